What follows belongs to an exercise in optimizing a design on an open flow for small area; a production flow would make more cautious choices. Where RTL was checked, it was by simulation tests only, not by an equivalence proof against the original. The runs stand in the order in which they began. Some may have run side by side, so a run need not build on the results above it, and the first need not be the original design. Some runs may be left out. An edit can pass the tests and still lose a function that they never use. Only the layout flow was run in run 1; the RTL was not checked for function there. In runs 7 to 20 the design's own scripts or RTL, not TritonCTS, make the clock network. The clock port is modelled as an ideal driver, which makes a skipped or thinned clock tree look cheaper than it is; a real chip needs a root buffer or a tree. No activity file was given, so power comes from the tool's default toggle rates.

## design/flow/run.sh

```bash
#!/bin/bash
# synth_recipe.tcl (not shown) runs the flow's synth.tcl, then flattens the netlist and writes it again
# the make line also repeats each setting of config.mk as NAME=value (left out here)
make -C /OpenROAD-flow-scripts/flow DESIGN_CONFIG=/design/flow/config.mk WORK_HOME=/design/flow/orfs CLKGATE_MAP_FILE= SYNTH_SCRIPT=/design/flow/synth_recipe.tcl finish
```

## design/flow/config.mk

```make
export PLATFORM = sky130hd
export DESIGN_NAME = adc_verilog
export DESIGN_NICKNAME = adc_verilog
export VERILOG_FILES = /design/flow/design.v
export SDC_FILE = /design/flow/constraint.sdc
export NUM_CORES = 4
export LEC_CHECK = 0
export CAP_MARGIN = 20
export CORE_MARGIN = 2
export CORE_UTILIZATION = 40
export SLEW_MARGIN = 20
```

## design/flow/constraint.sdc

```tcl
create_clock -name core_clock -period 10.0 [get_ports {CLK_IN}]
set_input_delay 2.0000 -clock core_clock [delete_from_list [all_inputs] [get_ports {CLK_IN}]]
set_output_delay 2.0000 -clock core_clock [all_outputs]
set_load 0.01 [all_outputs]
```

## design/flow/design.v

```verilog
`timescale 1ns / 1ps
module adc_verilog(CLK_IN, RST, SPI_MISO, AD_CONV, SPI_SCK, SPI_SS_B, AMP_CS,
	SF_CE0, FPGA_INIT_B, DAC_CS, SPI_MOSI, AMP_SHDN, DATA);
	input CLK_IN;		 
	input RST;			 
	input SPI_MISO;		 
	output reg AMP_CS;											 
	output SPI_MOSI, AD_CONV, SPI_SCK;							 
	output SPI_SS_B, SF_CE0, FPGA_INIT_B, AMP_SHDN, DAC_CS;		 
	output [13:0] DATA;											 
	integer counter_adc;			 
	integer counter_preamp;			 
	integer clk_divider_adc;		 
	integer clk_divider_preamp;		 
	reg init;			 
	reg data_conv;		 
	reg [13:0] data_in;		 
	reg [13:0] in_buffer;	 
	reg SPI_SCK_REG;		 
	reg SPI_MOSI_REG;		 
	reg AD_CONV_REG;		 
	reg CLK_AMP;			 
	reg CLK_ADC;			 
	wire adc_fall = (clk_divider_adc == 1) && CLK_ADC;
	wire amp_fall = (clk_divider_preamp == 20) && CLK_AMP;
	parameter preamp_gain = 8'b00010001;	 
	assign DATA = in_buffer;						 
	assign SPI_MOSI = SPI_MOSI_REG;					 
	assign SPI_SCK = init ? SPI_SCK_REG : CLK_AMP;	 
	assign AD_CONV = AD_CONV_REG;					 
	assign SPI_SS_B = 1; 							 
	assign SF_CE0 = 1;								 
	assign DAC_CS = 1;								 
	assign FPGA_INIT_B = 0;							 
	assign AMP_SHDN = 0;							 
	always@(posedge CLK_IN)
	begin
		if(RST)
		begin
			CLK_ADC <= 0;
			clk_divider_adc <= 0;
		end
		else if(clk_divider_adc == 1)
		begin
			CLK_ADC <= ~CLK_ADC;
			clk_divider_adc <= 0;
		end
		else
			clk_divider_adc <= clk_divider_adc + 1;
	end
	always@(posedge CLK_IN)
	begin
		if(RST)
		begin
			clk_divider_preamp <= 0;
			CLK_AMP <= 0;
		end
		else if(clk_divider_preamp == 20)
		begin
			clk_divider_preamp <= 0;
			CLK_AMP <= ~CLK_AMP;
		end
		else
			clk_divider_preamp <= clk_divider_preamp + 1;
	end
	always@(CLK_ADC, data_conv)
	begin
		SPI_SCK_REG = data_conv ? CLK_ADC : 0;
	end
	always@(posedge CLK_IN)
	begin
		if(RST)
		begin
			AD_CONV_REG <= 0;
			data_conv <= 0;
			counter_adc <= 0;
			data_in <= 14'b0;
			in_buffer <= 14'b0;
		end
		else if(adc_fall && init == 1)
		begin
			if(data_conv == 0)
			begin
				AD_CONV_REG <= 1;
				data_conv <= 1;
				counter_adc <= 0;
				data_in <= 14'b0;
			end
			else if(data_conv == 1)
			begin
				AD_CONV_REG <= 0;
				data_in[13:1] <= data_in[12:0];
				data_in[0] <= SPI_MISO;
				counter_adc <= counter_adc + 1;
				if(counter_adc == 16)
					in_buffer <= data_in;
				else if(counter_adc == 33)
				begin
					counter_adc <= 0;
					data_conv <= 0;
				end
			end
		end
	end
	always@(posedge CLK_IN)
	begin
		if(RST)
		begin
			AMP_CS <= 1;
			SPI_MOSI_REG <= 0;
			counter_preamp <= 0;
			init <= 0;
		end
		else if(amp_fall && init == 0)
		begin
			AMP_CS <= 0;
			SPI_MOSI_REG <= preamp_gain[7 - counter_preamp];
			counter_preamp <= counter_preamp + 1;
			if(counter_preamp == 8)
			begin
				SPI_MOSI_REG <= 0;
				counter_preamp <= 0;
				init <= 1;
				AMP_CS <= 1;
			end
		end
	end
endmodule
```

==> results of run 1 <==
[flip-flops by register name, summed over array words and instances (netlist names)]
name and count:
data_in 14, AMP_CS 1, AD_CONV_REG 1, counter_adc 32
in_buffer 14, counter_preamp 32, SPI_MOSI_REG 1, CLK_AMP 1
clk_divider_adc 32, init 1, data_conv 1, CLK_ADC 1
clk_divider_preamp 32
[critical path, delay by kind of cell (launching register included)]
family                 cells  cell delay, ns
buffers and inverters      1            0.54
and+or+nand+nor            2            0.32
DFF                        1            0.41
[area by class of cell]
type,count,area share
multi-input combinational,679,0.479
sequential,163,0.382
clock buffer,21,0.0551
tap,234,0.0343
timing repair buffer,23,0.0255
clock inverter,10,0.0126
inverter,25,0.0110
[kinds of logic (layout without fill, tap and decap cells)]
group,count (synthesis),in the layout,synth area share
AO/OA/AOI/OAI,109,109,0.0854
XOR/XNOR,86,86,0.0986
adder cells (fa/ha/maj),10,10,0.0164
buffers and inverters,74,79,0.0405
flip-flops,163,163,0.427
multiplexers,14,14,0.0183
other,2,5,0.000983
AND/OR/NAND/NOR,455,455,0.313
[report_power, final]
group / total [mW] / switching [mW] / internal [mW] / leakage (nW)
clock network: 0.636 / 0.253 / 0.384 / 0.281
logic: 0.0306 / 0.0220 / 0.00865 / 1.28
registers: 0.657 / 0.00442 / 0.653 / 1.31
total: 1.32 / 0.279 / 1.05 / 2.88
[stage by stage]
| step | std cells | setup slack (ns) |
|---|---|---|
| 2_1_floorplan | 916 | 6.97 |
| 3_3_place_gp | 1124 | 6.26 |
| 3_5_place_dp | 1124 | 6.25 |
| 4_1_cts | 1155 | 6.27 |
| 5_1_grt | 1155 | 6.24 |
| 6_report | 1155 | 6.31 |
[per-layer routing]
metal	vias up	global-route usage	wire (um)
li1	3213	-	-
met1	2903	0.235	8190
met2	86	0.259	7260
met3	9	0.0404	507
met4	0	0.0379	121
met5	-	0	0
[worst paths after layout]
kind                                start                            to  slack, ns  cells past startpoint
max                data_conv$_SDFFE_PP0P_                       SPI_SCK       6.31                      3
min                   AMP_CS$_SDFFE_PP1P_           AMP_CS$_SDFFE_PP1P_       0.45                      1
max reg2reg  counter_adc[14]$_SDFFE_PP0P_  counter_adc[12]$_SDFFE_PP0P_       7.18                      6
min reg2reg           AMP_CS$_SDFFE_PP1P_           AMP_CS$_SDFFE_PP1P_       0.45                      1
[cells in the final DEF, fill, tap and decap left out, types with 27 or more instances in the layout]
cell type                   n
sky130_fd_sc_hd__a21oi_1   32
sky130_fd_sc_hd__and3_1    29
sky130_fd_sc_hd__dfxtp_1  163
sky130_fd_sc_hd__nand2_1   46
sky130_fd_sc_hd__nand3_1   46
sky130_fd_sc_hd__nand4_1   36
sky130_fd_sc_hd__nor2_1   141
sky130_fd_sc_hd__nor3_1    33
sky130_fd_sc_hd__nor4_1    36
sky130_fd_sc_hd__or3_1     27
sky130_fd_sc_hd__xnor2_1   45
sky130_fd_sc_hd__xor2_1    41
==> impl_metrics.toml, run 1 <==
[run_status]
run_status = "finished clean"

[clock_tree]
clk_pin_slew_ns = 0.06
cts_inserted_buffers = 17
skew_pair_late_insertion_delay_ns = 0.42
cts-htree-levels = 4
postCtsResizedCells = 0
tritoncts = "yes"
cts-root-to-sink-buffers = 2
clock-sinks = 163
hold_buffers = 0
post-cts-setup-buffers = 0
cts_root_buffer = "sky130_fd_sc_hd__clkbuf_16"

[pwr]
leakage_nw = 2.88
power_density_nw_per_um2 = 155
p_total_mw = 1.32
worst_ir_drop_vdd_uv = 92.9

[grt]
grt_pass1_vias = 5641
grt_pass1_wl_um = 27800
grt_start_max_net_pins = 58
antenna_found_initial = 0
global_route.overflow_total = 0
grt_util_all_layers = 0.167

[sta]
number_of_pins_with_negative_max_slew_slack_in_the_final_report = 0
grt_setup_unrepaired = "no"
setup-tns-final_ns = 0
timing.slew.headroom = 0.404
timing_worst_slew_pin_value_ns = 0.891
finalClockSkew_ns = 0.00709
final_min_period_over_clock_period = 0.369
finalHoldViolations = 0
timing.fmax_mhz = 271
final_report_setup_violation_count = 0
finalCriticalPeriod_ns = 3.69
holdWs_ns = 0.455

[synthesis]
proportion_of_synthesized_chip_area_in_sequential_cells = 0.427
synth.most_common_cell = "sky130_fd_sc_hd__dfxtp_1"
count_of_yosys_warnings_during_synthesis = 1
synthArstFlopShare = 0
yosysTopAreaCellShare = 0.427
netlist_area_um2 = 7640
synth_top_flop_cell = "sky130_fd_sc_hd__dfxtp_1"
postSynthAreaPerCell_um2 = 8.37
synth.area.top_cells = "sky130_fd_sc_hd__dfxtp_1 (43%), sky130_fd_sc_hd__nor2_1 (6.9%), sky130_fd_sc_hd__xnor2_1 (5.2%)"
synth_edf_count = 0
ys_seq_elements = 163
netlist.top_cell.by_area = "sky130_fd_sc_hd__dfxtp_1"
post_synth_inst_count = 913
number_of_library_cell_types_mapped_by_synthesis = 50
top_cells_by_count_synth = "sky130_fd_sc_hd__dfxtp_1 (163), sky130_fd_sc_hd__nor2_1 (141), sky130_fd_sc_hd__nand2_1 (46), sky130_fd_sc_hd__nand3_1 (46), sky130_fd_sc_hd__xnor2_1 (45)"

[critical_path]
cp.arrival_ns = 1.69
critical_path.startpoint_type = "flop"
cpMaxStageDelayCell = "sky130_fd_sc_hd__clkdlybuf4s50_1"
kind_of_capture_point_of_the_worst_setup_path = "output port"
crit_path_max_cell_delay_ns = 0.54
critical_path.cell_chain = "nand3_1 -> nand2_1 -> clkdlybuf4s50_1"
kind_of_critical_path = "reg2out"
crit_path_max_fanout = 3
crit_required_ns = 8.00

[cells_and_area]
syn_to_final_growth_pct = 11.8
antenna-diode-count = 0
stdcell_area_um2 = 8540
filler_cell_count = 1811
final_layout_size_suffix_gt1_frac = 0.0521
finalCoreUtilization = 0.456
ff_latch_area_um2 = 3260
multi_input_area_um2 = 4090
finalNetCount = 922

[detailed_routing]
avgRoutedWirePerCell_um = 13.9
postRouteWirelength_um = 16100
vias_per_cell = 5.38
antenna_violating_nets_post_route = 0
routed-via-count = 6211
drtPass1Iterations = 5
initialDrtViolationCount = 464
drc = 0

[floorplan]
top_level_port_count = 26
floorplan.initialDensity = 0.408
core-area_um2 = 18700
fp.dieH_um = 142
floorplan.die_area_um2 = 20200
placementRows = 50
die_w_um = 142

[flow_run]
max_cap_violations = 0

[place]
hpwl_um = 10500
gp_congestion = 0.846
port-buffer-count = 20
placement.cell_area_um2 = 7950

[worst_hold_path]
holdCritPathClass = "reg2reg"
==> run 2: changes to the inputs <==
==> design/flow/design.v (replaced) <==
`timescale 1ns / 1ps
module adc_verilog(CLK_IN, RST, SPI_MISO, AD_CONV, SPI_SCK, SPI_SS_B, AMP_CS,
	SF_CE0, FPGA_INIT_B, DAC_CS, SPI_MOSI, AMP_SHDN, DATA);
	input CLK_IN;
	input RST;
	input SPI_MISO;
	output AMP_CS;
	output SPI_MOSI, AD_CONV, SPI_SCK;
	output SPI_SS_B, SF_CE0, FPGA_INIT_B, AMP_SHDN, DAC_CS;
	output [13:0] DATA;
	reg [4:0] L;
	reg [5:0] H;
	reg [13:0] data_in;
	reg [13:0] in_buffer;
	wire setup = H[5] & (H[4] | H[2]);
	wire wrap_l = setup ? (L == 5'd20) : (L[1:0] == 2'd3);
	wire last = setup & (H == 6'd63);
	wire sample = (L[1:0] == 2'd3);
	wire load = ~setup & (H == 6'd17) & sample;
	assign DATA = in_buffer;
	assign AMP_CS = ~(H[5] & H[4]);
	assign SPI_MOSI = H[5] & H[4] & H[2] & H[1];
	assign AD_CONV = (H == 6'd1);
	assign SPI_SCK = setup ? H[0] : ((H != 6'd0) & L[1]);
	assign SPI_SS_B = 1;
	assign SF_CE0 = 1;
	assign DAC_CS = 1;
	assign FPGA_INIT_B = 0;
	assign AMP_SHDN = 0;
	always @(posedge CLK_IN)
	begin
		if (RST)
		begin
			L <= 5'd0;
			H <= 6'd46;
		end
		else if (wrap_l)
		begin
			L <= last ? 5'd2 : 5'd0;
			H <= (~setup & (H == 6'd34)) ? 6'd0 : H + 6'd1;
		end
		else
			L <= L + 5'd1;
	end
	always @(posedge CLK_IN)
	begin
		if (sample)
			data_in <= {data_in[12:0], SPI_MISO};
	end
	always @(posedge CLK_IN)
	begin
		if (RST)
			in_buffer <= 14'b0;
		else if (load)
			in_buffer <= data_in;
	end
endmodule
==> impl_metrics.toml, run 2 <==
[detailed_routing]
drtPass1Iterations = 4
avgRoutedWirePerCell_um = 12.5
antenna_violating_nets_post_route = 0
initialDrtViolationCount = 30
drc = 0
vias_per_cell = 4.95
routed-via-count = 1024
postRouteWirelength_um = 2590

[clock_tree]
post-cts-setup-buffers = 0
clock-sinks = 39
cts_root_buffer = "sky130_fd_sc_hd__clkbuf_8"
skew_pair_late_insertion_delay_ns = 0.29
cts-htree-levels = 2
cts_inserted_buffers = 5
postCtsResizedCells = 0
hold_buffers = 0
cts-root-to-sink-buffers = 2
clk_pin_slew_ns = 0.07
tritoncts = "yes"

[critical_path]
crit_path_max_fanout = 6
cp.arrival_ns = 1.79
kind_of_critical_path = "reg2out"
kind_of_capture_point_of_the_worst_setup_path = "output port"
crit_required_ns = 8.00
ff2ff_setup_slack_ns = 7.53
critical_path.startpoint_type = "flop"

[cells_and_area]
final_layout_size_suffix_gt1_frac = 0.0503
finished_layout_cells = 207
syn_to_final_growth_pct = 16.4
final_cell_mix = "sky130_fd_sc_hd__dfxtp_1 (25), sky130_fd_sc_hd__nor2_1 (23), sky130_fd_sc_hd__clkdlybuf4s50_1 (20)"
antenna-diode-count = 0
finalCoreUtilization = 0.497
finalNetCount = 167
layout.cells.most_common = "sky130_fd_sc_hd__dfxtp_1"
layout_top_registers = "data_in (14), in_buffer (14), H (6)"
filler_cell_count = 349
stdcell_area_um2 = 1860

[sta]
timing_worst_slew_pin_value_ns = 0.858
number_of_pins_with_negative_max_slew_slack_in_the_final_report = 0
final_min_period_over_clock_period = 0.379
finalCriticalPeriod_ns = 3.79
timing.slew.headroom = 0.428
final_report_setup_violation_count = 0
setup-tns-final_ns = 0
timing.fmax_mhz = 264
grt_setup_unrepaired = "no"
finalClockSkew_ns = 0.00278
finalHoldViolations = 0

[pwr]
worst_ir_drop_vdd_uv = 79.6
combPwrFrac = 0.026
pwr-share-seq = 0.613
clkPwrFrac = 0.361
power_density_nw_per_um2 = 148
leakage_nw = 0.663
power.net_switching_mw = 0.0574
intPower_mw = 0.218
power.share.switching = 0.208

[synthesis]
top_cells_by_count_synth = "sky130_fd_sc_hd__dfxtp_1 (25), sky130_fd_sc_hd__nor2_1 (23), sky130_fd_sc_hd__mux2i_1 (15), sky130_fd_sc_hd__edfxtp_1 (14)"
count_of_yosys_warnings_during_synthesis = 1
number_of_library_cell_types_mapped_by_synthesis = 31
netlist.top_cell.by_area = "sky130_fd_sc_hd__dfxtp_1"
netlist_area_um2 = 1600
synth_edf_count = 14
synth_top_flop_cell = "sky130_fd_sc_hd__dfxtp_1"
ys_seq_elements = 39
synth.most_common_cell = "sky130_fd_sc_hd__dfxtp_1"
synthArstFlopShare = 0
proportion_of_synthesized_chip_area_in_sequential_cells = 0.576
post_synth_inst_count = 139
yosysTopAreaCellShare = 0.313
synth.area.top_cells = "sky130_fd_sc_hd__dfxtp_1 (31%), sky130_fd_sc_hd__edfxtp_1 (26%), sky130_fd_sc_hd__mux2i_1 (9.4%)"
postSynthAreaPerCell_um2 = 11.5

[grt]
grt_util_all_layers = 0.132
grt_pass1_vias = 992
grt_pass1_wl_um = 4360
global_route.overflow_total = 0
antenna_found_initial = 0
grt_start_max_net_pins = 23

[floorplan]
placementRows = 22
top_level_port_count = 26
core-area_um2 = 3740
fp.dieH_um = 67.2
die_w_um = 67.2
floorplan.die_area_um2 = 4520
floorplan.initialDensity = 0.427

[place]
hpwl_um = 1730
placed_cells = 199
gp_congestion = 0.772
port-buffer-count = 20
placement.cell_area_um2 = 1780

[flow_run]
max_cap_violations = 0

[run_status]
run_status = "finished clean"

[worst_hold_path]
holdCritPathClass = "reg2reg"
==> run 2: changes by cell type in the layout (fill, tap and decap cells not counted), moves of 36 or more <==
cell	delta
sky130_fd_sc_hd__nand3_1	-41
sky130_fd_sc_hd__nand4_1	-36
sky130_fd_sc_hd__xor2_1	-39
sky130_fd_sc_hd__nand2_1	-40
sky130_fd_sc_hd__xnor2_1	-44
sky130_fd_sc_hd__dfxtp_1	-138
sky130_fd_sc_hd__nor2_1	-118
==> run 2: final timing paths <==
| path | start | end | cells past startpoint |
|---|---|---|---|
| setup / recovery | H[0]$_SDFFE_PP0P_ | SPI_SCK | 6 |
| hold / removal | data_in[7]$_DFFE_PP_ | data_in[8]$_DFFE_PP_ | 0 |
| setup reg to reg | L[1]$_SDFF_PP0_ | in_buffer[12]$_SDFFE_PP0P_ | 4 |
| hold reg to reg | data_in[7]$_DFFE_PP_ | data_in[8]$_DFFE_PP_ | 0 |
==> run 2: final cells by class <==
cell class / instances / area, um2 / area share
clock buffer: 7 / 76.3 / 0.0410
clock inverter: 1 / 5.00 / 0.00269
timing repair buffer: 20 / 200 / 0.108
sequential: 39 / 921 / 0.495
inverter: 4 / 15.0 / 0.00806
multi-input combinational: 88 / 584 / 0.314
tap: 48 / 60.1 / 0.0323
==> run 2: metal layers <==
layer | up-vias | share of wire | GRT usage
met3 | 5 | 0.052 | 0.0400
li1 | 508 | - | -
met1 | 486 | 0.47 | 0.164
met5 | - | 0 | 0
met4 | 0 | 0.020 | 0.0689
met2 | 25 | 0.45 | 0.208
==> run 2: cells by family after synthesis <==
| group | count (synthesis) | synth area share |
|---|---|---|
| flip-flops | 39 | 0.576 |
| AND/OR/NAND/NOR | 48 | 0.146 |
| buffers and inverters | 15 | 0.0657 |
| other | 2 | 0.00470 |
| multiplexers | 16 | 0.102 |
| AO/OA/AOI/OAI | 10 | 0.0423 |
| XOR/XNOR | 3 | 0.0164 |
| adder cells (fa/ha/maj) | 6 | 0.0469 |
==> run 2: power groups by stage <==
stage,registers [mW],clock network (mW),logic [mW]
global route,0.169,0.110,0.00839
floorplan,0.172,0,0.00661
detailed placement,0.173,0,0.00734
finish,0.169,0.0995,0.00717
CTS,0.169,0.104,0.00731
global placement,0.172,0,0.00705
==> run 2: critical path: stages, from the launching register on <==
cell	delay, ns
sky130_fd_sc_hd__dfxtp_1	0.41
sky130_fd_sc_hd__inv_1	0.10
sky130_fd_sc_hd__ha_1	0.20
sky130_fd_sc_hd__nand3b_1	0.08
sky130_fd_sc_hd__nand3_1	0.08
sky130_fd_sc_hd__o21ai_0	0.08
sky130_fd_sc_hd__clkdlybuf4s50_1	0.55
==> run 2: per-stage QoR <==
| step | setup WS [ns] | power (mW) | hold slack (ns) |
|---|---|---|---|
| floorplan | 7.05 | 0.178 | 0.426 |
| global placement | 6.49 | 0.180 | 0.428 |
| detailed placement | 6.48 | 0.180 | 0.439 |
| CTS | 6.19 | 0.280 | 0.456 |
| global route | 6.11 | 0.287 | 0.473 |
| finish | 6.21 | 0.276 | 0.454 |
==> run 3: changes to the inputs <==
==> design/flow/flow/run.sh (new file) <==
#!/bin/bash
# Standard ORFS layout with smaller port buffers, a lean clock tree and no
# tie-cell fan-out splitting. Each tool's output goes to the ORFS logs and
# to flow.log here.
set -euo pipefail
export BUFFER_PORTS_ARGS="-buffer_cell sky130_fd_sc_hd__buf_1"
export CTS_ARGS="-sink_clustering_enable -repair_clock_nets -dont_use_dummy_load -buf_list sky130_fd_sc_hd__clkbuf_4 -root_buf sky130_fd_sc_hd__clkbuf_4 -sink_clustering_size 40 -sink_clustering_max_diameter 200"
export SKIP_REPAIR_TIE_FANOUT=1
bash standard.sh > flow.log 2>&1
==> design/flow/standard.sh (new file) <==
#!/bin/bash
# synth_recipe.tcl (not shown) runs the flow's synth.tcl, then flattens the netlist and writes it again
# the make line also repeats each setting of config.mk as NAME=value (left out here)
make -C /OpenROAD-flow-scripts/flow DESIGN_CONFIG=/design/flow/config.mk WORK_HOME=/design/flow/orfs CLKGATE_MAP_FILE= SYNTH_SCRIPT=/design/flow/synth_recipe.tcl "${@:-finish}"
removed: design/flow/run.sh
==> impl_metrics.toml, run 3 <==
[synthesis]
count_of_yosys_warnings_during_synthesis = 1
post_synth_inst_count = 139
netlist_area_um2 = 1600
netlist.top_cell.by_area = "sky130_fd_sc_hd__dfxtp_1"
synth_top_flop_cell = "sky130_fd_sc_hd__dfxtp_1"
yosysTopAreaCellShare = 0.313
synth.area.top_cells = "sky130_fd_sc_hd__dfxtp_1 (31%), sky130_fd_sc_hd__edfxtp_1 (26%), sky130_fd_sc_hd__mux2i_1 (9.4%)"
synthArstFlopShare = 0
top_cells_by_count_synth = "sky130_fd_sc_hd__dfxtp_1 (25), sky130_fd_sc_hd__nor2_1 (23), sky130_fd_sc_hd__mux2i_1 (15), sky130_fd_sc_hd__edfxtp_1 (14)"
postSynthAreaPerCell_um2 = 11.5
synth.most_common_cell = "sky130_fd_sc_hd__dfxtp_1"
synth_edf_count = 14
proportion_of_synthesized_chip_area_in_sequential_cells = 0.576
number_of_library_cell_types_mapped_by_synthesis = 31
ys_seq_elements = 39

[place]
port-buffer-count = 20
hpwl_um = 1770
gp_congestion = 0.762
placement.cell_area_um2 = 1640

[sta]
grt_setup_unrepaired = "no"
timing.slew.headroom = 0.345
final_report_setup_violation_count = 0
timing.fmax_mhz = 291
finalHoldViolations = 0
finalCriticalPeriod_ns = 3.44
timing_worst_slew_pin_value_ns = 0.982
number_of_pins_with_negative_max_slew_slack_in_the_final_report = 0
finalClockSkew_ns = 0.0165
final_min_period_over_clock_period = 0.344
setup-tns-final_ns = 0

[cells_and_area]
final_cell_mix = "sky130_fd_sc_hd__dfxtp_1 (25), sky130_fd_sc_hd__nor2_1 (23), sky130_fd_sc_hd__buf_1 (20)"
final_layout_size_suffix_gt1_frac = 0.0458
stdcell_area_um2 = 1680
filler_cell_count = 379
layout.cells.most_common = "sky130_fd_sc_hd__dfxtp_1"
syn_to_final_growth_pct = 5.16
finalNetCount = 164
layout_top_registers = "data_in (14), in_buffer (14), H (6)"
antenna-diode-count = 0

[floorplan]
floorplan.initialDensity = 0.427
die_w_um = 67.2
fp.dieH_um = 67.2
floorplan.die_area_um2 = 4520
placementRows = 22
core-area_um2 = 3740
top_level_port_count = 26

[grt]
grt_pass1_vias = 967
global_route.usage.met2 = 0.223
global_route.overflow_total = 0
grt_start_max_net_pins = 23
grt_pass1_wl_um = 4310
antenna_found_initial = 0
busiest_layer = "met2"
grt_use_met3 = 0.0433
grt_util_all_layers = 0.131
grt.met1_usage = 0.147

[detailed_routing]
avgRoutedWirePerCell_um = 12.8
vias_per_cell = 4.97
routed-via-count = 999
drtPass1Iterations = 5
postRouteWirelength_um = 2570
initialDrtViolationCount = 44
antenna_violating_nets_post_route = 0
drc = 0

[critical_path]
r2r_start = "L[0]$_SDFF_PP0_"
crit_required_ns = 8.00
critical_path.startpoint_type = "flop"
worst_r2r_path_depth = 4
setup.worst_path.start = "H[2]$_SDFFE_PP1P_"
crit_path_max_fanout = 8
cp.arrival_ns = 1.44
critical_path.endpoint = "SPI_SCK"
ff2ff_setup_slack_ns = 7.52
kind_of_capture_point_of_the_worst_setup_path = "output port"
rr_endpoint = "in_buffer[11]$_SDFFE_PP0P_"
kind_of_critical_path = "reg2out"

[pwr]
power_density_nw_per_um2 = 144
worst_ir_drop_vdd_uv = 67.5
leakage_nw = 0.588

[clock_tree]
clock-sinks = 39
skew_pair_late_insertion_delay_ns = 0.34
cts-htree-levels = 2
cts_root_buffer = "sky130_fd_sc_hd__clkbuf_4"
cts-root-to-sink-buffers = 2
clk_pin_slew_ns = 0.10
postCtsResizedCells = 0
tritoncts = "yes"
post-cts-setup-buffers = 0
hold_buffers = 0
cts_inserted_buffers = 5

[flow_run]
max_cap_violations = 0

[run_status]
run_status = "finished clean"

[worst_hold_path]
holdCritPathClass = "reg2reg"
[run 3: worst min path at each step]
stage,slack [ns],cells after the start,start,to
finish,0.45,0,data_in[5]$_DFFE_PP_,data_in[6]$_DFFE_PP_
global route,0.46,0,data_in[5]$_DFFE_PP_,data_in[6]$_DFFE_PP_
CTS,0.45,0,data_in[5]$_DFFE_PP_,data_in[6]$_DFFE_PP_
detailed placement,0.44,0,data_in[7]$_DFFE_PP_,data_in[8]$_DFFE_PP_
global placement,0.43,0,data_in[5]$_DFFE_PP_,data_in[6]$_DFFE_PP_
floorplan,0.43,0,data_in[9]$_DFFE_PP_,data_in[10]$_DFFE_PP_
[run 3: metal layers]
layer,routed length [um],vias to the layer above
li1,-,502
met1,1120,465
met2,1250,26
met3,148,6
met4,52,0
met5,0,-
[run 3: critical path: stages (launching register included)]
cell,delay (ns)
sky130_fd_sc_hd__dfxtp_1,0.40
sky130_fd_sc_hd__nor3_1,0.32
sky130_fd_sc_hd__nand3b_1,0.12
sky130_fd_sc_hd__nand3_1,0.08
sky130_fd_sc_hd__o21ai_0,0.07
sky130_fd_sc_hd__buf_1,0.13
[run 3: metrics by stage]
| step | power, mW | worst slack (ns) | hold WS, ns | utilization | instances |
|---|---|---|---|---|---|
| after floorplan | 0.178 | 7.05 | 0.426 | - | 139 |
| after global placement | 0.179 | 6.83 | 0.431 | 0.439 | 196 |
| after detailed placement | 0.179 | 6.77 | 0.435 | 0.439 | 196 |
| after CTS | 0.246 | 6.54 | 0.454 | 0.449 | 201 |
| after global routing | 0.253 | 6.40 | 0.456 | 0.449 | 201 |
| final | 0.243 | 6.56 | 0.453 | 0.449 | 201 |
[run 3: layout make-up]
cell class	count	area (um2)	area share
multi-input cells	85	573	0.341
well taps	48	60.1	0.0357
flip-flops and latches	39	921	0.548
inverters	4	15.0	0.00893
clock buffers	5	37.5	0.0223
repair buffers	20	75.1	0.0446
[run 3: cell families after synthesis]
| family | synth area share |
|---|---|
| simple gates | 0.146 |
| xor+xnor | 0.0164 |
| compound gates | 0.0423 |
| mux | 0.102 |
| flops | 0.576 |
| other cells | 0.00470 |
| buf+inv | 0.0657 |
| fa+ha+maj | 0.0469 |
[run 3: report_power, final]
group	internal (mW)	switching [mW]	leakage, nW
combinational	0.00175	0.00484	0.236
sequential	0.167	0.00194	0.329
clock	0.0235	0.0439	0.0230
total	0.192	0.0507	0.588
==> run 4: changes to the inputs <==
==> design/flow/design.v (replaced) <==
`timescale 1ns / 1ps
module adc_verilog(CLK_IN, RST, SPI_MISO, AD_CONV, SPI_SCK, SPI_SS_B, AMP_CS,
	SF_CE0, FPGA_INIT_B, DAC_CS, SPI_MOSI, AMP_SHDN, DATA);
	input CLK_IN;
	input RST;
	input SPI_MISO;
	output AD_CONV;
	output SPI_SCK;
	output SPI_SS_B;
	output AMP_CS;
	output SF_CE0;
	output FPGA_INIT_B;
	output DAC_CS;
	output SPI_MOSI;
	output AMP_SHDN;
	output [13:0] DATA;
	wire n5;
	wire n6;
	wire n8;
	wire n10;
	wire n11;
	wire n12;
	wire n13;
	wire n14;
	wire n15;
	wire n16;
	wire n17;
	wire n18;
	wire n19;
	wire n20;
	wire n21;
	wire n22;
	wire n23;
	wire n24;
	wire n25;
	wire n26;
	wire n27;
	wire n28;
	wire n29;
	wire n30;
	wire n31;
	wire n32;
	wire n33;
	wire n34;
	wire n35;
	wire n36;
	wire n37;
	wire n38;
	wire n39;
	wire n40;
	wire n41;
	wire n42;
	wire n43;
	wire n44;
	wire n45;
	wire n46;
	wire n47;
	wire n48;
	wire n49;
	wire n50;
	wire n51;
	wire n52;
	wire n53;
	wire n54;
	wire n55;
	wire n56;
	wire n57;
	wire n58;
	wire n59;
	wire n60;
	wire n61;
	wire n62;
	wire n63;
	wire n64;
	wire n65;
	wire n66;
	wire n67;
	wire n68;
	wire n69;
	wire n70;
	wire n71;
	wire n72;
	wire n73;
	wire n74;
	wire n75;
	wire n76;
	wire n77;
	wire n78;
	wire n79;
	wire n80;
	wire n81;
	wire n82;
	wire n83;
	wire n84;
	wire n85;
	wire n86;
	wire n87;
	wire n88;
	wire n89;
	wire n90;
	wire n91;
	wire n92;
	wire n93;
	wire n94;
	wire n95;
	wire n96;
	wire n97;
	wire n98;
	wire n99;
	wire n100;
	wire n101;
	wire n102;
	wire n103;
	wire n104;
	wire n105;
	wire n106;
	wire n107;
	wire n108;
	wire n109;
	wire n110;
	wire n111;
	wire n112;
	wire n113;
	wire n114;
	wire n115;
	wire n116;
	wire n117;
	wire n118;
	wire n119;
	wire n120;
	wire n121;
	wire n122;
	wire n123;
	wire n124;
	wire n125;
	wire n126;
	wire n127;
	wire n128;
	wire n7 = 1'b1;
	wire n9 = 1'b0;
	reg r_r_0;
	always @(posedge CLK_IN) r_r_0 <= n86;
	assign n55 = r_r_0;
	reg r_r_1;
	always @(posedge CLK_IN) r_r_1 <= n84;
	assign n51 = r_r_1;
	reg r_r_2;
	always @(posedge CLK_IN) r_r_2 <= n53;
	assign n57 = r_r_2;
	reg r_q_0;
	always @(posedge CLK_IN) r_q_0 <= n83;
	assign n25 = r_q_0;
	reg r_q_1;
	always @(posedge CLK_IN) r_q_1 <= n54;
	assign n27 = r_q_1;
	reg r_H_0;
	always @(posedge CLK_IN) r_H_0 <= n82;
	assign n35 = r_H_0;
	reg r_H_1;
	always @(posedge CLK_IN) r_H_1 <= n78;
	assign n37 = r_H_1;
	reg r_H_2;
	always @(posedge CLK_IN) r_H_2 <= n73;
	assign n32 = r_H_2;
	reg r_H_3;
	always @(posedge CLK_IN) r_H_3 <= n70;
	assign n33 = r_H_3;
	reg r_H_4;
	always @(posedge CLK_IN) r_H_4 <= n66;
	assign n29 = r_H_4;
	reg r_H_5;
	always @(posedge CLK_IN) r_H_5 <= n81;
	assign n39 = r_H_5;
	reg r_DATA_0;
	always @(posedge CLK_IN) r_DATA_0 <= n87;
	assign n11 = r_DATA_0;
	reg r_DATA_1;
	always @(posedge CLK_IN) r_DATA_1 <= n88;
	assign n12 = r_DATA_1;
	reg r_DATA_2;
	always @(posedge CLK_IN) r_DATA_2 <= n89;
	assign n13 = r_DATA_2;
	reg r_DATA_3;
	always @(posedge CLK_IN) r_DATA_3 <= n90;
	assign n14 = r_DATA_3;
	reg r_DATA_4;
	always @(posedge CLK_IN) r_DATA_4 <= n91;
	assign n15 = r_DATA_4;
	reg r_DATA_5;
	always @(posedge CLK_IN) r_DATA_5 <= n92;
	assign n16 = r_DATA_5;
	reg r_DATA_6;
	always @(posedge CLK_IN) r_DATA_6 <= n93;
	assign n17 = r_DATA_6;
	reg r_DATA_7;
	always @(posedge CLK_IN) r_DATA_7 <= n94;
	assign n18 = r_DATA_7;
	reg r_DATA_8;
	always @(posedge CLK_IN) r_DATA_8 <= n95;
	assign n19 = r_DATA_8;
	reg r_DATA_9;
	always @(posedge CLK_IN) r_DATA_9 <= n96;
	assign n20 = r_DATA_9;
	reg r_DATA_10;
	always @(posedge CLK_IN) r_DATA_10 <= n97;
	assign n21 = r_DATA_10;
	reg r_DATA_11;
	always @(posedge CLK_IN) r_DATA_11 <= n98;
	assign n22 = r_DATA_11;
	reg r_DATA_12;
	always @(posedge CLK_IN) r_DATA_12 <= n99;
	assign n23 = r_DATA_12;
	reg r_DATA_13;
	always @(posedge CLK_IN) r_DATA_13 <= n100;
	assign n24 = r_DATA_13;
	reg r_data_in_0;
	always @(posedge CLK_IN) r_data_in_0 <= n101;
	assign n102 = r_data_in_0;
	reg r_data_in_1;
	always @(posedge CLK_IN) r_data_in_1 <= n103;
	assign n104 = r_data_in_1;
	reg r_data_in_2;
	always @(posedge CLK_IN) r_data_in_2 <= n105;
	assign n106 = r_data_in_2;
	reg r_data_in_3;
	always @(posedge CLK_IN) r_data_in_3 <= n107;
	assign n108 = r_data_in_3;
	reg r_data_in_4;
	always @(posedge CLK_IN) r_data_in_4 <= n109;
	assign n110 = r_data_in_4;
	reg r_data_in_5;
	always @(posedge CLK_IN) r_data_in_5 <= n111;
	assign n112 = r_data_in_5;
	reg r_data_in_6;
	always @(posedge CLK_IN) r_data_in_6 <= n113;
	assign n114 = r_data_in_6;
	reg r_data_in_7;
	always @(posedge CLK_IN) r_data_in_7 <= n115;
	assign n116 = r_data_in_7;
	reg r_data_in_8;
	always @(posedge CLK_IN) r_data_in_8 <= n117;
	assign n118 = r_data_in_8;
	reg r_data_in_9;
	always @(posedge CLK_IN) r_data_in_9 <= n119;
	assign n120 = r_data_in_9;
	reg r_data_in_10;
	always @(posedge CLK_IN) r_data_in_10 <= n121;
	assign n122 = r_data_in_10;
	reg r_data_in_11;
	always @(posedge CLK_IN) r_data_in_11 <= n123;
	assign n124 = r_data_in_11;
	reg r_data_in_12;
	always @(posedge CLK_IN) r_data_in_12 <= n125;
	assign n126 = r_data_in_12;
	reg r_data_in_13;
	always @(posedge CLK_IN) r_data_in_13 <= n127;
	assign n128 = r_data_in_13;
	g_clkinv_1 u0 (.A(n25), .Y(n26));
	g_nor2_1 u1 (.A(n26), .B(n27), .Y(n28));
	g_clkinv_1 u2 (.A(n29), .Y(n30));
	g_clkinv_1 u3 (.A(n28), .Y(n31));
	g_nor2_1 u4 (.A(n32), .B(n33), .Y(n34));
	g_clkinv_1 u5 (.A(n35), .Y(n36));
	g_nor2_1 u6 (.A(n36), .B(n37), .Y(n38));
	g_clkinv_1 u7 (.A(n39), .Y(n40));
	g_nand3_1 u8 (.A(n34), .B(n38), .C(n40), .Y(n41));
	g_nor3_1 u9 (.A(n30), .B(n31), .C(n41), .Y(n42));
	g_nor2_1 u10 (.A(RST), .B(n42), .Y(n43));
	g_nor2b_1 u11 (.A(RST), .B_N(n42), .Y(n44));
	g_o21ai_0 u12 (.A1(n32), .A2(n29), .B1(n39), .Y(n45));
	g_nor3_1 u13 (.A(n32), .B(n33), .C(n29), .Y(n46));
	g_clkinv_1 u14 (.A(n37), .Y(n47));
	g_nand3_1 u15 (.A(n40), .B(n46), .C(n47), .Y(n48));
	g_a21oi_1 u16 (.A1(n48), .A2(n45), .B1(n35), .Y(n49));
	g_a21oi_1 u17 (.A1(n27), .A2(n45), .B1(n49), .Y(n6));
	g_nor2_1 u18 (.A(n29), .B(n41), .Y(n5));
	g_nand2_1 u19 (.A(n39), .B(n29), .Y(n8));
	g_clkinv_1 u20 (.A(n32), .Y(n50));
	g_nor3_1 u21 (.A(n47), .B(n50), .C(n8), .Y(n10));
	g_clkinv_1 u22 (.A(n51), .Y(n52));
	g_nor2_1 u23 (.A(RST), .B(n52), .Y(n53));
	g_nor2_1 u24 (.A(n26), .B(RST), .Y(n54));
	g_clkinv_1 u25 (.A(n55), .Y(n56));
	g_nor2b_1 u26 (.A(n51), .B_N(n57), .Y(n58));
	g_nand3_1 u27 (.A(n27), .B(n56), .C(n58), .Y(n59));
	g_clkinv_1 u28 (.A(n45), .Y(n60));
	g_o22ai_1 u29 (.A1(n45), .A2(n59), .B1(n31), .B2(n60), .Y(n61));
	g_clkinv_1 u30 (.A(n61), .Y(n62));
	g_nor4_1 u31 (.A(n47), .B(n50), .C(n36), .D(n62), .Y(n63));
	g_nand2_1 u32 (.A(n33), .B(n63), .Y(n64));
	g_nor2_1 u33 (.A(n30), .B(n64), .Y(n65));
	g_a211oi_1 u34 (.A1(n30), .A2(n64), .B1(n65), .C1(RST), .Y(n66));
	g_clkinv_1 u35 (.A(n64), .Y(n67));
	g_nor2_1 u36 (.A(n33), .B(n63), .Y(n68));
	g_clkinv_1 u37 (.A(RST), .Y(n69));
	g_o21ai_0 u38 (.A1(n67), .A2(n68), .B1(n69), .Y(n70));
	g_nor2_1 u39 (.A(n36), .B(n62), .Y(n71));
	g_a21oi_1 u40 (.A1(n37), .A2(n71), .B1(n32), .Y(n72));
	g_o21ai_0 u41 (.A1(n63), .A2(n72), .B1(n69), .Y(n73));
	g_nor2_1 u42 (.A(n35), .B(n47), .Y(n74));
	g_nor2_1 u43 (.A(n38), .B(n74), .Y(n75));
	g_nand3_1 u44 (.A(n39), .B(n46), .C(n74), .Y(n76));
	g_nand2_1 u45 (.A(n61), .B(n76), .Y(n77));
	g_o221ai_1 u46 (.A1(n75), .A2(n77), .B1(n47), .B2(n61), .C1(n69), .Y(n78));
	g_o22ai_1 u47 (.A1(n62), .A2(n76), .B1(n8), .B2(n64), .Y(n79));
	g_nor2_1 u48 (.A(n39), .B(n65), .Y(n80));
	g_o21ai_0 u49 (.A1(n79), .A2(n80), .B1(n69), .Y(n81));
	g_a211oi_1 u50 (.A1(n36), .A2(n77), .B1(RST), .C1(n71), .Y(n82));
	g_a211oi_1 u51 (.A1(n25), .A2(n60), .B1(n27), .C1(RST), .Y(n83));
	g_nor2_1 u52 (.A(RST), .B(n56), .Y(n84));
	g_nor2_1 u53 (.A(n52), .B(n57), .Y(n85));
	g_nor3_1 u54 (.A(RST), .B(n85), .C(n58), .Y(n86));
	adc_sel2 u55 (.a(n44), .b(n43), .x(n102), .y(n11), .z(n87));
	adc_sel2 u56 (.a(n44), .b(n43), .x(n122), .y(n21), .z(n97));
	adc_sel2 u57 (.a(n44), .b(n43), .x(n124), .y(n22), .z(n98));
	adc_sel2 u58 (.a(n44), .b(n43), .x(n126), .y(n23), .z(n99));
	adc_sel2 u59 (.a(n44), .b(n43), .x(n128), .y(n24), .z(n100));
	adc_sel2 u60 (.a(n44), .b(n43), .x(n104), .y(n12), .z(n88));
	adc_sel2 u61 (.a(n44), .b(n43), .x(n106), .y(n13), .z(n89));
	adc_sel2 u62 (.a(n44), .b(n43), .x(n108), .y(n14), .z(n90));
	adc_sel2 u63 (.a(n44), .b(n43), .x(n110), .y(n15), .z(n91));
	adc_sel2 u64 (.a(n44), .b(n43), .x(n112), .y(n16), .z(n92));
	adc_sel2 u65 (.a(n44), .b(n43), .x(n114), .y(n17), .z(n93));
	adc_sel2 u66 (.a(n44), .b(n43), .x(n116), .y(n18), .z(n94));
	adc_sel2 u67 (.a(n44), .b(n43), .x(n118), .y(n19), .z(n95));
	adc_sel2 u68 (.a(n44), .b(n43), .x(n120), .y(n20), .z(n96));
	adc_sel2 u69 (.a(n28), .b(n31), .x(SPI_MISO), .y(n102), .z(n101));
	adc_sel2 u70 (.a(n28), .b(n31), .x(n120), .y(n122), .z(n121));
	adc_sel2 u71 (.a(n28), .b(n31), .x(n122), .y(n124), .z(n123));
	adc_sel2 u72 (.a(n28), .b(n31), .x(n124), .y(n126), .z(n125));
	adc_sel2 u73 (.a(n28), .b(n31), .x(n126), .y(n128), .z(n127));
	adc_sel2 u74 (.a(n28), .b(n31), .x(n102), .y(n104), .z(n103));
	adc_sel2 u75 (.a(n28), .b(n31), .x(n104), .y(n106), .z(n105));
	adc_sel2 u76 (.a(n28), .b(n31), .x(n106), .y(n108), .z(n107));
	adc_sel2 u77 (.a(n28), .b(n31), .x(n108), .y(n110), .z(n109));
	adc_sel2 u78 (.a(n28), .b(n31), .x(n110), .y(n112), .z(n111));
	adc_sel2 u79 (.a(n28), .b(n31), .x(n112), .y(n114), .z(n113));
	adc_sel2 u80 (.a(n28), .b(n31), .x(n114), .y(n116), .z(n115));
	adc_sel2 u81 (.a(n28), .b(n31), .x(n116), .y(n118), .z(n117));
	adc_sel2 u82 (.a(n28), .b(n31), .x(n118), .y(n120), .z(n119));
	assign AD_CONV = n5;
	assign SPI_SCK = n6;
	assign SPI_SS_B = 1'b1;
	assign AMP_CS = n8;
	assign SF_CE0 = 1'b1;
	assign FPGA_INIT_B = 1'b0;
	assign DAC_CS = 1'b1;
	assign SPI_MOSI = n10;
	assign AMP_SHDN = 1'b0;
	assign DATA[0] = n11;
	assign DATA[1] = n12;
	assign DATA[2] = n13;
	assign DATA[3] = n14;
	assign DATA[4] = n15;
	assign DATA[5] = n16;
	assign DATA[6] = n17;
	assign DATA[7] = n18;
	assign DATA[8] = n19;
	assign DATA[9] = n20;
	assign DATA[10] = n21;
	assign DATA[11] = n22;
	assign DATA[12] = n23;
	assign DATA[13] = n24;
endmodule
module g_a211oi_1(A1, A2, B1, C1, Y);
	input A1, A2, B1, C1;
	output Y;
	assign Y = (~A1&~B1&~C1) | (~A2&~B1&~C1);
endmodule
module g_a21oi_1(A1, A2, B1, Y);
	input A1, A2, B1;
	output Y;
	assign Y = (~A1&~B1) | (~A2&~B1);
endmodule
module g_clkinv_1(A, Y);
	input A;
	output Y;
	assign Y = (~A);
endmodule
module g_nand2_1(A, B, Y);
	input A, B;
	output Y;
	assign Y = (~A) | (~B);
endmodule
module g_nand3_1(A, B, C, Y);
	input A, B, C;
	output Y;
	assign Y = (~A) | (~B) | (~C);
endmodule
module g_nor2_1(A, B, Y);
	input A, B;
	output Y;
	assign Y = (~A&~B);
endmodule
module g_nor2b_1(A, B_N, Y);
	input A, B_N;
	output Y;
	assign Y = (~A&B_N);
endmodule
module g_nor3_1(A, B, C, Y);
	input A, B, C;
	output Y;
	assign Y = (~A&~B&~C);
endmodule
module g_nor4_1(A, B, C, D, Y);
	input A, B, C, D;
	output Y;
	assign Y = (~A&~B&~C&~D);
endmodule
module g_o21ai_0(A1, A2, B1, Y);
	input A1, A2, B1;
	output Y;
	assign Y = (~A1&~A2) | (~B1);
endmodule
module g_o221ai_1(A1, A2, B1, B2, C1, Y);
	input A1, A2, B1, B2, C1;
	output Y;
	assign Y = (~B1&~B2) | (~A1&~A2) | (~C1);
endmodule
module g_o22ai_1(A1, A2, B1, B2, Y);
	input A1, A2, B1, B2;
	output Y;
	assign Y = (~B1&~B2) | (~A1&~A2);
endmodule
module adc_sel2(a, x, b, y, z);
	input a, x, b, y;
	output z;
	assign z = (a & x) | (b & y);
endmodule
==> design/flow/flow/run.sh (replaced) <==
#!/bin/bash
# Standard ORFS layout (standard.sh) with:
#  - the smallest buffer on every port,
#  - combinational cells downsized after floorplan (the design has slack to spare),
#  - a small clock tree without dummy loads,
#  - tie cells left as synthesis made them.
# ORFS writes each step's full log under orfs/logs; make's output goes to flow.log.
set -euo pipefail
HERE=$(pwd)
export BUFFER_PORTS_ARGS="-buffer_cell sky130_fd_sc_hd__buf_1"
export POST_FLOORPLAN_TCL="$HERE/flow/downsize.tcl"
export CTS_ARGS="-sink_clustering_enable -repair_clock_nets -dont_use_dummy_load -buf_list sky130_fd_sc_hd__clkbuf_4 -root_buf sky130_fd_sc_hd__clkbuf_4 -sink_clustering_size 40 -sink_clustering_max_diameter 200"
export SKIP_REPAIR_TIE_FANOUT=1
bash standard.sh > "$HERE/flow.log" 2>&1
==> design/flow/flow/downsize.tcl (new file) <==
# Give every combinational cell the smallest drive strength of its function.
# Flip-flops, tie cells, tap cells and buffers are left as they are.
set db [ord::get_db]
set n 0
foreach inst [[ord::get_db_block] getInsts] {
  set master [$inst getMaster]
  set name [$master getName]
  if {![regexp {^(sky130_fd_sc_hd__[a-z0-9]+)_([0-9]+)$} $name -> base sz]} { continue }
  if {[regexp {__(df|edf|sdf|dl|conb|tap|fill|decap|buf|clkbuf|clkdly|dlygate|dlymetal)} $name]} { continue }
  set best $name
  set bestw [$master getWidth]
  foreach s {0 1 2 4 6 8 12 16} {
    set cm [$db findMaster ${base}_$s]
    if {$cm eq "NULL"} { continue }
    if {[$cm getWidth] < $bestw} {
      set best ${base}_$s
      set bestw [$cm getWidth]
    }
  }
  if {$best ne $name} {
    replace_cell [$inst getName] $best
    incr n
  }
}
puts "downsize.tcl: resized $n cells"
--- a/design/flow/config.mk
+++ b/design/flow/config.mk
@@ -9,3 +9,4 @@
 export CORE_MARGIN = 2
 export CORE_UTILIZATION = 40
 export SLEW_MARGIN = 20
+export SYNTH_HIERARCHICAL = 1
==> impl_metrics.toml, run 4 <==
[run_status]
run_status = "finished clean"

[clock_tree]
post-cts-setup-buffers = 0
skew_pair_late_insertion_delay_ns = 0.34
tritoncts = "yes"
cts_inserted_buffers = 5
postCtsResizedCells = 0
cts-htree-levels = 2
cts_root_buffer = "sky130_fd_sc_hd__clkbuf_4"
clk_pin_slew_ns = 0.09
hold_buffers = 0
cts-root-to-sink-buffers = 2
clock-sinks = 39

[floorplan]
die_w_um = 65.3
top_level_port_count = 26
core-area_um2 = 3630
floorplan.initialDensity = 0.414
floorplan.die_area_um2 = 4270
fp.dieH_um = 65.3
placementRows = 22

[pwr]
worst_ir_drop_vdd_uv = 75.1
leakage_nw = 0.585
power_density_nw_per_um2 = 195

[critical_path]
crit_path_max_fanout = 5
kind_of_capture_point_of_the_worst_setup_path = "output port"
cp.arrival_ns = 1.36
kind_of_critical_path = "reg2out"
cpMaxStageDelayCell = "sky130_fd_sc_hd__dfxtp_1"
worst_r2r_path_depth = 10
worst_path_most_repeated_cell = "sky130_fd_sc_hd__a21oi_1"
crit_path_max_cell_delay_ns = 0.36
critical_path.startpoint_type = "flop"
crit_required_ns = 8.00
critical_path.cell_chain = "o21ai_1 -> a21oi_1 -> a21oi_1 -> buf_1"

[sta]
final_min_period_over_clock_period = 0.336
grt_setup_unrepaired = "no"
setup-tns-final_ns = 0
finalClockSkew_ns = 0.0311
final_report_setup_violation_count = 0
timing.slew.headroom = 0.282
finalHoldViolations = 0
timing_worst_slew_pin_value_ns = 1.08
number_of_pins_with_negative_max_slew_slack_in_the_final_report = 0
finalCriticalPeriod_ns = 3.36
timing.fmax_mhz = 297

[grt]
global_route.overflow_total = 0
grt_start_max_net_pins = 17
grt_pass1_vias = 925
grt_util_all_layers = 0.128
grt_pass1_wl_um = 4060
antenna_found_initial = 0

[flow_run]
max_cap_violations = 0

[synthesis]
synth_edf_count = 0
count_of_yosys_warnings_during_synthesis = 7
yosysTopAreaCellShare = 0.519
number_of_library_cell_types_mapped_by_synthesis = 16
ys_seq_elements = 39
yosys.area_share.simple = 0.111
share_of_the_synthesized_area_in_compound_gates_ao_oa_aoi_oai = 0.237
top_cells_by_count_synth = "sky130_fd_sc_hd__dfxtp_1 (39), sky130_fd_sc_hd__a22o_1 (28), sky130_fd_sc_hd__buf_4 (19), sky130_fd_sc_hd__nor2_1 (15), sky130_fd_sc_hd__inv_1 (13)"
synth_top_family_by_area = "compound AO/OA/AOI/OAI gates"
postSynthAreaPerCell_um2 = 10.5
synth_top_flop_cell = "sky130_fd_sc_hd__dfxtp_1"
synth_fa_ha_area_frac = 0
netlist_area_um2 = 1500
synth_xor_area_frac = 0
synth.area.top_cells = "sky130_fd_sc_hd__dfxtp_1 (52%), sky130_fd_sc_hd__a22o_1 (16%), sky130_fd_sc_hd__buf_4 (9.5%)"
netlist.top_cell.by_area = "sky130_fd_sc_hd__dfxtp_1"
synth.most_common_cell = "sky130_fd_sc_hd__dfxtp_1"
proportion_of_synthesized_chip_area_in_sequential_cells = 0.519
synthArstFlopShare = 0
yosys-mux-area-fraction = 0
post_synth_inst_count = 143

[place]
placed_cells = 192
port-buffer-count = 20
placement.cell_area_um2 = 1420
gp_congestion = 0.802
hpwl_um = 1710

[worst_hold_path]
holdCritPathClass = "reg2reg"
whs_path_depth = 2

[detailed_routing]
drtPass1Iterations = 6
avgRoutedWirePerCell_um = 13.1
routed-via-count = 1019
vias_per_cell = 5.17
initialDrtViolationCount = 63
drc = 0
antenna_violating_nets_post_route = 0
postRouteWirelength_um = 2580

[cells_and_area]
filler_cell_count = 379
finished_layout_cells = 197
antenna-diode-count = 0
finalNetCount = 154
final_cell_mix = "sky130_fd_sc_hd__dfxtp_1 (39), sky130_fd_sc_hd__a22o_1 (28), sky130_fd_sc_hd__buf_1 (20)"
final_layout_size_suffix_gt1_frac = 0.0336
multi_input_area_um2 = 458
stdcell_area_um2 = 1460
finalCoreUtilization = 0.402
layout.cells.most_common = "sky130_fd_sc_hd__dfxtp_1"
syn_to_final_growth_pct = -2.91
ff_latch_area_um2 = 781
run 4: cell count changes after synthesis, moves of 4 or more:
cell / before / now
sky130_fd_sc_hd__dfxtp_1: 25 / 39
sky130_fd_sc_hd__buf_4: 6 / 19
sky130_fd_sc_hd__inv_1: 4 / 13
sky130_fd_sc_hd__edfxtp_1: 14 / 0
sky130_fd_sc_hd__mux2i_1: 15 / 0
sky130_fd_sc_hd__nor2_1: 23 / 15
sky130_fd_sc_hd__nor3_2: 0 / 4
sky130_fd_sc_hd__ha_1: 6 / 0
sky130_fd_sc_hd__o21ai_1: 0 / 4
sky130_fd_sc_hd__a22o_1: 0 / 28
run 4: report_power, final:
part	total [mW]	leakage, nW	switching (mW)	internal, mW
sequential	0.194	0.318	0.0166	0.177
combinational	0.0259	0.244	0.0112	0.0147
clock	0.0657	0.0230	0.0422	0.0235
total	0.285	0.585	0.0700	0.215
run 4: layer usage:
metal	global-route usage	wire [um]	vias up	part of all wire
met1	0.148	1210	492	0.47
met5	0	0	-	0
met4	0.0703	37	0	0.014
met2	0.207	1190	26	0.46
met3	0.0428	142	4	0.055
li1	-	-	497	-
run 4: cell families (layout without fill, tap and decap cells):
kind of cell    Yosys count  count (layout)
compound gates           41              41
buf+inv                  32              38
flops                    39              39
other cells               2               2
simple gates             29              29
run 4: area by class of cell:
type / instances / share of cell area
Timing Repair Buffer: 20 / 0.0514
Inverter: 13 / 0.0334
Sequential cell: 39 / 0.535
Tap cell: 48 / 0.0411
Clock buffer: 5 / 0.0257
Multi-Input combinational cell: 72 / 0.314
run 4: critical path: cells and delay by family (launching register included):
family / cells / cell delay (ns)
compound gates: 3 / 0.51
buf+inv: 1 / 0.17
flops: 1 / 0.36
run 4: worst paths after layout:
check,start,to,slack (ns)
worst max-delay path,r_H_4$_DFF_P_,SPI_SCK,6.64
worst min-delay path,r_q_0$_DFF_P_,r_q_1$_DFF_P_,0.46
worst max register to register,r_q_0$_DFF_P_,r_H_5$_DFF_P_,6.74
worst min register to register,r_q_0$_DFF_P_,r_q_1$_DFF_P_,0.46
run 4: per-module statistics from Yosys, one instance, submodules excluded, a selection:
module       copies in the design  cells inside
g_nand2_1                       3             1
g_a21oi_1                       3             1
g_o221ai_1                      1             1
g_nor3_1                        4             1
g_clkinv_1                     13             1
adc_verilog                     1            60
g_o22ai_1                       2             1
g_nor2_1                       15             1
run 4: metrics by stage:
stage                     total power [mW]  hold slack (ns)  setup WS [ns]
after global routing                 0.300            0.480           6.41
after global placement               0.220            0.429           6.68
after CTS                            0.289            0.459           6.62
final                                0.285            0.459           6.64
after detailed placement             0.223            0.442           6.59
after floorplan                      0.216            0.412           7.14
==> run 5: changes to the inputs <==
--- a/design/flow/config.mk
+++ b/design/flow/config.mk
@@ -7,6 +7,6 @@
 export LEC_CHECK = 0
 export CAP_MARGIN = 20
 export CORE_MARGIN = 2
-export CORE_UTILIZATION = 40
+export CORE_UTILIZATION = 60
 export SLEW_MARGIN = 20
 export SYNTH_HIERARCHICAL = 1
==> impl_metrics.toml, run 5 <==
[run_status]
run_status = "finished clean"

[synthesis]
count_of_yosys_warnings_during_synthesis = 7
top_cells_by_count_synth = "sky130_fd_sc_hd__dfxtp_1 (39), sky130_fd_sc_hd__a22o_1 (28), sky130_fd_sc_hd__buf_4 (19), sky130_fd_sc_hd__nor2_1 (15), sky130_fd_sc_hd__inv_1 (13)"
netlist.top_cell.by_area = "sky130_fd_sc_hd__dfxtp_1"
proportion_of_synthesized_chip_area_in_sequential_cells = 0.519
yosysTopAreaCellShare = 0.519
postSynthAreaPerCell_um2 = 10.5
synth.area.top_cells = "sky130_fd_sc_hd__dfxtp_1 (52%), sky130_fd_sc_hd__a22o_1 (16%), sky130_fd_sc_hd__buf_4 (9.5%)"
synth_top_flop_cell = "sky130_fd_sc_hd__dfxtp_1"
synthArstFlopShare = 0
synth.most_common_cell = "sky130_fd_sc_hd__dfxtp_1"
number_of_library_cell_types_mapped_by_synthesis = 16
synth_edf_count = 0
post_synth_inst_count = 143
ys_seq_elements = 39
netlist_area_um2 = 1500

[clock_tree]
hold_buffers = 0
post-cts-setup-buffers = 0
cts-htree-levels = 2
clock-sinks = 39
clk_pin_slew_ns = 0.11
postCtsResizedCells = 0
skew_pair_late_insertion_delay_ns = 0.33
cts_root_buffer = "sky130_fd_sc_hd__clkbuf_4"
cts_inserted_buffers = 5
tritoncts = "yes"
cts-root-to-sink-buffers = 2

[grt]
antenna_found_initial = 0
global_route.usage.met2 = 0.309
grt_pass1_vias = 879
grt_util_all_layers = 0.191
grt_use_met3 = 0.0833
busiest_layer = "met2"
grt.met1_usage = 0.221
global_route.overflow_total = 0
grt_pass1_wl_um = 3840
grt_start_max_net_pins = 17

[detailed_routing]
routed-via-count = 987
antenna_violating_nets_post_route = 0
postRouteWirelength_um = 2310
avgRoutedWirePerCell_um = 12.9
drc = 0
vias_per_cell = 5.51
initialDrtViolationCount = 9
drtPass1Iterations = 2

[place]
hpwl_um = 1600
placed_cells = 174
gp_congestion = 0.872
placement.cell_area_um2 = 1400
port-buffer-count = 20

[sta]
finalCriticalPeriod_ns = 3.39
number_of_pins_with_negative_max_slew_slack_in_the_final_report = 0
final_report_setup_violation_count = 0
timing.fmax_mhz = 295
grt_setup_unrepaired = "no"
finalHoldViolations = 0
setup-tns-final_ns = 0
timing.slew.headroom = 0.325
final_min_period_over_clock_period = 0.339
timing_worst_slew_pin_value_ns = 1.01
finalClockSkew_ns = 0.0243

[worst_hold_path]
hold_path.startpoint = "r_q_0$_DFF_P_"
hold-path-endpoint = "r_q_1$_DFF_P_"
whs_path_depth = 2
holdCritPathClass = "reg2reg"

[critical_path]
r2r_start = "r_q_1$_DFF_P_"
crit_required_ns = 8.00
worst_r2r_path_depth = 9
kind_of_capture_point_of_the_worst_setup_path = "output port"
ff2ff_setup_slack_ns = 6.80
critical_path.startpoint_type = "flop"
cp.arrival_ns = 1.39
crit_path_max_fanout = 5
rr_endpoint = "r_H_5$_DFF_P_"
kind_of_critical_path = "reg2out"

[flow_run]
max_cap_violations = 0

[cells_and_area]
stdcell_area_um2 = 1440
antenna-diode-count = 0
syn_to_final_growth_pct = -4.41
finalNetCount = 154
final_layout_size_suffix_gt1_frac = 0.0336
finished_layout_cells = 179
final_cell_mix = "sky130_fd_sc_hd__dfxtp_1 (39), sky130_fd_sc_hd__a22o_1 (28), sky130_fd_sc_hd__buf_1 (20)"
layout.cells.most_common = "sky130_fd_sc_hd__dfxtp_1"

[floorplan]
placementRows = 18
floorplan.die_area_um2 = 2920
top_level_port_count = 26
floorplan.initialDensity = 0.618
core-area_um2 = 2430
die_w_um = 54.1
fp.dieH_um = 54.1

[pwr]
power_density_nw_per_um2 = 197
worst_ir_drop_vdd_uv = 120
leakage_nw = 0.585
[run 5: cells by family (layout without fill, tap and decap cells)]
family          Yosys count  count (layout)  synth area share
flops                    39              39             0.519
buf+inv                  32              38             0.127
compound gates           41              41             0.237
simple gates             29              29             0.111
other cells               2               2           0.00499
[run 5: modules after synthesis (local to each module, per instance), a selection]
module | flops+latches | cell area [um2] | cells inside | copies in the design
adc_sel2 | 0 | 8.76 | 1 | 28
g_a211oi_1 | 0 | 12.5 | 1 | 3
g_a21oi_1 | 0 | 8.76 | 1 | 3
g_nand2_1 | 0 | 3.75 | 1 | 3
g_nand3_1 | 0 | 5.00 | 1 | 4
g_nor2_1 | 0 | 3.75 | 1 | 15
g_nor4_1 | 0 | 12.5 | 1 | 1
g_o221ai_1 | 0 | 15.0 | 1 | 1
g_o22ai_1 | 0 | 6.26 | 1 | 2
[run 5: report_power, final]
| part | internal, mW | leakage (nW) | total, mW | switching (mW) |
|---|---|---|---|---|
| Clock | 0.0235 | 0.0230 | 0.0644 | 0.0409 |
| Combinational | 0.0147 | 0.244 | 0.0253 | 0.0106 |
| Sequential | 0.177 | 0.318 | 0.193 | 0.0159 |
| Total | 0.215 | 0.585 | 0.283 | 0.0675 |
[run 5: worst max-delay path by stage]
stage,startpoint,to,depth (start not counted)
global placement,RST,r_DATA_1$_DFF_P_,3
global route,r_q_1$_DFF_P_,r_H_5$_DFF_P_,9
floorplan,r_H_4$_DFF_P_,SPI_SCK,3
finish,r_H_2$_DFF_P_,SPI_SCK,5
detailed placement,RST,r_DATA_10$_DFF_P_,3
CTS,r_H_2$_DFF_P_,SPI_SCK,5
[run 5: per-stage QoR]
step | utilization | setup slack, ns | power [mW] | hold slack (ns)
2_1_floorplan | - | 7.14 | 0.216 | 0.412
3_3_place_gp | 0.576 | 6.67 | 0.221 | 0.430
3_5_place_dp | 0.576 | 6.64 | 0.222 | 0.433
4_1_cts | 0.591 | 6.61 | 0.287 | 0.430
5_1_grt | 0.591 | 6.30 | 0.301 | 0.450
6_report | 0.591 | 6.61 | 0.283 | 0.425
[run 5: routing by layer]
| metal | share of wire | wire length [um] | vias up |
|---|---|---|---|
| met2 | 0.47 | 1080 | 21 |
| met4 | 0.013 | 29 | 0 |
| met5 | 0 | 0 | - |
| met1 | 0.47 | 1080 | 463 |
| li1 | - | - | 499 |
| met3 | 0.049 | 114 | 4 |
[run 5: area by class of cell]
class | count | area [um2]
Fill cell | 226 | 995
Clock buffer | 5 | 37.5
Sequential cell | 39 | 781
Multi-Input combinational cell | 72 | 458
Tap cell | 30 | 37.5
Timing Repair Buffer | 20 | 75.1
Inverter | 13 | 48.8
[run 5: worst max-delay path, stage by stage (launching register included)]
cell and delay, ns:
sky130_fd_sc_hd__dfxtp_1 0.35, sky130_fd_sc_hd__nor3_1 0.28, sky130_fd_sc_hd__nand3_1 0.12, sky130_fd_sc_hd__a21oi_1 0.15, sky130_fd_sc_hd__a21oi_1 0.05, sky130_fd_sc_hd__buf_1 0.13
==> run 6: changes to the inputs <==
--- a/design/flow/config.mk
+++ b/design/flow/config.mk
@@ -7,6 +7,6 @@
 export LEC_CHECK = 0
 export CAP_MARGIN = 20
 export CORE_MARGIN = 2
-export CORE_UTILIZATION = 60
+export CORE_UTILIZATION = 80
 export SLEW_MARGIN = 20
 export SYNTH_HIERARCHICAL = 1
==> impl_metrics.toml, run 6 <==
[synthesis]
top_cells_by_count_synth = "sky130_fd_sc_hd__dfxtp_1 (39), sky130_fd_sc_hd__a22o_1 (28), sky130_fd_sc_hd__buf_4 (19), sky130_fd_sc_hd__nor2_1 (15), sky130_fd_sc_hd__inv_1 (13)"
netlist.top_cell.by_area = "sky130_fd_sc_hd__dfxtp_1"
count_of_yosys_warnings_during_synthesis = 7
synth.most_common_cell = "sky130_fd_sc_hd__dfxtp_1"
ys_seq_elements = 39
synth.area.top_cells = "sky130_fd_sc_hd__dfxtp_1 (52%), sky130_fd_sc_hd__a22o_1 (16%), sky130_fd_sc_hd__buf_4 (9.5%)"
netlist_area_um2 = 1500
number_of_library_cell_types_mapped_by_synthesis = 16
proportion_of_synthesized_chip_area_in_sequential_cells = 0.519
post_synth_inst_count = 143
yosysTopAreaCellShare = 0.519
synthArstFlopShare = 0
postSynthAreaPerCell_um2 = 10.5
synth_top_flop_cell = "sky130_fd_sc_hd__dfxtp_1"
synth_edf_count = 0

[detailed_routing]
avgRoutedWirePerCell_um = 15.2
drc = 0
postRouteWirelength_um = 2650
antenna_violating_nets_post_route = 0
initialDrtViolationCount = 25
routed-via-count = 1037
drtPass1Iterations = 4
vias_per_cell = 5.96

[floorplan]
fp.dieH_um = 47.4
floorplan.initialDensity = 0.862
placementRows = 15
core-area_um2 = 1750
die_w_um = 47.4
top_level_port_count = 26
floorplan.die_area_um2 = 2240

[sta]
final_report_setup_violation_count = 0
number_of_pins_with_negative_max_slew_slack_in_the_final_report = 0
finalClockSkew_ns = 0.0178
final_min_period_over_clock_period = 0.337
grt_setup_unrepaired = "no"
timing.fmax_mhz = 297
timing.slew.headroom = 0.355
setup-tns-final_ns = 0
finalHoldViolations = 0
finalCriticalPeriod_ns = 3.37
timing_worst_slew_pin_value_ns = 0.965

[clock_tree]
hold_buffers = 0
clk_pin_slew_ns = 0.11
skew_pair_late_insertion_delay_ns = 0.34
tritoncts = "yes"
post-cts-setup-buffers = 0
postCtsResizedCells = 0
cts_inserted_buffers = 5
cts-htree-levels = 2
cts_root_buffer = "sky130_fd_sc_hd__clkbuf_4"
cts-root-to-sink-buffers = 2
clock-sinks = 39

[grt]
grt_start_max_net_pins = 17
grt_util_all_layers = 0.262
grt_pass1_wl_um = 3930
global_route.overflow_total = 0
antenna_found_initial = 0
grt_pass1_vias = 904

[cells_and_area]
final_layout_size_suffix_gt1_frac = 0.0336
antenna-diode-count = 0
finished_layout_cells = 174
filler_cell_count = 116
layout.cells.most_common = "sky130_fd_sc_hd__dfxtp_1"
syn_to_final_growth_pct = -4.83
finalNetCount = 154
final_cell_mix = "sky130_fd_sc_hd__dfxtp_1 (39), sky130_fd_sc_hd__a22o_1 (28), sky130_fd_sc_hd__buf_1 (20)"

[place]
placed_cells = 169
port-buffer-count = 20
hpwl_um = 1810
gp_congestion = 0.874

[critical_path]
kind_of_critical_path = "reg2out"
crit_path_max_fanout = 5
kind_of_capture_point_of_the_worst_setup_path = "output port"
crit_required_ns = 8.00
critical_path.startpoint_type = "flop"
cp.arrival_ns = 1.37

[pwr]
p_total_mw = 0.288
worst_ir_drop_vdd_uv = 158
power_density_nw_per_um2 = 201
leakage_nw = 0.585

[worst_hold_path]
holdCritPathClass = "reg2reg"

[run_status]
run_status = "finished clean"

[flow_run]
max_cap_violations = 0
## run 6: cell counts after synthesis
No cell type changed its count.
## run 6: cell families after synthesis
| logic type | share of synthesized area |
|---|---|
| other | 0.00499 |
| buffers and inverters | 0.127 |
| AND/OR/NAND/NOR | 0.111 |
| flip-flops | 0.519 |
| AO/OA/AOI/OAI | 0.237 |
## run 6: worst paths after layout
kind                      start       endpoint  slack, ns  cells past startpoint
setup / recovery  r_H_4$_DFF_P_        SPI_SCK       6.63                      4
hold reg to reg   r_q_0$_DFF_P_  r_q_1$_DFF_P_       0.46                      2
hold / removal    r_q_0$_DFF_P_  r_q_1$_DFF_P_       0.46                      2
setup reg to reg  r_q_0$_DFF_P_  r_H_5$_DFF_P_       6.73                     10
## run 6: modules after synthesis, one instance, submodules excluded, excerpt
module / flip-flops and latches / cells / area [um2] / times used
g_a211oi_1: 0 / 1 / 12.5 / 3
g_nor2_1: 0 / 1 / 3.75 / 15
g_o22ai_1: 0 / 1 / 6.26 / 2
g_nor3_1: 0 / 1 / 10.0 / 4
g_nand2_1: 0 / 1 / 3.75 / 3
g_nand3_1: 0 / 1 / 5.00 / 4
g_o221ai_1: 0 / 1 / 15.0 / 1
adc_verilog: 39 / 60 / 931 / 1
g_o21ai_0: 0 / 1 / 5.00 / 4
g_clkinv_1: 0 / 1 / 3.75 / 13
g_nor2b_1: 0 / 1 / 13.8 / 2
## run 6: critical path: stages, from the launching register on
cell and delay (ns):
sky130_fd_sc_hd__dfxtp_1 0.36, sky130_fd_sc_hd__o21ai_1 0.27, sky130_fd_sc_hd__a21oi_1 0.11, sky130_fd_sc_hd__a21oi_1 0.12
sky130_fd_sc_hd__buf_1 0.17
## run 6: layout make-up
type,count,area (um2),area share
tap,25,31.3,0.0219
sequential,39,781,0.545
clock buffer,5,37.5,0.0262
inverter,13,48.8,0.0341
multi-input combinational,72,458,0.320
timing repair buffer,20,75.1,0.0524
## run 6: power breakdown
group	internal [mW]	switching [mW]
Sequential	0.177	0.0173
Clock	0.0235	0.0435
Combinational	0.0148	0.0120
Total	0.215	0.0728
## run 6: layer usage
layer  vias up  routed length [um]  track usage
li1        495                   -            -
met4         0                  65        0.144
met1       484                1110        0.302
met5         -                   0            0
met3        12                 153       0.0846
met2        46                1320        0.427
## run 6: through the flow
| stage | util | setup WS, ns | area [um2] | hold slack (ns) |
|---|---|---|---|---|
| floorplan | - | 7.14 | 1500 | 0.412 |
| global placement | 0.799 | 6.72 | 1390 | 0.430 |
| detailed placement | 0.799 | 6.65 | 1390 | 0.435 |
| CTS | 0.820 | 6.62 | 1430 | 0.457 |
| global route | 0.820 | 6.37 | 1430 | 0.487 |
| finish | 0.820 | 6.63 | 1430 | 0.457 |
==> run 7: changes to the inputs <==
==> design/flow/flow/run.sh (replaced) <==
#!/bin/bash
# Standard ORFS layout (standard.sh) with:
#  - the smallest buffer on every port,
#  - combinational cells downsized and tie cells merged after floorplan
#    (flow/downsize.tcl; the design has slack to spare),
#  - CTS's tree replaced by one level of clock buffers (flow/clock.tcl),
#  - tie cells left as synthesis made them.
# ORFS writes each step's full log under orfs/logs; make's output goes to flow.log.
set -euo pipefail
HERE=$(pwd)
export BUFFER_PORTS_ARGS="-buffer_cell sky130_fd_sc_hd__buf_1"
export POST_FLOORPLAN_TCL="$HERE/flow/downsize.tcl"
export POST_CTS_TCL="$HERE/flow/clock.tcl"
export CTS_ARGS="-sink_clustering_enable -repair_clock_nets -dont_use_dummy_load -buf_list sky130_fd_sc_hd__clkbuf_4 -root_buf sky130_fd_sc_hd__clkbuf_4 -sink_clustering_size 40 -sink_clustering_max_diameter 200"
export SKIP_REPAIR_TIE_FANOUT=1
bash standard.sh > "$HERE/flow.log" 2>&1
==> design/flow/flow/clock.tcl (new file) <==
# Replace the clock tree built by CTS with one level of clock buffers driven
# straight from the clock port: sinks are split into equal groups by location
# (recursive median bisection) and each group gets one buffer at its centre.
set cbuf [expr {[info exists ::env(CLK_LEAF_BUF)] ? $::env(CLK_LEAF_BUF) : "sky130_fd_sc_hd__clkbuf_8"}]
set ngroups [expr {[info exists ::env(CLK_GROUPS)] ? $::env(CLK_GROUPS) : 2}]
set block [ord::get_db_block]
set db [ord::get_db]
set clk [$block findNet CLK_IN]

# remove the existing clock buffers (everything CTS put between port and flops)
set changed 1
while {$changed} {
  set changed 0
  foreach it [$clk getITerms] {
    set inst [$it getInst]
    set m [[$inst getMaster] getName]
    if {![regexp {clkbuf|clkinv|buf_} $m]} { continue }
    set out [[$inst findITerm X] getNet]
    foreach s [$out getITerms] {
      if {[$s getInst] eq $inst} { continue }
      $s disconnect
      $s connect $clk
    }
    [$inst findITerm A] disconnect
    [$inst findITerm X] disconnect
    odb::dbInst_destroy $inst
    odb::dbNet_destroy $out
    set changed 1
    break
  }
}
set sinks {}
foreach it [$clk getITerms] { lappend sinks $it }
set n [llength $sinks]

# balanced split: recursive bisection at the median along the wider side
set pts {}
set i 0
foreach s $sinks {
  set b [[$s getInst] getBBox]
  lappend pts [list [expr {([$b xMin]+[$b xMax])/2.0}] [expr {([$b yMin]+[$b yMax])/2.0}] $i]
  incr i
}
proc split_groups {pts k} {
  if {$k <= 1} { return [list $pts] }
  set xs {}; set ys {}
  foreach p $pts { lappend xs [lindex $p 0]; lappend ys [lindex $p 1] }
  set xs [lsort -real $xs]; set ys [lsort -real $ys]
  set dim [expr {([lindex $xs end]-[lindex $xs 0]) >= ([lindex $ys end]-[lindex $ys 0]) ? 0 : 1}]
  set sorted [lsort -real -index $dim $pts]
  set k1 [expr {$k / 2}]
  set n1 [expr {int(round([llength $pts] * double($k1) / $k))}]
  return [concat [split_groups [lrange $sorted 0 [expr {$n1-1}]] $k1] [split_groups [lrange $sorted $n1 end] [expr {$k-$k1}]]]
}
set groups [split_groups $pts $ngroups]
set asg [lrepeat [llength $sinks] 0]
set cent {}
set g 0
foreach grp $groups {
  set sx 0; set sy 0
  foreach p $grp { set sx [expr {$sx+[lindex $p 0]}]; set sy [expr {$sy+[lindex $p 1]}]; lset asg [lindex $p 2] $g }
  lappend cent [list [expr {$sx/[llength $grp]}] [expr {$sy/[llength $grp]}]]
  incr g
}
set master [$db findMaster $cbuf]
for {set g 0} {$g < $ngroups} {incr g} {
  set inst [odb::dbInst_create $block $master "clkbuf_leaf_$g"]
  set net [odb::dbNet_create $block "clknet_leaf_$g"]
  $net setSigType CLOCK
  set c [lindex $cent $g]
  $inst setLocation [expr {int([lindex $c 0])}] [expr {int([lindex $c 1])}]
  $inst setPlacementStatus PLACED
  [$inst findITerm A] connect $clk
  [$inst findITerm X] connect $net
  set k 0
  foreach s $sinks a $asg {
    if {$a == $g} { $s disconnect; $s connect $net; incr k }
  }
  puts "clock.tcl: group $g has $k sinks"
}
detailed_placement
estimate_parasitics -placement
--- a/design/flow/flow/downsize.tcl
+++ b/design/flow/flow/downsize.tcl
@@ -23,3 +23,33 @@
   }
 }
 puts "downsize.tcl: resized $n cells"
+
+# One tie cell has both a high and a low output: let a single conb_1 drive
+# every constant net.
+set ties {}
+foreach inst [[ord::get_db_block] getInsts] {
+  if {[[$inst getMaster] getName] eq "sky130_fd_sc_hd__conb_1"} { lappend ties $inst }
+}
+if {[llength $ties] > 1} {
+  set keep [lindex $ties 0]
+  foreach inst [lrange $ties 1 end] {
+    foreach pin {HI LO} {
+      set net [[$inst findITerm $pin] getNet]
+      if {$net eq "NULL"} { continue }
+      set kt [$keep findITerm $pin]
+      if {[$kt getNet] ne "NULL"} {
+        # keep's pin is already used: move this net's loads onto keep's net
+        set knet [$kt getNet]
+        foreach it [$net getITerms] { if {[$it getInst] ne $inst} { $it disconnect; $it connect $knet } }
+        foreach bt [$net getBTerms] { $bt disconnect; $bt connect $knet }
+        [$inst findITerm $pin] disconnect
+        odb::dbNet_destroy $net
+      } else {
+        [$inst findITerm $pin] disconnect
+        $kt connect $net
+      }
+    }
+    odb::dbInst_destroy $inst
+  }
+  puts "downsize.tcl: merged [llength $ties] tie cells into one"
+}
--- a/design/flow/config.mk
+++ b/design/flow/config.mk
@@ -7,6 +7,6 @@
 export LEC_CHECK = 0
 export CAP_MARGIN = 20
 export CORE_MARGIN = 2
-export CORE_UTILIZATION = 80
+export CORE_UTILIZATION = 60
 export SLEW_MARGIN = 20
 export SYNTH_HIERARCHICAL = 1
==> impl_metrics.toml, run 7 <==
[clock_tree]
clock-sinks = 39
clk_pin_slew_ns = 0.11
skew_pair_late_insertion_delay_ns = 0.16

[sta]
final_report_setup_violation_count = 0
setup-tns-final_ns = 0
timing.slew.headroom = 0.332
final_min_period_over_clock_period = 0.323
grt_setup_unrepaired = "no"
finalCriticalPeriod_ns = 3.23
timing_worst_slew_pin_value_ns = 0.998
holdWs_ns = 0.447
finalHoldViolations = 0
fin_ws_ns = 6.77
timing.fmax_mhz = 310
finalClockSkew_ns = 0.00341
number_of_pins_with_negative_max_slew_slack_in_the_final_report = 0

[detailed_routing]
postRouteWirelength_um = 2340
initialDrtViolationCount = 25
drc = 0
drtPass1Iterations = 4
antenna_violating_nets_post_route = 0
avgRoutedWirePerCell_um = 13.4
routed-via-count = 970
vias_per_cell = 5.54

[place]
preCtsSetupSlack_ns = 6.64
hpwl_um = 1610
port-buffer-count = 20
placement.cell_area_um2 = 1400
placed_cells = 173
gp_congestion = 0.809

[synthesis]
top_cells_by_count_synth = "sky130_fd_sc_hd__dfxtp_1 (39), sky130_fd_sc_hd__a22o_1 (28), sky130_fd_sc_hd__buf_4 (19), sky130_fd_sc_hd__nor2_1 (15), sky130_fd_sc_hd__inv_1 (13)"
synth_edf_count = 0
number_of_library_cell_types_mapped_by_synthesis = 16
synthArstFlopShare = 0
synth.area.top_cells = "sky130_fd_sc_hd__dfxtp_1 (52%), sky130_fd_sc_hd__a22o_1 (16%), sky130_fd_sc_hd__buf_4 (9.5%)"
proportion_of_synthesized_chip_area_in_sequential_cells = 0.519
postSynthAreaPerCell_um2 = 10.5
ys_seq_elements = 39
synth_xor_area_frac = 0
netlist.top_cell.by_area = "sky130_fd_sc_hd__dfxtp_1"
count_of_yosys_warnings_during_synthesis = 7
synth.most_common_cell = "sky130_fd_sc_hd__dfxtp_1"
netlist_area_um2 = 1500
share_of_the_synthesized_area_in_compound_gates_ao_oa_aoi_oai = 0.237
yosysTopAreaCellShare = 0.519
post_synth_inst_count = 143
synth_top_flop_cell = "sky130_fd_sc_hd__dfxtp_1"
yosys-mux-area-fraction = 0
synth_fa_ha_area_frac = 0
yosys.area_share.simple = 0.111
synth_top_family_by_area = "compound AO/OA/AOI/OAI gates"

[cells_and_area]
ff_latch_area_um2 = 781
stdcell_area_um2 = 1420
finalCoreUtilization = 0.585
finished_layout_cells = 175
multi_input_area_um2 = 454
filler_cell_count = 213
syn_to_final_growth_pct = -5.32
finalNetCount = 151
layout.cells.most_common = "sky130_fd_sc_hd__dfxtp_1"
antenna-diode-count = 0
final_layout_size_suffix_gt1_frac = 0.0138
final_cell_mix = "sky130_fd_sc_hd__dfxtp_1 (39), sky130_fd_sc_hd__a22o_1 (28), sky130_fd_sc_hd__buf_1 (20)"

[floorplan]
die_w_um = 54.1
top_level_port_count = 26
core-area_um2 = 2430
floorplan.die_area_um2 = 2920
fp.dieH_um = 54.1
floorplan.initialDensity = 0.618
placementRows = 18

[critical_path]
kind_of_critical_path = "reg2reg"
critical_path.startpoint_type = "flop"
crit_path_max_fanout = 16
cp.arrival_ns = 3.33
crit_required_ns = 10.11
kind_of_capture_point_of_the_worst_setup_path = "flop"

[grt]
grt_start_max_net_pins = 21
global_route.overflow_total = 0
grt_pass1_wl_um = 3620
grt_util_all_layers = 0.172
antenna_found_initial = 0
grt_pass1_vias = 781

[flow_run]
max_cap_violations = 0

[run_status]
run_status = "finished clean"

[pwr]
leakage_nw = 0.573
worst_ir_drop_vdd_uv = 145
power_density_nw_per_um2 = 193
p_total_mw = 0.275

[worst_hold_path]
holdCritPathClass = "reg2reg"
run 7: cell type report:
| class | instances | area share |
|---|---|---|
| plain buffers | 2 | 0.0193 |
| inverters | 13 | 0.0343 |
| multi-input cells | 71 | 0.319 |
| flip-flops and latches | 39 | 0.548 |
| well taps | 30 | 0.0264 |
| repair buffers | 20 | 0.0527 |
run 7: critical path, cell delays in order (launching register included):
cell and delay, ns:
sky130_fd_sc_hd__dfxtp_1 0.34, sky130_fd_sc_hd__inv_1 0.05, sky130_fd_sc_hd__nor2_1 0.75, sky130_fd_sc_hd__inv_1 0.52, sky130_fd_sc_hd__o22ai_1 0.40, sky130_fd_sc_hd__inv_1 0.13, sky130_fd_sc_hd__nor4_1 0.43, sky130_fd_sc_hd__nand2_1 0.20
sky130_fd_sc_hd__nor2_1 0.18, sky130_fd_sc_hd__nor2_1 0.06, sky130_fd_sc_hd__o21ai_1 0.12
run 7: modules after synthesis, one instance, submodules excluded, excerpt:
module,times used,flip-flops and latches,cell area (um2),cells
g_a21oi_1,3,0,8.76,1
g_nor2_1,15,0,3.75,1
g_o221ai_1,1,0,15.0,1
g_o21ai_0,4,0,5.00,1
g_o22ai_1,2,0,6.26,1
g_nand2_1,3,0,3.75,1
g_clkinv_1,13,0,3.75,1
g_nand3_1,4,0,5.00,1
g_nor3_1,4,0,10.0,1
adc_verilog,1,39,931,60
g_a211oi_1,3,0,12.5,1
g_nor4_1,1,0,12.5,1
run 7: report_power, final:
group	total (mW)	internal [mW]	switching (mW)
clock network	0.0556	0.0187	0.0369
registers	0.194	0.177	0.0166
logic	0.0260	0.0147	0.0113
run 7: cell families after synthesis:
family	Yosys count
and+or+nand+nor	29
buffers and inverters	32
AOI/OAI and AO/OA	41
other	2
DFF	39
run 7: final timing paths:
kind	start	end	slack (ns)	cells after the start
worst max-delay path	r_q_0$_DFF_P_	r_H_5$_DFF_P_	6.77	10
worst min-delay path	r_r_0$_DFF_P_	r_r_1$_DFF_P_	0.45	2
worst max register to register	r_q_0$_DFF_P_	r_H_5$_DFF_P_	6.77	10
worst min register to register	r_r_0$_DFF_P_	r_r_1$_DFF_P_	0.45	2
run 7: routing by layer:
| metal | up-vias | part of all wire | wire length, um | track usage |
|---|---|---|---|---|
| met1 | 460 | 0.53 | 1230 | 0.266 |
| met4 | 0 | 0.0081 | 19 | 0.0500 |
| met3 | 2 | 0.038 | 88 | 0.0333 |
| met5 | - | 0 | 0 | 0 |
| li1 | 488 | - | - | - |
| met2 | 20 | 0.43 | 1000 | 0.240 |
==> run 8: changes to the inputs <==
--- a/design/flow/config.mk
+++ b/design/flow/config.mk
@@ -6,7 +6,7 @@
 export NUM_CORES = 4
 export LEC_CHECK = 0
 export CAP_MARGIN = 20
-export CORE_MARGIN = 2
-export CORE_UTILIZATION = 60
+export CORE_AREA = 2 2 46 46
+export DIE_AREA = 0 0 48 48
 export SLEW_MARGIN = 20
 export SYNTH_HIERARCHICAL = 1
==> impl_metrics.toml, run 8 <==
[sta]
final_min_period_over_clock_period = 0.324
holdWs_ns = 0.466
finalClockSkew_ns = 0.00676
finalHoldViolations = 0
grt_setup_unrepaired = "no"
setup-tns-final_ns = 0
final_report_setup_violation_count = 0
finalCriticalPeriod_ns = 3.24
number_of_pins_with_negative_max_slew_slack_in_the_final_report = 0
timing.slew.headroom = 0.347
timing.fmax_mhz = 309
timing_worst_slew_pin_value_ns = 0.977

[synthesis]
top_cells_by_count_synth = "sky130_fd_sc_hd__dfxtp_1 (39), sky130_fd_sc_hd__a22o_1 (28), sky130_fd_sc_hd__buf_4 (19), sky130_fd_sc_hd__nor2_1 (15), sky130_fd_sc_hd__inv_1 (13)"
synth.area.top_cells = "sky130_fd_sc_hd__dfxtp_1 (52%), sky130_fd_sc_hd__a22o_1 (16%), sky130_fd_sc_hd__buf_4 (9.5%)"
yosysTopAreaCellShare = 0.519
netlist.top_cell.by_area = "sky130_fd_sc_hd__dfxtp_1"
yosys.area_share.simple = 0.111
synthArstFlopShare = 0
netlist_area_um2 = 1500
synth_top_family_by_area = "compound AO/OA/AOI/OAI gates"
synth_xor_area_frac = 0
post_synth_inst_count = 143
synth_edf_count = 0
synth_fa_ha_area_frac = 0
ys_seq_elements = 39
share_of_the_synthesized_area_in_compound_gates_ao_oa_aoi_oai = 0.237
synth_top_flop_cell = "sky130_fd_sc_hd__dfxtp_1"
proportion_of_synthesized_chip_area_in_sequential_cells = 0.519
number_of_library_cell_types_mapped_by_synthesis = 16
count_of_yosys_warnings_during_synthesis = 7
postSynthAreaPerCell_um2 = 10.5
yosys-mux-area-fraction = 0
synth.most_common_cell = "sky130_fd_sc_hd__dfxtp_1"

[critical_path]
ff2ff_setup_slack_ns = 6.79
critical_path.cell_chain = "o21ai_1 -> a21oi_1 -> a21oi_1 -> buf_1"
cpMaxStageDelayCell = "sky130_fd_sc_hd__dfxtp_1"
r2r_start = "r_q_0$_DFF_P_"
critical_path.startpoint_type = "flop"
crit_required_ns = 8.00
worst_r2r_path_depth = 10
cp.arrival_ns = 1.24
kind_of_critical_path = "reg2out"
kind_of_capture_point_of_the_worst_setup_path = "output port"
rr_endpoint = "r_H_5$_DFF_P_"
crit_path_max_fanout = 5
crit_path_max_cell_delay_ns = 0.37
worst_path_most_repeated_cell = "sky130_fd_sc_hd__a21oi_1"

[pwr]
leakage_nw = 0.573
worst_ir_drop_vdd_uv = 147
power_density_nw_per_um2 = 192
p_total_mw = 0.273

[grt]
antenna_found_initial = 0
grt_util_all_layers = 0.232
grt_pass1_vias = 869
grt_pass1_wl_um = 3730
grt_start_max_net_pins = 21
global_route.overflow_total = 0

[detailed_routing]
avgRoutedWirePerCell_um = 13.7
routed_wire_length_on_met2_um = 1160
vias_per_cell = 5.77
postRouteWirelength_um = 2340
routed_metal_1_wire_length_um = 1050
drc = 0
top_layer = "met4"
routed-via-count = 981
drtPass1Iterations = 4
antenna_violating_nets_post_route = 0
initialDrtViolationCount = 19
wl_met3_um = 79

[place]
placed_cells = 168
port-buffer-count = 20
gp_congestion = 0.841
hpwl_um = 1670

[flow_run]
max_cap_violations = 0

[worst_hold_path]
whs_path_depth = 1
hold-path-endpoint = "r_q_0$_DFF_P_"
hold_path.startpoint = "r_q_0$_DFF_P_"
holdCritPathClass = "reg2reg"

[cells_and_area]
final_layout_size_suffix_gt1_frac = 0.0138
final_cell_mix = "sky130_fd_sc_hd__dfxtp_1 (39), sky130_fd_sc_hd__a22o_1 (28), sky130_fd_sc_hd__buf_1 (20)"
antenna-diode-count = 0
finished_layout_cells = 170
layout.cells.most_common = "sky130_fd_sc_hd__dfxtp_1"
syn_to_final_growth_pct = -5.74
finalNetCount = 151

[clock_tree]
clk_pin_slew_ns = 0.11
skew_pair_late_insertion_delay_ns = 0.16
clock-sinks = 39

[floorplan]
floorplan.die_area_um2 = 2300
core-area_um2 = 1780
top_level_port_count = 26
floorplan.initialDensity = 0.844
fp.dieH_um = 48
placementRows = 15
die_w_um = 48

[run_status]
run_status = "finished clean"
-- run 8: layout make-up --
cell class                      count  area, um2
Fill cell                         121        365
Buffer                              2       27.5
Tap cell                           25       31.3
Timing Repair Buffer               20       75.1
Sequential cell                    39        781
Inverter                           13       48.8
Multi-Input combinational cell     71        454
-- run 8: routing by layer --
metal / vias to the layer above / global-route usage
li1: 490 / -
met1: 464 / 0.298
met2: 22 / 0.379
met3: 5 / 0.0377
met4: 0 / 0.108
met5: - / 0
-- run 8: how the worst max path moves through the flow --
stage | depth (start not counted) | slack, ns | start | end
after floorplan | 3 | 7.14 | r_H_4$_DFF_P_ | SPI_SCK
after global placement | 3 | 6.71 | RST | r_DATA_5$_DFF_P_
after detailed placement | 3 | 6.64 | RST | r_DATA_13$_DFF_P_
after global routing | 10 | 6.42 | r_q_0$_DFF_P_ | r_H_5$_DFF_P_
final | 4 | 6.76 | r_H_4$_DFF_P_ | SPI_SCK
-- run 8: kinds of logic after synthesis --
family	count (synthesis)
simple gates	29
compound gates	41
flops	39
buf+inv	32
other cells	2
-- run 8: through the flow --
stage	util	instance area, um2	worst slack (ns)
floorplan	-	1500	7.14
finish	0.795	1420	6.76
global route	0.795	1420	6.42
detailed placement	0.780	1390	6.64
global placement	0.780	1390	6.71
-- run 8: report_power, final --
group / internal (mW) / switching (mW)
clock network: 0.0187 / 0.0355
registers: 0.177 / 0.0163
logic: 0.0147 / 0.0106
total: 0.210 / 0.0624
-- run 8: modules after synthesis (local to each module, per instance) --
module / times used / area [um2] / flops+latches / cells inside
adc_sel2: 28 / 8.76 / 0 / 1
g_a21oi_1: 3 / 8.76 / 0 / 1
g_clkinv_1: 13 / 3.75 / 0 / 1
g_nor4_1: 1 / 12.5 / 0 / 1
g_nand2_1: 3 / 3.75 / 0 / 1
g_o22ai_1: 2 / 6.26 / 0 / 1
g_nor2b_1: 2 / 13.8 / 0 / 1
g_nor3_1: 4 / 10.0 / 0 / 1
adc_verilog: 1 / 931 / 39 / 60
g_o21ai_0: 4 / 5.00 / 0 / 1
g_o221ai_1: 1 / 15.0 / 0 / 1
g_nor2_1: 15 / 3.75 / 0 / 1
g_nand3_1: 4 / 5.00 / 0 / 1
g_a211oi_1: 3 / 12.5 / 0 / 1
-- run 8: critical path, delay by kind of cell, from the launching register on --
family / cells / cell delay (ns)
AO/OA/AOI/OAI: 3 / 0.52
buffers and inverters: 1 / 0.17
flip-flops: 1 / 0.37
==> run 9: changes to the inputs <==
--- a/design/flow/config.mk
+++ b/design/flow/config.mk
@@ -6,7 +6,8 @@
 export NUM_CORES = 4
 export LEC_CHECK = 0
 export CAP_MARGIN = 20
-export CORE_AREA = 2 2 46 46
-export DIE_AREA = 0 0 48 48
+export CORE_AREA = 2 2 59 59
+export DIE_AREA = 0 0 61 61
+export PLACE_DENSITY = 0.85
 export SLEW_MARGIN = 20
 export SYNTH_HIERARCHICAL = 1
==> impl_metrics.toml, run 9 <==
[sta]
grt_setup_unrepaired = "no"
finalClockSkew_ns = 0.00998
finalCriticalPeriod_ns = 3.27
timing.fmax_mhz = 306
fin_ws_ns = 6.73
final_report_setup_violation_count = 0
timing.slew.headroom = 0.347
finalHoldViolations = 0
final_min_period_over_clock_period = 0.327
setup-tns-final_ns = 0
number_of_pins_with_negative_max_slew_slack_in_the_final_report = 0
timing_worst_slew_pin_value_ns = 0.977

[detailed_routing]
antenna_violating_nets_post_route = 0
postRouteWirelength_um = 2360
top_layer = "met4"
initialDrtViolationCount = 35
routed_metal_1_wire_length_um = 1110
drc = 0
wl_met3_um = 157
drtPass1Iterations = 4
routed_wire_length_on_met2_um = 1080
routed-via-count = 1013
vias_per_cell = 5.36
avgRoutedWirePerCell_um = 12.5

[clock_tree]
skew_pair_late_insertion_delay_ns = 0.17
clock-sinks = 39
clk_pin_slew_ns = 0.11

[synthesis]
netlist_area_um2 = 1500
number_of_library_cell_types_mapped_by_synthesis = 16
synthArstFlopShare = 0
proportion_of_synthesized_chip_area_in_sequential_cells = 0.519
synth_edf_count = 0
yosysTopAreaCellShare = 0.519
synth.area.top_cells = "sky130_fd_sc_hd__dfxtp_1 (52%), sky130_fd_sc_hd__a22o_1 (16%), sky130_fd_sc_hd__buf_4 (9.5%)"
top_cells_by_count_synth = "sky130_fd_sc_hd__dfxtp_1 (39), sky130_fd_sc_hd__a22o_1 (28), sky130_fd_sc_hd__buf_4 (19), sky130_fd_sc_hd__nor2_1 (15), sky130_fd_sc_hd__inv_1 (13)"
netlist.top_cell.by_area = "sky130_fd_sc_hd__dfxtp_1"
synth.most_common_cell = "sky130_fd_sc_hd__dfxtp_1"
post_synth_inst_count = 143
postSynthAreaPerCell_um2 = 10.5
ys_seq_elements = 39
synth_top_flop_cell = "sky130_fd_sc_hd__dfxtp_1"
count_of_yosys_warnings_during_synthesis = 7

[place]
preCtsSetupSlack_ns = 6.65
gp_congestion = 0.883
hpwl_um = 1690
port-buffer-count = 20

[grt]
antenna_found_initial = 0
grt_start_max_net_pins = 21
grt_pass1_vias = 894
grt_util_all_layers = 0.133
grt_pass1_wl_um = 3790
global_route.overflow_total = 0

[pwr]
worst_ir_drop_vdd_uv = 85.0
power_density_nw_per_um2 = 190
leakage_nw = 0.573

[worst_hold_path]
hold_path.startpoint = "r_r_0$_DFF_P_"
holdCritPathClass = "reg2reg"
hold-path-endpoint = "r_r_1$_DFF_P_"
whs_path_depth = 2

[cells_and_area]
filler_cell_count = 299
antenna-diode-count = 0
final_cell_mix = "sky130_fd_sc_hd__dfxtp_1 (39), sky130_fd_sc_hd__a22o_1 (28), sky130_fd_sc_hd__buf_1 (20)"
finalNetCount = 151
layout.cells.most_common = "sky130_fd_sc_hd__dfxtp_1"
syn_to_final_growth_pct = -4.16
finalCoreUtilization = 0.468
final_layout_size_suffix_gt1_frac = 0.0138

[floorplan]
floorplan.die_area_um2 = 3720
fp.dieH_um = 61
floorplan.initialDensity = 0.489
placementRows = 20
core-area_um2 = 3080
top_level_port_count = 26
die_w_um = 61

[critical_path]
ff2ff_setup_slack_ns = 6.73
kind_of_capture_point_of_the_worst_setup_path = "flop"
crit_required_ns = 10.11
cpMaxStageDelayCell = "sky130_fd_sc_hd__nor2_1"
crit_path_max_fanout = 16
crit_buf_inv = 3
cp.arrival_ns = 3.38
r2r_start = "r_q_0$_DFF_P_"
worst_r2r_path_depth = 10
setup.worst_path.start = "r_q_0$_DFF_P_"
crit_family = "simple AND/OR/NAND/NOR gates"
rr_endpoint = "r_H_5$_DFF_P_"
critical_path.startpoint_type = "flop"
critical_path.cell_chain = "inv_1 -> nor2_1 -> inv_1 -> o22ai_1 -> inv_1 -> nor4_1 -> nand2_1 -> nor2_1 -> nor2_1 -> o21ai_1"
crit_path_max_cell_delay_ns = 0.69
kind_of_critical_path = "reg2reg"

[run_status]
run_status = "finished clean"

[flow_run]
max_cap_violations = 0
run 9: kinds of logic after synthesis:
kind of cell / share of synthesized area
AND/OR/NAND/NOR: 0.111
other: 0.00499
AO/OA/AOI/OAI: 0.237
flip-flops: 0.519
buffers and inverters: 0.127
run 9: how the worst max path moves through the flow:
| stage | to | slack, ns | cells past startpoint |
|---|---|---|---|
| 3_5_place_dp | r_DATA_9$_DFF_P_ | 6.65 | 3 |
| 5_1_grt | r_H_5$_DFF_P_ | 6.43 | 10 |
| 2_1_floorplan | SPI_SCK | 7.14 | 3 |
| 6_report | r_H_5$_DFF_P_ | 6.73 | 10 |
| 3_3_place_gp | r_DATA_9$_DFF_P_ | 6.75 | 3 |
run 9: Yosys stat by module, one instance, submodules excluded, a selection:
| module | cells | flops+latches |
|---|---|---|
| adc_sel2 | 1 | 0 |
| adc_verilog | 60 | 39 |
| g_a21oi_1 | 1 | 0 |
| g_clkinv_1 | 1 | 0 |
| g_nand2_1 | 1 | 0 |
| g_nor2_1 | 1 | 0 |
| g_nor2b_1 | 1 | 0 |
| g_nor3_1 | 1 | 0 |
| g_o21ai_0 | 1 | 0 |
| g_o22ai_1 | 1 | 0 |
run 9: through the flow:
stage,cells,hold slack [ns],power [mW],cell area [um2]
6_report,189,0.447,0.274,1440
3_5_place_dp,187,0.436,0.222,1410
2_1_floorplan,143,0.412,0.216,1500
3_3_place_gp,187,0.426,0.220,1410
5_1_grt,189,0.481,0.287,1440
run 9: tightest hold or removal path, stage by stage (launching register included):
cell and delay (ns):
sky130_fd_sc_hd__dfxtp_1 0.32, sky130_fd_sc_hd__inv_1 0.06, sky130_fd_sc_hd__nor2_1 0.04
run 9: final cells by class:
cell class	instances	area (um2)	share of cell area
inverters	13	48.8	0.0339
multi-input cells	71	454	0.315
plain buffers	2	27.5	0.0191
well taps	44	55.1	0.0382
flip-flops and latches	39	781	0.542
repair buffers	20	75.1	0.0521
run 9: power by group:
group	total, mW	leakage (nW)	switching (mW)	internal (mW)
Sequential	0.193	0.318	0.0161	0.177
Clock	0.0544	0.0144	0.0357	0.0187
Combinational	0.0261	0.241	0.0114	0.0148
run 9: routing by layer:
metal	global-route usage	up-vias
li1	-	490
met1	0.184	477
met2	0.210	40
met3	0.0426	6
met4	0.0155	0
met5	0	-
==> run 10: changes to the inputs <==
--- a/design/flow/config.mk
+++ b/design/flow/config.mk
@@ -8,6 +8,5 @@
 export CAP_MARGIN = 20
 export CORE_AREA = 2 2 59 59
 export DIE_AREA = 0 0 61 61
-export PLACE_DENSITY = 0.85
 export SLEW_MARGIN = 20
 export SYNTH_HIERARCHICAL = 1
==> impl_metrics.toml, run 10 <==
[synthesis]
proportion_of_synthesized_chip_area_in_sequential_cells = 0.519
synth_edf_count = 0
number_of_library_cell_types_mapped_by_synthesis = 16
count_of_yosys_warnings_during_synthesis = 7
ys_seq_elements = 39
synth.most_common_cell = "sky130_fd_sc_hd__dfxtp_1"
yosysTopAreaCellShare = 0.519
postSynthAreaPerCell_um2 = 10.5
netlist_area_um2 = 1500
top_cells_by_count_synth = "sky130_fd_sc_hd__dfxtp_1 (39), sky130_fd_sc_hd__a22o_1 (28), sky130_fd_sc_hd__buf_4 (19), sky130_fd_sc_hd__nor2_1 (15), sky130_fd_sc_hd__inv_1 (13)"
synth.area.top_cells = "sky130_fd_sc_hd__dfxtp_1 (52%), sky130_fd_sc_hd__a22o_1 (16%), sky130_fd_sc_hd__buf_4 (9.5%)"
synth_top_flop_cell = "sky130_fd_sc_hd__dfxtp_1"
synthArstFlopShare = 0
post_synth_inst_count = 143
netlist.top_cell.by_area = "sky130_fd_sc_hd__dfxtp_1"

[floorplan]
floorplan.initialDensity = 0.489
floorplan.die_area_um2 = 3720
core-area_um2 = 3080
placementRows = 20
top_level_port_count = 26
die_w_um = 61
fp.dieH_um = 61

[place]
placed_cells = 187
placement.cell_area_um2 = 1410
hpwl_um = 1640
gp_congestion = 0.934
port-buffer-count = 20

[sta]
finalClockSkew_ns = 0.00371
timing_worst_slew_pin_value_ns = 1.03
final_report_setup_violation_count = 0
grt_setup_unrepaired = "no"
finalHoldViolations = 0
number_of_pins_with_negative_max_slew_slack_in_the_final_report = 0
timing.fmax_mhz = 304
timing.slew.headroom = 0.310
setup-tns-final_ns = 0
final_min_period_over_clock_period = 0.329
finalCriticalPeriod_ns = 3.29

[pwr]
power.share.switching = 0.230
pwr-share-seq = 0.705
combPwrFrac = 0.094
p_total_mw = 0.273
worst_ir_drop_vdd_uv = 108
power.net_switching_mw = 0.0629
leakage_nw = 0.573
clkPwrFrac = 0.201
intPower_mw = 0.210
power_density_nw_per_um2 = 190

[detailed_routing]
wl_met3_um = 95
postRouteWirelength_um = 2350
routed_wire_length_on_met2_um = 1010
avgRoutedWirePerCell_um = 12.4
initialDrtViolationCount = 90
antenna_violating_nets_post_route = 0
top_layer = "met4"
drc = 0
vias_per_cell = 5.05
routed_metal_1_wire_length_um = 1220
drtPass1Iterations = 4
routed-via-count = 955

[clock_tree]
clk_pin_slew_ns = 0.11
clock-sinks = 39
skew_pair_late_insertion_delay_ns = 0.16

[cells_and_area]
layout.cells.most_common = "sky130_fd_sc_hd__dfxtp_1"
multi_input_area_um2 = 454
finished_layout_cells = 189
ff_latch_area_um2 = 781
antenna-diode-count = 0
final_layout_size_suffix_gt1_frac = 0.0138
stdcell_area_um2 = 1440
syn_to_final_growth_pct = -4.16
final_cell_mix = "sky130_fd_sc_hd__dfxtp_1 (39), sky130_fd_sc_hd__a22o_1 (28), sky130_fd_sc_hd__buf_1 (20)"
filler_cell_count = 290
finalNetCount = 151

[critical_path]
ff2ff_setup_slack_ns = 6.79
worst_r2r_path_depth = 10
kind_of_capture_point_of_the_worst_setup_path = "output port"
r2r_start = "r_q_0$_DFF_P_"
rr_endpoint = "r_H_5$_DFF_P_"
cp.arrival_ns = 1.29
critical_path.startpoint_type = "flop"
kind_of_critical_path = "reg2out"
crit_required_ns = 8.00
crit_path_max_fanout = 5

[worst_hold_path]
hold-path-endpoint = "r_r_1$_DFF_P_"
holdCritPathClass = "reg2reg"
hold_path.startpoint = "r_r_0$_DFF_P_"
whs_path_depth = 2

[grt]
grt_util_all_layers = 0.147
antenna_found_initial = 0
global_route.overflow_total = 0
grt_start_max_net_pins = 21
grt_pass1_vias = 943
grt_pass1_wl_um = 4160

[run_status]
run_status = "finished clean"

[flow_run]
max_cap_violations = 0
run 10: through the flow:
| step | setup slack, ns | hold slack, ns | util |
|---|---|---|---|
| 2_1_floorplan | 7.14 | 0.412 | - |
| 3_3_place_gp | 6.65 | 0.430 | 0.459 |
| 3_5_place_dp | 6.65 | 0.433 | 0.459 |
| 5_1_grt | 6.39 | 0.479 | 0.468 |
| 6_report | 6.71 | 0.443 | 0.468 |
run 10: Yosys stat by module, one instance, submodules excluded, excerpt:
module      copies in the design  cell area, um2  cells
adc_sel2                      28            8.76      1
g_a211oi_1                     3            12.5      1
g_nand2_1                      3            3.75      1
g_nand3_1                      4            5.00      1
g_o21ai_0                      4            5.00      1
g_o221ai_1                     1            15.0      1
g_o22ai_1                      2            6.26      1
run 10: layout make-up:
cell class | count | share of cell area
multi-input cells | 71 | 0.315
inverters | 13 | 0.0339
plain buffers | 2 | 0.0191
well taps | 44 | 0.0382
repair buffers | 20 | 0.0521
flip-flops and latches | 39 | 0.542
run 10: routing by layer:
layer / track usage / vias to the layer above
met4: 0.0435 / 0
met5: 0 / -
met3: 0.0426 / 4
met1: 0.194 / 429
met2: 0.235 / 32
li1: - / 490
run 10: critical path: stages (launching register included):
cell	delay, ns
sky130_fd_sc_hd__dfxtp_1	0.37
sky130_fd_sc_hd__nor3_1	0.29
sky130_fd_sc_hd__nand3_1	0.13
sky130_fd_sc_hd__a21oi_1	0.15
sky130_fd_sc_hd__a21oi_1	0.06
sky130_fd_sc_hd__buf_1	0.13
run 10: worst max-delay path by stage:
stage / from / to / slack [ns] / cells past startpoint
final: r_H_2$_DFF_P_ / SPI_SCK / 6.71 / 5
after global routing: r_q_0$_DFF_P_ / r_H_5$_DFF_P_ / 6.39 / 10
after detailed placement: RST / r_DATA_0$_DFF_P_ / 6.65 / 3
after global placement: RST / r_DATA_0$_DFF_P_ / 6.65 / 3
after floorplan: r_H_4$_DFF_P_ / SPI_SCK / 7.14 / 3
run 10: cells by family after synthesis:
logic type	synth area share
other	0.00499
AOI/OAI and AO/OA	0.237
DFF	0.519
buffers and inverters	0.127
and+or+nand+nor	0.111
run 10: power groups by stage:
stage,Clock (mW),Sequential (mW),Combinational (mW)
floorplan,0,0.192,0.0237
global placement,0,0.196,0.0248
detailed placement,0,0.197,0.0258
global route,0.0634,0.197,0.0286
finish,0.0548,0.193,0.0257
==> run 11: changes to the inputs <==
==> design/flow/design.v (replaced) <==
`timescale 1ns / 1ps
module adc_verilog(CLK_IN, RST, SPI_MISO, AD_CONV, SPI_SCK, SPI_SS_B, AMP_CS,
	SF_CE0, FPGA_INIT_B, DAC_CS, SPI_MOSI, AMP_SHDN, DATA);
	input CLK_IN;
	input RST;
	input SPI_MISO;
	output AD_CONV;
	output SPI_SCK;
	output SPI_SS_B;
	output AMP_CS;
	output SF_CE0;
	output FPGA_INIT_B;
	output DAC_CS;
	output SPI_MOSI;
	output AMP_SHDN;
	output [13:0] DATA;
	wire n5;
	wire n6;
	wire n8;
	wire n10;
	wire n11;
	wire n12;
	wire n13;
	wire n14;
	wire n15;
	wire n16;
	wire n17;
	wire n18;
	wire n19;
	wire n20;
	wire n21;
	wire n22;
	wire n23;
	wire n24;
	wire n25;
	wire n26;
	wire n27;
	wire n28;
	wire n29;
	wire n30;
	wire n31;
	wire n32;
	wire n33;
	wire n34;
	wire n35;
	wire n36;
	wire n37;
	wire n38;
	wire n39;
	wire n40;
	wire n41;
	wire n42;
	wire n43;
	wire n44;
	wire n45;
	wire n46;
	wire n47;
	wire n48;
	wire n49;
	wire n50;
	wire n51;
	wire n52;
	wire n53;
	wire n54;
	wire n55;
	wire n56;
	wire n57;
	wire n58;
	wire n59;
	wire n60;
	wire n61;
	wire n62;
	wire n63;
	wire n64;
	wire n65;
	wire n66;
	wire n67;
	wire n68;
	wire n69;
	wire n70;
	wire n71;
	wire n72;
	wire n73;
	wire n74;
	wire n75;
	wire n76;
	wire n77;
	wire n78;
	wire n79;
	wire n80;
	wire n81;
	wire n82;
	wire n83;
	wire n84;
	wire n85;
	wire n86;
	wire n87;
	wire n88;
	wire n89;
	wire n90;
	wire n91;
	wire n92;
	wire n93;
	wire n94;
	wire n95;
	wire n96;
	wire n97;
	wire n98;
	wire n99;
	wire n100;
	wire n101;
	wire n102;
	wire n103;
	wire n104;
	wire n105;
	wire n106;
	wire n107;
	wire n108;
	wire n109;
	wire n110;
	wire n111;
	wire n112;
	wire n113;
	wire n114;
	wire n115;
	wire n116;
	wire n117;
	wire n118;
	wire n119;
	wire n120;
	wire n121;
	wire n7 = 1'b1;
	wire n9 = 1'b0;
	reg r_q_0;
	always @(posedge CLK_IN) r_q_0 <= n76;
	assign n25 = r_q_0;
	reg r_q_1;
	always @(posedge CLK_IN) r_q_1 <= n56;
	assign n27 = r_q_1;
	reg r_H_0;
	always @(posedge CLK_IN) r_H_0 <= n75;
	assign n40 = r_H_0;
	reg r_H_1;
	always @(posedge CLK_IN) r_H_1 <= n72;
	assign n29 = r_H_1;
	reg r_H_2;
	always @(posedge CLK_IN) r_H_2 <= n70;
	assign n35 = r_H_2;
	reg r_H_3;
	always @(posedge CLK_IN) r_H_3 <= n68;
	assign n37 = r_H_3;
	reg r_H_4;
	always @(posedge CLK_IN) r_H_4 <= n64;
	assign n38 = r_H_4;
	reg r_DATA_0;
	always @(posedge CLK_IN) r_DATA_0 <= n77;
	assign n11 = r_DATA_0;
	reg r_DATA_1;
	always @(posedge CLK_IN) r_DATA_1 <= n78;
	assign n12 = r_DATA_1;
	reg r_DATA_2;
	always @(posedge CLK_IN) r_DATA_2 <= n79;
	assign n13 = r_DATA_2;
	reg r_DATA_3;
	always @(posedge CLK_IN) r_DATA_3 <= n80;
	assign n14 = r_DATA_3;
	reg r_DATA_4;
	always @(posedge CLK_IN) r_DATA_4 <= n81;
	assign n15 = r_DATA_4;
	reg r_DATA_5;
	always @(posedge CLK_IN) r_DATA_5 <= n82;
	assign n16 = r_DATA_5;
	reg r_DATA_6;
	always @(posedge CLK_IN) r_DATA_6 <= n83;
	assign n17 = r_DATA_6;
	reg r_DATA_7;
	always @(posedge CLK_IN) r_DATA_7 <= n84;
	assign n18 = r_DATA_7;
	reg r_DATA_8;
	always @(posedge CLK_IN) r_DATA_8 <= n85;
	assign n19 = r_DATA_8;
	reg r_DATA_9;
	always @(posedge CLK_IN) r_DATA_9 <= n86;
	assign n20 = r_DATA_9;
	reg r_DATA_10;
	always @(posedge CLK_IN) r_DATA_10 <= n87;
	assign n21 = r_DATA_10;
	reg r_DATA_11;
	always @(posedge CLK_IN) r_DATA_11 <= n88;
	assign n22 = r_DATA_11;
	reg r_DATA_12;
	always @(posedge CLK_IN) r_DATA_12 <= n89;
	assign n23 = r_DATA_12;
	reg r_DATA_13;
	always @(posedge CLK_IN) r_DATA_13 <= n90;
	assign n24 = r_DATA_13;
	reg r_data_in_0;
	always @(posedge CLK_IN) r_data_in_0 <= n91;
	assign n92 = r_data_in_0;
	reg r_data_in_1;
	always @(posedge CLK_IN) r_data_in_1 <= n93;
	assign n94 = r_data_in_1;
	reg r_data_in_2;
	always @(posedge CLK_IN) r_data_in_2 <= n95;
	assign n96 = r_data_in_2;
	reg r_data_in_3;
	always @(posedge CLK_IN) r_data_in_3 <= n97;
	assign n98 = r_data_in_3;
	reg r_data_in_4;
	always @(posedge CLK_IN) r_data_in_4 <= n99;
	assign n100 = r_data_in_4;
	reg r_data_in_5;
	always @(posedge CLK_IN) r_data_in_5 <= n101;
	assign n102 = r_data_in_5;
	reg r_data_in_6;
	always @(posedge CLK_IN) r_data_in_6 <= n103;
	assign n104 = r_data_in_6;
	reg r_data_in_7;
	always @(posedge CLK_IN) r_data_in_7 <= n105;
	assign n106 = r_data_in_7;
	reg r_data_in_8;
	always @(posedge CLK_IN) r_data_in_8 <= n107;
	assign n108 = r_data_in_8;
	reg r_data_in_9;
	always @(posedge CLK_IN) r_data_in_9 <= n109;
	assign n110 = r_data_in_9;
	reg r_data_in_10;
	always @(posedge CLK_IN) r_data_in_10 <= n111;
	assign n112 = r_data_in_10;
	reg r_data_in_11;
	always @(posedge CLK_IN) r_data_in_11 <= n113;
	assign n114 = r_data_in_11;
	reg r_data_in_12;
	always @(posedge CLK_IN) r_data_in_12 <= n115;
	assign n116 = r_data_in_12;
	reg r_data_in_13;
	always @(posedge CLK_IN) r_data_in_13 <= n117;
	assign n118 = r_data_in_13;
	reg r_r_0;
	always @(posedge CLK_IN) r_r_0 <= n119;
	assign n54 = r_r_0;
	reg r_r_1;
	always @(posedge CLK_IN) r_r_1 <= n120;
	assign n33 = r_r_1;
	reg r_r_2;
	always @(posedge CLK_IN) r_r_2 <= n121;
	assign n32 = r_r_2;
	g_clkinv_1 u0 (.A(n25), .Y(n26));
	g_nor2_1 u1 (.A(n26), .B(n27), .Y(n28));
	g_clkinv_1 u2 (.A(n29), .Y(n30));
	g_clkinv_1 u3 (.A(n28), .Y(n31));
	g_nand2_1 u4 (.A(n32), .B(n33), .Y(n34));
	g_clkinv_1 u5 (.A(n35), .Y(n36));
	g_nor2_1 u6 (.A(n37), .B(n38), .Y(n39));
	g_clkinv_1 u7 (.A(n40), .Y(n41));
	g_nand3_1 u8 (.A(n36), .B(n39), .C(n41), .Y(n42));
	g_nor4_1 u9 (.A(n30), .B(n31), .C(n34), .D(n42), .Y(n43));
	g_nor2_1 u10 (.A(RST), .B(n43), .Y(n44));
	g_nor2b_1 u11 (.A(RST), .B_N(n43), .Y(n45));
	g_clkinv_1 u12 (.A(n32), .Y(n46));
	g_nand2b_1 u13 (.A_N(n33), .B(n46), .Y(n47));
	g_nand2_1 u14 (.A(n34), .B(n47), .Y(n48));
	g_clkinv_1 u15 (.A(n39), .Y(n49));
	g_nor3_1 u16 (.A(n28), .B(n49), .C(RST), .Y(n50));
	g_nor2_1 u17 (.A(n28), .B(n49), .Y(n51));
	g_nor2_1 u18 (.A(RST), .B(n51), .Y(n52));
	g_clkinv_1 u19 (.A(n38), .Y(n8));
	g_or3_1 u20 (.A(n29), .B(n42), .C(n47), .X(n53));
	g_nor2_1 u21 (.A(n54), .B(n53), .Y(n55));
	g_o32ai_1 u22 (.A1(n27), .A2(n49), .A3(n55), .B1(n41), .B2(n39), .Y(n6));
	g_nor2b_1 u23 (.A(n53), .B_N(n54), .Y(n5));
	g_nor3_1 u24 (.A(n30), .B(n8), .C(n36), .Y(n10));
	g_nor2_1 u25 (.A(n26), .B(RST), .Y(n56));
	g_nor4_1 u26 (.A(n46), .B(n33), .C(n54), .D(n51), .Y(n57));
	g_o21ai_0 u27 (.A1(n27), .A2(n39), .B1(n57), .Y(n58));
	g_nor2_1 u28 (.A(n41), .B(n58), .Y(n59));
	g_nand2_1 u29 (.A(n29), .B(n59), .Y(n60));
	g_nor2_1 u30 (.A(n36), .B(n60), .Y(n61));
	g_nand2_1 u31 (.A(n37), .B(n61), .Y(n62));
	g_nor2_1 u32 (.A(n8), .B(n62), .Y(n63));
	g_a211oi_1 u33 (.A1(n8), .A2(n62), .B1(RST), .C1(n63), .Y(n64));
	g_nor3_1 u34 (.A(n49), .B(n58), .C(n36), .Y(n65));
	g_o21ai_0 u35 (.A1(n37), .A2(n61), .B1(n62), .Y(n66));
	g_clkinv_1 u36 (.A(RST), .Y(n67));
	g_o21ai_0 u37 (.A1(n65), .A2(n66), .B1(n67), .Y(n68));
	g_a211o_1 u38 (.A1(n36), .A2(n60), .B1(n61), .C1(n65), .X(n69));
	g_nand2_1 u39 (.A(n67), .B(n69), .Y(n70));
	g_o21ai_0 u40 (.A1(n29), .A2(n59), .B1(n60), .Y(n71));
	g_o21ai_0 u41 (.A1(n65), .A2(n71), .B1(n67), .Y(n72));
	g_a21oi_1 u42 (.A1(n35), .A2(n39), .B1(n58), .Y(n73));
	g_nor2_1 u43 (.A(n40), .B(n73), .Y(n74));
	g_nor3_1 u44 (.A(n59), .B(n74), .C(RST), .Y(n75));
	g_a211oi_1 u45 (.A1(n25), .A2(n49), .B1(n27), .C1(RST), .Y(n76));
	adc_sel2 u46 (.a(n45), .b(n44), .x(n92), .y(n11), .z(n77));
	adc_sel2 u47 (.a(n45), .b(n44), .x(n112), .y(n21), .z(n87));
	adc_sel2 u48 (.a(n45), .b(n44), .x(n114), .y(n22), .z(n88));
	adc_sel2 u49 (.a(n45), .b(n44), .x(n116), .y(n23), .z(n89));
	adc_sel2 u50 (.a(n45), .b(n44), .x(n118), .y(n24), .z(n90));
	adc_sel2 u51 (.a(n45), .b(n44), .x(n94), .y(n12), .z(n78));
	adc_sel2 u52 (.a(n45), .b(n44), .x(n96), .y(n13), .z(n79));
	adc_sel2 u53 (.a(n45), .b(n44), .x(n98), .y(n14), .z(n80));
	adc_sel2 u54 (.a(n45), .b(n44), .x(n100), .y(n15), .z(n81));
	adc_sel2 u55 (.a(n45), .b(n44), .x(n102), .y(n16), .z(n82));
	adc_sel2 u56 (.a(n45), .b(n44), .x(n104), .y(n17), .z(n83));
	adc_sel2 u57 (.a(n45), .b(n44), .x(n106), .y(n18), .z(n84));
	adc_sel2 u58 (.a(n45), .b(n44), .x(n108), .y(n19), .z(n85));
	adc_sel2 u59 (.a(n45), .b(n44), .x(n110), .y(n20), .z(n86));
	adc_sel2 u60 (.a(n52), .b(n50), .x(n48), .y(n54), .z(n119));
	adc_sel2 u61 (.a(n52), .b(n50), .x(n54), .y(n33), .z(n120));
	adc_sel2 u62 (.a(n52), .b(n50), .x(n33), .y(n32), .z(n121));
	adc_sel2 u63 (.a(n28), .b(n31), .x(SPI_MISO), .y(n92), .z(n91));
	adc_sel2 u64 (.a(n28), .b(n31), .x(n110), .y(n112), .z(n111));
	adc_sel2 u65 (.a(n28), .b(n31), .x(n112), .y(n114), .z(n113));
	adc_sel2 u66 (.a(n28), .b(n31), .x(n114), .y(n116), .z(n115));
	adc_sel2 u67 (.a(n28), .b(n31), .x(n116), .y(n118), .z(n117));
	adc_sel2 u68 (.a(n28), .b(n31), .x(n92), .y(n94), .z(n93));
	adc_sel2 u69 (.a(n28), .b(n31), .x(n94), .y(n96), .z(n95));
	adc_sel2 u70 (.a(n28), .b(n31), .x(n96), .y(n98), .z(n97));
	adc_sel2 u71 (.a(n28), .b(n31), .x(n98), .y(n100), .z(n99));
	adc_sel2 u72 (.a(n28), .b(n31), .x(n100), .y(n102), .z(n101));
	adc_sel2 u73 (.a(n28), .b(n31), .x(n102), .y(n104), .z(n103));
	adc_sel2 u74 (.a(n28), .b(n31), .x(n104), .y(n106), .z(n105));
	adc_sel2 u75 (.a(n28), .b(n31), .x(n106), .y(n108), .z(n107));
	adc_sel2 u76 (.a(n28), .b(n31), .x(n108), .y(n110), .z(n109));
	assign AD_CONV = n5;
	assign SPI_SCK = n6;
	assign SPI_SS_B = 1'b1;
	assign AMP_CS = n8;
	assign SF_CE0 = 1'b1;
	assign FPGA_INIT_B = 1'b0;
	assign DAC_CS = 1'b1;
	assign SPI_MOSI = n10;
	assign AMP_SHDN = 1'b0;
	assign DATA[0] = n11;
	assign DATA[1] = n12;
	assign DATA[2] = n13;
	assign DATA[3] = n14;
	assign DATA[4] = n15;
	assign DATA[5] = n16;
	assign DATA[6] = n17;
	assign DATA[7] = n18;
	assign DATA[8] = n19;
	assign DATA[9] = n20;
	assign DATA[10] = n21;
	assign DATA[11] = n22;
	assign DATA[12] = n23;
	assign DATA[13] = n24;
endmodule
module g_a211o_1(A1, A2, B1, C1, X);
	input A1, A2, B1, C1;
	output X;
	assign X = (A1&A2) | (B1) | (C1);
endmodule
module g_a211oi_1(A1, A2, B1, C1, Y);
	input A1, A2, B1, C1;
	output Y;
	assign Y = (~A1&~B1&~C1) | (~A2&~B1&~C1);
endmodule
module g_a21oi_1(A1, A2, B1, Y);
	input A1, A2, B1;
	output Y;
	assign Y = (~A1&~B1) | (~A2&~B1);
endmodule
module g_clkinv_1(A, Y);
	input A;
	output Y;
	assign Y = (~A);
endmodule
module g_nand2_1(A, B, Y);
	input A, B;
	output Y;
	assign Y = (~A) | (~B);
endmodule
module g_nand2b_1(A_N, B, Y);
	input A_N, B;
	output Y;
	assign Y = (A_N) | (~B);
endmodule
module g_nand3_1(A, B, C, Y);
	input A, B, C;
	output Y;
	assign Y = (~A) | (~B) | (~C);
endmodule
module g_nor2_1(A, B, Y);
	input A, B;
	output Y;
	assign Y = (~A&~B);
endmodule
module g_nor2b_1(A, B_N, Y);
	input A, B_N;
	output Y;
	assign Y = (~A&B_N);
endmodule
module g_nor3_1(A, B, C, Y);
	input A, B, C;
	output Y;
	assign Y = (~A&~B&~C);
endmodule
module g_nor4_1(A, B, C, D, Y);
	input A, B, C, D;
	output Y;
	assign Y = (~A&~B&~C&~D);
endmodule
module g_o21ai_0(A1, A2, B1, Y);
	input A1, A2, B1;
	output Y;
	assign Y = (~A1&~A2) | (~B1);
endmodule
module g_o32ai_1(A1, A2, A3, B1, B2, Y);
	input A1, A2, A3, B1, B2;
	output Y;
	assign Y = (~A1&~A2&~A3) | (~B1&~B2);
endmodule
module g_or3_1(A, B, C, X);
	input A, B, C;
	output X;
	assign X = (A) | (B) | (C);
endmodule
module adc_sel2(a, x, b, y, z);
	input a, x, b, y;
	output z;
	assign z = (a & x) | (b & y);
endmodule
==> impl_metrics.toml, run 11 <==
[place]
hpwl_um = 1540
port-buffer-count = 20
gp_congestion = 0.743
placed_cells = 181

[clock_tree]
skew_pair_late_insertion_delay_ns = 0.16
clock-sinks = 38
clk_pin_slew_ns = 0.11

[detailed_routing]
postRouteWirelength_um = 2190
vias_per_cell = 5.06
drc = 0
antenna_violating_nets_post_route = 0
routed-via-count = 926
avgRoutedWirePerCell_um = 12.0
initialDrtViolationCount = 17
drtPass1Iterations = 4

[pwr]
clkPwrFrac = 0.201
intPower_mw = 0.207
power.share.switching = 0.232
leakage_nw = 0.560
combPwrFrac = 0.097
power.net_switching_mw = 0.0625
worst_ir_drop_vdd_uv = 74.4
p_total_mw = 0.270
power_density_nw_per_um2 = 190
pwr-share-seq = 0.702

[synthesis]
netlist_area_um2 = 1470
count_of_yosys_warnings_during_synthesis = 7
postSynthAreaPerCell_um2 = 10.8
yosysTopAreaCellShare = 0.517
synth_top_flop_cell = "sky130_fd_sc_hd__dfxtp_1"
ys_seq_elements = 38
synth.area.top_cells = "sky130_fd_sc_hd__dfxtp_1 (52%), sky130_fd_sc_hd__a22o_1 (18%), sky130_fd_sc_hd__buf_4 (9.7%)"
top_cells_by_count_synth = "sky130_fd_sc_hd__dfxtp_1 (38), sky130_fd_sc_hd__a22o_1 (31), sky130_fd_sc_hd__buf_4 (19), sky130_fd_sc_hd__nor2_1 (11), sky130_fd_sc_hd__inv_1 (9)"
netlist.top_cell.by_area = "sky130_fd_sc_hd__dfxtp_1"
proportion_of_synthesized_chip_area_in_sequential_cells = 0.517
number_of_library_cell_types_mapped_by_synthesis = 18
synth_edf_count = 0
synthArstFlopShare = 0
post_synth_inst_count = 136
synth.most_common_cell = "sky130_fd_sc_hd__dfxtp_1"

[sta]
final_min_period_over_clock_period = 0.361
number_of_pins_with_negative_max_slew_slack_in_the_final_report = 0
grt_setup_unrepaired = "no"
timing.fmax_mhz = 277
timing_worst_slew_pin_value_ns = 1.04
finalHoldViolations = 0
finalCriticalPeriod_ns = 3.61
timing.slew.headroom = 0.302
final_report_setup_violation_count = 0
setup-tns-final_ns = 0
finalClockSkew_ns = 0.00334

[floorplan]
core-area_um2 = 3080
die_w_um = 61
top_level_port_count = 26
floorplan.initialDensity = 0.478
floorplan.die_area_um2 = 3720
placementRows = 20
fp.dieH_um = 61

[critical_path]
crit_required_ns = 8.00
cpMaxStageDelayCell = "sky130_fd_sc_hd__or3_1"
critical_path.cell_chain = "nor2_1 -> nand3_1 -> or3_1 -> nor2_1 -> o32ai_1 -> buf_1"
crit_path_max_fanout = 5
crit_family = "simple AND/OR/NAND/NOR gates"
critical_path.startpoint_type = "flop"
worst_path_most_repeated_cell = "sky130_fd_sc_hd__nor2_1"
cp.arrival_ns = 1.61
crit_path_max_cell_delay_ns = 0.40
crit_buf_inv = 1
kind_of_critical_path = "reg2out"
kind_of_capture_point_of_the_worst_setup_path = "output port"

[cells_and_area]
finished_layout_cells = 183
layout.cells.most_common = "sky130_fd_sc_hd__dfxtp_1"
syn_to_final_growth_pct = -3.40
antenna-diode-count = 0
final_layout_size_suffix_gt1_frac = 0.0216
finalNetCount = 145
final_cell_mix = "sky130_fd_sc_hd__dfxtp_1 (38), sky130_fd_sc_hd__a22o_1 (31), sky130_fd_sc_hd__buf_1 (20)"

[grt]
grt_pass1_wl_um = 3680
grt_pass1_vias = 831
antenna_found_initial = 0
global_route.overflow_total = 0
grt_start_max_net_pins = 20
grt_util_all_layers = 0.133

[worst_hold_path]
holdCritPathClass = "reg2reg"

[run_status]
run_status = "finished clean"

[flow_run]
max_cap_violations = 0
==> run 11: cell count changes after synthesis, sizes merged, moves of 2 or more <==
cell | before | now
nor2 | 15 | 11
a22o | 28 | 31
nand3 | 4 | 1
nand2 | 3 | 5
a21oi | 3 | 1
o22ai | 2 | 0
inv | 13 | 9
==> run 11: per-module statistics from Yosys (local to each module, per instance), excerpt <==
module	flip-flops and latches	cells inside	area (um2)	times used
g_nor2b_1	0	1	13.8	2
g_nand3_1	0	1	5.00	1
g_o21ai_0	0	1	5.00	5
adc_verilog	38	59	911	1
g_a211oi_1	0	1	12.5	2
g_o32ai_1	0	1	16.3	1
g_a211o_1	0	1	8.76	1
g_nor2_1	0	1	3.75	11
g_nand2_1	0	1	3.75	5
==> run 11: layer usage <==
layer / track usage / vias to the layer above / wire length [um]
li1: - / 477 / -
met1: 0.187 / 425 / 1140
met2: 0.201 / 22 / 908
met3: 0.0299 / 2 / 107
met4: 0.0466 / 0 / 27
met5: 0 / - / 0
==> run 11: final timing paths <==
path	from	to	slack, ns	depth (start not counted)
hold reg to reg	r_q_0$_DFF_P_	r_q_0$_DFF_P_	0.45	1
setup reg to reg	r_q_0$_DFF_P_	r_DATA_2$_DFF_P_	7.49	7
hold / removal	r_q_0$_DFF_P_	r_q_0$_DFF_P_	0.45	1
setup / recovery	r_H_3$_DFF_P_	SPI_SCK	6.39	6
==> run 11: worst reg2reg max path, cell delays in order (launching register included) <==
cell	delay, ns
sky130_fd_sc_hd__dfxtp_1	0.34
sky130_fd_sc_hd__inv_1	0.05
sky130_fd_sc_hd__nor2_1	0.08
sky130_fd_sc_hd__buf_4	0.22
sky130_fd_sc_hd__inv_1	0.24
sky130_fd_sc_hd__nor4_1	0.39
sky130_fd_sc_hd__nor2b_1	0.87
sky130_fd_sc_hd__a22o_1	0.27
==> run 11: layout make-up <==
cell class                      instances  area, um2
Multi-Input combinational cell         69        460
Fill cell                             307       1660
Buffer                                  2       27.5
Sequential cell                        38        761
Tap cell                               44       55.1
Timing Repair Buffer                   21       82.6
Inverter                                9       33.8
==> run 11: kinds of logic after synthesis <==
group / after synthesis / synth area share
other: 2 / 0.00511
AND/OR/NAND/NOR: 27 / 0.116
AO/OA/AOI/OAI: 41 / 0.242
buffers and inverters: 28 / 0.120
flip-flops: 38 / 0.517
==> run 11: power groups by stage <==
| stage | combinational [mW] | sequential (mW) | clock (mW) |
|---|---|---|---|
| global route | 0.0295 | 0.192 | 0.0636 |
| detailed placement | 0.0263 | 0.193 | 0 |
| finish | 0.0263 | 0.189 | 0.0542 |
| global placement | 0.0255 | 0.193 | 0 |
| floorplan | 0.0240 | 0.188 | 0 |
==> run 11: per-stage QoR <==
step,hold slack [ns],instance area [um2],utilization,setup slack (ns)
final,0.449,1420,0.461,6.39
after detailed placement,0.431,1390,0.452,6.59
after global routing,0.461,1420,0.461,6.21
after global placement,0.433,1390,0.452,6.63
after floorplan,0.423,1470,-,6.62
==> run 12: changes to the inputs <==
--- a/design/flow/flow/downsize.tcl
+++ b/design/flow/flow/downsize.tcl
@@ -1,5 +1,7 @@
-# Give every combinational cell the smallest drive strength of its function.
+# Remove the buffers synthesis inserted (global placement does this only when
+# it is timing driven), then give every combinational cell the smallest drive strength of its function.
 # Flip-flops, tie cells, tap cells and buffers are left as they are.
+remove_buffers
 set db [ord::get_db]
 set n 0
 foreach inst [[ord::get_db_block] getInsts] {
--- a/design/flow/config.mk
+++ b/design/flow/config.mk
@@ -8,5 +8,6 @@
 export CAP_MARGIN = 20
 export CORE_AREA = 2 2 59 59
 export DIE_AREA = 0 0 61 61
+export GPL_TIMING_DRIVEN = 0
 export SLEW_MARGIN = 20
 export SYNTH_HIERARCHICAL = 1
==> impl_metrics.toml, run 12 <==
[grt]
grt_start_max_net_pins = 20
global_route.overflow_total = 0
grt_util_all_layers = 0.136
grt_pass1_vias = 860
grt_pass1_wl_um = 3790
antenna_found_initial = 0

[detailed_routing]
routed-via-count = 935
drc = 0
avgRoutedWirePerCell_um = 12.4
initialDrtViolationCount = 50
drtPass1Iterations = 4
postRouteWirelength_um = 2250
antenna_violating_nets_post_route = 0
vias_per_cell = 5.14

[critical_path]
worst_r2r_path_depth = 6
cp.arrival_ns = 1.67
rr_endpoint = "r_DATA_2$_DFF_P_"
ff2ff_setup_slack_ns = 7.13
r2r_start = "r_q_0$_DFF_P_"
crit_required_ns = 8.00
critical_path.startpoint_type = "flop"
kind_of_capture_point_of_the_worst_setup_path = "output port"
crit_path_max_fanout = 5
kind_of_critical_path = "reg2out"
critical_path.endpoint = "SPI_SCK"
setup.worst_path.start = "r_H_3$_DFF_P_"

[pwr]
pwr-share-seq = 0.698
leakage_nw = 0.554
worst_ir_drop_vdd_uv = 53.7
power.net_switching_mw = 0.0638
combPwrFrac = 0.094
intPower_mw = 0.207
clkPwrFrac = 0.208
power_density_nw_per_um2 = 191
power.share.switching = 0.236

[place]
placement.cell_area_um2 = 1390
placed_cells = 180
port-buffer-count = 20
gp_congestion = 0.794
hpwl_um = 1570

[floorplan]
placementRows = 20
floorplan.die_area_um2 = 3720
floorplan.initialDensity = 0.478
fp.dieH_um = 61
core-area_um2 = 3080
die_w_um = 61
top_level_port_count = 26

[synthesis]
yosys-mux-area-fraction = 0
postSynthAreaPerCell_um2 = 10.8
yosys.area_share.simple = 0.116
number_of_library_cell_types_mapped_by_synthesis = 18
synth.most_common_cell = "sky130_fd_sc_hd__dfxtp_1"
ys_seq_elements = 38
count_of_yosys_warnings_during_synthesis = 7
synth_edf_count = 0
synth.area.top_cells = "sky130_fd_sc_hd__dfxtp_1 (52%), sky130_fd_sc_hd__a22o_1 (18%), sky130_fd_sc_hd__buf_4 (9.7%)"
synth_fa_ha_area_frac = 0
synth_top_flop_cell = "sky130_fd_sc_hd__dfxtp_1"
synth_xor_area_frac = 0
yosysTopAreaCellShare = 0.517
top_cells_by_count_synth = "sky130_fd_sc_hd__dfxtp_1 (38), sky130_fd_sc_hd__a22o_1 (31), sky130_fd_sc_hd__buf_4 (19), sky130_fd_sc_hd__nor2_1 (11), sky130_fd_sc_hd__inv_1 (9)"
synthArstFlopShare = 0
post_synth_inst_count = 136
synth_top_family_by_area = "compound AO/OA/AOI/OAI gates"
netlist.top_cell.by_area = "sky130_fd_sc_hd__dfxtp_1"
netlist_area_um2 = 1470
share_of_the_synthesized_area_in_compound_gates_ao_oa_aoi_oai = 0.242
proportion_of_synthesized_chip_area_in_sequential_cells = 0.517

[cells_and_area]
syn_to_final_growth_pct = -3.74
antenna-diode-count = 0
finished_layout_cells = 182
final_cell_mix = "sky130_fd_sc_hd__dfxtp_1 (38), sky130_fd_sc_hd__a22o_1 (31), sky130_fd_sc_hd__buf_1 (20)"
final_layout_size_suffix_gt1_frac = 0.0217
stdcell_area_um2 = 1420
finalNetCount = 144
layout.cells.most_common = "sky130_fd_sc_hd__dfxtp_1"

[clock_tree]
clk_pin_slew_ns = 0.11
clock-sinks = 38
skew_pair_late_insertion_delay_ns = 0.17

[sta]
number_of_pins_with_negative_max_slew_slack_in_the_final_report = 0
final_min_period_over_clock_period = 0.367
finalHoldViolations = 0
final_report_setup_violation_count = 0
setup-tns-final_ns = 0
grt_setup_unrepaired = "no"
finalClockSkew_ns = 0.00637
timing.fmax_mhz = 272
timing.slew.headroom = 0.336
timing_worst_slew_pin_value_ns = 0.994
finalCriticalPeriod_ns = 3.67

[run_status]
run_status = "finished clean"

[flow_run]
max_cap_violations = 0

[worst_hold_path]
holdCritPathClass = "reg2reg"
## run 12: cell counts after synthesis
No cell type changed its count.
## run 12: worst max-delay path, cell delays in order, from the launching register on
cell and delay (ns):
sky130_fd_sc_hd__dfxtp_1 0.34, sky130_fd_sc_hd__nor2_1 0.25, sky130_fd_sc_hd__nand3_1 0.14, sky130_fd_sc_hd__or3_1 0.41
sky130_fd_sc_hd__nor2_1 0.13, sky130_fd_sc_hd__o32ai_1 0.09, sky130_fd_sc_hd__buf_1 0.14
## run 12: stage by stage
stage               total power, mW  hold WS, ns  worst slack (ns)  utilization
floorplan                     0.213        0.423              6.62            -
global placement              0.217        0.432              6.55        0.450
detailed placement            0.218        0.434              6.52        0.450
global route                  0.286        0.469              6.18        0.460
finish                        0.271        0.447              6.33        0.460
## run 12: final cells by class
cell class,count,area [um2]
timing repair buffer,20,75.1
buffer,2,27.5
inverter,9,33.8
multi-input combinational,69,463
tap,44,55.1
fill,313,1660
sequential,38,761
## run 12: layer usage
metal	global-route usage	share of wire	wire length, um	up-vias
met5	0	0	0	-
met3	0.0256	0.039	88	2
met4	0.0373	0.0080	18	0
met1	0.177	0.47	1060	440
met2	0.229	0.48	1090	17
li1	-	-	-	476
## run 12: worst min-delay path by stage
stage | start | endpoint | slack, ns | cells after the start
floorplan | r_q_0$_DFF_P_ | r_q_0$_DFF_P_ | 0.42 | 1
global placement | r_q_0$_DFF_P_ | r_q_0$_DFF_P_ | 0.43 | 1
detailed placement | r_q_0$_DFF_P_ | r_q_0$_DFF_P_ | 0.43 | 1
global route | r_q_0$_DFF_P_ | r_q_0$_DFF_P_ | 0.47 | 1
finish | r_q_0$_DFF_P_ | r_q_0$_DFF_P_ | 0.45 | 1
## run 12: power by group through the flow
stage / combinational [mW] / clock [mW] / sequential [mW]
detailed placement: 0.0256 / 0 / 0.193
finish: 0.0256 / 0.0562 / 0.189
floorplan: 0.0240 / 0 / 0.188
global route: 0.0292 / 0.0655 / 0.192
global placement: 0.0252 / 0 / 0.192
## run 12: cells by family (layout without fill, tap and decap cells)
| kind of cell | after synthesis | after routing |
|---|---|---|
| buffers and inverters | 28 | 31 |
| flip-flops | 38 | 38 |
| AO/OA/AOI/OAI | 41 | 41 |
| other | 2 | 1 |
| AND/OR/NAND/NOR | 27 | 27 |
## run 12: modules after synthesis (local to each module, per instance), a selection
| module | times used | area [um2] | cells inside |
|---|---|---|---|
| g_o21ai_0 | 5 | 5.00 | 1 |
| g_a21oi_1 | 1 | 8.76 | 1 |
| g_a211o_1 | 1 | 8.76 | 1 |
| adc_sel2 | 31 | 8.76 | 1 |
| g_nor2_1 | 11 | 3.75 | 1 |
| g_a211oi_1 | 2 | 12.5 | 1 |
| g_nand2b_1 | 1 | 6.26 | 1 |
| g_or3_1 | 1 | 6.26 | 1 |
| g_nand2_1 | 5 | 3.75 | 1 |
| g_nand3_1 | 1 | 5.00 | 1 |
| g_o32ai_1 | 1 | 16.3 | 1 |
| g_nor2b_1 | 2 | 13.8 | 1 |
==> run 13: changes to the inputs <==
--- a/design/flow/flow/run.sh
+++ b/design/flow/flow/run.sh
@@ -11,6 +11,7 @@
 export BUFFER_PORTS_ARGS="-buffer_cell sky130_fd_sc_hd__buf_1"
 export POST_FLOORPLAN_TCL="$HERE/flow/downsize.tcl"
 export POST_CTS_TCL="$HERE/flow/clock.tcl"
+export CLK_GROUPS=3 CLK_LEAF_BUF=sky130_fd_sc_hd__clkbuf_4
 export CTS_ARGS="-sink_clustering_enable -repair_clock_nets -dont_use_dummy_load -buf_list sky130_fd_sc_hd__clkbuf_4 -root_buf sky130_fd_sc_hd__clkbuf_4 -sink_clustering_size 40 -sink_clustering_max_diameter 200"
 export SKIP_REPAIR_TIE_FANOUT=1
 bash standard.sh > "$HERE/flow.log" 2>&1
==> impl_metrics.toml, run 13 <==
[synthesis]
share_of_the_synthesized_area_in_compound_gates_ao_oa_aoi_oai = 0.242
synth.most_common_cell = "sky130_fd_sc_hd__dfxtp_1"
count_of_yosys_warnings_during_synthesis = 7
synth.area.top_cells = "sky130_fd_sc_hd__dfxtp_1 (52%), sky130_fd_sc_hd__a22o_1 (18%), sky130_fd_sc_hd__buf_4 (9.7%)"
synth_top_flop_cell = "sky130_fd_sc_hd__dfxtp_1"
synth_xor_area_frac = 0
synth_edf_count = 0
netlist_area_um2 = 1470
yosys-mux-area-fraction = 0
yosys.area_share.simple = 0.116
proportion_of_synthesized_chip_area_in_sequential_cells = 0.517
synth_fa_ha_area_frac = 0
post_synth_inst_count = 136
netlist.top_cell.by_area = "sky130_fd_sc_hd__dfxtp_1"
top_cells_by_count_synth = "sky130_fd_sc_hd__dfxtp_1 (38), sky130_fd_sc_hd__a22o_1 (31), sky130_fd_sc_hd__buf_4 (19), sky130_fd_sc_hd__nor2_1 (11), sky130_fd_sc_hd__inv_1 (9)"
synthArstFlopShare = 0
yosysTopAreaCellShare = 0.517
ys_seq_elements = 38
number_of_library_cell_types_mapped_by_synthesis = 18
postSynthAreaPerCell_um2 = 10.8
synth_top_family_by_area = "compound AO/OA/AOI/OAI gates"

[grt]
global_route.overflow_total = 0
grt_pass1_wl_um = 3900
grt_pass1_vias = 882
grt_start_max_net_pins = 18
grt_util_all_layers = 0.143
antenna_found_initial = 0

[floorplan]
core-area_um2 = 3080
top_level_port_count = 26
placementRows = 20
fp.dieH_um = 61
floorplan.die_area_um2 = 3720
die_w_um = 61
floorplan.initialDensity = 0.478

[pwr]
power_density_nw_per_um2 = 189
power.share.switching = 0.239
leakage_nw = 0.554
clkPwrFrac = 0.192
worst_ir_drop_vdd_uv = 79.1
pwr-share-seq = 0.711
power.net_switching_mw = 0.0638
intPower_mw = 0.203
combPwrFrac = 0.097

[cells_and_area]
antenna-diode-count = 0
layout.cells.most_common = "sky130_fd_sc_hd__dfxtp_1"
syn_to_final_growth_pct = -4.09
final_cell_mix = "sky130_fd_sc_hd__dfxtp_1 (38), sky130_fd_sc_hd__a22o_1 (31), sky130_fd_sc_hd__buf_1 (20)"
stdcell_area_um2 = 1410
finalNetCount = 145
final_layout_size_suffix_gt1_frac = 0.0288
finished_layout_cells = 183

[sta]
timing.slew.headroom = 0.356
final_min_period_over_clock_period = 0.371
holdWs_ns = 0.448
timing.fmax_mhz = 269
finalClockSkew_ns = 0.00521
final_report_setup_violation_count = 0
finalCriticalPeriod_ns = 3.71
setup-tns-final_ns = 0
finalHoldViolations = 0
grt_setup_unrepaired = "no"
fin_ws_ns = 6.29
timing_worst_slew_pin_value_ns = 0.963
number_of_pins_with_negative_max_slew_slack_in_the_final_report = 0

[clock_tree]
clock-sinks = 38
skew_pair_late_insertion_delay_ns = 0.18
clk_pin_slew_ns = 0.12

[critical_path]
crit_path_max_cell_delay_ns = 0.41
crit_family = "simple AND/OR/NAND/NOR gates"
cp.arrival_ns = 1.71
kind_of_critical_path = "reg2out"
kind_of_capture_point_of_the_worst_setup_path = "output port"
critical_path.startpoint_type = "flop"
worst_path_most_repeated_cell = "sky130_fd_sc_hd__nor2_1"
crit_required_ns = 8.00
crit_path_max_fanout = 5
cpMaxStageDelayCell = "sky130_fd_sc_hd__or3_1"
crit_buf_inv = 1
critical_path.cell_chain = "nor2_1 -> nand3_1 -> or3_1 -> nor2_1 -> o32ai_1 -> buf_1"

[place]
preCtsSetupSlack_ns = 6.52
gp_congestion = 0.794
hpwl_um = 1570
placed_cells = 180
placement.cell_area_um2 = 1390
port-buffer-count = 20

[worst_hold_path]
holdCritPathClass = "reg2reg"

[detailed_routing]
postRouteWirelength_um = 2320
antenna_violating_nets_post_route = 0
vias_per_cell = 5.16
drc = 0
routed-via-count = 944
initialDrtViolationCount = 32
avgRoutedWirePerCell_um = 12.7
drtPass1Iterations = 4

[flow_run]
max_cap_violations = 0

[run_status]
run_status = "finished clean"
==> run 13: cell count changes in the layout (fill, tap and decap cells not counted) <==
cell                       change
sky130_fd_sc_hd__clkbuf_4      +3
sky130_fd_sc_hd__clkbuf_8      -2
==> run 13: kinds of logic after synthesis <==
family                 after synthesis
AOI/OAI and AO/OA                   41
buffers and inverters               28
DFF                                 38
other                                2
and+or+nand+nor                     27
==> run 13: final timing paths <==
check | startpoint | end | slack (ns) | cells after the start
worst max-delay path | r_H_3$_DFF_P_ | SPI_SCK | 6.29 | 6
worst min-delay path | r_q_0$_DFF_P_ | r_q_0$_DFF_P_ | 0.45 | 1
worst max register to register | r_q_0$_DFF_P_ | r_DATA_2$_DFF_P_ | 7.12 | 6
worst min register to register | r_q_0$_DFF_P_ | r_q_0$_DFF_P_ | 0.45 | 1
==> run 13: power by group through the flow <==
stage | clock [mW] | sequential [mW] | combinational (mW)
after floorplan | 0 | 0.188 | 0.0240
after detailed placement | 0 | 0.193 | 0.0256
after global routing | 0.0611 | 0.192 | 0.0293
after global placement | 0 | 0.192 | 0.0252
final | 0.0513 | 0.189 | 0.0257
==> run 13: per-stage QoR <==
stage,power [mW],utilization
6_report,0.266,0.458
3_3_place_gp,0.217,0.450
5_1_grt,0.282,0.458
2_1_floorplan,0.213,-
3_5_place_dp,0.218,0.450
==> run 13: per-module statistics from Yosys, one instance, submodules excluded, a selection <==
module,copies in the design,cell area [um2],flops+latches
adc_verilog,1,911,38
g_a211oi_1,2,12.5,0
g_nor4_1,2,12.5,0
adc_sel2,31,8.76,0
g_a211o_1,1,8.76,0
g_or3_1,1,6.26,0
g_nand3_1,1,5.00,0
g_o21ai_0,5,5.00,0
g_nor2_1,11,3.75,0
g_clkinv_1,9,3.75,0
==> run 13: layout make-up <==
type	instances	area (um2)
Timing Repair Buffer	20	75.1
Inverter	9	33.8
Fill cell	320	1670
Buffer	3	22.5
Multi-Input combinational cell	69	463
Tap cell	44	55.1
Sequential cell	38	761
==> run 13: routing by layer <==
metal	up-vias	track usage	part of all wire
li1	479	-	-
met5	-	0	0
met1	443	0.179	0.47
met4	0	0.0466	0.0099
met2	20	0.233	0.48
met3	2	0.0448	0.038
==> run 14: changes to the inputs <==
==> design/flow/flow/run.sh (replaced) <==
#!/bin/bash
# Standard ORFS layout (standard.sh) with:
#  - the smallest buffer on every port,
#  - synthesis buffers removed, combinational cells downsized and tie cells
#    merged after floorplan
#    (flow/downsize.tcl; the design has slack to spare),
#  - CTS's tree replaced by one level of clock buffers (flow/clock.tcl),
#  - tie cells left as synthesis made them.
# ORFS writes each step's full log under orfs/logs; make's output goes to flow.log.
set -euo pipefail
HERE=$(pwd)
export BUFFER_PORTS_ARGS="-buffer_cell sky130_fd_sc_hd__buf_1"
export POST_FLOORPLAN_TCL="$HERE/flow/downsize.tcl"
export POST_CTS_TCL="$HERE/flow/clock.tcl"
export CTS_ARGS="-sink_clustering_enable -repair_clock_nets -dont_use_dummy_load -buf_list sky130_fd_sc_hd__clkbuf_4 -root_buf sky130_fd_sc_hd__clkbuf_4 -sink_clustering_size 40 -sink_clustering_max_diameter 200"
export SKIP_REPAIR_TIE_FANOUT=1
bash standard.sh > "$HERE/flow.log" 2>&1
==> impl_metrics.toml, run 14 <==
[run_status]
run_status = "finished clean"

[synthesis]
count_of_yosys_warnings_during_synthesis = 7
postSynthAreaPerCell_um2 = 10.8
top_cells_by_count_synth = "sky130_fd_sc_hd__dfxtp_1 (38), sky130_fd_sc_hd__a22o_1 (31), sky130_fd_sc_hd__buf_4 (19), sky130_fd_sc_hd__nor2_1 (11), sky130_fd_sc_hd__inv_1 (9)"
yosysTopAreaCellShare = 0.517
proportion_of_synthesized_chip_area_in_sequential_cells = 0.517
synth.area.top_cells = "sky130_fd_sc_hd__dfxtp_1 (52%), sky130_fd_sc_hd__a22o_1 (18%), sky130_fd_sc_hd__buf_4 (9.7%)"
synth_top_family_by_area = "compound AO/OA/AOI/OAI gates"
share_of_the_synthesized_area_in_compound_gates_ao_oa_aoi_oai = 0.242
netlist_area_um2 = 1470
post_synth_inst_count = 136
synthArstFlopShare = 0
netlist.top_cell.by_area = "sky130_fd_sc_hd__dfxtp_1"
yosys-mux-area-fraction = 0
synth.most_common_cell = "sky130_fd_sc_hd__dfxtp_1"
synth_xor_area_frac = 0
synth_top_flop_cell = "sky130_fd_sc_hd__dfxtp_1"
ys_seq_elements = 38
synth_edf_count = 0
synth_fa_ha_area_frac = 0
number_of_library_cell_types_mapped_by_synthesis = 18
yosys.area_share.simple = 0.116

[critical_path]
ff2ff_setup_slack_ns = 7.13
kind_of_critical_path = "reg2out"
crit_path_max_fanout = 5
kind_of_capture_point_of_the_worst_setup_path = "output port"
cp.arrival_ns = 1.67
crit_required_ns = 8.00
critical_path.startpoint_type = "flop"

[pwr]
pwr-share-seq = 0.698
power.net_switching_mw = 0.0638
clkPwrFrac = 0.208
combPwrFrac = 0.094
power_density_nw_per_um2 = 191
worst_ir_drop_vdd_uv = 53.7
power.share.switching = 0.236
intPower_mw = 0.207
leakage_nw = 0.554

[place]
placed_cells = 180
preCtsSetupSlack_ns = 6.52
placement.cell_area_um2 = 1390
hpwl_um = 1570
gp_congestion = 0.794
port-buffer-count = 20

[detailed_routing]
drc = 0
avgRoutedWirePerCell_um = 12.4
initialDrtViolationCount = 50
antenna_violating_nets_post_route = 0
vias_per_cell = 5.14
drtPass1Iterations = 4
postRouteWirelength_um = 2250
routed-via-count = 935

[floorplan]
floorplan.initialDensity = 0.478
fp.dieH_um = 61
placementRows = 20
top_level_port_count = 26
core-area_um2 = 3080
floorplan.die_area_um2 = 3720
die_w_um = 61

[cells_and_area]
antenna-diode-count = 0
final_layout_size_suffix_gt1_frac = 0.0217
layout.cells.most_common = "sky130_fd_sc_hd__dfxtp_1"
final_cell_mix = "sky130_fd_sc_hd__dfxtp_1 (38), sky130_fd_sc_hd__a22o_1 (31), sky130_fd_sc_hd__buf_1 (20)"
finalNetCount = 144
filler_cell_count = 313
stdcell_area_um2 = 1420
multi_input_area_um2 = 463
syn_to_final_growth_pct = -3.74
finished_layout_cells = 182
ff_latch_area_um2 = 761

[sta]
final_min_period_over_clock_period = 0.367
setup-tns-final_ns = 0
grt_setup_unrepaired = "no"
final_report_setup_violation_count = 0
finalHoldViolations = 0
finalCriticalPeriod_ns = 3.67
timing.fmax_mhz = 272
fin_ws_ns = 6.33
timing.slew.headroom = 0.336
holdWs_ns = 0.447
finalClockSkew_ns = 0.00637
number_of_pins_with_negative_max_slew_slack_in_the_final_report = 0
timing_worst_slew_pin_value_ns = 0.994

[clock_tree]
clk_pin_slew_ns = 0.11
clock-sinks = 38
skew_pair_late_insertion_delay_ns = 0.17

[grt]
global_route.usage.met2 = 0.229
grt_use_met3 = 0.0256
grt_pass1_wl_um = 3790
grt.met1_usage = 0.177
grt_util_all_layers = 0.136
global_route.overflow_total = 0
grt_start_max_net_pins = 20
busiest_layer = "met2"
antenna_found_initial = 0
grt_pass1_vias = 860

[worst_hold_path]
holdCritPathClass = "reg2reg"

[flow_run]
max_cap_violations = 0
## run 14: final cells by class
cell class | instances | share of cell area
sequential | 38 | 0.538
multi-input combinational | 69 | 0.327
timing repair buffer | 20 | 0.0531
tap | 44 | 0.0389
inverter | 9 | 0.0239
buffer | 2 | 0.0195
## run 14: Yosys stat by module, one instance, submodules excluded, excerpt
| module | area [um2] | flip-flops and latches | times used |
|---|---|---|---|
| g_nand3_1 | 5.00 | 0 | 1 |
| adc_sel2 | 8.76 | 0 | 31 |
| g_nand2b_1 | 6.26 | 0 | 1 |
| g_nor4_1 | 12.5 | 0 | 2 |
| g_nor2_1 | 3.75 | 0 | 11 |
| g_or3_1 | 6.26 | 0 | 1 |
| g_nand2_1 | 3.75 | 0 | 5 |
| g_a211oi_1 | 12.5 | 0 | 2 |
| g_a211o_1 | 8.76 | 0 | 1 |
| g_nor3_1 | 10.0 | 0 | 4 |
| g_a21oi_1 | 8.76 | 0 | 1 |
## run 14: through the flow
stage | util | power, mW
final | 0.460 | 0.271
after global routing | 0.460 | 0.286
after detailed placement | 0.450 | 0.218
after global placement | 0.450 | 0.217
after floorplan | - | 0.213
## run 14: layer usage
layer	vias to the layer above	part of all wire	wire length (um)
li1	476	-	-
met1	440	0.47	1060
met2	17	0.48	1090
met3	2	0.039	88
met4	0	0.0080	18
met5	-	0	0
## run 14: worst max-delay path, stage by stage (launching register included)
cell,delay (ns)
sky130_fd_sc_hd__dfxtp_1,0.34
sky130_fd_sc_hd__nor2_1,0.25
sky130_fd_sc_hd__nand3_1,0.14
sky130_fd_sc_hd__or3_1,0.41
sky130_fd_sc_hd__nor2_1,0.13
sky130_fd_sc_hd__o32ai_1,0.09
sky130_fd_sc_hd__buf_1,0.14
## run 14: path summary, 6_finish.rpt
check,from,end,depth (start not counted)
worst max-delay path,r_H_3$_DFF_P_,SPI_SCK,6
worst min-delay path,r_q_0$_DFF_P_,r_q_0$_DFF_P_,1
worst max register to register,r_q_0$_DFF_P_,r_DATA_2$_DFF_P_,6
worst min register to register,r_q_0$_DFF_P_,r_q_0$_DFF_P_,1
## run 14: logic make-up after synthesis
family                 after synthesis
AO/OA/AOI/OAI                       41
other                                2
flip-flops                          38
buffers and inverters               28
AND/OR/NAND/NOR                     27
## run 14: power groups by stage
| stage | sequential (mW) | clock, mW | combinational [mW] |
|---|---|---|---|
| after global routing | 0.192 | 0.0655 | 0.0292 |
| final | 0.189 | 0.0562 | 0.0256 |
| after global placement | 0.192 | 0 | 0.0252 |
| after detailed placement | 0.193 | 0 | 0.0256 |
| after floorplan | 0.188 | 0 | 0.0240 |
==> run 15: changes to the inputs <==
==> design/flow/design.v (replaced) <==
`timescale 1ns / 1ps
module adc_verilog(CLK_IN, RST, SPI_MISO, AD_CONV, SPI_SCK, SPI_SS_B, AMP_CS,
	SF_CE0, FPGA_INIT_B, DAC_CS, SPI_MOSI, AMP_SHDN, DATA);
	input CLK_IN;
	input RST;
	input SPI_MISO;
	output AD_CONV;
	output SPI_SCK;
	output SPI_SS_B;
	output AMP_CS;
	output SF_CE0;
	output FPGA_INIT_B;
	output DAC_CS;
	output SPI_MOSI;
	output AMP_SHDN;
	output [13:0] DATA;
	wire n5;
	wire n6;
	wire n8;
	wire n10;
	wire n11;
	wire n12;
	wire n13;
	wire n14;
	wire n15;
	wire n16;
	wire n17;
	wire n18;
	wire n19;
	wire n20;
	wire n21;
	wire n22;
	wire n23;
	wire n24;
	wire n25;
	wire n26;
	wire n27;
	wire n28;
	wire n29;
	wire n30;
	wire n31;
	wire n32;
	wire n33;
	wire n34;
	wire n35;
	wire n36;
	wire n37;
	wire n38;
	wire n39;
	wire n40;
	wire n41;
	wire n42;
	wire n43;
	wire n44;
	wire n45;
	wire n46;
	wire n47;
	wire n48;
	wire n49;
	wire n50;
	wire n51;
	wire n52;
	wire n53;
	wire n54;
	wire n55;
	wire n56;
	wire n57;
	wire n58;
	wire n59;
	wire n60;
	wire n61;
	wire n62;
	wire n63;
	wire n64;
	wire n65;
	wire n66;
	wire n67;
	wire n68;
	wire n69;
	wire n70;
	wire n71;
	wire n72;
	wire n73;
	wire n74;
	wire n75;
	wire n76;
	wire n77;
	wire n78;
	wire n79;
	wire n80;
	wire n81;
	wire n82;
	wire n83;
	wire n84;
	wire n85;
	wire n86;
	wire n87;
	wire n88;
	wire n89;
	wire n90;
	wire n91;
	wire n92;
	wire n93;
	wire n94;
	wire n95;
	wire n96;
	wire n97;
	wire n98;
	wire n99;
	wire n100;
	wire n101;
	wire n102;
	wire n103;
	wire n104;
	wire n105;
	wire n106;
	wire n107;
	wire n108;
	wire n109;
	wire n110;
	wire n111;
	wire n112;
	wire n113;
	wire n114;
	wire n115;
	wire n116;
	wire n117;
	wire n118;
	wire n119;
	wire n120;
	wire n7 = 1'b1;
	wire n9 = 1'b0;
	reg r_q_0;
	always @(posedge CLK_IN) r_q_0 <= n44;
	assign n25 = r_q_0;
	reg r_q_1;
	always @(posedge CLK_IN) r_q_1 <= n55;
	assign n27 = r_q_1;
	reg r_H_0;
	always @(posedge CLK_IN) r_H_0 <= n75;
	assign n31 = r_H_0;
	reg r_H_1;
	always @(posedge CLK_IN) r_H_1 <= n72;
	assign n29 = r_H_1;
	reg r_H_2;
	always @(posedge CLK_IN) r_H_2 <= n69;
	assign n33 = r_H_2;
	reg r_H_3;
	always @(posedge CLK_IN) r_H_3 <= n66;
	assign n40 = r_H_3;
	reg r_H_4;
	always @(posedge CLK_IN) r_H_4 <= n64;
	assign n41 = r_H_4;
	reg r_DATA_0;
	always @(posedge CLK_IN) r_DATA_0 <= n76;
	assign n11 = r_DATA_0;
	reg r_DATA_1;
	always @(posedge CLK_IN) r_DATA_1 <= n77;
	assign n12 = r_DATA_1;
	reg r_DATA_2;
	always @(posedge CLK_IN) r_DATA_2 <= n78;
	assign n13 = r_DATA_2;
	reg r_DATA_3;
	always @(posedge CLK_IN) r_DATA_3 <= n79;
	assign n14 = r_DATA_3;
	reg r_DATA_4;
	always @(posedge CLK_IN) r_DATA_4 <= n80;
	assign n15 = r_DATA_4;
	reg r_DATA_5;
	always @(posedge CLK_IN) r_DATA_5 <= n81;
	assign n16 = r_DATA_5;
	reg r_DATA_6;
	always @(posedge CLK_IN) r_DATA_6 <= n82;
	assign n17 = r_DATA_6;
	reg r_DATA_7;
	always @(posedge CLK_IN) r_DATA_7 <= n83;
	assign n18 = r_DATA_7;
	reg r_DATA_8;
	always @(posedge CLK_IN) r_DATA_8 <= n84;
	assign n19 = r_DATA_8;
	reg r_DATA_9;
	always @(posedge CLK_IN) r_DATA_9 <= n85;
	assign n20 = r_DATA_9;
	reg r_DATA_10;
	always @(posedge CLK_IN) r_DATA_10 <= n86;
	assign n21 = r_DATA_10;
	reg r_DATA_11;
	always @(posedge CLK_IN) r_DATA_11 <= n87;
	assign n22 = r_DATA_11;
	reg r_DATA_12;
	always @(posedge CLK_IN) r_DATA_12 <= n88;
	assign n23 = r_DATA_12;
	reg r_DATA_13;
	always @(posedge CLK_IN) r_DATA_13 <= n89;
	assign n24 = r_DATA_13;
	reg r_data_in_0;
	always @(posedge CLK_IN) r_data_in_0 <= n90;
	assign n91 = r_data_in_0;
	reg r_data_in_1;
	always @(posedge CLK_IN) r_data_in_1 <= n92;
	assign n93 = r_data_in_1;
	reg r_data_in_2;
	always @(posedge CLK_IN) r_data_in_2 <= n94;
	assign n95 = r_data_in_2;
	reg r_data_in_3;
	always @(posedge CLK_IN) r_data_in_3 <= n96;
	assign n97 = r_data_in_3;
	reg r_data_in_4;
	always @(posedge CLK_IN) r_data_in_4 <= n98;
	assign n99 = r_data_in_4;
	reg r_data_in_5;
	always @(posedge CLK_IN) r_data_in_5 <= n100;
	assign n101 = r_data_in_5;
	reg r_data_in_6;
	always @(posedge CLK_IN) r_data_in_6 <= n102;
	assign n103 = r_data_in_6;
	reg r_data_in_7;
	always @(posedge CLK_IN) r_data_in_7 <= n104;
	assign n105 = r_data_in_7;
	reg r_data_in_8;
	always @(posedge CLK_IN) r_data_in_8 <= n106;
	assign n107 = r_data_in_8;
	reg r_data_in_9;
	always @(posedge CLK_IN) r_data_in_9 <= n108;
	assign n109 = r_data_in_9;
	reg r_data_in_10;
	always @(posedge CLK_IN) r_data_in_10 <= n110;
	assign n111 = r_data_in_10;
	reg r_data_in_11;
	always @(posedge CLK_IN) r_data_in_11 <= n112;
	assign n113 = r_data_in_11;
	reg r_data_in_12;
	always @(posedge CLK_IN) r_data_in_12 <= n114;
	assign n115 = r_data_in_12;
	reg r_data_in_13;
	always @(posedge CLK_IN) r_data_in_13 <= n116;
	assign n117 = r_data_in_13;
	reg r_r_0;
	always @(posedge CLK_IN) r_r_0 <= n118;
	assign n53 = r_r_0;
	reg r_r_1;
	always @(posedge CLK_IN) r_r_1 <= n119;
	assign n37 = r_r_1;
	reg r_r_2;
	always @(posedge CLK_IN) r_r_2 <= n120;
	assign n36 = r_r_2;
	g_clkinv_1 u0 (.A(n25), .Y(n26));
	g_nor2_1 u1 (.A(n26), .B(n27), .Y(n28));
	g_clkinv_1 u2 (.A(n29), .Y(n30));
	g_clkinv_1 u3 (.A(n31), .Y(n32));
	g_clkinv_1 u4 (.A(n33), .Y(n34));
	g_nand2_1 u5 (.A(n32), .B(n34), .Y(n35));
	g_nand2_1 u6 (.A(n36), .B(n37), .Y(n38));
	g_nor3_1 u7 (.A(n30), .B(n35), .C(n38), .Y(n39));
	g_nor2_1 u8 (.A(n40), .B(n41), .Y(n42));
	g_clkinv_1 u9 (.A(n42), .Y(n43));
	g_a211oi_1 u10 (.A1(n25), .A2(n43), .B1(n27), .C1(RST), .Y(n44));
	g_and3_1 u11 (.A(n25), .B(n39), .C(n44), .X(n45));
	g_nor2_1 u12 (.A(RST), .B(n45), .Y(n46));
	g_clkinv_1 u13 (.A(n28), .Y(n47));
	g_o21ai_0 u14 (.A1(n36), .A2(n37), .B1(n38), .Y(n48));
	g_nor3_1 u15 (.A(n28), .B(n43), .C(RST), .Y(n49));
	g_nor2_1 u16 (.A(n28), .B(n43), .Y(n50));
	g_nor2_1 u17 (.A(RST), .B(n50), .Y(n51));
	g_clkinv_1 u18 (.A(n41), .Y(n8));
	g_or4_1 u19 (.A(n36), .B(n37), .C(n35), .D(n29), .X(n52));
	g_o22ai_1 u20 (.A1(n31), .A2(n42), .B1(n53), .B2(n52), .Y(n54));
	g_a21oi_1 u21 (.A1(n27), .A2(n42), .B1(n54), .Y(n6));
	g_nor2_1 u22 (.A(n52), .B(n54), .Y(n5));
	g_nor3_1 u23 (.A(n30), .B(n8), .C(n34), .Y(n10));
	g_nor2_1 u24 (.A(n26), .B(RST), .Y(n55));
	g_nor4b_1 u25 (.A(n50), .B(n37), .C(n53), .D_N(n36), .Y(n56));
	g_o21ai_0 u26 (.A1(n27), .A2(n42), .B1(n56), .Y(n57));
	g_nor3_1 u27 (.A(n32), .B(n57), .C(n30), .Y(n58));
	g_a31oi_1 u28 (.A1(n33), .A2(n42), .A3(n56), .B1(n58), .Y(n59));
	g_clkinv_1 u29 (.A(n59), .Y(n60));
	g_and3_1 u30 (.A(n33), .B(n60), .C(n40), .X(n61));
	g_clkinv_1 u31 (.A(RST), .Y(n62));
	g_o21ai_0 u32 (.A1(n41), .A2(n61), .B1(n62), .Y(n63));
	g_a21oi_1 u33 (.A1(n41), .A2(n61), .B1(n63), .Y(n64));
	g_a21oi_1 u34 (.A1(n10), .A2(n60), .B1(n40), .Y(n65));
	g_o21ai_0 u35 (.A1(n61), .A2(n65), .B1(n62), .Y(n66));
	g_nor2_1 u36 (.A(n34), .B(n59), .Y(n67));
	g_nor2_1 u37 (.A(n33), .B(n58), .Y(n68));
	g_o21ai_0 u38 (.A1(n67), .A2(n68), .B1(n62), .Y(n69));
	g_o21ai_0 u39 (.A1(n32), .A2(n57), .B1(n62), .Y(n70));
	g_nor2_1 u40 (.A(n29), .B(n70), .Y(n71));
	g_a21oi_1 u41 (.A1(n62), .A2(n60), .B1(n71), .Y(n72));
	g_a21oi_1 u42 (.A1(n33), .A2(n42), .B1(n57), .Y(n73));
	g_nor2_1 u43 (.A(n31), .B(n73), .Y(n74));
	g_nor2_1 u44 (.A(n70), .B(n74), .Y(n75));
	adc_sel2 u45 (.a(n45), .b(n46), .x(n91), .y(n11), .z(n76));
	adc_sel2 u46 (.a(n45), .b(n46), .x(n111), .y(n21), .z(n86));
	adc_sel2 u47 (.a(n45), .b(n46), .x(n113), .y(n22), .z(n87));
	adc_sel2 u48 (.a(n45), .b(n46), .x(n115), .y(n23), .z(n88));
	adc_sel2 u49 (.a(n45), .b(n46), .x(n117), .y(n24), .z(n89));
	adc_sel2 u50 (.a(n45), .b(n46), .x(n93), .y(n12), .z(n77));
	adc_sel2 u51 (.a(n45), .b(n46), .x(n95), .y(n13), .z(n78));
	adc_sel2 u52 (.a(n45), .b(n46), .x(n97), .y(n14), .z(n79));
	adc_sel2 u53 (.a(n45), .b(n46), .x(n99), .y(n15), .z(n80));
	adc_sel2 u54 (.a(n45), .b(n46), .x(n101), .y(n16), .z(n81));
	adc_sel2 u55 (.a(n45), .b(n46), .x(n103), .y(n17), .z(n82));
	adc_sel2 u56 (.a(n45), .b(n46), .x(n105), .y(n18), .z(n83));
	adc_sel2 u57 (.a(n45), .b(n46), .x(n107), .y(n19), .z(n84));
	adc_sel2 u58 (.a(n45), .b(n46), .x(n109), .y(n20), .z(n85));
	adc_sel2 u59 (.a(n51), .b(n49), .x(n48), .y(n53), .z(n118));
	adc_sel2 u60 (.a(n51), .b(n49), .x(n53), .y(n37), .z(n119));
	adc_sel2 u61 (.a(n51), .b(n49), .x(n37), .y(n36), .z(n120));
	adc_sel2 u62 (.a(n28), .b(n47), .x(SPI_MISO), .y(n91), .z(n90));
	adc_sel2 u63 (.a(n28), .b(n47), .x(n109), .y(n111), .z(n110));
	adc_sel2 u64 (.a(n28), .b(n47), .x(n111), .y(n113), .z(n112));
	adc_sel2 u65 (.a(n28), .b(n47), .x(n113), .y(n115), .z(n114));
	adc_sel2 u66 (.a(n28), .b(n47), .x(n115), .y(n117), .z(n116));
	adc_sel2 u67 (.a(n28), .b(n47), .x(n91), .y(n93), .z(n92));
	adc_sel2 u68 (.a(n28), .b(n47), .x(n93), .y(n95), .z(n94));
	adc_sel2 u69 (.a(n28), .b(n47), .x(n95), .y(n97), .z(n96));
	adc_sel2 u70 (.a(n28), .b(n47), .x(n97), .y(n99), .z(n98));
	adc_sel2 u71 (.a(n28), .b(n47), .x(n99), .y(n101), .z(n100));
	adc_sel2 u72 (.a(n28), .b(n47), .x(n101), .y(n103), .z(n102));
	adc_sel2 u73 (.a(n28), .b(n47), .x(n103), .y(n105), .z(n104));
	adc_sel2 u74 (.a(n28), .b(n47), .x(n105), .y(n107), .z(n106));
	adc_sel2 u75 (.a(n28), .b(n47), .x(n107), .y(n109), .z(n108));
	assign AD_CONV = n5;
	assign SPI_SCK = n6;
	assign SPI_SS_B = 1'b1;
	assign AMP_CS = n8;
	assign SF_CE0 = 1'b1;
	assign FPGA_INIT_B = 1'b0;
	assign DAC_CS = 1'b1;
	assign SPI_MOSI = n10;
	assign AMP_SHDN = 1'b0;
	assign DATA[0] = n11;
	assign DATA[1] = n12;
	assign DATA[2] = n13;
	assign DATA[3] = n14;
	assign DATA[4] = n15;
	assign DATA[5] = n16;
	assign DATA[6] = n17;
	assign DATA[7] = n18;
	assign DATA[8] = n19;
	assign DATA[9] = n20;
	assign DATA[10] = n21;
	assign DATA[11] = n22;
	assign DATA[12] = n23;
	assign DATA[13] = n24;
endmodule
module g_a211oi_1(A1, A2, B1, C1, Y);
	input A1, A2, B1, C1;
	output Y;
	assign Y = (~A1&~B1&~C1) | (~A2&~B1&~C1);
endmodule
module g_a21oi_1(A1, A2, B1, Y);
	input A1, A2, B1;
	output Y;
	assign Y = (~A1&~B1) | (~A2&~B1);
endmodule
module g_a31oi_1(A1, A2, A3, B1, Y);
	input A1, A2, A3, B1;
	output Y;
	assign Y = (~A1&~B1) | (~A2&~B1) | (~A3&~B1);
endmodule
module g_and3_1(A, B, C, X);
	input A, B, C;
	output X;
	assign X = (A&B&C);
endmodule
module g_clkinv_1(A, Y);
	input A;
	output Y;
	assign Y = (~A);
endmodule
module g_nand2_1(A, B, Y);
	input A, B;
	output Y;
	assign Y = (~A) | (~B);
endmodule
module g_nor2_1(A, B, Y);
	input A, B;
	output Y;
	assign Y = (~A&~B);
endmodule
module g_nor3_1(A, B, C, Y);
	input A, B, C;
	output Y;
	assign Y = (~A&~B&~C);
endmodule
module g_nor4b_1(A, B, C, D_N, Y);
	input A, B, C, D_N;
	output Y;
	assign Y = (~A&~B&~C&D_N);
endmodule
module g_o21ai_0(A1, A2, B1, Y);
	input A1, A2, B1;
	output Y;
	assign Y = (~A1&~A2) | (~B1);
endmodule
module g_o22ai_1(A1, A2, B1, B2, Y);
	input A1, A2, B1, B2;
	output Y;
	assign Y = (~B1&~B2) | (~A1&~A2);
endmodule
module g_or4_1(A, B, C, D, X);
	input A, B, C, D;
	output X;
	assign X = (A) | (B) | (C) | (D);
endmodule
module adc_sel2(a, x, b, y, z);
	input a, x, b, y;
	output z;
	assign z = (a & x) | (b & y);
endmodule
==> impl_metrics.toml, run 15 <==
[run_status]
run_status = "finished clean"

[floorplan]
placementRows = 20
floorplan.die_area_um2 = 3720
fp.dieH_um = 61
die_w_um = 61
core-area_um2 = 3080
floorplan.initialDensity = 0.469
top_level_port_count = 26

[clock_tree]
clk_pin_slew_ns = 0.11
clock-sinks = 38
skew_pair_late_insertion_delay_ns = 0.16

[cells_and_area]
syn_to_final_growth_pct = -2.52
antenna-diode-count = 0
filler_cell_count = 310
layout.cells.most_common = "sky130_fd_sc_hd__dfxtp_1"
final_layout_size_suffix_gt1_frac = 0.0219
finalNetCount = 143
finished_layout_cells = 181
final_cell_mix = "sky130_fd_sc_hd__dfxtp_1 (38), sky130_fd_sc_hd__a22o_1 (31), sky130_fd_sc_hd__buf_1 (20)"

[sta]
finalHoldViolations = 0
setup-tns-final_ns = 0
finalCriticalPeriod_ns = 3.67
grt_setup_unrepaired = "no"
timing.fmax_mhz = 273
final_min_period_over_clock_period = 0.367
final_report_setup_violation_count = 0
timing.slew.headroom = 0.357
timing_worst_slew_pin_value_ns = 0.961
finalClockSkew_ns = 0.00281
number_of_pins_with_negative_max_slew_slack_in_the_final_report = 0

[pwr]
worst_ir_drop_vdd_uv = 87.3
leakage_nw = 0.562
power_density_nw_per_um2 = 192

[synthesis]
postSynthAreaPerCell_um2 = 10.7
count_of_yosys_warnings_during_synthesis = 7
ys_seq_elements = 38
netlist.top_cell.by_area = "sky130_fd_sc_hd__dfxtp_1"
proportion_of_synthesized_chip_area_in_sequential_cells = 0.527
synth_edf_count = 0
yosysTopAreaCellShare = 0.527
synthArstFlopShare = 0
post_synth_inst_count = 135
synth_top_flop_cell = "sky130_fd_sc_hd__dfxtp_1"
synth.area.top_cells = "sky130_fd_sc_hd__dfxtp_1 (53%), sky130_fd_sc_hd__a22o_1 (19%), sky130_fd_sc_hd__buf_4 (9.9%)"
number_of_library_cell_types_mapped_by_synthesis = 16
synth.most_common_cell = "sky130_fd_sc_hd__dfxtp_1"
top_cells_by_count_synth = "sky130_fd_sc_hd__dfxtp_1 (38), sky130_fd_sc_hd__a22o_1 (31), sky130_fd_sc_hd__buf_4 (19), sky130_fd_sc_hd__nor2_1 (12), sky130_fd_sc_hd__inv_1 (9)"
netlist_area_um2 = 1440

[place]
placed_cells = 179
port-buffer-count = 20
hpwl_um = 1590
gp_congestion = 0.827

[detailed_routing]
vias_per_cell = 5.09
postRouteWirelength_um = 2320
drtPass1Iterations = 4
routed-via-count = 922
drc = 0
avgRoutedWirePerCell_um = 12.8
initialDrtViolationCount = 41
antenna_violating_nets_post_route = 0

[critical_path]
crit_path_max_fanout = 15
crit_path_max_cell_delay_ns = 0.82
crit_buf_inv = 1
critical_path.cell_chain = "buf_1 -> a211oi_1 -> and3_1 -> nor2_1 -> a22o_1"
kind_of_capture_point_of_the_worst_setup_path = "flop"
critical_path.startpoint_type = "primary input"
kind_of_critical_path = "in2reg"
crit_required_ns = 10.11
crit_family = "simple AND/OR/NAND/NOR gates"
cpMaxStageDelayCell = "sky130_fd_sc_hd__nor2_1"
cp.arrival_ns = 3.78

[grt]
grt_pass1_vias = 878
grt_start_max_net_pins = 20
global_route.overflow_total = 0
grt_pass1_wl_um = 4020
grt_util_all_layers = 0.140
antenna_found_initial = 0

[worst_hold_path]
holdCritPathClass = "reg2reg"

[flow_run]
max_cap_violations = 0
-- run 15: cell count changes in the layout (fill, tap and decap cells not counted), sizes merged, moves of 2 or more --
cell,delta
and3,+2
nor2b,-2
nand2,-3
nor4,-2
a21oi,+4
-- run 15: worst paths after layout --
path                                        from                 to  slack (ns)  cells past startpoint
worst max-delay path                         RST  r_DATA_10$_DFF_P_        6.33                      5
worst min-delay path            r_DATA_7$_DFF_P_   r_DATA_7$_DFF_P_        0.48                      1
worst max register to register     r_q_0$_DFF_P_      r_H_4$_DFF_P_        7.31                     11
worst min register to register  r_DATA_7$_DFF_P_   r_DATA_7$_DFF_P_        0.48                      1
-- run 15: area by class of cell --
| class | count | area [um2] | area share |
|---|---|---|---|
| Buffer | 2 | 27.5 | 0.0196 |
| Inverter | 9 | 33.8 | 0.0240 |
| Multi-Input combinational cell | 68 | 454 | 0.323 |
| Sequential cell | 38 | 761 | 0.541 |
| Tap cell | 44 | 55.1 | 0.0391 |
| Timing Repair Buffer | 20 | 75.1 | 0.0534 |
-- run 15: kinds of logic (layout without fill, tap and decap cells) --
family	Yosys count	in the layout	synth area share
AOI/OAI and AO/OA	45	45	0.257
other	2	1	0.00521
and+or+nand+nor	22	22	0.0885
buffers and inverters	28	31	0.122
DFF	38	38	0.527
-- run 15: per-module statistics from Yosys (local to each module, per instance) --
module	cells	flip-flops and latches	cell area (um2)
g_nor2_1	1	0	3.75
adc_verilog	59	38	911
g_clkinv_1	1	0	3.75
adc_sel2	1	0	8.76
g_o21ai_0	1	0	5.00
g_and3_1	1	0	6.26
g_nand2_1	1	0	3.75
g_o22ai_1	1	0	6.26
g_nor3_1	1	0	10.0
g_a21oi_1	1	0	8.76
g_a211oi_1	1	0	12.5
g_nor4b_1	1	0	15.0
g_a31oi_1	1	0	6.26
g_or4_1	1	0	7.51
-- run 15: where the power goes --
group	internal (mW)	total (mW)	switching, mW
Sequential	0.173	0.189	0.0164
Clock	0.0187	0.0550	0.0363
Combinational	0.0151	0.0257	0.0106
-- run 15: metrics by stage --
step	power, mW	area (um2)	setup slack, ns	hold slack [ns]	utilization
2_1_floorplan	0.212	1440	6.76	0.440	-
3_3_place_gp	0.217	1380	6.19	0.444	0.447
3_5_place_dp	0.218	1380	6.12	0.451	0.447
5_1_grt	0.285	1410	6.13	0.504	0.457
6_report	0.270	1410	6.33	0.478	0.457
-- run 15: per-layer routing --
metal	wire, um	track usage
met1	1190	0.205
met2	1040	0.218
met3	88	0.0256
met4	0	0.0280
met5	0	0
==> run 16: changes to the inputs <==
==> design/flow/design.v (replaced) <==
`timescale 1ns / 1ps
module adc_verilog(CLK_IN, RST, SPI_MISO, AD_CONV, SPI_SCK, SPI_SS_B, AMP_CS,
	SF_CE0, FPGA_INIT_B, DAC_CS, SPI_MOSI, AMP_SHDN, DATA);
	input CLK_IN;
	input RST;
	input SPI_MISO;
	output AD_CONV;
	output SPI_SCK;
	output SPI_SS_B;
	output AMP_CS;
	output SF_CE0;
	output FPGA_INIT_B;
	output DAC_CS;
	output SPI_MOSI;
	output AMP_SHDN;
	output [13:0] DATA;
	wire n5;
	wire n6;
	wire n8;
	wire n10;
	wire n11;
	wire n12;
	wire n13;
	wire n14;
	wire n15;
	wire n16;
	wire n17;
	wire n18;
	wire n19;
	wire n20;
	wire n21;
	wire n22;
	wire n23;
	wire n24;
	wire n25;
	wire n26;
	wire n27;
	wire n28;
	wire n29;
	wire n30;
	wire n31;
	wire n32;
	wire n33;
	wire n34;
	wire n35;
	wire n36;
	wire n37;
	wire n38;
	wire n39;
	wire n40;
	wire n41;
	wire n42;
	wire n43;
	wire n44;
	wire n45;
	wire n46;
	wire n47;
	wire n48;
	wire n49;
	wire n50;
	wire n51;
	wire n52;
	wire n53;
	wire n54;
	wire n55;
	wire n56;
	wire n57;
	wire n58;
	wire n59;
	wire n60;
	wire n61;
	wire n62;
	wire n63;
	wire n64;
	wire n65;
	wire n66;
	wire n67;
	wire n68;
	wire n69;
	wire n70;
	wire n71;
	wire n72;
	wire n73;
	wire n74;
	wire n75;
	wire n76;
	wire n77;
	wire n78;
	wire n79;
	wire n80;
	wire n81;
	wire n82;
	wire n83;
	wire n84;
	wire n85;
	wire n86;
	wire n87;
	wire n88;
	wire n89;
	wire n90;
	wire n91;
	wire n92;
	wire n93;
	wire n94;
	wire n95;
	wire n96;
	wire n97;
	wire n98;
	wire n99;
	wire n100;
	wire n101;
	wire n102;
	wire n103;
	wire n104;
	wire n105;
	wire n106;
	wire n107;
	wire n108;
	wire n109;
	wire n110;
	wire n111;
	wire n112;
	wire n113;
	wire n114;
	wire n115;
	wire n7 = 1'b1;
	wire n9 = 1'b0;
	reg r_H_0;
	always @(posedge CLK_IN) r_H_0 <= n69;
	assign n35 = r_H_0;
	reg r_sH_1;
	always @(posedge CLK_IN) r_sH_1 <= n53;
	assign n31 = r_sH_1;
	reg r_sH_2;
	always @(posedge CLK_IN) r_sH_2 <= n52;
	assign n33 = r_sH_2;
	reg r_sH_3;
	always @(posedge CLK_IN) r_sH_3 <= n50;
	assign n29 = r_sH_3;
	reg r_AMP_CS;
	always @(posedge CLK_IN) r_AMP_CS <= n63;
	assign n8 = r_AMP_CS;
	reg r_sq_0;
	always @(posedge CLK_IN) r_sq_0 <= n65;
	assign n26 = r_sq_0;
	reg r_q_1;
	always @(posedge CLK_IN) r_q_1 <= n70;
	assign n25 = r_q_1;
	reg r_DATA_0;
	always @(posedge CLK_IN) r_DATA_0 <= n71;
	assign n11 = r_DATA_0;
	reg r_DATA_1;
	always @(posedge CLK_IN) r_DATA_1 <= n72;
	assign n12 = r_DATA_1;
	reg r_DATA_2;
	always @(posedge CLK_IN) r_DATA_2 <= n73;
	assign n13 = r_DATA_2;
	reg r_DATA_3;
	always @(posedge CLK_IN) r_DATA_3 <= n74;
	assign n14 = r_DATA_3;
	reg r_DATA_4;
	always @(posedge CLK_IN) r_DATA_4 <= n75;
	assign n15 = r_DATA_4;
	reg r_DATA_5;
	always @(posedge CLK_IN) r_DATA_5 <= n76;
	assign n16 = r_DATA_5;
	reg r_DATA_6;
	always @(posedge CLK_IN) r_DATA_6 <= n77;
	assign n17 = r_DATA_6;
	reg r_DATA_7;
	always @(posedge CLK_IN) r_DATA_7 <= n78;
	assign n18 = r_DATA_7;
	reg r_DATA_8;
	always @(posedge CLK_IN) r_DATA_8 <= n79;
	assign n19 = r_DATA_8;
	reg r_DATA_9;
	always @(posedge CLK_IN) r_DATA_9 <= n80;
	assign n20 = r_DATA_9;
	reg r_DATA_10;
	always @(posedge CLK_IN) r_DATA_10 <= n81;
	assign n21 = r_DATA_10;
	reg r_DATA_11;
	always @(posedge CLK_IN) r_DATA_11 <= n82;
	assign n22 = r_DATA_11;
	reg r_DATA_12;
	always @(posedge CLK_IN) r_DATA_12 <= n83;
	assign n23 = r_DATA_12;
	reg r_DATA_13;
	always @(posedge CLK_IN) r_DATA_13 <= n84;
	assign n24 = r_DATA_13;
	reg r_data_in_0;
	always @(posedge CLK_IN) r_data_in_0 <= n85;
	assign n86 = r_data_in_0;
	reg r_data_in_1;
	always @(posedge CLK_IN) r_data_in_1 <= n87;
	assign n88 = r_data_in_1;
	reg r_data_in_2;
	always @(posedge CLK_IN) r_data_in_2 <= n89;
	assign n90 = r_data_in_2;
	reg r_data_in_3;
	always @(posedge CLK_IN) r_data_in_3 <= n91;
	assign n92 = r_data_in_3;
	reg r_data_in_4;
	always @(posedge CLK_IN) r_data_in_4 <= n93;
	assign n94 = r_data_in_4;
	reg r_data_in_5;
	always @(posedge CLK_IN) r_data_in_5 <= n95;
	assign n96 = r_data_in_5;
	reg r_data_in_6;
	always @(posedge CLK_IN) r_data_in_6 <= n97;
	assign n98 = r_data_in_6;
	reg r_data_in_7;
	always @(posedge CLK_IN) r_data_in_7 <= n99;
	assign n100 = r_data_in_7;
	reg r_data_in_8;
	always @(posedge CLK_IN) r_data_in_8 <= n101;
	assign n102 = r_data_in_8;
	reg r_data_in_9;
	always @(posedge CLK_IN) r_data_in_9 <= n103;
	assign n104 = r_data_in_9;
	reg r_data_in_10;
	always @(posedge CLK_IN) r_data_in_10 <= n105;
	assign n106 = r_data_in_10;
	reg r_data_in_11;
	always @(posedge CLK_IN) r_data_in_11 <= n107;
	assign n108 = r_data_in_11;
	reg r_data_in_12;
	always @(posedge CLK_IN) r_data_in_12 <= n109;
	assign n110 = r_data_in_12;
	reg r_data_in_13;
	always @(posedge CLK_IN) r_data_in_13 <= n111;
	assign n112 = r_data_in_13;
	reg r_r_0;
	always @(posedge CLK_IN) r_r_0 <= n113;
	assign n39 = r_r_0;
	reg r_r_1;
	always @(posedge CLK_IN) r_r_1 <= n114;
	assign n38 = r_r_1;
	reg r_r_2;
	always @(posedge CLK_IN) r_r_2 <= n115;
	assign n43 = r_r_2;
	g_nor2_1 u0 (.A(n25), .B(n26), .Y(n27));
	g_clkinv_1 u1 (.A(n27), .Y(n28));
	g_nand2_1 u2 (.A(n8), .B(n29), .Y(n30));
	g_clkinv_1 u3 (.A(n31), .Y(n32));
	g_nor2_1 u4 (.A(n33), .B(n30), .Y(n34));
	g_nor2_1 u5 (.A(n35), .B(n34), .Y(n36));
	g_clkinv_1 u6 (.A(n30), .Y(n37));
	g_nor2_1 u7 (.A(n38), .B(n39), .Y(n40));
	g_nor2_1 u8 (.A(n27), .B(n30), .Y(n41));
	g_clkinv_1 u9 (.A(n41), .Y(n42));
	g_o2111ai_1 u10 (.A1(n25), .A2(n37), .B1(n43), .C1(n40), .D1(n42), .Y(n44));
	g_nor2_1 u11 (.A(n36), .B(n44), .Y(n45));
	g_o21ai_0 u12 (.A1(n32), .A2(n34), .B1(n45), .Y(n46));
	g_nor3_1 u13 (.A(n33), .B(n39), .C(n46), .Y(n47));
	g_nand2b_1 u14 (.A_N(n29), .B(n47), .Y(n48));
	g_nand2b_1 u15 (.A_N(n47), .B(n29), .Y(n49));
	g_a31oi_1 u16 (.A1(n30), .A2(n48), .A3(n49), .B1(RST), .Y(n50));
	g_a21oi_1 u17 (.A1(n33), .A2(n46), .B1(n47), .Y(n51));
	g_nor2_1 u18 (.A(RST), .B(n51), .Y(n52));
	g_o32ai_1 u19 (.A1(RST), .A2(n45), .A3(n32), .B1(RST), .B2(n46), .Y(n53));
	g_nand2_1 u20 (.A(n38), .B(n43), .Y(n54));
	g_nand2_1 u21 (.A(n37), .B(n36), .Y(n55));
	g_nor4_1 u22 (.A(n31), .B(n28), .C(n54), .D(n55), .Y(n56));
	g_nor2_1 u23 (.A(RST), .B(n56), .Y(n57));
	g_nor2b_1 u24 (.A(RST), .B_N(n56), .Y(n58));
	g_o21ai_0 u25 (.A1(n38), .A2(n43), .B1(n54), .Y(n59));
	g_nor2_1 u26 (.A(RST), .B(n42), .Y(n60));
	g_nor2_1 u27 (.A(RST), .B(n41), .Y(n61));
	g_a21oi_1 u28 (.A1(n8), .A2(n48), .B1(RST), .Y(n62));
	g_o21ai_0 u29 (.A1(n8), .A2(n48), .B1(n62), .Y(n63));
	g_nor2_1 u30 (.A(n25), .B(RST), .Y(n64));
	g_o21ai_0 u31 (.A1(n26), .A2(n37), .B1(n64), .Y(n65));
	g_or4_1 u32 (.A(n38), .B(n43), .C(n55), .D(n32), .X(n66));
	g_nor2_1 u33 (.A(n39), .B(n66), .Y(n67));
	g_clkinv_1 u34 (.A(n35), .Y(n68));
	g_o32ai_1 u35 (.A1(n25), .A2(n30), .A3(n67), .B1(n68), .B2(n37), .Y(n6));
	g_nor2b_1 u36 (.A(n66), .B_N(n39), .Y(n5));
	g_nor3_1 u37 (.A(n8), .B(n31), .C(n33), .Y(n10));
	g_a211oi_1 u38 (.A1(n68), .A2(n44), .B1(RST), .C1(n45), .Y(n69));
	g_nor2_1 u39 (.A(n26), .B(RST), .Y(n70));
	adc_sel2 u40 (.a(n58), .b(n57), .x(n86), .y(n11), .z(n71));
	adc_sel2 u41 (.a(n58), .b(n57), .x(n106), .y(n21), .z(n81));
	adc_sel2 u42 (.a(n58), .b(n57), .x(n108), .y(n22), .z(n82));
	adc_sel2 u43 (.a(n58), .b(n57), .x(n110), .y(n23), .z(n83));
	adc_sel2 u44 (.a(n58), .b(n57), .x(n112), .y(n24), .z(n84));
	adc_sel2 u45 (.a(n58), .b(n57), .x(n88), .y(n12), .z(n72));
	adc_sel2 u46 (.a(n58), .b(n57), .x(n90), .y(n13), .z(n73));
	adc_sel2 u47 (.a(n58), .b(n57), .x(n92), .y(n14), .z(n74));
	adc_sel2 u48 (.a(n58), .b(n57), .x(n94), .y(n15), .z(n75));
	adc_sel2 u49 (.a(n58), .b(n57), .x(n96), .y(n16), .z(n76));
	adc_sel2 u50 (.a(n58), .b(n57), .x(n98), .y(n17), .z(n77));
	adc_sel2 u51 (.a(n58), .b(n57), .x(n100), .y(n18), .z(n78));
	adc_sel2 u52 (.a(n58), .b(n57), .x(n102), .y(n19), .z(n79));
	adc_sel2 u53 (.a(n58), .b(n57), .x(n104), .y(n20), .z(n80));
	adc_sel2 u54 (.a(n61), .b(n60), .x(n59), .y(n39), .z(n113));
	adc_sel2 u55 (.a(n61), .b(n60), .x(n39), .y(n38), .z(n114));
	adc_sel2 u56 (.a(n61), .b(n60), .x(n38), .y(n43), .z(n115));
	adc_sel2 u57 (.a(n27), .b(n28), .x(SPI_MISO), .y(n86), .z(n85));
	adc_sel2 u58 (.a(n27), .b(n28), .x(n104), .y(n106), .z(n105));
	adc_sel2 u59 (.a(n27), .b(n28), .x(n106), .y(n108), .z(n107));
	adc_sel2 u60 (.a(n27), .b(n28), .x(n108), .y(n110), .z(n109));
	adc_sel2 u61 (.a(n27), .b(n28), .x(n110), .y(n112), .z(n111));
	adc_sel2 u62 (.a(n27), .b(n28), .x(n86), .y(n88), .z(n87));
	adc_sel2 u63 (.a(n27), .b(n28), .x(n88), .y(n90), .z(n89));
	adc_sel2 u64 (.a(n27), .b(n28), .x(n90), .y(n92), .z(n91));
	adc_sel2 u65 (.a(n27), .b(n28), .x(n92), .y(n94), .z(n93));
	adc_sel2 u66 (.a(n27), .b(n28), .x(n94), .y(n96), .z(n95));
	adc_sel2 u67 (.a(n27), .b(n28), .x(n96), .y(n98), .z(n97));
	adc_sel2 u68 (.a(n27), .b(n28), .x(n98), .y(n100), .z(n99));
	adc_sel2 u69 (.a(n27), .b(n28), .x(n100), .y(n102), .z(n101));
	adc_sel2 u70 (.a(n27), .b(n28), .x(n102), .y(n104), .z(n103));
	assign AD_CONV = n5;
	assign SPI_SCK = n6;
	assign SPI_SS_B = 1'b1;
	assign AMP_CS = n8;
	assign SF_CE0 = 1'b1;
	assign FPGA_INIT_B = 1'b0;
	assign DAC_CS = 1'b1;
	assign SPI_MOSI = n10;
	assign AMP_SHDN = 1'b0;
	assign DATA[0] = n11;
	assign DATA[1] = n12;
	assign DATA[2] = n13;
	assign DATA[3] = n14;
	assign DATA[4] = n15;
	assign DATA[5] = n16;
	assign DATA[6] = n17;
	assign DATA[7] = n18;
	assign DATA[8] = n19;
	assign DATA[9] = n20;
	assign DATA[10] = n21;
	assign DATA[11] = n22;
	assign DATA[12] = n23;
	assign DATA[13] = n24;
endmodule
module g_a211oi_1(A1, A2, B1, C1, Y);
	input A1, A2, B1, C1;
	output Y;
	assign Y = (~A1&~B1&~C1) | (~A2&~B1&~C1);
endmodule
module g_a21oi_1(A1, A2, B1, Y);
	input A1, A2, B1;
	output Y;
	assign Y = (~A1&~B1) | (~A2&~B1);
endmodule
module g_a31oi_1(A1, A2, A3, B1, Y);
	input A1, A2, A3, B1;
	output Y;
	assign Y = (~A1&~B1) | (~A2&~B1) | (~A3&~B1);
endmodule
module g_clkinv_1(A, Y);
	input A;
	output Y;
	assign Y = (~A);
endmodule
module g_nand2_1(A, B, Y);
	input A, B;
	output Y;
	assign Y = (~A) | (~B);
endmodule
module g_nand2b_1(A_N, B, Y);
	input A_N, B;
	output Y;
	assign Y = (A_N) | (~B);
endmodule
module g_nor2_1(A, B, Y);
	input A, B;
	output Y;
	assign Y = (~A&~B);
endmodule
module g_nor2b_1(A, B_N, Y);
	input A, B_N;
	output Y;
	assign Y = (~A&B_N);
endmodule
module g_nor3_1(A, B, C, Y);
	input A, B, C;
	output Y;
	assign Y = (~A&~B&~C);
endmodule
module g_nor4_1(A, B, C, D, Y);
	input A, B, C, D;
	output Y;
	assign Y = (~A&~B&~C&~D);
endmodule
module g_o2111ai_1(A1, A2, B1, C1, D1, Y);
	input A1, A2, B1, C1, D1;
	output Y;
	assign Y = (~A1&~A2) | (~B1) | (~C1) | (~D1);
endmodule
module g_o21ai_0(A1, A2, B1, Y);
	input A1, A2, B1;
	output Y;
	assign Y = (~A1&~A2) | (~B1);
endmodule
module g_o32ai_1(A1, A2, A3, B1, B2, Y);
	input A1, A2, A3, B1, B2;
	output Y;
	assign Y = (~A1&~A2&~A3) | (~B1&~B2);
endmodule
module g_or4_1(A, B, C, D, X);
	input A, B, C, D;
	output X;
	assign X = (A) | (B) | (C) | (D);
endmodule
module adc_sel2(a, x, b, y, z);
	input a, x, b, y;
	output z;
	assign z = (a & x) | (b & y);
endmodule
==> impl_metrics.toml, run 16 <==
[floorplan]
fp.dieH_um = 61
floorplan.initialDensity = 0.470
top_level_port_count = 26
floorplan.die_area_um2 = 3720
die_w_um = 61
core-area_um2 = 3080
placementRows = 20

[sta]
timing.fmax_mhz = 267
grt_setup_unrepaired = "no"
timing.slew.headroom = 0.326
number_of_pins_with_negative_max_slew_slack_in_the_final_report = 0
final_report_setup_violation_count = 0
finalHoldViolations = 0
fin_ws_ns = 6.25
timing_worst_slew_pin_value_ns = 1.01
finalCriticalPeriod_ns = 3.75
finalClockSkew_ns = 0.00337
final_min_period_over_clock_period = 0.375
setup-tns-final_ns = 0

[detailed_routing]
vias_per_cell = 5.22
wl_met3_um = 85
top_layer = "met4"
drc = 0
routed_metal_1_wire_length_um = 1080
antenna_violating_nets_post_route = 0
avgRoutedWirePerCell_um = 12.6
postRouteWirelength_um = 2230
routed-via-count = 918
initialDrtViolationCount = 68
drtPass1Iterations = 4
routed_wire_length_on_met2_um = 1030

[critical_path]
worst_path_most_repeated_cell = "sky130_fd_sc_hd__nor2_1"
critical_path.cell_chain = "nand2_1 -> nor2_1 -> nor2_1 -> nand2_1 -> or4_1 -> nor2_1 -> o32ai_1 -> buf_1"
cp.arrival_ns = 1.75
critical_path.startpoint_type = "flop"
crit_path_max_cell_delay_ns = 0.43
kind_of_critical_path = "reg2out"
cpMaxStageDelayCell = "sky130_fd_sc_hd__or4_1"
crit_path_max_fanout = 5
kind_of_capture_point_of_the_worst_setup_path = "output port"
crit_required_ns = 8.00

[synthesis]
synth.most_common_cell = "sky130_fd_sc_hd__dfxtp_1"
top_cells_by_count_synth = "sky130_fd_sc_hd__dfxtp_1 (38), sky130_fd_sc_hd__a22o_1 (31), sky130_fd_sc_hd__buf_4 (19), sky130_fd_sc_hd__nor2_1 (13), sky130_fd_sc_hd__inv_1 (5)"
synth_xor_area_frac = 0
yosys-mux-area-fraction = 0
netlist_area_um2 = 1450
synth_top_flop_cell = "sky130_fd_sc_hd__dfxtp_1"
proportion_of_synthesized_chip_area_in_sequential_cells = 0.526
netlist.top_cell.by_area = "sky130_fd_sc_hd__dfxtp_1"
synth.area.top_cells = "sky130_fd_sc_hd__dfxtp_1 (53%), sky130_fd_sc_hd__a22o_1 (19%), sky130_fd_sc_hd__buf_4 (9.9%)"
count_of_yosys_warnings_during_synthesis = 7
synth_top_family_by_area = "compound AO/OA/AOI/OAI gates"
synth_fa_ha_area_frac = 0
postSynthAreaPerCell_um2 = 11.1
synth_edf_count = 0
post_synth_inst_count = 130
synthArstFlopShare = 0
number_of_library_cell_types_mapped_by_synthesis = 18
share_of_the_synthesized_area_in_compound_gates_ao_oa_aoi_oai = 0.260
yosysTopAreaCellShare = 0.526
ys_seq_elements = 38
yosys.area_share.simple = 0.0970

[pwr]
worst_ir_drop_vdd_uv = 63.7
power_density_nw_per_um2 = 207
power.net_switching_mw = 0.0717
intPower_mw = 0.216
pwr-share-seq = 0.692
clkPwrFrac = 0.188
p_total_mw = 0.288
leakage_nw = 0.516
combPwrFrac = 0.120
power.share.switching = 0.249

[cells_and_area]
final_cell_mix = "sky130_fd_sc_hd__dfxtp_1 (38), sky130_fd_sc_hd__a22o_1 (31), sky130_fd_sc_hd__buf_1 (20)"
antenna-diode-count = 0
layout.cells.most_common = "sky130_fd_sc_hd__dfxtp_1"
syn_to_final_growth_pct = -3.72
final_layout_size_suffix_gt1_frac = 0.0152
filler_cell_count = 327
ff_latch_area_um2 = 761
multi_input_area_um2 = 454
finalCoreUtilization = 0.452
finalNetCount = 138

[grt]
grt_start_max_net_pins = 20
global_route.overflow_total = 0
grt_util_all_layers = 0.131
antenna_found_initial = 0
grt_pass1_vias = 844
grt_pass1_wl_um = 3690

[clock_tree]
skew_pair_late_insertion_delay_ns = 0.16
clock-sinks = 38
clk_pin_slew_ns = 0.11

[place]
gp_congestion = 0.805
port-buffer-count = 20
preCtsSetupSlack_ns = 6.47
hpwl_um = 1540

[flow_run]
max_cap_violations = 0

[worst_hold_path]
holdCritPathClass = "reg2reg"

[run_status]
run_status = "finished clean"
==> run 16: changes by cell type after synthesis, sizes merged, moves of 2 or more <==
cell	delta
inv	-4
nor2b	+2
a21oi	-3
nand2b	+2
o21ai	-2
and3	-2
o32ai	+2
nor3	-2
==> run 16: Yosys stat by module, one instance, submodules excluded <==
module / copies in the design / cell area [um2]
g_o32ai_1: 2 / 16.3
g_clkinv_1: 5 / 3.75
adc_sel2: 31 / 8.76
g_a31oi_1: 1 / 6.26
g_nor3_1: 2 / 10.0
g_nand2b_1: 2 / 6.26
g_nor2_1: 13 / 3.75
g_o2111ai_1: 1 / 15.0
g_or4_1: 1 / 7.51
g_a21oi_1: 2 / 8.76
adc_verilog: 1 / 911
g_o21ai_0: 4 / 5.00
g_nor4_1: 1 / 12.5
g_nor2b_1: 2 / 13.8
g_a211oi_1: 1 / 12.5
g_nand2_1: 3 / 3.75
==> run 16: cell families (layout without fill, tap and decap cells) <==
kind of cell	Yosys count	count (layout)
AO/OA/AOI/OAI	42	42
flip-flops	38	38
AND/OR/NAND/NOR	24	24
buffers and inverters	24	27
other	2	1
==> run 16: critical path: cells and delay by family, from the launching register on <==
| family | cells | cell delay [ns] |
|---|---|---|
| AOI/OAI and AO/OA | 1 | 0.08 |
| buffers and inverters | 1 | 0.13 |
| DFF | 1 | 0.36 |
| and+or+nand+nor | 6 | 1.01 |
==> run 16: power by group through the flow <==
stage | logic, mW | registers (mW) | clock network (mW)
finish | 0.0345 | 0.199 | 0.0542
global route | 0.0393 | 0.203 | 0.0639
detailed placement | 0.0347 | 0.203 | 0
global placement | 0.0337 | 0.202 | 0
floorplan | 0.0321 | 0.197 | 0
==> run 16: final timing paths <==
check	slack (ns)	depth (start not counted)	from	to
setup / recovery	6.25	8	r_AMP_CS$_DFF_P_	SPI_SCK
hold reg to reg	0.46	1	r_sq_0$_DFF_P_	r_q_1$_DFF_P_
setup reg to reg	6.74	5	r_q_1$_DFF_P_	r_DATA_1$_DFF_P_
hold / removal	0.46	1	r_sq_0$_DFF_P_	r_q_1$_DFF_P_
==> run 16: stage by stage <==
step / instances / hold WS [ns] / cell area, um2
3_5_place_dp: 174 / 0.431 / 1360
5_1_grt: 176 / 0.493 / 1390
3_3_place_gp: 174 / 0.408 / 1360
2_1_floorplan: 130 / 0.399 / 1450
6_report: 176 / 0.460 / 1390
==> run 16: area by class of cell <==
cell class                      instances  share of cell area
Buffer                                  2              0.0198
Inverter                                5              0.0135
Multi-Input combinational cell         67               0.326
Sequential cell                        38               0.547
Tap cell                               44              0.0396
Timing Repair Buffer                   20              0.0540
==> run 16: layer usage <==
| layer | GRT usage | up-vias |
|---|---|---|
| met2 | 0.226 | 21 |
| met4 | 0.0373 | 0 |
| met3 | 0.0299 | 3 |
| met1 | 0.164 | 432 |
| met5 | 0 | - |
| li1 | - | 462 |
==> run 17: changes to the inputs <==
--- a/design/flow/design.v
+++ b/design/flow/design.v
@@ -135,7 +135,7 @@
 	always @(posedge CLK_IN) r_sH_2 <= n52;
 	assign n33 = r_sH_2;
 	reg r_sH_3;
-	always @(posedge CLK_IN) r_sH_3 <= n50;
+	always @(posedge CLK_IN) r_sH_3 <= n49;
 	assign n29 = r_sH_3;
 	reg r_AMP_CS;
 	always @(posedge CLK_IN) r_AMP_CS <= n63;
@@ -252,11 +252,11 @@
 	g_o2111ai_1 u10 (.A1(n25), .A2(n37), .B1(n43), .C1(n40), .D1(n42), .Y(n44));
 	g_nor2_1 u11 (.A(n36), .B(n44), .Y(n45));
 	g_o21ai_0 u12 (.A1(n32), .A2(n34), .B1(n45), .Y(n46));
-	g_nor3_1 u13 (.A(n33), .B(n39), .C(n46), .Y(n47));
-	g_nand2b_1 u14 (.A_N(n29), .B(n47), .Y(n48));
-	g_nand2b_1 u15 (.A_N(n47), .B(n29), .Y(n49));
-	g_a31oi_1 u16 (.A1(n30), .A2(n48), .A3(n49), .B1(RST), .Y(n50));
-	g_a21oi_1 u17 (.A1(n33), .A2(n46), .B1(n47), .Y(n51));
+	g_or3_1 u13 (.A(n33), .B(n46), .C(n29), .X(n47));
+	g_o21ai_0 u14 (.A1(n33), .A2(n46), .B1(n29), .Y(n48));
+	g_a31oi_1 u15 (.A1(n30), .A2(n47), .A3(n48), .B1(RST), .Y(n49));
+	g_nor2_1 u16 (.A(n33), .B(n46), .Y(n50));
+	g_a21oi_1 u17 (.A1(n33), .A2(n46), .B1(n50), .Y(n51));
 	g_nor2_1 u18 (.A(RST), .B(n51), .Y(n52));
 	g_o32ai_1 u19 (.A1(RST), .A2(n45), .A3(n32), .B1(RST), .B2(n46), .Y(n53));
 	g_nand2_1 u20 (.A(n38), .B(n43), .Y(n54));
@@ -267,8 +267,8 @@
 	g_o21ai_0 u25 (.A1(n38), .A2(n43), .B1(n54), .Y(n59));
 	g_nor2_1 u26 (.A(RST), .B(n42), .Y(n60));
 	g_nor2_1 u27 (.A(RST), .B(n41), .Y(n61));
-	g_a21oi_1 u28 (.A1(n8), .A2(n48), .B1(RST), .Y(n62));
-	g_o21ai_0 u29 (.A1(n8), .A2(n48), .B1(n62), .Y(n63));
+	g_a21oi_1 u28 (.A1(n8), .A2(n47), .B1(RST), .Y(n62));
+	g_o21ai_0 u29 (.A1(n8), .A2(n47), .B1(n62), .Y(n63));
 	g_nor2_1 u30 (.A(n25), .B(RST), .Y(n64));
 	g_o21ai_0 u31 (.A1(n26), .A2(n37), .B1(n64), .Y(n65));
 	g_or4_1 u32 (.A(n38), .B(n43), .C(n55), .D(n32), .X(n66));
@@ -276,7 +276,7 @@
 	g_clkinv_1 u34 (.A(n35), .Y(n68));
 	g_o32ai_1 u35 (.A1(n25), .A2(n30), .A3(n67), .B1(n68), .B2(n37), .Y(n6));
 	g_nor2b_1 u36 (.A(n66), .B_N(n39), .Y(n5));
-	g_nor3_1 u37 (.A(n8), .B(n31), .C(n33), .Y(n10));
+	g_nor3_1 u37 (.A(n8), .B(n33), .C(n31), .Y(n10));
 	g_a211oi_1 u38 (.A1(n68), .A2(n44), .B1(RST), .C1(n45), .Y(n69));
 	g_nor2_1 u39 (.A(n26), .B(RST), .Y(n70));
 	adc_sel2 u40 (.a(n58), .b(n57), .x(n86), .y(n11), .z(n71));
@@ -359,11 +359,6 @@
 	output Y;
 	assign Y = (~A) | (~B);
 endmodule
-module g_nand2b_1(A_N, B, Y);
-	input A_N, B;
-	output Y;
-	assign Y = (A_N) | (~B);
-endmodule
 module g_nor2_1(A, B, Y);
 	input A, B;
 	output Y;
@@ -399,6 +394,11 @@
 	output Y;
 	assign Y = (~A1&~A2&~A3) | (~B1&~B2);
 endmodule
+module g_or3_1(A, B, C, X);
+	input A, B, C;
+	output X;
+	assign X = (A) | (B) | (C);
+endmodule
 module g_or4_1(A, B, C, D, X);
 	input A, B, C, D;
 	output X;
==> impl_metrics.toml, run 17 <==
[grt]
grt_util_all_layers = 0.133
grt_pass1_wl_um = 3690
grt_pass1_vias = 786
global_route.overflow_total = 0
antenna_found_initial = 0
grt_start_max_net_pins = 20

[floorplan]
fp.dieH_um = 61
top_level_port_count = 26
floorplan.initialDensity = 0.467
floorplan.die_area_um2 = 3720
placementRows = 20
core-area_um2 = 3080
die_w_um = 61

[place]
placement.cell_area_um2 = 1360
port-buffer-count = 20
placed_cells = 174
gp_congestion = 0.789
hpwl_um = 1510

[synthesis]
ys_seq_elements = 38
top_cells_by_count_synth = "sky130_fd_sc_hd__dfxtp_1 (38), sky130_fd_sc_hd__a22o_1 (31), sky130_fd_sc_hd__buf_4 (19), sky130_fd_sc_hd__nor2_1 (14)"
netlist_area_um2 = 1440
post_synth_inst_count = 130
synth_edf_count = 0
synthArstFlopShare = 0
synth.area.top_cells = "sky130_fd_sc_hd__dfxtp_1 (53%), sky130_fd_sc_hd__a22o_1 (19%), sky130_fd_sc_hd__buf_4 (9.9%)"
number_of_library_cell_types_mapped_by_synthesis = 18
proportion_of_synthesized_chip_area_in_sequential_cells = 0.529
postSynthAreaPerCell_um2 = 11.1
yosysTopAreaCellShare = 0.529
netlist.top_cell.by_area = "sky130_fd_sc_hd__dfxtp_1"
count_of_yosys_warnings_during_synthesis = 7
synth_top_flop_cell = "sky130_fd_sc_hd__dfxtp_1"
synth.most_common_cell = "sky130_fd_sc_hd__dfxtp_1"

[flow_run]
max_cap_violations = 0

[sta]
finalCriticalPeriod_ns = 3.78
grt_setup_unrepaired = "no"
timing.fmax_mhz = 265
setup-tns-final_ns = 0
final_report_setup_violation_count = 0
timing_worst_slew_pin_value_ns = 0.994
number_of_pins_with_negative_max_slew_slack_in_the_final_report = 0
finalHoldViolations = 0
finalClockSkew_ns = 0.00463
timing.slew.headroom = 0.335
final_min_period_over_clock_period = 0.378

[cells_and_area]
finished_layout_cells = 177
finalNetCount = 139
final_layout_size_suffix_gt1_frac = 0.0301
final_cell_mix = "sky130_fd_sc_hd__dfxtp_1 (38), sky130_fd_sc_hd__a22o_1 (31), sky130_fd_sc_hd__buf_1 (20)"
layout.cells.most_common = "sky130_fd_sc_hd__dfxtp_1"
syn_to_final_growth_pct = -2.70
antenna-diode-count = 0
stdcell_area_um2 = 1400

[clock_tree]
clock-sinks = 38
skew_pair_late_insertion_delay_ns = 0.16
clk_pin_slew_ns = 0.11

[pwr]
worst_ir_drop_vdd_uv = 105
p_total_mw = 0.290
power_density_nw_per_um2 = 207
leakage_nw = 0.521

[critical_path]
crit_buf_inv = 1
critical_path_cell_count = 8
worst_r2r_path_depth = 6
worst_path_most_repeated_cell = "sky130_fd_sc_hd__nor2_1"
critical_path.cell_chain = "nand2_1 -> nor2_1 -> nor2_1 -> nand2_1 -> or4_1 -> nor2_1 -> o32ai_1 -> buf_1"
kind_of_critical_path = "reg2out"
cp.arrival_ns = 1.78
crit_required_ns = 8.00
crit_family = "simple AND/OR/NAND/NOR gates"
crit_path_max_cell_delay_ns = 0.44
critical_path.startpoint_type = "flop"
crit_path_max_fanout = 5
cpMaxStageDelayCell = "sky130_fd_sc_hd__or4_1"
kind_of_capture_point_of_the_worst_setup_path = "output port"

[worst_hold_path]
whs_path_depth = 1
holdCritPathClass = "reg2reg"

[detailed_routing]
avgRoutedWirePerCell_um = 12.9
initialDrtViolationCount = 67
routed-via-count = 924
postRouteWirelength_um = 2280
drc = 0
antenna_violating_nets_post_route = 0
vias_per_cell = 5.22
drtPass1Iterations = 4

[run_status]
run_status = "finished clean"
[run 17: cell types whose count changed in the layout (fill, tap and decap cells not counted)]
cell                       delta
sky130_fd_sc_hd__nand2b_1     -2
sky130_fd_sc_hd__buf_4        +1
sky130_fd_sc_hd__nor2_1       +1
sky130_fd_sc_hd__nor2b_1      -1
sky130_fd_sc_hd__nor2b_2      +1
sky130_fd_sc_hd__nor3_1       -1
sky130_fd_sc_hd__o21ai_1      +1
sky130_fd_sc_hd__or3_1        +1
[run 17: path summary, 6_finish.rpt]
check,startpoint,to,slack [ns]
worst max register to register,r_q_1$_DFF_P_,r_DATA_2$_DFF_P_,7.53
worst min-delay path,r_sq_0$_DFF_P_,r_q_1$_DFF_P_,0.45
worst min register to register,r_sq_0$_DFF_P_,r_q_1$_DFF_P_,0.45
worst max-delay path,r_AMP_CS$_DFF_P_,SPI_SCK,6.22
[run 17: kinds of logic (layout without fill, tap and decap cells)]
| logic type | count (synthesis) | after routing | synth area share |
|---|---|---|---|
| AND/OR/NAND/NOR | 23 | 23 | 0.0888 |
| buffers and inverters | 24 | 28 | 0.112 |
| flip-flops | 38 | 38 | 0.529 |
| AO/OA/AOI/OAI | 43 | 43 | 0.265 |
| other | 2 | 1 | 0.00522 |
[run 17: power by group]
group	switching, mW	internal, mW
registers	0.0219	0.178
clock network	0.0356	0.0187
logic	0.0149	0.0203
[run 17: stage by stage]
step	utilization	setup slack, ns	hold WS, ns
after floorplan	-	6.47	0.399
after global placement	0.442	6.47	0.408
after detailed placement	0.442	6.45	0.427
after global routing	0.454	6.04	0.464
final	0.454	6.22	0.446
[run 17: per-module statistics from Yosys (local to each module, per instance), excerpt]
| module | copies in the design | cells inside |
|---|---|---|
| g_a31oi_1 | 1 | 1 |
| g_a211oi_1 | 1 | 1 |
| g_a21oi_1 | 2 | 1 |
| g_o32ai_1 | 2 | 1 |
| adc_sel2 | 31 | 1 |
| g_nor4_1 | 1 | 1 |
| g_o21ai_0 | 5 | 1 |
[run 17: area by class of cell]
| type | count | area, um2 |
|---|---|---|
| Fill cell | 303 | 1680 |
| Sequential cell | 38 | 761 |
| Multi-Input combinational cell | 67 | 454 |
| Timing Repair Buffer | 21 | 82.6 |
| Tap cell | 44 | 55.1 |
| Buffer | 2 | 27.5 |
| Inverter | 5 | 18.8 |
[run 17: routing by layer]
layer  track usage  part of all wire  vias to the layer above
met2         0.214              0.46                       23
met3        0.0384             0.042                        2
met4        0.0280            0.0057                        0
met5             0                 0                        -
li1              -                 -                      463
met1         0.178              0.49                      436
==> run 18: changes to the inputs <==
--- a/design/flow/config.mk
+++ b/design/flow/config.mk
@@ -5,9 +5,9 @@
 export SDC_FILE = /design/flow/constraint.sdc
 export NUM_CORES = 4
 export LEC_CHECK = 0
-export CAP_MARGIN = 20
+export CAP_MARGIN = 0
 export CORE_AREA = 2 2 59 59
 export DIE_AREA = 0 0 61 61
 export GPL_TIMING_DRIVEN = 0
-export SLEW_MARGIN = 20
+export SLEW_MARGIN = 0
 export SYNTH_HIERARCHICAL = 1
==> impl_metrics.toml, run 18 <==
[floorplan]
floorplan.initialDensity = 0.467
core-area_um2 = 3080
die_w_um = 61
top_level_port_count = 26
floorplan.die_area_um2 = 3720
placementRows = 20
fp.dieH_um = 61

[detailed_routing]
routed_wire_length_on_met2_um = 1010
postRouteWirelength_um = 2290
antenna_violating_nets_post_route = 0
vias_per_cell = 5.27
wl_met3_um = 84
top_layer = "met4"
routed_metal_1_wire_length_um = 1170
initialDrtViolationCount = 63
avgRoutedWirePerCell_um = 13.0
drc = 0
routed-via-count = 927
drtPass1Iterations = 4

[grt]
grt_start_max_net_pins = 20
global_route.overflow_total = 0
antenna_found_initial = 0
grt_util_all_layers = 0.133
grt_pass1_wl_um = 3690
grt_pass1_vias = 786

[critical_path]
r2r_start = "r_q_1$_DFF_P_"
crit_path_max_fanout = 5
crit_buf_inv = 1
critical_path.cell_chain = "nand2_1 -> nor2_1 -> nor2_1 -> nand2_1 -> or4_1 -> nor2_1 -> o32ai_1 -> buf_1"
rr_endpoint = "r_DATA_2$_DFF_P_"
cpMaxStageDelayCell = "sky130_fd_sc_hd__or4_1"
setup.worst_path.start = "r_AMP_CS$_DFF_P_"
crit_required_ns = 8.00
worst_path_most_repeated_cell = "sky130_fd_sc_hd__nor2_1"
critical_path.endpoint = "SPI_SCK"
worst_r2r_path_depth = 5
critical_path.startpoint_type = "flop"
cp.arrival_ns = 1.77
kind_of_critical_path = "reg2out"
crit_family = "simple AND/OR/NAND/NOR gates"
kind_of_capture_point_of_the_worst_setup_path = "output port"
critical_path_cell_count = 8
ff2ff_setup_slack_ns = 6.71
crit_path_max_cell_delay_ns = 0.43

[pwr]
pwr-share-seq = 0.693
power.share.switching = 0.251
p_total_mw = 0.289
combPwrFrac = 0.119
power_density_nw_per_um2 = 208
intPower_mw = 0.217
clkPwrFrac = 0.188
power.net_switching_mw = 0.0724
leakage_nw = 0.516
worst_ir_drop_vdd_uv = 105

[synthesis]
synthArstFlopShare = 0
netlist_area_um2 = 1440
synth.most_common_cell = "sky130_fd_sc_hd__dfxtp_1"
number_of_library_cell_types_mapped_by_synthesis = 18
postSynthAreaPerCell_um2 = 11.1
top_cells_by_count_synth = "sky130_fd_sc_hd__dfxtp_1 (38), sky130_fd_sc_hd__a22o_1 (31), sky130_fd_sc_hd__buf_4 (19), sky130_fd_sc_hd__nor2_1 (14)"
synth.area.top_cells = "sky130_fd_sc_hd__dfxtp_1 (53%), sky130_fd_sc_hd__a22o_1 (19%), sky130_fd_sc_hd__buf_4 (9.9%)"
count_of_yosys_warnings_during_synthesis = 7
synth_edf_count = 0
netlist.top_cell.by_area = "sky130_fd_sc_hd__dfxtp_1"
post_synth_inst_count = 130
synth_top_flop_cell = "sky130_fd_sc_hd__dfxtp_1"
ys_seq_elements = 38
yosysTopAreaCellShare = 0.529
proportion_of_synthesized_chip_area_in_sequential_cells = 0.529

[sta]
timing.slew.headroom = 0.278
finalHoldViolations = 0
finalCriticalPeriod_ns = 3.77
final_report_setup_violation_count = 0
grt_setup_unrepaired = "no"
final_min_period_over_clock_period = 0.377
setup-tns-final_ns = 0
fin_ws_ns = 6.23
finalClockSkew_ns = 0.00459
timing.fmax_mhz = 265
number_of_pins_with_negative_max_slew_slack_in_the_final_report = 0
timing_worst_slew_pin_value_ns = 1.08

[run_status]
run_status = "finished clean"

[cells_and_area]
final_cell_mix = "sky130_fd_sc_hd__dfxtp_1 (38), sky130_fd_sc_hd__a22o_1 (31), sky130_fd_sc_hd__buf_1 (20)"
finalCoreUtilization = 0.451
syn_to_final_growth_pct = -3.39
final_layout_size_suffix_gt1_frac = 0.0152
layout.cells.most_common = "sky130_fd_sc_hd__dfxtp_1"
filler_cell_count = 303
antenna-diode-count = 0
finalNetCount = 138

[place]
gp_congestion = 0.789
port-buffer-count = 20
hpwl_um = 1510
preCtsSetupSlack_ns = 6.45

[worst_hold_path]
holdCritPathClass = "reg2reg"

[clock_tree]
clock-sinks = 38
skew_pair_late_insertion_delay_ns = 0.16
clk_pin_slew_ns = 0.11

[flow_run]
max_cap_violations = 0
==> run 18: worst min path at each step <==
stage / from / depth (start not counted) / endpoint / slack, ns
finish: r_sq_0$_DFF_P_ / 1 / r_q_1$_DFF_P_ / 0.45
global route: r_sq_0$_DFF_P_ / 1 / r_q_1$_DFF_P_ / 0.46
detailed placement: r_sq_0$_DFF_P_ / 1 / r_q_1$_DFF_P_ / 0.43
global placement: r_sq_0$_DFF_P_ / 1 / r_q_1$_DFF_P_ / 0.41
floorplan: r_sq_0$_DFF_P_ / 1 / r_q_1$_DFF_P_ / 0.40
==> run 18: cell type report <==
type | instances | area [um2] | share of cell area
inverters | 5 | 18.8 | 0.0135
well taps | 44 | 55.1 | 0.0396
flip-flops and latches | 38 | 761 | 0.548
repair buffers | 20 | 75.1 | 0.0541
multi-input cells | 67 | 452 | 0.325
plain buffers | 2 | 27.5 | 0.0198
==> run 18: Yosys stat by module (local to each module, per instance), a selection <==
module / cells inside / area (um2)
adc_verilog: 59 / 911
g_a211oi_1: 1 / 12.5
g_a21oi_1: 1 / 8.76
g_a31oi_1: 1 / 6.26
g_clkinv_1: 1 / 3.75
g_nand2_1: 1 / 3.75
g_nor2_1: 1 / 3.75
g_nor4_1: 1 / 12.5
g_o2111ai_1: 1 / 15.0
g_o21ai_0: 1 / 5.00
g_o32ai_1: 1 / 16.3
g_or3_1: 1 / 6.26
g_or4_1: 1 / 7.51
==> run 18: cells by family (layout without fill, tap and decap cells) <==
| group | after synthesis | count (layout) | share of synthesized area |
|---|---|---|---|
| other | 2 | 1 | 0.00522 |
| buffers and inverters | 24 | 27 | 0.112 |
| DFF | 38 | 38 | 0.529 |
| AOI/OAI and AO/OA | 43 | 43 | 0.265 |
| and+or+nand+nor | 23 | 23 | 0.0888 |
==> run 18: power by group through the flow <==
stage | sequential [mW] | combinational, mW | clock (mW)
final | 0.200 | 0.0345 | 0.0543
after global routing | 0.205 | 0.0383 | 0.0613
after detailed placement | 0.203 | 0.0346 | 0
after floorplan | 0.197 | 0.0323 | 0
after global placement | 0.202 | 0.0337 | 0
==> run 18: metal layers <==
metal | GRT usage | up-vias
met5 | 0 | -
met4 | 0.0280 | 0
met3 | 0.0384 | 4
met2 | 0.214 | 21
met1 | 0.178 | 441
li1 | - | 461
==> run 18: metrics by stage <==
| stage | cells | hold WS, ns | cell area [um2] |
|---|---|---|---|
| after floorplan | 130 | 0.399 | 1440 |
| after global placement | 174 | 0.408 | 1360 |
| after detailed placement | 174 | 0.427 | 1360 |
| after global routing | 176 | 0.464 | 1390 |
| final | 176 | 0.445 | 1390 |
==> run 19: changes to the inputs <==
--- a/design/flow/flow/downsize.tcl
+++ b/design/flow/flow/downsize.tcl
@@ -9,6 +9,14 @@
   set name [$master getName]
   if {![regexp {^(sky130_fd_sc_hd__[a-z0-9]+)_([0-9]+)$} $name -> base sz]} { continue }
   if {[regexp {__(df|edf|sdf|dl|conb|tap|fill|decap|buf|clkbuf|clkdly|dlygate|dlymetal)} $name]} { continue }
+  # drivers of wide nets keep the drive strength synthesis gave them
+  set fanout 0
+  foreach it [$inst getITerms] {
+    if {[$it isOutputSignal] && [$it getNet] ne "NULL"} {
+      set fanout [expr {max($fanout, [llength [[$it getNet] getITerms]] - 1)}]
+    }
+  }
+  if {$fanout >= 10} { continue }
   set best $name
   set bestw [$master getWidth]
   foreach s {0 1 2 4 6 8 12 16} {
--- a/design/flow/config.mk
+++ b/design/flow/config.mk
@@ -5,9 +5,9 @@
 export SDC_FILE = /design/flow/constraint.sdc
 export NUM_CORES = 4
 export LEC_CHECK = 0
-export CAP_MARGIN = 0
+export CAP_MARGIN = 20
 export CORE_AREA = 2 2 59 59
 export DIE_AREA = 0 0 61 61
 export GPL_TIMING_DRIVEN = 0
-export SLEW_MARGIN = 0
+export SLEW_MARGIN = 20
 export SYNTH_HIERARCHICAL = 1
==> impl_metrics.toml, run 19 <==
[detailed_routing]
antenna_violating_nets_post_route = 0
drc = 0
drtPass1Iterations = 4
vias_per_cell = 5.26
routed-via-count = 925
initialDrtViolationCount = 30
postRouteWirelength_um = 2220
avgRoutedWirePerCell_um = 12.6

[floorplan]
die_w_um = 61
core-area_um2 = 3080
placementRows = 20
floorplan.initialDensity = 0.467
floorplan.die_area_um2 = 3720
top_level_port_count = 26
fp.dieH_um = 61

[sta]
grt_setup_unrepaired = "no"
final_min_period_over_clock_period = 0.381
timing.fmax_mhz = 263
timing_worst_slew_pin_value_ns = 0.998
holdWs_ns = 0.450
timing.slew.headroom = 0.332
number_of_pins_with_negative_max_slew_slack_in_the_final_report = 0
final_report_setup_violation_count = 0
finalCriticalPeriod_ns = 3.81
finalClockSkew_ns = 0.00461
finalHoldViolations = 0
setup-tns-final_ns = 0

[synthesis]
proportion_of_synthesized_chip_area_in_sequential_cells = 0.529
synth.most_common_cell = "sky130_fd_sc_hd__dfxtp_1"
number_of_library_cell_types_mapped_by_synthesis = 18
netlist_area_um2 = 1440
yosysTopAreaCellShare = 0.529
top_cells_by_count_synth = "sky130_fd_sc_hd__dfxtp_1 (38), sky130_fd_sc_hd__a22o_1 (31), sky130_fd_sc_hd__buf_4 (19), sky130_fd_sc_hd__nor2_1 (14)"
post_synth_inst_count = 130
synth.area.top_cells = "sky130_fd_sc_hd__dfxtp_1 (53%), sky130_fd_sc_hd__a22o_1 (19%), sky130_fd_sc_hd__buf_4 (9.9%)"
count_of_yosys_warnings_during_synthesis = 7
synthArstFlopShare = 0
ys_seq_elements = 38
postSynthAreaPerCell_um2 = 11.1
netlist.top_cell.by_area = "sky130_fd_sc_hd__dfxtp_1"
synth_edf_count = 0
synth_top_flop_cell = "sky130_fd_sc_hd__dfxtp_1"

[grt]
grt_pass1_wl_um = 3790
global_route.overflow_total = 0
antenna_found_initial = 0
grt_util_all_layers = 0.135
grt_start_max_net_pins = 20
grt_pass1_vias = 840

[cells_and_area]
syn_to_final_growth_pct = -2.87
antenna-diode-count = 0
layout.cells.most_common = "sky130_fd_sc_hd__dfxtp_1"
final_layout_size_suffix_gt1_frac = 0.0227
filler_cell_count = 309
final_cell_mix = "sky130_fd_sc_hd__dfxtp_1 (38), sky130_fd_sc_hd__a22o_1 (31), sky130_fd_sc_hd__buf_1 (20)"
finalNetCount = 138

[pwr]
power_density_nw_per_um2 = 207
intPower_mw = 0.217
power.share.switching = 0.250
power.net_switching_mw = 0.0722
clkPwrFrac = 0.188
worst_ir_drop_vdd_uv = 65.5
combPwrFrac = 0.120
leakage_nw = 0.516
pwr-share-seq = 0.692

[run_status]
run_status = "finished clean"

[critical_path]
critical_path.startpoint_type = "flop"
cp.arrival_ns = 1.81
crit_required_ns = 8.00
crit_path_max_fanout = 5
kind_of_capture_point_of_the_worst_setup_path = "output port"
worst_r2r_path_depth = 5
kind_of_critical_path = "reg2out"

[worst_hold_path]
whs_path_depth = 1
holdCritPathClass = "reg2reg"

[clock_tree]
clk_pin_slew_ns = 0.11
clock-sinks = 38
skew_pair_late_insertion_delay_ns = 0.16

[flow_run]
max_cap_violations = 0

[place]
hpwl_um = 1590
port-buffer-count = 20
gp_congestion = 0.821
## run 19: layer usage
layer | up-vias | track usage | share of wire | wire (um)
met5 | - | 0 | 0 | 0
met4 | 0 | 0.0373 | 0.0081 | 18
met3 | 2 | 0.0256 | 0.031 | 68
met1 | 447 | 0.190 | 0.48 | 1080
met2 | 15 | 0.212 | 0.48 | 1060
li1 | 461 | - | - | -
## run 19: power by group through the flow
stage | logic (mW) | clock network (mW) | registers, mW
6_report | 0.0348 | 0.0543 | 0.200
2_1_floorplan | 0.0323 | 0 | 0.197
5_1_grt | 0.0383 | 0.0635 | 0.204
3_3_place_gp | 0.0338 | 0 | 0.202
3_5_place_dp | 0.0348 | 0 | 0.203
## run 19: logic make-up after synthesis
| kind of cell | after synthesis | share of synthesized area |
|---|---|---|
| other cells | 2 | 0.00522 |
| compound gates | 43 | 0.265 |
| flops | 38 | 0.529 |
| buf+inv | 24 | 0.112 |
| simple gates | 23 | 0.0888 |
## run 19: final cells by class
type                       count  area, um2  area share
multi-input combinational     67        459       0.329
tap                           44       55.1      0.0394
buffer                         2       27.5      0.0197
timing repair buffer          20       75.1      0.0538
sequential                    38        761       0.545
inverter                       5       18.8      0.0134
## run 19: worst paths after layout
path,to,slack (ns),from
worst min register to register,r_q_1$_DFF_P_,0.45,r_sq_0$_DFF_P_
worst min-delay path,r_q_1$_DFF_P_,0.45,r_sq_0$_DFF_P_
worst max register to register,r_DATA_13$_DFF_P_,7.27,r_q_1$_DFF_P_
worst max-delay path,SPI_SCK,6.19,r_AMP_CS$_DFF_P_
## run 19: metrics by stage
step / instances / total power [mW] / utilization / setup slack, ns / area (um2)
2_1_floorplan: 130 / 0.229 / - / 6.47 / 1440
3_3_place_gp: 174 / 0.236 / 0.445 / 6.44 / 1370
3_5_place_dp: 174 / 0.238 / 0.445 / 6.42 / 1370
5_1_grt: 176 / 0.306 / 0.454 / 6.06 / 1400
6_report: 176 / 0.289 / 0.454 / 6.19 / 1400
## run 19: per-module statistics from Yosys (local to each module, per instance)
module	copies in the design	flip-flops and latches	area [um2]	cells inside
adc_verilog	1	38	911	59
g_o32ai_1	2	0	16.3	1
g_o2111ai_1	1	0	15.0	1
g_nor2b_1	2	0	13.8	1
g_a211oi_1	1	0	12.5	1
g_nor4_1	1	0	12.5	1
g_nor3_1	1	0	10.0	1
adc_sel2	31	0	8.76	1
g_a21oi_1	2	0	8.76	1
g_or4_1	1	0	7.51	1
g_a31oi_1	1	0	6.26	1
g_or3_1	1	0	6.26	1
g_o21ai_0	5	0	5.00	1
g_clkinv_1	5	0	3.75	1
g_nand2_1	3	0	3.75	1
g_nor2_1	14	0	3.75	1
## run 19: worst max-delay path, cell delays in order, from the launching register on
cell,delay [ns]
sky130_fd_sc_hd__dfxtp_1,0.36
sky130_fd_sc_hd__nand2_1,0.17
sky130_fd_sc_hd__nor2_1,0.08
sky130_fd_sc_hd__nor2_1,0.14
sky130_fd_sc_hd__nand2_1,0.09
sky130_fd_sc_hd__or4_1,0.45
sky130_fd_sc_hd__nor2_1,0.14
sky130_fd_sc_hd__o32ai_1,0.09
sky130_fd_sc_hd__buf_1,0.13
==> run 20: changes to the inputs <==
--- a/design/flow/flow/run.sh
+++ b/design/flow/flow/run.sh
@@ -5,8 +5,7 @@
 #    merged after floorplan
 #    (flow/downsize.tcl; the design has slack to spare),
 #  - CTS's tree replaced by one level of clock buffers (flow/clock.tcl),
-#  - tie cells left as synthesis made them.
-# ORFS writes each step's full log under orfs/logs; make's output goes to flow.log.
+#  - tie cells left as synthesis made them,
 set -euo pipefail
 HERE=$(pwd)
 export BUFFER_PORTS_ARGS="-buffer_cell sky130_fd_sc_hd__buf_1"
--- a/design/flow/flow/downsize.tcl
+++ b/design/flow/flow/downsize.tcl
@@ -9,14 +9,6 @@
   set name [$master getName]
   if {![regexp {^(sky130_fd_sc_hd__[a-z0-9]+)_([0-9]+)$} $name -> base sz]} { continue }
   if {[regexp {__(df|edf|sdf|dl|conb|tap|fill|decap|buf|clkbuf|clkdly|dlygate|dlymetal)} $name]} { continue }
-  # drivers of wide nets keep the drive strength synthesis gave them
-  set fanout 0
-  foreach it [$inst getITerms] {
-    if {[$it isOutputSignal] && [$it getNet] ne "NULL"} {
-      set fanout [expr {max($fanout, [llength [[$it getNet] getITerms]] - 1)}]
-    }
-  }
-  if {$fanout >= 10} { continue }
   set best $name
   set bestw [$master getWidth]
   foreach s {0 1 2 4 6 8 12 16} {
--- a/design/flow/config.mk
+++ b/design/flow/config.mk
@@ -5,9 +5,9 @@
 export SDC_FILE = /design/flow/constraint.sdc
 export NUM_CORES = 4
 export LEC_CHECK = 0
-export CAP_MARGIN = 20
+export CAP_MARGIN = 0
 export CORE_AREA = 2 2 59 59
 export DIE_AREA = 0 0 61 61
 export GPL_TIMING_DRIVEN = 0
-export SLEW_MARGIN = 20
+export SLEW_MARGIN = 0
 export SYNTH_HIERARCHICAL = 1
==> impl_metrics.toml, run 20 <==
[run_status]
run_status = "finished clean"

[cells_and_area]
filler_cell_count = 303
syn_to_final_growth_pct = -3.39
finished_layout_cells = 176
antenna-diode-count = 0
layout.cells.most_common = "sky130_fd_sc_hd__dfxtp_1"
final_layout_size_suffix_gt1_frac = 0.0152
finalNetCount = 138
final_cell_mix = "sky130_fd_sc_hd__dfxtp_1 (38), sky130_fd_sc_hd__a22o_1 (31), sky130_fd_sc_hd__buf_1 (20)"

[worst_hold_path]
hold-path-endpoint = "r_q_1$_DFF_P_"
whs_path_depth = 1
holdCritPathClass = "reg2reg"
hold_path.startpoint = "r_sq_0$_DFF_P_"

[critical_path]
ff2ff_setup_slack_ns = 6.71
critical_path.startpoint_type = "flop"
crit_family = "simple AND/OR/NAND/NOR gates"
r2r_start = "r_q_1$_DFF_P_"
crit_buf_inv = 1
kind_of_critical_path = "reg2out"
cpMaxStageDelayCell = "sky130_fd_sc_hd__or4_1"
crit_path_max_cell_delay_ns = 0.43
rr_endpoint = "r_DATA_2$_DFF_P_"
kind_of_capture_point_of_the_worst_setup_path = "output port"
crit_path_max_fanout = 5
cp.arrival_ns = 1.77
worst_path_most_repeated_cell = "sky130_fd_sc_hd__nor2_1"
worst_r2r_path_depth = 5
crit_required_ns = 8.00
critical_path.cell_chain = "nand2_1 -> nor2_1 -> nor2_1 -> nand2_1 -> or4_1 -> nor2_1 -> o32ai_1 -> buf_1"

[synthesis]
synth.area.top_cells = "sky130_fd_sc_hd__dfxtp_1 (53%), sky130_fd_sc_hd__a22o_1 (19%), sky130_fd_sc_hd__buf_4 (9.9%)"
postSynthAreaPerCell_um2 = 11.1
share_of_the_synthesized_area_in_compound_gates_ao_oa_aoi_oai = 0.265
synth_top_family_by_area = "compound AO/OA/AOI/OAI gates"
netlist_area_um2 = 1440
synth_top_flop_cell = "sky130_fd_sc_hd__dfxtp_1"
yosys.area_share.simple = 0.0888
post_synth_inst_count = 130
top_cells_by_count_synth = "sky130_fd_sc_hd__dfxtp_1 (38), sky130_fd_sc_hd__a22o_1 (31), sky130_fd_sc_hd__buf_4 (19), sky130_fd_sc_hd__nor2_1 (14)"
count_of_yosys_warnings_during_synthesis = 7
number_of_library_cell_types_mapped_by_synthesis = 18
synthArstFlopShare = 0
synth_xor_area_frac = 0
synth_edf_count = 0
synth.most_common_cell = "sky130_fd_sc_hd__dfxtp_1"
proportion_of_synthesized_chip_area_in_sequential_cells = 0.529
ys_seq_elements = 38
yosys-mux-area-fraction = 0
synth_fa_ha_area_frac = 0
netlist.top_cell.by_area = "sky130_fd_sc_hd__dfxtp_1"
yosysTopAreaCellShare = 0.529

[clock_tree]
skew_pair_late_insertion_delay_ns = 0.16
clock-sinks = 38
clk_pin_slew_ns = 0.11

[sta]
timing_worst_slew_pin_value_ns = 1.08
setup-tns-final_ns = 0
grt_setup_unrepaired = "no"
finalHoldViolations = 0
number_of_pins_with_negative_max_slew_slack_in_the_final_report = 0
final_report_setup_violation_count = 0
finalCriticalPeriod_ns = 3.77
finalClockSkew_ns = 0.00459
timing.slew.headroom = 0.278
timing.fmax_mhz = 265
fin_ws_ns = 6.23
final_min_period_over_clock_period = 0.377

[detailed_routing]
drtPass1Iterations = 4
vias_per_cell = 5.27
avgRoutedWirePerCell_um = 13.0
initialDrtViolationCount = 63
postRouteWirelength_um = 2290
antenna_violating_nets_post_route = 0
routed-via-count = 927
drc = 0

[floorplan]
floorplan.initialDensity = 0.467
core-area_um2 = 3080
die_w_um = 61
top_level_port_count = 26
fp.dieH_um = 61
placementRows = 20
floorplan.die_area_um2 = 3720

[pwr]
power.net_switching_mw = 0.0724
intPower_mw = 0.217
p_total_mw = 0.289
clkPwrFrac = 0.188
leakage_nw = 0.516
worst_ir_drop_vdd_uv = 105
power.share.switching = 0.251
pwr-share-seq = 0.693
combPwrFrac = 0.119
power_density_nw_per_um2 = 208

[place]
placed_cells = 174
gp_congestion = 0.789
preCtsSetupSlack_ns = 6.45
hpwl_um = 1510
port-buffer-count = 20

[grt]
grt_pass1_vias = 786
grt_pass1_wl_um = 3690
grt_util_all_layers = 0.133
grt_start_max_net_pins = 20
global_route.overflow_total = 0
antenna_found_initial = 0

[flow_run]
max_cap_violations = 0
run 20: cell counts after synthesis:
No cell type changed its count.
run 20: metal layers:
layer | track usage | vias up | share of wire
met2 | 0.214 | 21 | 0.44
li1 | - | 461 | -
met4 | 0.0280 | 0 | 0.010
met1 | 0.178 | 441 | 0.51
met5 | 0 | - | 0
met3 | 0.0384 | 4 | 0.037
run 20: stage by stage:
step,util,area (um2),hold slack [ns]
6_report,0.451,1390,0.445
3_3_place_gp,0.442,1360,0.408
5_1_grt,0.451,1390,0.464
3_5_place_dp,0.442,1360,0.427
2_1_floorplan,-,1440,0.399
run 20: cell type report:
class,count,area [um2],area share
inverter,5,18.8,0.0135
multi-input combinational,67,452,0.325
buffer,2,27.5,0.0198
timing repair buffer,20,75.1,0.0541
tap,44,55.1,0.0396
sequential,38,761,0.548
run 20: cells by family (layout without fill, tap and decap cells):
group           after synthesis  count (layout)
compound gates               43              43
buf+inv                      24              27
flops                        38              38
other cells                   2               1
simple gates                 23              23
run 20: per-module statistics from Yosys (local to each module, per instance), a selection:
| module | times used | flops+latches | area, um2 | cells inside |
|---|---|---|---|---|
| g_clkinv_1 | 5 | 0 | 3.75 | 1 |
| g_o32ai_1 | 2 | 0 | 16.3 | 1 |
| g_a211oi_1 | 1 | 0 | 12.5 | 1 |
| adc_sel2 | 31 | 0 | 8.76 | 1 |
| g_a21oi_1 | 2 | 0 | 8.76 | 1 |
| g_o2111ai_1 | 1 | 0 | 15.0 | 1 |
| g_a31oi_1 | 1 | 0 | 6.26 | 1 |
| g_or3_1 | 1 | 0 | 6.26 | 1 |
| g_nor4_1 | 1 | 0 | 12.5 | 1 |
run 20: power by group through the flow:
stage | combinational [mW] | sequential, mW | clock [mW]
2_1_floorplan | 0.0323 | 0.197 | 0
3_3_place_gp | 0.0337 | 0.202 | 0
6_report | 0.0345 | 0.200 | 0.0543
5_1_grt | 0.0383 | 0.205 | 0.0613
3_5_place_dp | 0.0346 | 0.203 | 0
run 20: worst max-delay path by stage:
| stage | from | end | cells past startpoint |
|---|---|---|---|
| 5_1_grt | r_AMP_CS$_DFF_P_ | SPI_SCK | 8 |
| 3_3_place_gp | r_AMP_CS$_DFF_P_ | SPI_SCK | 8 |
| 2_1_floorplan | r_AMP_CS$_DFF_P_ | SPI_SCK | 6 |
| 3_5_place_dp | r_AMP_CS$_DFF_P_ | SPI_SCK | 8 |
| 6_report | r_AMP_CS$_DFF_P_ | SPI_SCK | 8 |
run 20: worst reg2reg max path, delay by kind of cell, from the launching register on:
kind            cells  cell delay (ns)
simple gates        3             2.12
flops               1             0.36
compound gates      1             0.28
buf+inv             1             0.49

what the ideal ports hide:
The results above use ideal ports. As a check the final layouts listed here were re-extracted and re-timed, cells and wires unchanged.
Step 1 sets driving cells, clkbuf_16 on the clock port and buf_2 on the other inputs (assumed; they add their load-dependent delay and slew).
Step 2 moves the port delays by t, midway between the first and last clock arrival at a register: inputs arrive t later, outputs are due t later. That takes back most of the time a late clock gives input paths.
Slacks: no drivers / after step 1 / after step 2; pairs: no drivers / after step 1.
run | shift t [ns] | setup slack, ns | latest minus earliest clock arrival (ns) | worst register clock-pin slew, ns
run 1 | 0.459 | 6.312 / 6.269 / 6.311 | 0.007 / 0.007 | 0.06 / 0.06
run 2 | 0.308 | 6.213 / 6.191 / 6.499 | 0.003 / 0.003 | 0.07 / 0.07
run 3 | 0.351 | 6.564 / 6.541 / 6.838 | 0.016 / 0.016 | 0.10 / 0.10
run 4 | 0.352 | 6.637 / 6.612 / 6.551 | 0.032 / 0.032 | 0.12 / 0.12
run 5 | 0.343 | 6.612 / 6.590 / 6.637 | 0.024 / 0.024 | 0.11 / 0.11
run 6 | 0.350 | 6.627 / 6.607 / 6.638 | 0.017 / 0.018 | 0.11 / 0.11
run 7 | 0.197 | 6.773 / 6.772 / 6.653 | 0.004 / 0.003 | 0.11 / 0.11
run 8 | 0.193 | 6.765 / 6.732 / 6.670 | 0.008 / 0.007 | 0.11 / 0.11
run 9 | 0.192 | 6.729 / 6.729 / 6.658 | 0.010 / 0.010 | 0.11 / 0.11
run 10 | 0.194 | 6.706 / 6.673 / 6.591 | 0.004 / 0.004 | 0.11 / 0.11
run 11 | 0.194 | 6.392 / 6.359 / 6.552 | 0.003 / 0.003 | 0.11 / 0.11
run 12 | 0.197 | 6.326 / 6.294 / 6.490 | 0.007 / 0.007 | 0.11 / 0.11
run 13 | 0.212 | 6.286 / 6.251 / 6.463 | 0.005 / 0.005 | 0.12 / 0.12
run 14 | 0.197 | 6.326 / 6.294 / 6.490 | 0.007 / 0.007 | 0.11 / 0.11
run 15 | 0.190 | 6.332 / 6.334 / 6.145 | 0.003 / 0.003 | 0.11 / 0.11
run 16 | 0.193 | 6.248 / 6.216 / 6.408 | 0.004 / 0.003 | 0.11 / 0.11
run 17 | 0.194 | 6.220 / 6.186 / 6.380 | 0.005 / 0.005 | 0.11 / 0.11
run 18 | 0.194 | 6.232 / 6.198 / 6.392 | 0.004 / 0.005 | 0.11 / 0.11
run 19 | 0.192 | 6.194 / 6.162 / 6.354 | 0.005 / 0.005 | 0.11 / 0.11
run 20 | 0.194 | 6.232 / 6.198 / 6.392 | 0.004 / 0.005 | 0.11 / 0.11
After both steps setup and hold are still met in every run listed. For run 15, which loses most, drivers alone change the setup slack by +0.002 ns; drivers and shift together by -0.187 ns.
